Background: an optimization exercise with open tools, aiming at small area, a short achievable clock period and few clock cycles. Do not read the settings as production practice.
RTL that was checked went through simulation tests only; none was proved equivalent to the original.
Order is by start time. A run may have started before the one above it ended, and the first run may already hold edits.
Some runs may be left out. An edit can pass the tests and still lose a function that they never use.
For runs 1 to 5, 9, 10, 12 and 13, only the layout was checked, not whether the RTL still works.
Power is estimated from default activity; no workload was simulated.

==> run.sh <==
#!/bin/bash
# synth_recipe.tcl (not shown) runs the flow's synth.tcl, then flattens the netlist and writes it again
# the make line also repeats each setting of config.mk as NAME=value (left out here)
make -C /OpenROAD-flow-scripts/flow DESIGN_CONFIG=/design/flow/config.mk WORK_HOME=/design/flow/orfs CLKGATE_MAP_FILE= SYNTH_SCRIPT=/design/flow/synth_recipe.tcl finish
==> config.mk <==
export PLATFORM = sky130hd
export DESIGN_NAME = alu_unit
export DESIGN_NICKNAME = alu_unit
export VERILOG_FILES = /design/flow/design.v
export SDC_FILE = /design/flow/constraint.sdc
export NUM_CORES = 4
export LEC_CHECK = 0
export CAP_MARGIN = 20
export CORE_MARGIN = 2
export CORE_UTILIZATION = 40
export PLACE_DENSITY = 0.6
export SLEW_MARGIN = 20
==> constraint.sdc <==
create_clock -name core_clock -period 64.0 [get_ports {clk}]
set_input_delay 12.8000 -clock core_clock [delete_from_list [all_inputs] [get_ports {clk}]]
set_output_delay 12.8000 -clock core_clock [all_outputs]
set_load 0.01 [all_outputs]
==> design.v <==
module ALU (
    input  wire [ 4:0] ALUOp,
    input  wire [31:0] A,
    input  wire [31:0] B,
    output wire [31:0] Result,
    output wire        ALUExp
);
  wire        is_sub = (ALUOp == 5'b00001) | (ALUOp == 5'b00010) | (ALUOp == 5'b00011);
  wire [31:0] adder_b = is_sub ? ~B : B;
  wire [31:0] adder_res;
  wire        adder_cout;
  assign {adder_cout, adder_res} = A + adder_b + is_sub;
  wire ovf = (A[31] ~^ adder_b[31]) & (A[31] ^ adder_res[31]);
  wire slt = (A[31] & ~B[31]) | ((A[31] ~^ B[31]) & adder_res[31]);
  wire sltu = ~adder_cout;
  wire [31:0] sll_res = A << B[4:0];
  wire [63:0] sr64 = {{32{(ALUOp == 5'b01010) & A[31]}}, A} >> B[4:0];
  reg [31:0] r;
  always @(*) begin
    case (ALUOp)
      5'b00000, 5'b00001: r = adder_res;
      5'b00010:  r = {31'b0, slt};
      5'b00011: r = {31'b0, sltu};
      5'b00100:  r = A & B;
      5'b00101:  r = ~(A | B);
      5'b00110:   r = A | B;
      5'b00111:  r = A ^ B;
      5'b01000:  r = sll_res;
      5'b01001, 5'b01010: r = sr64[31:0];
      5'b01011:  r = B;
      5'b01100: r = A & ~B;
      5'b01101:  r = A | ~B;
      default:   r = 32'b0;
    endcase
  end
  assign Result = r;
  assign ALUExp = ((ALUOp == 5'b00000) | (ALUOp == 5'b00001)) & ovf;
endmodule
module alu_unit (
    input  wire        clk,
    input  wire        rst,
    input  wire        in_valid,
    output wire        in_ready,
    input  wire [ 4:0] in_op,
    input  wire [31:0] in_a,
    input  wire [31:0] in_b,
    output reg         out_valid,
    output reg  [31:0] out_result,
    output reg         out_exc
);
  reg        busy;
  reg        v1;
  reg [ 4:0] op1;
  reg [31:0] a1;
  reg [31:0] b1;
  reg [ 1:0] ph;   
  assign in_ready = ~busy;
  wire acc = in_valid & ~busy;
  wire in_long = (in_op == 5'b01110) | (in_op == 5'b01111);
  wire is_mul = (op1 == 5'b01110);
  wire is_div = (op1 == 5'b01111);
  wire [31:0] alu_res;
  wire        alu_exc;
  ALU u_alu (
      .ALUOp (op1),
      .A     (a1),
      .B     (b1),
      .Result(alu_res),
      .ALUExp(alu_exc)
  );
  wire        first = (ph == 2'd0);
  wire [31:0] mul_acc = (first ? 32'b0 : out_result)
                      + (b1[0] ? a1 : 32'b0)
                      + (b1[1] ? {a1[30:0], 1'b0} : 32'b0)
                      + (b1[2] ? {a1[29:0], 2'b0} : 32'b0)
                      + (b1[3] ? {a1[28:0], 3'b0} : 32'b0);
  wire        mul_last = (b1[31:4] == 28'b0);
  wire        mul_next_last = (b1[31:8] == 24'b0);
  function [5:0] bitlen;
    input [31:0] x;
    integer i;
    begin
      bitlen = 6'd0;
      for (i = 0; i < 32; i = i + 1) if (x[i]) bitlen = i + 1;
    end
  endfunction
  wire [5:0] la = bitlen(a1);
  wire [5:0] lb = bitlen(b1);
  wire        b_zero = (lb == 6'd0);
  wire        div_triv = b_zero | (la < lb);   
  wire [4:0]  d = la[4:0] - lb[4:0];           
  wire [31:0] a_sr = a1 >> d;
  wire [31:0] a_sl = a1 << (5'd0 - d);
  wire [ 4:0] cnt_init = d;
  wire [32:0] r_in = (ph == 2'd1) ? {1'b0, out_result} : {out_result, a1[31]};
  wire [32:0] r_sub = r_in - {1'b0, b1};
  wire        q = ~r_sub[32];
  wire [31:0] r_new = q ? r_sub[31:0] : r_in[31:0];
  reg  [ 4:0] cnt;
  always @(posedge clk) begin
    if (rst) begin
      busy      <= 1'b0;
      v1        <= 1'b0;
      out_valid <= 1'b0;
      ph        <= 2'd0;
    end else begin
      out_valid <= 1'b0;
      if (v1 && is_mul) begin
        out_result <= mul_acc;
        a1 <= {a1[27:0], 4'b0};
        b1 <= {4'b0, b1[31:4]};
        ph <= 2'd2;
        if (mul_last) begin
          out_valid <= 1'b1;
          out_exc   <= 1'b0;
          v1        <= 1'b0;
          busy      <= 1'b0;
          ph        <= 2'd0;
        end else if (mul_next_last) begin
          busy <= 1'b0;
        end
      end else if (v1 && is_div) begin
        if (ph == 2'd0) begin
          if (div_triv) begin
            out_result <= 32'b0;
            out_exc    <= b_zero;
            out_valid  <= 1'b1;
            v1         <= 1'b0;
            busy       <= 1'b0;
          end else begin
            out_result <= a_sr;
            ph         <= 2'd1;
            if (d == 5'd0) busy <= 1'b0;
          end
        end else if (ph == 2'd1) begin
          out_result <= r_new;
          a1         <= (d == 5'd0) ? {31'b0, q} : (a_sl | {31'b0, q});
          cnt        <= cnt_init;
          ph         <= 2'd2;
          if (d == 5'd0) begin
            out_result <= {31'b0, q};
            out_exc    <= 1'b0;
            out_valid  <= 1'b1;
            v1         <= 1'b0;
            ph         <= 2'd0;
          end else if (d == 5'd1) begin
            busy <= 1'b0;
          end
        end else begin
          out_result <= r_new;
          a1         <= {a1[30:0], q};
          cnt        <= cnt - 5'd1;
          if (cnt == 5'd1) begin
            out_result <= {a1[30:0], q};
            out_exc    <= 1'b0;
            out_valid  <= 1'b1;
            v1         <= 1'b0;
            ph         <= 2'd0;
          end else if (cnt == 5'd2) begin
            busy <= 1'b0;
          end
        end
      end else if (v1) begin
        out_result <= alu_res;
        out_exc    <= alu_exc;
        out_valid  <= 1'b1;
        v1         <= 1'b0;
      end
      if (acc) begin
        v1   <= 1'b1;
        op1  <= in_op;
        a1   <= in_a;
        b1   <= in_b;
        busy <= in_long;
        ph   <= 2'd0;
      end
    end
  end
endmodule
==> run_results.csv, run 1 <==
group,metric,value,unit
cts,post_cts_buffers,0,
detailed_routing,drt_iter0_markers,3812,
synthesis,ys_ff_latch,112,
worst_setup_path,r2r-end,"a1[29]",
grt,use_met1,50.31,%
timing,fin_crit,14.93,ns
grt,grt_pass1_wl,175400,µm
worst_setup_path,cp-start-kind,"primary input",
finish,multi_input_area,19730,µm²
timing,tns,0,ns
min_path,hold_depth,2,
power,combPwrFrac,67.6,%
cts,clkTransAtPathRegs,0.09,ns
timing,fin_skew,0.02553,ns
power,p_int,229.7,µW
worst_setup_path,reg2reg_setup_slack,55.84,ns
power,clkPwrFrac,13.0,%
power,p_sw_share,50.63,%
timing,grt_setup_unrepaired,"no",
detailed_routing,ant_nets,0,
cts,cts_made_buffers,9,
worst_setup_path,crit_type,"primary input to flop",
timing,setup_violations,0,
cts,cts_max_level,3,
detailed_routing,drt-vias-per-instance,6.926,
job,drv_cap,0,
timing,hold_ws,0.5616,ns
floorplanning,dieHeight,251.7,µm
timing,slew_headroom,23.36,%
synthesis,synthArstFlopShare,0,%
grt,grt_pass1_vias,24910,
grt,grt_max_degree,101,
cts,cts_buffer_depth,2,
placed_design,gp_congestion,1.044,
placed_design,io_buffers,106,
placed_design,place_ws,47.72,ns
finish,ff_latch_area,3313,µm²
power,pwr-share-seq,19.4,%
power,p_leak,10.85,nW
floorplanning,io_pins,107,
cts,root_buffer,"clkbuf_16",
power,netSwitchingPower,235.6,µW
placed_design,hpwl,88810,µm
synthesis,synth_cells,3082,
cts,hold_buffers,0,
finish,fillers,6055,
cts,clock-sinks,112,
grt,use_met3,9.037,%
worst_setup_path,arrival,15.07,ns
synthesis,yosysTopAreaCellShare,13.10,%
min_path,whs_endpoint,"busy",
synthesis,ys_warn_count,2,
status,status,"no timing/DRC/antenna violations",
synthesis,syn-cell-area,24530,µm²
detailed_routing,drt-pass1-iter-count,6,
power,ir_drop,0.01529,mV
detailed_routing,drc,0,
synthesis,avgSynthCellArea,7.960,µm²
timing,worst_slack,49.07,ns
synthesis,ys_top_cells_by_area,"edfxtp_1 13%, mux4_2 9.5%, ha_1 8.9%",
detailed_routing,wire_per_inst,31.82,µm
synthesis,synth_seq_area_share,13.50,%
finish,area_delta_synth_final,8.767,%
synthesis,synthFlopType,"edfxtp_1",
timing,drv_slew,0,
timing,finalCritPeriodShare,23.33,%
power,power.total,465.2,µW
grt,antenna_found_initial,8,
timing,tightest_slew,1.139,ns
power,p_per_area,17.43,nW/µm²
cts,cts_tree,"yes",
timing,max_clock_freq,66.97,MHz
synthesis,yosys.area.top_type,"edfxtp_1",
detailed_routing,via_count,26480,
finish,nets,3372,
min_path,hold_start,"busy",
floorplanning,die_x,251.7,µm
grt,grtUsageTotal,37.83,%
floorplanning,num_rows,90,
grt,overflow,0,
cts,cts_resized,0,
floorplanning,fp.dieArea,63330,µm²
floorplanning,start_util,40.57,%
floorplanning,design.core.area,60470,µm²
worst_setup_path,crit_fanout,17,
worst_setup_path,ff2ff_path_depth,16,
detailed_routing,wl,121700,µm
synthesis,yosysUniqueCellTypes,92,
cts,clk_latency,0.43,ns
worst_setup_path,crit_path_end_kind,"flop",
worst_setup_path,r2r-start,"b1[2]",
finish,layout-drive-gt1-share,9.082,%
grt,grt_busiest_layer,"met2",
grt,use_met2,56.42,%
timing,hold_viol,0,
synthesis,syn_nets,3420,
min_path,hold_path_class,"flop to flop",
worst_setup_path,crit_required,64.14,ns
synthesis,synth_edf_count,107,
-- final cells by class --
cell class | count | share of cell area, %
clock buffer | 9 | 0.8440
tap | 782 | 3.667
multi-input combinational | 2551 | 73.93
antenna | 2 | 0.01876
timing repair buffer | 193 | 6.593
clock inverter | 7 | 0.1735
inverter | 167 | 2.354
sequential | 112 | 12.42
-- worst max-delay path by stage --
stage,start,end,cells after the start
6_report,in_valid,a1[31],6
5_1_grt,in_valid,a1[30],6
4_1_cts,in_valid,a1[30],5
3_5_place_dp,in_valid,a1[30],5
3_3_place_gp,in_valid,a1[30],5
2_1_floorplan,in_valid,a1[30],5
-- registers in the layout (all words and copies together) (netlist names) --
register and cells:
out_exc 1, cnt 5, ph 2, v1 1
op1 5, busy 1, out_valid 1, out_result 32
b1 32, a1 32
-- metal layers --
metal  wire length (µm)  up-vias
li1                   -    11250
met1              48460    13110
met2              51780     1727
met3              13740      379
met4               7620        8
met5                 53        -
-- cells by family (layout without fill, tap and decap cells) --
family	Yosys count	after routing	share of synthesized area [%]
buf+inv	419	376	6.701
xor+xnor	136	136	5.003
compound gates	864	864	24.00
flops	112	112	13.50
fa+ha+maj	266	266	16.35
mux	267	267	16.26
other cells	0	2	0
simple gates	1018	1018	18.18
-- Yosys cell counts, types with 54 or more instances --
library cell and instances:
a21oi_1 172, clkbuf_1 180, edfxtp_1 107, fa_1 91, ha_1 175, inv_1 162
mux2i_1 144, mux4_2 103, nand2_1 442, nand3_1 54, nor2_1 297, o211ai_1 56
o21ai_0 206, xnor2_1 95
-- layout by cell type, fill, tap and decap left out, types with 46 or more instances in the layout --
| master | count |
|---|---|
| mux4_2 | 103 |
| xnor2_1 | 92 |
| nor2_1 | 293 |
| ha_1 | 173 |
| a21oi_1 | 170 |
| nand3_1 | 53 |
| edfxtp_1 | 107 |
| a211oi_1 | 52 |
| mux2i_1 | 144 |
| fa_1 | 90 |
| clkdlybuf4s50_1 | 106 |
| inv_1 | 161 |
| nor3_1 | 46 |
| o21ai_0 | 206 |
| o211ai_1 | 56 |
| buf_4 | 84 |
| nand2_1 | 442 |
-- power by group through the flow --
stage / clock network, mW / registers (mW) / logic (mW)
5_1_grt: 0.0642 / 0.0905 / 0.333
6_report: 0.0607 / 0.0902 / 0.314
4_1_cts: 0.0618 / 0.0900 / 0.304
2_1_floorplan: 0 / 0.0898 / 0.210
3_3_place_gp: 0 / 0.0915 / 0.299
3_5_place_dp: 0 / 0.0917 / 0.302
-- critical path, cell delays in order --
cell	delay, ns
clkdlybuf4s50_1	0.49
nor2b_4	0.42
nor2_1	0.31
a21oi_4	0.63
buf_16	0.24
o21a_1	0.17
-- per-stage QoR --
stage | cells | utilization [%] | instance area, µm²
2_1_floorplan | 3082 | - | 24530
3_3_place_gp | 3803 | 43.59 | 26360
3_5_place_dp | 3803 | 43.59 | 26360
4_1_cts | 3819 | 44.04 | 26630
5_1_grt | 3821 | 44.12 | 26680
6_report | 3823 | 44.13 | 26680
==> run 2, diff against run 1 <==
==> design.v (replaced) <==
module ALU_add #(
    parameter W = 32,
    parameter L = 24
) (
    input  wire [W-1:0] x,
    input  wire [W-1:0] y,
    input  wire         ci,
    output wire [W-1:0] s,
    output wire         co
);
  wire [L:0] cl;
  wire [W:L] c0, c1;
  wire [W-1:L] s0, s1;
  assign cl[0] = ci;
  genvar i;
  generate
    for (i = 0; i < L; i = i + 1) begin : g_lo
      assign s[i] = x[i] ^ y[i] ^ cl[i];
      assign cl[i+1] = (x[i] & y[i]) | (x[i] & cl[i]) | (y[i] & cl[i]);
    end
    assign c0[L] = 1'b0;
    assign c1[L] = 1'b1;
    for (i = L; i < W; i = i + 1) begin : g_hi
      assign s0[i] = x[i] ^ y[i] ^ c0[i];
      assign c0[i+1] = (x[i] & y[i]) | (x[i] & c0[i]) | (y[i] & c0[i]);
      assign s1[i] = x[i] ^ y[i] ^ c1[i];
      assign c1[i+1] = (x[i] & y[i]) | (x[i] & c1[i]) | (y[i] & c1[i]);
    end
  endgenerate
  assign s[W-1:L] = cl[L] ? s1 : s0;
  assign co = cl[L] ? c1[W] : c0[W];
endmodule
module ALU_bitlen (
    input  wire [31:0] x,
    output reg  [ 5:0] n
);
  integer i;
  always @(*) begin
    n = 6'd0;
    for (i = 0; i < 32; i = i + 1) if (x[i]) n = i + 1;
  end
endmodule
module alu_unit (
    input  wire        clk,
    input  wire        rst,
    input  wire        in_valid,
    output wire        in_ready,
    input  wire [ 4:0] in_op,
    input  wire [31:0] in_a,
    input  wire [31:0] in_b,
    output reg         out_valid,
    output reg  [31:0] out_result,
    output reg         out_exc
);
  reg        rdy;
  reg        v1;
  reg [ 4:0] op1;
  reg [31:0] a1;
  reg [31:0] b1;
  reg        first;  
  reg [ 4:0] cnt;    
  reg        bprev;  
  assign in_ready = rdy;
  wire acc     = in_valid & rdy;
  wire in_long = (in_op[4:1] == 4'b0111);   
  wire o_add  = (op1 == 5'b00000);
  wire o_sub  = (op1 == 5'b00001);
  wire o_slt  = (op1 == 5'b00010);
  wire o_sltu = (op1 == 5'b00011);
  wire o_sll  = (op1 == 5'b01000);
  wire o_srl  = (op1 == 5'b01001);
  wire o_sra  = (op1 == 5'b01010);
  wire o_mul  = (op1 == 5'b01110);
  wire o_div  = (op1 == 5'b01111);
  wire o_sh   = o_sll | o_srl | o_sra;
  wire [5:0] la, lb;
  ALU_bitlen u_la (.x(a1), .n(la));
  ALU_bitlen u_lb (.x(b1), .n(lb));
  wire       b_zero   = (lb == 6'd0);
  wire       div_triv = b_zero | (la < lb);   
  wire [4:0] d        = la[4:0] - lb[4:0];    
  wire        sh_left = ~(o_srl | o_sra);
  wire [31:0] sh_in = o_div ? b1 : a1;
  wire [31:0] sh_hi = sh_left ? {1'b0, sh_in[31:1]} : {32{o_sra & a1[31]}};
  wire [31:0] sh_lo = sh_left ? {sh_in[0], 31'b0} : sh_in;
  wire [ 4:0] sh_amt = o_div ? ~d : (o_sll ? ~b1[4:0] : b1[4:0]);
  wire [62:0] f0 = {sh_hi[30:0], sh_lo};
  wire [46:0] f1 = sh_amt[4] ? f0[62:16] : f0[46:0];
  wire [38:0] f2 = sh_amt[3] ? f1[46:8] : f1[38:0];
  wire [34:0] f3 = sh_amt[2] ? f2[38:4] : f2[34:0];
  wire [32:0] f4 = sh_amt[1] ? f3[34:2] : f3[32:0];
  wire [31:0] sh_res = sh_amt[0] ? f4[32:1] : f4[31:0];
  reg [3:0] lt;
  always @(*) begin
    case (op1)
      5'b00100:  lt = 4'b1000;
      5'b00101:  lt = 4'b0001;
      5'b00110:   lt = 4'b1110;
      5'b00111:  lt = 4'b0110;
      5'b01011:  lt = 4'b1010;
      5'b01100: lt = 4'b0100;
      5'b01101:  lt = 4'b1101;
      default:   lt = 4'b0000;
    endcase
  end
  wire [31:0] lg_res;
  genvar gi;
  generate
    for (gi = 0; gi < 32; gi = gi + 1) begin : g_lg
      assign lg_res[gi] = a1[gi] ? (b1[gi] ? lt[3] : lt[2]) : (b1[gi] ? lt[1] : lt[0]);
    end
  endgenerate
  function [32:0] booth_row;   
    input [31:0] a;
    input [2:0] bits;
    reg one, two, neg;
    begin
      one = bits[1] ^ bits[0];
      two = (bits == 3'b100) | (bits == 3'b011);
      neg = bits[2] & ~(bits[1] & bits[0]);
      booth_row = {neg, ({32{one}} & a | {32{two}} & {a[30:0], 1'b0}) ^ {32{neg}}};
    end
  endfunction
  wire [32:0] r0 = booth_row(a1, {b1[1:0], bprev & ~first});
  wire [32:0] r1 = booth_row(a1, b1[3:1]);
  wire        n0 = r0[32];
  wire        n1 = r1[32];
  wire [31:0] m_acc = first ? 32'b0 : out_result;
  wire [31:0] m_p = r0[31:0];
  wire [31:0] m_q = {r1[29:0], n1, n1};   
  wire [31:0] csa_s = m_acc ^ m_p ^ m_q;
  wire [31:0] csa_c = (m_acc & m_p) | (m_acc & m_q) | (m_p & m_q);
  wire        mul_last = ((b1[31:4] == 28'b0) & ~b1[3]) | (cnt == 5'd7);
  wire        mul_next_last = ((b1[31:8] == 24'b0) & ~b1[7]) | (cnt == 5'd6);
  wire [31:0] ax = o_mul ? csa_s : a1;
  wire [31:0] ay = o_mul ? {csa_c[30:0], n1} : (o_add ? b1 : ~b1);
  wire        aci = o_mul ? n0 : ~o_add;
  wire [31:0] sum;
  wire        cout;
  ALU_add #(.W(32), .L(24)) u_add (.x(ax), .y(ay), .ci(aci), .s(sum), .co(cout));
  wire ovf  = (a1[31] ~^ ay[31]) & (a1[31] ^ sum[31]);
  wire slt  = (a1[31] & ~b1[31]) | ((a1[31] ~^ b1[31]) & sum[31]);
  wire sltu = ~cout;
  wire q    = cout;   
  wire [31:0] quo = {out_result[30:0], q};
  wire sel_sum = o_add | o_sub | o_mul;
  wire sel_b0  = o_slt | o_sltu;
  wire [31:0] res_ops = ({32{sel_sum}} & sum) | ({32{o_sh}} & sh_res) | lg_res
                      | {31'b0, sel_b0 & (o_slt ? slt : sltu)};
  wire exc_ops = (o_add | o_sub) & ovf;
  wire mul_go = v1 & o_mul;
  wire div_go = v1 & o_div;
  always @(posedge clk) begin
    out_result <= res_ops;
    out_exc    <= exc_ops;
    if (rst) begin
      rdy       <= 1'b1;
      v1        <= 1'b0;
      out_valid <= 1'b0;
    end else begin
      out_valid <= v1 & ~o_mul & ~o_div;
      if (v1) v1 <= 1'b0;
      if (mul_go) begin
        a1    <= {a1[27:0], 4'b0};
        b1    <= {4'b0, b1[31:4]};
        bprev <= b1[3];
        cnt   <= cnt + 5'd1;
        first <= 1'b0;
        if (mul_last) begin
          out_valid <= 1'b1;
          rdy       <= 1'b1;
        end else begin
          v1 <= 1'b1;
          if (mul_next_last) rdy <= 1'b1;
        end
      end
      if (div_go) begin
        first <= 1'b0;
        if (first) begin
          out_result <= 32'b0;
          out_exc    <= b_zero;
          b1         <= sh_res;
          cnt        <= d;
          if (div_triv) begin
            out_valid <= 1'b1;
            rdy       <= 1'b1;
          end else begin
            v1 <= 1'b1;
            if (d == 5'd0) rdy <= 1'b1;
          end
        end else begin
          out_result <= quo;
          out_exc    <= 1'b0;
          if (q) a1 <= sum;
          b1  <= {1'b0, b1[31:1]};
          cnt <= cnt - 5'd1;
          if (cnt == 5'd0) begin
            out_valid <= 1'b1;
          end else begin
            v1 <= 1'b1;
            if (cnt == 5'd1) rdy <= 1'b1;
          end
        end
      end
      if (rdy) begin
        op1   <= in_op;
        a1    <= in_a;
        b1    <= in_b;
        first <= 1'b1;
        cnt   <= 5'd0;
      end
      if (acc) begin
        v1  <= 1'b1;
        rdy <= ~in_long;
      end
    end
  end
endmodule
==> run_results.csv, run 2 <==
group,metric,value,unit
status,status,"no timing/DRC/antenna violations",
cts,clkTransAtPathRegs,0.10,ns
synthesis,ys_ff_latch,112,
finish,final_cells,2539,
floorplanning,io_pins,107,
grt,use_met2,55.09,%
finish,multi_input_area,11640,µm²
synthesis,yosysUniqueCellTypes,94,
synthesis,synth.most_common_cell,"nand2_1",
timing,slew_headroom,32.20,%
worst_setup_path,r2r-start,"op1[1]",
worst_setup_path,crit_path_end_kind,"flop",
cts,cts_resized,0,
floorplanning,fp.dieArea,40560,µm²
finish,layout-drive-gt1-share,8.659,%
finish,nets,2168,
synthesis,ys_top_cells_by_area,"edfxtp_1 15%, fa_1 7.2%, a21oi_1 7.1%",
grt,grt_busiest_layer,"met2",
cts,root_buffer,"clkbuf_16",
cts,cts_max_level,3,
grt,grt_pass1_vias,16520,
power,power.total,310.7,µW
cts,cts_made_buffers,9,
grt,antenna_found_initial,0,
floorplanning,num_rows,72,
detailed_routing,drc,0,
placed_design,dpl.cell_count,2523,
timing,grt_setup_unrepaired,"no",
placed_design,placed_area,16890,µm²
worst_setup_path,r2r-end,"a1[29]",
timing,tightest_slew,1.015,ns
power,p_leak,6.297,nW
synthesis,ys_warn_count,2,
synthesis,synthFlopType,"edfxtp_1",
worst_setup_path,ff2ff_path_depth,36,
cts,clock-sinks,112,
min_path,hold_path_class,"flop to flop",
worst_setup_path,arrival,16.87,ns
worst_setup_path,crit_fanout,49,
detailed_routing,wire_per_inst,29.94,µm
grt,grt_pass1_wl,111600,µm
grt,grt_max_degree,142,
detailed_routing,via_count,17260,
finish,reg_top3,"a1 (32), b1 (32), out_result (32)",
cts,clk_latency,0.40,ns
placed_design,hpwl,55160,µm
finish,fillers,3990,
grt,use_met3,8.358,%
floorplanning,dieHeight,201.4,µm
synthesis,synth_edf_count,76,
synthesis,yosysTopAreaCellShare,14.64,%
worst_setup_path,crit_required,64.15,ns
floorplanning,die_x,201.4,µm
cts,cts_tree,"yes",
min_path,whs_endpoint,"out_result[16]",
detailed_routing,drt-pass1-iter-count,6,
timing,fin_skew,0.01696,ns
finish,ff_latch_area,3007,µm²
placed_design,io_buffers,106,
job,drv_cap,0,
power,p_per_area,18.03,nW/µm²
placed_design,gp_congestion,1.032,
synthesis,syn-cell-area,15580,µm²
grt,use_met1,48.69,%
worst_setup_path,cp-start-kind,"flop",
worst_setup_path,crit_path_frequent_cell,"fa_1",
finish,diodes,0,
synthesis,avgSynthCellArea,7.507,µm²
synthesis,synth_cells,2076,
cts,cts_buffer_depth,2,
grt,overflow,0,
timing,hold_ws,0.6511,ns
synthesis,syn_nets,2228,
timing,finalCritPeriodShare,26.13,%
cts,post_cts_buffers,0,
timing,setup_violations,0,
power,ir_drop,0.01176,mV
floorplanning,design.core.area,38560,µm²
detailed_routing,drt_iter0_markers,2130,
synthesis,synthArstFlopShare,0,%
finish,area_delta_synth_final,10.61,%
min_path,hold_depth,3,
finish,final_area,17240,µm²
worst_setup_path,crit_path_max_incr_delay,0.81,ns
timing,tns,0,ns
worst_setup_path,reg2reg_setup_slack,47.28,ns
detailed_routing,wl,76020,µm
timing,max_clock_freq,59.80,MHz
min_path,hold_start,"out_result[15]",
detailed_routing,drt-vias-per-instance,6.798,
floorplanning,start_util,40.42,%
timing,hold_viol,0,
synthesis,synth_seq_area_share,19.27,%
detailed_routing,ant_nets,0,
timing,fin_crit,16.72,ns
grt,grtUsageTotal,36.81,%
finish,layout_commonest_cell,"nand2_1",
synthesis,synthTopCellsByCount,"256 x nand2_1, 222 x a21oi_1, 170 x clkbuf_1",
synthesis,yosys.area.top_type,"edfxtp_1",
worst_setup_path,critPathSlowestCell,"edfxtp_1",
cts,hold_buffers,0,
finish,final_cell_mix,"254 x nand2_1, 220 x a21oi_1, 151 x nor2_1",
timing,drv_slew,0,
worst_setup_path,crit_type,"flop to flop",
==> run 2: cell count changes after synthesis, sizes merged, moves of 57 or more <==
cell   change
nor2     -139
ha       -151
inv      -125
mux4      -80
nand2    -184
mux2i    -106
a22oi     +57
==> run 2: cells by family after synthesis <==
family,count (synthesis),share of synthesized area (%)
AND/OR/NAND/NOR,702,20.96
multiplexers,94,8.173
buffers and inverters,267,6.944
XOR/XNOR,109,6.214
AO/OA/AOI/OAI,712,29.32
flip-flops,112,19.27
adder cells (fa/ha/maj),80,9.120
==> run 2: metal layers <==
metal,wire length [µm],part of all wire (%)
met4,4697,6.2
met5,0,0
met3,8139,11
met2,32930,43
met1,30260,40
==> run 2: critical path: cells and delay by family (launching register included) <==
kind	cells	cell delay, ns
muxes	2	0.41
DFF	1	0.81
AOI/OAI and AO/OA	6	1.54
and+or+nand+nor	3	1.89
adders and majority gates	24	11.22
buffers and inverters	1	0.55
==> run 2: area by class of cell <==
cell class | count | area share [%]
clock buffer | 9 | 1.307
clock inverter | 7 | 0.6533
inverter | 38 | 0.8275
multi-input combinational | 1697 | 67.52
sequential | 112 | 17.44
tap | 518 | 3.760
timing repair buffer | 158 | 8.492
==> run 2: stage by stage <==
stage / utilization [%] / worst slack, ns
final: 44.71 / 47.28
after global routing: 44.71 / 46.45
after CTS: 44.69 / 47.28
after detailed placement: 43.81 / 47.29
after global placement: 43.79 / 47.51
after floorplan: - / 48.28
==> run 2: worst max path at each step <==
stage                     startpoint     end  slack [ns]
final                         op1[1]  a1[29]       47.28
after global routing          op1[1]  a1[26]       46.45
after CTS                      first  a1[29]       47.28
after detailed placement       first  a1[29]       47.29
after global placement         first  a1[29]       47.51
after floorplan                first  a1[28]       48.28
==> run 2: where the power goes <==
part | total, mW | internal [mW] | switching [mW]
combinational | 0.144 | 0.0559 | 0.0879
sequential | 0.0968 | 0.0838 | 0.0130
clock | 0.0700 | 0.0355 | 0.0345
==> run 3, diff against run 2 <==
--- a/design.v
+++ b/design.v
@@ -77,8 +77,9 @@
   ALU_bitlen u_la (.x(a1), .n(la));
   ALU_bitlen u_lb (.x(b1), .n(lb));
   wire       b_zero   = (lb == 6'd0);
-  wire       div_triv = b_zero | (la < lb);   
-  wire [4:0] d        = la[4:0] - lb[4:0];    
+  wire [6:0] ldiff    = {1'b0, la} - {1'b0, lb};
+  wire       div_triv = b_zero | ldiff[6];   
+  wire [4:0] d        = ldiff[4:0];          
   wire        sh_left = ~(o_srl | o_sra);
   wire [31:0] sh_in = o_div ? b1 : a1;
   wire [31:0] sh_hi = sh_left ? {1'b0, sh_in[31:1]} : {32{o_sra & a1[31]}};
@@ -130,8 +131,8 @@
   wire [31:0] m_q = {r1[29:0], n1, n1};   
   wire [31:0] csa_s = m_acc ^ m_p ^ m_q;
   wire [31:0] csa_c = (m_acc & m_p) | (m_acc & m_q) | (m_p & m_q);
-  wire        mul_last = ((b1[31:4] == 28'b0) & ~b1[3]) | (cnt == 5'd7);
-  wire        mul_next_last = ((b1[31:8] == 24'b0) & ~b1[7]) | (cnt == 5'd6);
+  wire        mul_last = ((b1[31:4] == 28'b0) & ~b1[3]) | (a1[27:0] == 28'b0);
+  wire        mul_next_last = ((b1[31:8] == 24'b0) & ~b1[7]) | (a1[23:0] == 24'b0);
   wire [31:0] ax = o_mul ? csa_s : a1;
   wire [31:0] ay = o_mul ? {csa_c[30:0], n1} : (o_add ? b1 : ~b1);
   wire        aci = o_mul ? n0 : ~o_add;
@@ -151,21 +152,35 @@
   wire mul_go = v1 & o_mul;
   wire div_go = v1 & o_div;
   always @(posedge clk) begin
-    out_result <= res_ops;
-    out_exc    <= exc_ops;
+    if (rdy) begin
+      op1 <= in_op;
+      a1  <= in_a;
+      b1  <= in_b;
+    end else if (o_mul) begin
+      a1 <= {a1[27:0], 4'b0};
+      b1 <= {4'b0, b1[31:4]};
+    end else begin   
+      if (~first & q) a1 <= sum;
+      b1 <= first ? sh_res : {1'b0, b1[31:1]};
+    end
+    first <= rdy;
+    bprev <= b1[3];
+    cnt   <= first ? d : cnt - 5'd1;
+    if (div_go)
+      out_result <= first ? 32'b0 : quo;
+    else
+      out_result <= res_ops;
+    out_exc <= div_go ? first & b_zero : exc_ops;
+  end
+  always @(posedge clk) begin
     if (rst) begin
       rdy       <= 1'b1;
       v1        <= 1'b0;
       out_valid <= 1'b0;
     end else begin
-      out_valid <= v1 & ~o_mul & ~o_div;
-      if (v1) v1 <= 1'b0;
+      out_valid <= 1'b0;
+      v1        <= 1'b0;
       if (mul_go) begin
-        a1    <= {a1[27:0], 4'b0};
-        b1    <= {4'b0, b1[31:4]};
-        bprev <= b1[3];
-        cnt   <= cnt + 5'd1;
-        first <= 1'b0;
         if (mul_last) begin
           out_valid <= 1'b1;
           rdy       <= 1'b1;
@@ -173,41 +188,16 @@
           v1 <= 1'b1;
           if (mul_next_last) rdy <= 1'b1;
         end
-      end
-      if (div_go) begin
-        first <= 1'b0;
-        if (first) begin
-          out_result <= 32'b0;
-          out_exc    <= b_zero;
-          b1         <= sh_res;
-          cnt        <= d;
-          if (div_triv) begin
-            out_valid <= 1'b1;
-            rdy       <= 1'b1;
-          end else begin
-            v1 <= 1'b1;
-            if (d == 5'd0) rdy <= 1'b1;
-          end
+      end else if (div_go) begin
+        if (first ? div_triv : cnt == 5'd0) begin
+          out_valid <= 1'b1;
+          rdy       <= 1'b1;
         end else begin
-          out_result <= quo;
-          out_exc    <= 1'b0;
-          if (q) a1 <= sum;
-          b1  <= {1'b0, b1[31:1]};
-          cnt <= cnt - 5'd1;
-          if (cnt == 5'd0) begin
-            out_valid <= 1'b1;
-          end else begin
-            v1 <= 1'b1;
-            if (cnt == 5'd1) rdy <= 1'b1;
-          end
+          v1 <= 1'b1;
+          if (first ? d == 5'd0 : cnt == 5'd1) rdy <= 1'b1;
         end
-      end
-      if (rdy) begin
-        op1   <= in_op;
-        a1    <= in_a;
-        b1    <= in_b;
-        first <= 1'b1;
-        cnt   <= 5'd0;
+      end else begin
+        out_valid <= v1;
       end
       if (acc) begin
         v1  <= 1'b1;
--- a/config.mk
+++ b/config.mk
@@ -5,6 +5,7 @@
 export SDC_FILE = /design/flow/constraint.sdc
 export NUM_CORES = 4
 export LEC_CHECK = 0
+export ABC_AREA = 1
 export CAP_MARGIN = 20
 export CORE_MARGIN = 2
 export CORE_UTILIZATION = 40
==> run_results.csv, run 3 <==
group,metric,value,unit
cts,hold_buffers,0,
worst_setup_path,cp.depth,54,
detailed_routing,wire_per_inst,22.58,µm
synthesis,synthFlopType,"dfxtp_1",
cts,cts_max_level,3,
cts,post_cts_buffers,0,
cts,clk_latency,0.40,ns
detailed_routing,drt-pass1-iter-count,6,
finish,fillers,3542,
detailed_routing,drt-vias-per-instance,6.026,
synthesis,yosys.area.top_type,"nand2_1",
finish,fin_util,45.08,%
finish,final_cell_mix,"491 x nand2_1, 256 x o21ai_0, 174 x a21oi_1",
synthesis,syn-cell-area,13670,µm²
grt,grt_max_degree,89,
finish,ff_latch_area,2618,µm²
timing,tns,0,ns
synthesis,ys_top_cells_by_area,"nand2_1 13%, dfxtp_1 11%, o21ai_0 9.4%",
finish,diodes,0,
floorplanning,design.core.area,33620,µm²
timing,grt_setup_unrepaired,"no",
timing,setup_violations,0,
synthesis,synthTopCellsByCount,"491 x nand2_1, 257 x o21ai_0, 174 x a21oi_1",
finish,reg_top3,"a1 (32), b1 (32), out_result (32)",
timing,fin_crit,15.68,ns
cts,cts_made_buffers,9,
worst_setup_path,critPathSlowestCell,"inv_2",
timing,finalCritPeriodShare,24.50,%
detailed_routing,drc,0,
status,status,"no timing/DRC/antenna violations",
cts,cts_resized,0,
synthesis,synth_edf_count,37,
synthesis,ys_warn_count,2,
grt,grt_pass1_vias,14830,
floorplanning,die_x,188.9,µm
timing,fin_skew,0.01408,ns
floorplanning,num_rows,67,
synthesis,ys_ff_latch,112,
synthesis,yosysUniqueCellTypes,60,
detailed_routing,via_count,15490,
floorplanning,fp.dieArea,35680,µm²
finish,layout-drive-gt1-share,5.323,%
worst_setup_path,ff2ff_path_depth,54,
synthesis,syn_nets,2280,
worst_setup_path,crit_required,64.05,ns
placed_design,gp_congestion,0.9722,
timing,slew_headroom,29.71,%
synthesis,synth_seq_area_share,19.11,%
finish,multi_input_area,9604,µm²
timing,hold_viol,0,
worst_setup_path,crit_fanout,46,
worst_setup_path,arrival,15.73,ns
synthesis,synth.most_common_cell,"nand2_1",
detailed_routing,ant_nets,0,
timing,max_clock_freq,63.77,MHz
synthesis,avgSynthCellArea,6.420,µm²
floorplanning,io_pins,107,
grt,overflow,0,
synthesis,yosysTopAreaCellShare,13.48,%
finish,area_delta_synth_final,10.82,%
cts,cts_tree,"yes",
worst_setup_path,crit_type,"flop to flop",
worst_setup_path,crit_path_frequent_cell,"fa_1",
grt,antenna_found_initial,1,
floorplanning,dieHeight,188.9,µm
floorplanning,start_util,40.68,%
min_path,hold_path_class,"flop to flop",
worst_setup_path,cp-start-kind,"flop",
job,drv_cap,0,
cts,root_buffer,"clkbuf_16",
placed_design,io_buffers,106,
placed_design,hpwl,42600,µm
worst_setup_path,worst_path_dominant_cell_family,"adder cells",
grt,grt_pass1_wl,88280,µm
cts,cts_buffer_depth,2,
finish,layout_commonest_cell,"nand2_1",
cts,clkTransAtPathRegs,0.09,ns
worst_setup_path,cp_num_buf_inv,9,
worst_setup_path,crit_path_max_incr_delay,0.50,ns
synthesis,synthArstFlopShare,0,%
synthesis,synth_cells,2130,
finish,nets,2268,
timing,drv_slew,0,
cts,clock-sinks,112,
worst_setup_path,crit_path_end_kind,"flop",
detailed_routing,drt_iter0_markers,1835,
grt,grtUsageTotal,32.46,%
detailed_routing,wl,58040,µm
timing,tightest_slew,1.053,ns
min_path,hold_depth,2,
-- run 3: worst register-to-register path: cells and delay by family, from the launching register on --
family	cells	cell delay, ns
AOI/OAI and AO/OA	9	0.97
buffers and inverters	9	1.49
and+or+nand+nor	12	1.75
DFF	1	0.46
adders and majority gates	24	10.61
-- run 3: metal layers --
metal / share of wire [%] / vias up / track usage, %
li1: - / 7184 / -
met1: 41 / 7310 / 42.40
met2: 44 / 838 / 49.99
met3: 11 / 162 / 9.138
met4: 4.2 / 0 / 14.30
met5: 0 / - / 0
-- run 3: kinds of logic (layout without fill, tap and decap cells) --
kind of cell / Yosys count / after routing / synth area share, %
buf+inv: 357 / 350 / 10.84
fa+ha+maj: 78 / 78 / 10.21
compound gates: 726 / 726 / 30.45
xor+xnor: 82 / 82 / 5.307
simple gates: 753 / 753 / 22.47
mux: 22 / 22 / 1.610
flops: 112 / 112 / 19.11
-- run 3: final timing paths --
check,startpoint,endpoint,slack (ns)
setup / recovery,op1[4],a1[7],48.32
hold reg to reg,v1,out_valid,0.47
hold / removal,v1,out_valid,0.47
setup reg to reg,op1[4],a1[7],48.32
-- run 3: cell type report --
type / count / share of cell area, %
Inverter: 202 / 5.053
Clock inverter: 7 / 0.8256
Timing Repair Buffer: 132 / 8.289
Multi-Input combinational cell: 1661 / 63.38
Sequential cell: 112 / 17.27
Tap cell: 448 / 3.699
Clock buffer: 9 / 1.486
-- run 3: metrics by stage --
stage               setup slack (ns)  hold slack (ns)  area [µm²]  instances
floorplan                      48.54           0.3258       13670       2130
global placement               48.43           0.4634       14800       2555
detailed placement             48.37           0.4593       14800       2555
CTS                            48.32           0.4704       15150       2571
global route                   47.62           0.4993       15150       2571
finish                         48.32           0.4740       15150       2571
Power of run 3 is not shown: the default activity estimate is doubtful for this run.
==> run 4, diff against run 3 <==
--- a/design.v
+++ b/design.v
@@ -138,7 +138,7 @@
   wire        aci = o_mul ? n0 : ~o_add;
   wire [31:0] sum;
   wire        cout;
-  ALU_add #(.W(32), .L(24)) u_add (.x(ax), .y(ay), .ci(aci), .s(sum), .co(cout));
+  ALU_add #(.W(32), .L(16)) u_add (.x(ax), .y(ay), .ci(aci), .s(sum), .co(cout));
   wire ovf  = (a1[31] ~^ ay[31]) & (a1[31] ^ sum[31]);
   wire slt  = (a1[31] & ~b1[31]) | ((a1[31] ~^ b1[31]) & sum[31]);
   wire sltu = ~cout;
--- a/config.mk
+++ b/config.mk
@@ -5,7 +5,6 @@
 export SDC_FILE = /design/flow/constraint.sdc
 export NUM_CORES = 4
 export LEC_CHECK = 0
-export ABC_AREA = 1
 export CAP_MARGIN = 20
 export CORE_MARGIN = 2
 export CORE_UTILIZATION = 40
==> run_results.csv, run 4 <==
group,metric,value,unit
finish,layout_commonest_cell,"nand2_1",
worst_setup_path,ff2ff_path_depth,31,
finish,diodes,0,
floorplanning,design.core.area,36700,µm²
synthesis,yosys.area.top_type,"dfxtp_1",
worst_setup_path,crit_path_max_incr_delay,0.76,ns
worst_setup_path,crit_type,"flop to output port",
synthesis,yosysUniqueCellTypes,85,
worst_setup_path,r2r-start,"op1[1]",
worst_setup_path,crit_path_end_kind,"output port",
timing,fin_crit,14.62,ns
worst_setup_path,arrival,1.82,ns
worst_setup_path,worst_path_dominant_cell_family,"flip-flops",
timing,tns,0,ns
timing,tightest_slew,1.209,ns
finish,layout-drive-gt1-share,8.373,%
synthesis,avgSynthCellArea,7.625,µm²
grt,antenna_found_initial,0,
detailed_routing,ant_nets,0,
worst_setup_path,crit_fanout,64,
detailed_routing,via_count,15930,
synthesis,ys_top_cells_by_area,"dfxtp_1 10%, edfxtp_1 7.4%, mux2i_1 7.3%",
worst_setup_path,path_cells,"clkdlybuf4s50_1",
floorplanning,num_rows,70,
status,status,"no timing/DRC/antenna violations",
timing,hold_viol,0,
cts,clock-sinks,112,
synthesis,synth.most_common_cell,"nand2_1",
detailed_routing,drt_iter0_markers,1960,
cts,cts_max_level,3,
detailed_routing,drt-pass1-iter-count,8,
grt,grt_max_degree,77,
floorplanning,start_util,40.75,%
worst_setup_path,reg2reg_setup_slack,50.94,ns
finish,final_cell_mix,"266 x nand2_1, 139 x o21ai_0, 124 x nor2_1",
min_path,whs_endpoint,"cnt[0]",
cts,cts_made_buffers,9,
floorplanning,dieHeight,197.3,µm
cts,cts_tree,"yes",
worst_setup_path,cp_num_buf_inv,1,
synthesis,synth_cells,1961,
worst_setup_path,critPathLaunch,"rdy",
cts,root_buffer,"clkbuf_16",
timing,hold_ws,0.5152,ns
synthesis,synthFlopType,"dfxtp_1",
synthesis,syn_nets,2111,
timing,finalCritPeriodShare,22.85,%
finish,nets,2056,
grt,grt_pass1_wl,97080,µm
timing,setup_violations,0,
timing,grt_setup_unrepaired,"no",
synthesis,synth_edf_count,37,
detailed_routing,drt-vias-per-instance,6.696,
detailed_routing,drc,0,
timing,max_clock_freq,68.39,MHz
placed_design,gp_congestion,0.9703,
detailed_routing,wire_per_inst,27.41,µm
grt,overflow,0,
cts,hold_buffers,0,
timing,slew_headroom,19.39,%
synthesis,syn-cell-area,14950,µm²
cts,clk_latency,0.39,ns
synthesis,synthArstFlopShare,0,%
worst_setup_path,critPathSlowestCell,"dfxtp_4",
min_path,hold_start,"cnt[0]",
cts,post_cts_buffers,0,
floorplanning,fp.dieArea,38950,µm²
floorplanning,io_pins,107,
synthesis,ys_warn_count,2,
detailed_routing,wl,65220,µm
worst_setup_path,r2r-end,"a1[8]",
min_path,hold_depth,1,
min_path,hold_path_class,"flop to flop",
cts,clkTransAtPathRegs,0.09,ns
worst_setup_path,cp-start-kind,"flop",
placed_design,hpwl,46580,µm
cts,cts_resized,0,
finish,area_delta_synth_final,9.773,%
placed_design,io_buffers,106,
synthesis,synth_seq_area_share,17.47,%
finish,reg_top3,"a1 (32), b1 (32), out_result (32)",
synthesis,ys_ff_latch,112,
synthesis,yosysTopAreaCellShare,10.04,%
synthesis,synthTopCellsByCount,"268 x nand2_1, 156 x clkbuf_1, 141 x o21ai_0",
floorplanning,die_x,197.3,µm
cts,cts_buffer_depth,2,
grt,grtUsageTotal,33.19,%
job,drv_cap,0,
timing,drv_slew,0,
grt,grt_pass1_vias,15140,
worst_setup_path,crit_required,51.20,ns
timing,fin_skew,0.01539,ns
run 4: changes by cell type after synthesis, moves of 28 or more:
cell      before  now
nand2_1      491  268
a221oi_1       1   29
xor2_1        76   46
a21oi_1      174  120
mux2i_1       22  109
o22ai_1       64   17
o21ai_0      257  141
clkbuf_1     101  156
xnor2_1        5   69
inv_1        173   34
nor2b_1        0   37
o21ai_1       97    2
a22oi_1        1   69
run 4: cells by family after synthesis:
family                     synth area share (%)
and+or+nand+nor                           19.62
AOI/OAI and AO/OA                         27.55
buffers and inverters                     6.660
muxes                                     13.02
xor gates and xnor gates                  6.736
DFF                                       17.47
adders and majority gates                 8.936
run 4: how the worst max path moves through the flow:
| stage | to | slack [ns] | cells past startpoint |
|---|---|---|---|
| 5_1_grt | in_ready | 49.30 | 1 |
| 3_3_place_gp | in_ready | 49.79 | 1 |
| 2_1_floorplan | a1[0] | 50.23 | 37 |
| 3_5_place_dp | in_ready | 49.79 | 1 |
| 4_1_cts | in_ready | 49.37 | 1 |
| 6_report | in_ready | 49.38 | 1 |
run 4: final cells by class:
type	count	area, µm²
Clock inverter	6	52.55
Tap cell	468	585.6
Timing Repair Buffer	149	1384
Inverter	35	131.4
Fill cell	3691	20280
Multi-Input combinational cell	1599	11410
Clock buffer	10	229.0
Sequential cell	112	2618
run 4: routing by layer:
metal	track usage (%)	share of wire [%]	vias to the layer above
li1	-	-	7053
met1	45.43	41	7692
met2	49.96	43	987
met3	6.727	11	197
met4	15.76	4.9	0
met5	0	0	-
run 4: stage by stage:
stage / cells / instance area, µm² / util (%) / worst slack [ns]
after CTS: 2379 / 16410 / 44.71 / 49.37
after global placement: 2363 / 16120 / 43.94 / 49.79
final: 2379 / 16410 / 44.73 / 49.38
after detailed placement: 2363 / 16120 / 43.94 / 49.79
after global routing: 2379 / 16410 / 44.73 / 49.30
after floorplan: 1961 / 14950 / - / 50.23
Power of run 4 is not shown: the default activity estimate is doubtful for this run.
==> run 5, diff against run 4 <==
--- a/config.mk
+++ b/config.mk
@@ -5,6 +5,7 @@
 export SDC_FILE = /design/flow/constraint.sdc
 export NUM_CORES = 4
 export LEC_CHECK = 0
+export ABC_AREA = 1
 export CAP_MARGIN = 20
 export CORE_MARGIN = 2
 export CORE_UTILIZATION = 40
==> run_results.csv, run 5 <==
group,metric,value,unit
cts,hold_buffers,0,
timing,fin_crit,14.40,ns
synthesis,synth_seq_area_share,18.72,%
detailed_routing,wl,62230,µm
synthesis,synthMuxAreaShare,0.2869,%
cts,cts_resized,0,
synthesis,yosysUniqueCellTypes,48,
timing,drv_slew,0,
synthesis,synth_fa_ha_area_share,9.574,%
synthesis,ys_top_cells_by_area,"nand2_1 16%, o21ai_0 14%, dfxtp_1 11%",
synthesis,synth_edf_count,37,
finish,final_cell_mix,"580 x nand2_1, 379 x o21ai_0, 205 x inv_1",
detailed_routing,drc,0,
cts,cts_made_buffers,9,
timing,worst_slack,49.60,ns
floorplanning,fp.dieArea,36400,µm²
detailed_routing,ant_nets,0,
finish,diodes,0,
detailed_routing,via_count,16670,
worst_setup_path,crit_path_max_incr_delay,0.61,ns
finish,area_delta_synth_final,11.39,%
worst_setup_path,arrival,1.60,ns
synthesis,ys_warn_count,2,
timing,fin_skew,0.01916,ns
cts,cts_buffer_depth,2,
min_path,hold_path_class,"flop to flop",
synthesis,ys_ff_latch,112,
synthesis,yosys.area_share.xor_xnor,5.585,%
worst_setup_path,cp_num_buf_inv,1,
synthesis,synth_top_family_by_area,"compound AO/OA/AOI/OAI gates",
finish,layout-drive-gt1-share,4.456,%
synthesis,synth.most_common_cell,"nand2_1",
finish,reg_top3,"a1 (32), b1 (32), out_result (32)",
timing,setup_violations,0,
cts,cts_max_level,3,
grt,grt_max_degree,78,
timing,max_clock_freq,69.45,MHz
placed_design,place_ws,50.00,ns
timing,hold_viol,0,
floorplanning,dieHeight,190.8,µm
worst_setup_path,worst_path_dominant_cell_family,"buffers and inverters",
synthesis,syn_nets,2435,
synthesis,synthArstFlopShare,0,%
finish,nets,2434,
synthesis,synthSimpleGateAreaFrac,26.08,%
finish,layout_commonest_cell,"nand2_1",
finish,fin_util,45.12,%
grt,grt_pass1_wl,94080,µm
synthesis,yosysTopAreaCellShare,15.60,%
floorplanning,die_x,190.8,µm
synthesis,synth_compound_area_share,29.10,%
worst_setup_path,path_cells,"clkdlybuf4s50_1",
cts,root_buffer,"clkbuf_16",
placed_design,gp_congestion,1.033,
timing,grt_setup_unrepaired,"no",
timing,slew_headroom,26.24,%
detailed_routing,drt_iter0_markers,2395,
worst_setup_path,critPathSlowestCell,"clkdlybuf4s50_1",
synthesis,yosys.area.top_type,"nand2_1",
worst_setup_path,crit_path_end_kind,"output port",
worst_setup_path,crit_required,51.20,ns
timing,finalCritPeriodShare,22.50,%
cts,cts_tree,"yes",
status,status,"no timing/DRC/antenna violations",
cts,post_cts_buffers,0,
synthesis,avgSynthCellArea,6.108,µm²
timing,tightest_slew,1.095,ns
floorplanning,io_pins,107,
job,drv_cap,0,
placed_design,io_buffers,106,
worst_setup_path,crit_fanout,31,
floorplanning,design.core.area,34460,µm²
floorplanning,num_rows,68,
cts,clkTransAtPathRegs,0.08,ns
detailed_routing,drt-pass1-iter-count,7,
placed_design,hpwl,44900,µm
cts,clk_latency,0.40,ns
synthesis,synthTopCellsByCount,"580 x nand2_1, 381 x o21ai_0, 205 x inv_1",
grt,antenna_found_initial,0,
synthesis,syn-cell-area,13960,µm²
synthesis,synthFlopType,"dfxtp_1",
worst_setup_path,crit_type,"flop to output port",
grt,grt_pass1_vias,15270,
synthesis,synth_cells,2285,
worst_setup_path,cp-start-kind,"flop",
timing,tns,0,ns
finish,fillers,3789,
floorplanning,start_util,40.50,%
cts,clock-sinks,112,
grt,overflow,0,
detailed_routing,wire_per_inst,22.68,µm
grt,grtUsageTotal,34.13,%
detailed_routing,drt-vias-per-instance,6.074,
run 5: metal layers:
layer	track usage, %	vias to the layer above	share of wire [%]
li1	-	7693	-
met1	48.60	7766	43
met2	50.93	1061	42
met3	6.680	146	12
met4	12.10	0	3.5
met5	0	-	0
run 5: kinds of logic after synthesis:
family | Yosys count
and+or+nand+nor | 879
xor gates and xnor gates | 89
AOI/OAI and AO/OA | 738
DFF | 112
buffers and inverters | 385
muxes | 4
adders and majority gates | 78
run 5: layout make-up:
class | instances | area (µm²) | share of cell area, %
multi-input combinational | 1788 | 9893 | 63.63
tap | 455 | 569.3 | 3.662
clock inverter | 6 | 45.04 | 0.2897
timing repair buffer | 138 | 1309 | 8.418
clock buffer | 10 | 229.0 | 1.473
inverter | 235 | 884.6 | 5.690
sequential | 112 | 2618 | 16.84
run 5: worst paths after layout:
kind | start | end | slack (ns) | depth (start not counted)
worst max-delay path | rdy | in_ready | 49.60 | 1
worst min-delay path | v1 | out_valid | 0.48 | 2
worst max register to register | op1[0] | a1[29] | 51.64 | 35
worst min register to register | v1 | out_valid | 0.48 | 2
run 5: metrics by stage:
stage                     hold slack [ns]  area (µm²)  std cells
after CTS                          0.4833       15530       2743
final                              0.4812       15550       2744
after global routing               0.5275       15550       2744
after detailed placement           0.4692       15260       2727
after floorplan                    0.3290       13960       2285
after global placement             0.4687       15260       2727
Power of run 5 is not shown: default switching activity piles up to over one toggle a cycle in this logic, so the estimate is an artifact.
==> run 6, diff against run 5 <==
--- a/design.v
+++ b/design.v
@@ -52,7 +52,8 @@
     output reg  [31:0] out_result,
     output reg         out_exc
 );
-  reg        rdy;
+  reg        rdy;    
+  reg        busy;   
   reg        v1;
   reg [ 4:0] op1;
   reg [31:0] a1;
@@ -61,7 +62,7 @@
   reg [ 4:0] cnt;    
   reg        bprev;  
   assign in_ready = rdy;
-  wire acc     = in_valid & rdy;
+  wire acc     = in_valid & ~busy;
   wire in_long = (in_op[4:1] == 4'b0111);   
   wire o_add  = (op1 == 5'b00000);
   wire o_sub  = (op1 == 5'b00001);
@@ -91,26 +92,20 @@
   wire [34:0] f3 = sh_amt[2] ? f2[38:4] : f2[34:0];
   wire [32:0] f4 = sh_amt[1] ? f3[34:2] : f3[32:0];
   wire [31:0] sh_res = sh_amt[0] ? f4[32:1] : f4[31:0];
-  reg [3:0] lt;
-  always @(*) begin
-    case (op1)
-      5'b00100:  lt = 4'b1000;
-      5'b00101:  lt = 4'b0001;
-      5'b00110:   lt = 4'b1110;
-      5'b00111:  lt = 4'b0110;
-      5'b01011:  lt = 4'b1010;
-      5'b01100: lt = 4'b0100;
-      5'b01101:  lt = 4'b1101;
-      default:   lt = 4'b0000;
-    endcase
-  end
-  wire [31:0] lg_res;
-  genvar gi;
-  generate
-    for (gi = 0; gi < 32; gi = gi + 1) begin : g_lg
-      assign lg_res[gi] = a1[gi] ? (b1[gi] ? lt[3] : lt[2]) : (b1[gi] ? lt[1] : lt[0]);
-    end
-  endgenerate
+  wire o_and  = (op1 == 5'b00100);
+  wire o_nor  = (op1 == 5'b00101);
+  wire o_or   = (op1 == 5'b00110);
+  wire o_xor  = (op1 == 5'b00111);
+  wire o_lui  = (op1 == 5'b01011);
+  wire o_andn = (op1 == 5'b01100);
+  wire o_orn  = (op1 == 5'b01101);
+  wire arith_sub = o_sub | o_slt | o_sltu | o_div;
+  wire inv_b  = arith_sub | o_nor | o_andn | o_or;   
+  wire neg_a  = o_nor | o_or | o_orn;                 
+  wire zero_a = o_lui;                                
+  wire sel_c  = o_and | o_nor | o_andn | o_or | o_orn;
+  wire inv_c  = o_or | o_orn;
+  wire sel_s  = o_xor | o_lui;
   function [32:0] booth_row;   
     input [31:0] a;
     input [2:0] bits;
@@ -122,37 +117,40 @@
       booth_row = {neg, ({32{one}} & a | {32{two}} & {a[30:0], 1'b0}) ^ {32{neg}}};
     end
   endfunction
-  wire [32:0] r0 = booth_row(a1, {b1[1:0], bprev & ~first});
-  wire [32:0] r1 = booth_row(a1, b1[3:1]);
+  wire [ 2:0] r0b = o_mul ? {b1[1:0], bprev & ~first}
+                          : (zero_a ? 3'b000 : (neg_a ? 3'b101 : 3'b010));
+  wire [ 2:0] r1b = o_mul ? b1[3:1] : 3'b000;
+  wire [32:0] r0 = booth_row(a1, r0b);
+  wire [32:0] r1 = booth_row(a1, r1b);
   wire        n0 = r0[32];
   wire        n1 = r1[32];
-  wire [31:0] m_acc = first ? 32'b0 : out_result;
+  wire [31:0] m_acc = o_mul ? (first ? 32'b0 : out_result) : (b1 ^ {32{inv_b}});
   wire [31:0] m_p = r0[31:0];
   wire [31:0] m_q = {r1[29:0], n1, n1};   
   wire [31:0] csa_s = m_acc ^ m_p ^ m_q;
   wire [31:0] csa_c = (m_acc & m_p) | (m_acc & m_q) | (m_p & m_q);
   wire        mul_last = ((b1[31:4] == 28'b0) & ~b1[3]) | (a1[27:0] == 28'b0);
   wire        mul_next_last = ((b1[31:8] == 24'b0) & ~b1[7]) | (a1[23:0] == 24'b0);
-  wire [31:0] ax = o_mul ? csa_s : a1;
-  wire [31:0] ay = o_mul ? {csa_c[30:0], n1} : (o_add ? b1 : ~b1);
-  wire        aci = o_mul ? n0 : ~o_add;
   wire [31:0] sum;
-  wire        cout;
-  ALU_add #(.W(32), .L(16)) u_add (.x(ax), .y(ay), .ci(aci), .s(sum), .co(cout));
-  wire ovf  = (a1[31] ~^ ay[31]) & (a1[31] ^ sum[31]);
+  wire        acout;
+  ALU_add #(.W(32), .L(16)) u_add (.x(csa_s), .y({csa_c[30:0], n1}), .ci(o_mul ? n0 : arith_sub),
+                                   .s(sum), .co(acout));
+  wire        cout = acout | csa_c[31];   
+  wire ovf  = (a1[31] ~^ m_acc[31]) & (a1[31] ^ sum[31]);
   wire slt  = (a1[31] & ~b1[31]) | ((a1[31] ~^ b1[31]) & sum[31]);
   wire sltu = ~cout;
   wire q    = cout;   
   wire [31:0] quo = {out_result[30:0], q};
   wire sel_sum = o_add | o_sub | o_mul;
   wire sel_b0  = o_slt | o_sltu;
+  wire [31:0] lg_res = ({32{sel_c}} & (csa_c ^ {32{inv_c}})) | ({32{sel_s}} & csa_s);
   wire [31:0] res_ops = ({32{sel_sum}} & sum) | ({32{o_sh}} & sh_res) | lg_res
                       | {31'b0, sel_b0 & (o_slt ? slt : sltu)};
   wire exc_ops = (o_add | o_sub) & ovf;
   wire mul_go = v1 & o_mul;
   wire div_go = v1 & o_div;
   always @(posedge clk) begin
-    if (rdy) begin
+    if (~busy) begin
       op1 <= in_op;
       a1  <= in_a;
       b1  <= in_b;
@@ -163,7 +161,7 @@
       if (~first & q) a1 <= sum;
       b1 <= first ? sh_res : {1'b0, b1[31:1]};
     end
-    first <= rdy;
+    first <= ~busy;
     bprev <= b1[3];
     cnt   <= first ? d : cnt - 5'd1;
     if (div_go)
@@ -175,6 +173,7 @@
   always @(posedge clk) begin
     if (rst) begin
       rdy       <= 1'b1;
+      busy      <= 1'b0;
       v1        <= 1'b0;
       out_valid <= 1'b0;
     end else begin
@@ -184,24 +183,33 @@
         if (mul_last) begin
           out_valid <= 1'b1;
           rdy       <= 1'b1;
+      busy      <= 1'b0;
         end else begin
           v1 <= 1'b1;
-          if (mul_next_last) rdy <= 1'b1;
+          if (mul_next_last) begin
+            rdy  <= 1'b1;
+            busy <= 1'b0;
+          end
         end
       end else if (div_go) begin
         if (first ? div_triv : cnt == 5'd0) begin
           out_valid <= 1'b1;
           rdy       <= 1'b1;
+      busy      <= 1'b0;
         end else begin
           v1 <= 1'b1;
-          if (first ? d == 5'd0 : cnt == 5'd1) rdy <= 1'b1;
+          if (first ? d == 5'd0 : cnt == 5'd1) begin
+            rdy  <= 1'b1;
+            busy <= 1'b0;
+          end
         end
       end else begin
         out_valid <= v1;
       end
       if (acc) begin
         v1  <= 1'b1;
-        rdy <= ~in_long;
+        rdy  <= ~in_long;
+        busy <= in_long;
       end
     end
   end
==> run_results.csv, run 6 <==
group,metric,value,unit
status,status,"no timing/DRC/antenna violations",
floorplanning,num_rows,66,
grt,grtUsageTotal,32.94,%
power,ir_drop,0.02069,mV
min_path,whs_endpoint,"bprev",
cts,hold_buffers,0,
worst_setup_path,crit_type,"flop to output port",
synthesis,yosysTopAreaCellShare,11.53,%
cts,post_cts_buffers,0,
detailed_routing,drt-vias-per-instance,6.131,
timing,drv_slew,0,
synthesis,avgSynthCellArea,6.628,µm²
timing,tightest_slew,1.121,ns
cts,clk_latency,0.46,ns
detailed_routing,drc,0,
synthesis,synthArstFlopShare,0,%
min_path,hold_start,"b1[3]",
timing,fin_crit,14.31,ns
cts,cts_max_level,4,
worst_setup_path,r2r-start,"op1[2]",
synthesis,ys_warn_count,2,
synthesis,syn_nets,2141,
worst_setup_path,ff2ff_path_depth,65,
synthesis,ys_top_cells_by_area,"dfxtp_1 12%, nand2_1 11%, o21ai_0 9.4%",
finish,area_delta_synth_final,14.14,%
floorplanning,io_pins,107,
timing,max_clock_freq,69.88,MHz
finish,fin_util,46.27,%
worst_setup_path,arrival,1.51,ns
power,p_int,213.7,µW
cts,cts_buffer_depth,2,
floorplanning,design.core.area,32540,µm²
timing,fin_skew,0.01389,ns
worst_setup_path,cp.depth,1,
worst_setup_path,crit_path_end_kind,"output port",
worst_setup_path,reg2reg_setup_slack,50.30,ns
timing,finalCritPeriodShare,22.36,%
floorplanning,start_util,40.54,%
placed_design,io_buffers,106,
timing,slew_headroom,25.29,%
synthesis,synth_cells,1990,
timing,setup_violations,0,
worst_setup_path,r2r-end,"a1[7]",
grt,overflow,0,
detailed_routing,met3_length,5612,µm
synthesis,syn-cell-area,13190,µm²
synthesis,ys_ff_latch,113,
synthesis,synthTopCellsByCount,"401 x nand2_1, 248 x o21ai_0, 169 x inv_1",
power,p_leak,6.410,nW
finish,reg_top3,"a1 (32), b1 (32), out_result (32)",
grt,antenna_found_initial,0,
job,drv_cap,0,
power,p_per_area,25.96,nW/µm²
detailed_routing,wl,56390,µm
detailed_routing,drt_iter0_markers,2111,
detailed_routing,route.top_layer_used,"met4",
cts,root_buffer,"clkbuf_16",
detailed_routing,dr_wl_met2,24770,µm
detailed_routing,drt-pass1-iter-count,6,
synthesis,synth.most_common_cell,"nand2_1",
power,combPwrFrac,50.5,%
cts,cts_made_buffers,17,
placed_design,gp_congestion,0.9630,
synthesis,synthFlopType,"dfxtp_1",
timing,tns,0,ns
detailed_routing,via_count,15080,
placed_design,hpwl,41960,µm
cts,cts_tree,"yes",
worst_setup_path,crit_required,51.20,ns
detailed_routing,wl_met1,23070,µm
power,clkPwrFrac,25.6,%
finish,diodes,0,
cts,clkTransAtPathRegs,0.06,ns
min_path,hold_depth,0,
timing,grt_setup_unrepaired,"no",
detailed_routing,wire_per_inst,22.92,µm
synthesis,yosys.area.top_type,"dfxtp_1",
cts,clock-sinks,113,
cts,cts_resized,0,
finish,nets,2156,
worst_setup_path,worst_path_dominant_cell_family,"buffers and inverters",
grt,grt_pass1_wl,84570,µm
synthesis,synth_seq_area_share,19.96,%
power,netSwitchingPower,177.2,µW
grt,grt_pass1_vias,14040,
power,p_sw_share,45.32,%
floorplanning,die_x,185.6,µm
finish,layout-drive-gt1-share,8.077,%
timing,hold_viol,0,
power,pwr-share-seq,23.9,%
worst_setup_path,cp_num_buf_inv,1,
detailed_routing,ant_nets,0,
floorplanning,fp.dieArea,34440,µm²
min_path,hold_path_class,"flop to flop",
worst_setup_path,crit_path_max_incr_delay,0.60,ns
worst_setup_path,critPathSlowestCell,"clkdlybuf4s50_1",
worst_setup_path,cp-start-kind,"flop",
worst_setup_path,crit_fanout,3,
synthesis,synth_edf_count,37,
finish,final_cell_mix,"400 x nand2_1, 247 x o21ai_0, 167 x inv_1",
floorplanning,dieHeight,185.6,µm
finish,layout_commonest_cell,"nand2_1",
worst_setup_path,path_cells,"clkdlybuf4s50_1",
synthesis,yosysUniqueCellTypes,61,
grt,grt_max_degree,77,
run 6: how the worst max path moves through the flow:
stage / to / slack, ns / startpoint
5_1_grt: a1[7] / 49.63 / op1[1]
3_5_place_dp: busy / 49.71 / in_valid
4_1_cts: out_result[30] / 49.72 / out_result[30]
2_1_floorplan: busy / 50.27 / in_valid
6_report: out_result[30] / 49.69 / out_result[30]
3_3_place_gp: busy / 49.74 / in_valid
run 6: cells by family (layout without fill, tap and decap cells):
| logic type | after synthesis | count (layout) | share of synthesized area [%] |
|---|---|---|---|
| flip-flops | 113 | 113 | 19.96 |
| multiplexers | 17 | 17 | 1.290 |
| AND/OR/NAND/NOR | 702 | 702 | 23.00 |
| AO/OA/AOI/OAI | 638 | 638 | 28.18 |
| XOR/XNOR | 114 | 114 | 7.570 |
| buffers and inverters | 327 | 355 | 9.770 |
| adder cells (fa/ha/maj) | 79 | 79 | 10.23 |
run 6: layout make-up:
cell class	instances	area [µm²]
Fill cell	3483	17480
Clock inverter	15	157.7
Sequential cell	113	2634
Timing Repair Buffer	134	1271
Inverter	189	713.2
Clock buffer	17	425.4
Multi-Input combinational cell	1550	9301
Tap cell	442	553.0
run 6: stage by stage:
| step | worst slack (ns) | instance area, µm² | hold WS (ns) | total power, mW | cells |
|---|---|---|---|---|---|
| after floorplan | 50.27 | 13190 | 0.3961 | 0.2196 | 1990 |
| after global routing | 49.63 | 15060 | 0.4867 | 0.4121 | 2460 |
| after detailed placement | 49.71 | 14470 | 0.4528 | 0.2872 | 2428 |
| after global placement | 49.74 | 14470 | 0.4582 | 0.2858 | 2428 |
| final | 49.69 | 15060 | 0.4732 | 0.3909 | 2460 |
| after CTS | 49.72 | 15060 | 0.4735 | 0.3869 | 2460 |
run 6: power by group through the flow:
stage / logic (mW) / clock network (mW) / registers [mW]
global route: 0.216 / 0.102 / 0.0944
floorplan: 0.126 / 0 / 0.0931
global placement: 0.192 / 0 / 0.0941
CTS: 0.194 / 0.0994 / 0.0930
finish: 0.197 / 0.100 / 0.0933
detailed placement: 0.193 / 0 / 0.0943
run 6: metal layers:
metal,global-route usage (%),vias up
met3,5.107,156
met1,44.51,7146
met2,50.96,920
li1,-,6860
met4,16.66,0
met5,0,-
Testbench counts for the RTL of run 6, summed over its fixed seeds: cycles 39,421.
==> run 7, diff against run 6 <==
==> flow/run.sh (new file) <==
#!/bin/bash
set -e
export BUFFER_PORTS_ARGS="-buffer_cell sky130_fd_sc_hd__buf_1"
cp standard.sh standard.sh.copy.txt
bash standard.sh > standard.log 2>&1
==> standard.sh (new file) <==
#!/bin/bash
# synth_recipe.tcl (not shown) runs the flow's synth.tcl, then flattens the netlist and writes it again
# the make line also repeats each setting of config.mk as NAME=value (left out here)
make -C /OpenROAD-flow-scripts/flow DESIGN_CONFIG=/design/flow/config.mk WORK_HOME=/design/flow/orfs CLKGATE_MAP_FILE= SYNTH_SCRIPT=/design/flow/synth_recipe.tcl "${@:-finish}"
removed: run.sh
==> run_results.csv, run 7 <==
group,metric,value,unit
worst_setup_path,crit_path_max_incr_delay,0.46,ns
synthesis,syn-cell-area,13190,µm²
timing,grt_setup_unrepaired,"no",
placed_design,dpl.cell_count,2429,
worst_setup_path,crit_required,51.20,ns
synthesis,synth_edf_count,37,
cts,root_buffer,"clkbuf_16",
detailed_routing,drt-pass1-iter-count,6,
worst_setup_path,critPathSlowestCell,"dfxtp_1",
min_path,hold_start,"b1[3]",
synthesis,ys_ff_latch,113,
floorplanning,die_x,185.6,µm
grt,grt_pass1_vias,13950,
cts,post_cts_buffers,0,
power,p_leak,6.123,nW
power,p_per_area,26.08,nW/µm²
synthesis,avgSynthCellArea,6.628,µm²
placed_design,place_ws,50.09,ns
finish,final_cells,2461,
cts,clock-sinks,113,
synthesis,synthFlopType,"dfxtp_1",
cts,clkTransAtPathRegs,0.06,ns
timing,max_clock_freq,71.91,MHz
finish,layout-drive-gt1-share,7.875,%
placed_design,hpwl,41500,µm
synthesis,synthTopCellsByCount,"401 x nand2_1, 248 x o21ai_0, 169 x inv_1",
detailed_routing,wire_per_inst,22.64,µm
synthesis,yosysTopAreaCellShare,11.53,%
timing,fin_crit,13.91,ns
synthesis,synthArstFlopShare,0,%
grt,overflow,0,
worst_setup_path,cp-start-kind,"flop",
detailed_routing,drt-vias-per-instance,6.051,
synthesis,syn_nets,2141,
cts,cts_tree,"yes",
power,ir_drop,0.02133,mV
finish,diodes,0,
synthesis,synth_seq_area_share,19.96,%
floorplanning,num_rows,66,
cts,cts_resized,0,
timing,hold_viol,0,
synthesis,ys_top_cells_by_area,"dfxtp_1 12%, nand2_1 11%, o21ai_0 9.4%",
synthesis,synth.most_common_cell,"nand2_1",
finish,multi_input_area,9306,µm²
timing,worst_slack,50.09,ns
placed_design,io_buffers,106,
grt,grt_max_degree,76,
grt,antenna_found_initial,1,
finish,fin_util,44.15,%
finish,final_cell_mix,"399 x nand2_1, 247 x o21ai_0, 167 x inv_1",
detailed_routing,wl,55720,µm
finish,ff_latch_area,2634,µm²
cts,cts_made_buffers,17,
worst_setup_path,critPathLaunch,"out_result[4]",
detailed_routing,drc,0,
worst_setup_path,crit_fanout,3,
finish,area_delta_synth_final,8.917,%
detailed_routing,drt_iter0_markers,1973,
worst_setup_path,crit_path_end_kind,"output port",
cts,cts_buffer_depth,2,
floorplanning,io_pins,107,
floorplanning,dieHeight,185.6,µm
worst_setup_path,path_cells,"buf_1",
worst_setup_path,crit_type,"flop to output port",
finish,layout_commonest_cell,"nand2_1",
timing,tns,0,ns
status,status,"no timing/DRC/antenna violations",
cts,cts_max_level,4,
timing,setup_violations,0,
floorplanning,design.core.area,32540,µm²
finish,nets,2157,
grt,grt_pass1_wl,84200,µm
timing,slew_headroom,26.15,%
worst_setup_path,r2r-start,"op1[2]",
timing,drv_slew,0,
placed_design,gp_congestion,0.9709,
detailed_routing,via_count,14890,
timing,tightest_slew,1.092,ns
worst_setup_path,arrival,1.11,ns
timing,fin_skew,0.01436,ns
job,drv_cap,0,
finish,reg_top3,"a1 (32), b1 (32), out_result (32)",
power,power.total,374.6,µW
floorplanning,start_util,40.54,%
floorplanning,fp.dieArea,34440,µm²
cts,clk_latency,0.45,ns
synthesis,yosys.area.top_type,"dfxtp_1",
detailed_routing,ant_nets,0,
synthesis,yosysUniqueCellTypes,61,
grt,grtUsageTotal,32.71,%
timing,finalCritPeriodShare,21.73,%
synthesis,synth_cells,1990,
min_path,hold_path_class,"flop to flop",
worst_setup_path,cp_num_buf_inv,1,
cts,hold_buffers,0,
finish,fillers,3482,
worst_setup_path,worst_path_dominant_cell_family,"flip-flops",
synthesis,ys_warn_count,2,
==> run 7: path summary, 6_finish.rpt <==
check | to | slack [ns] | cells after the start
max | out_result[4] | 50.09 | 1
min | bprev | 0.46 | 0
max reg2reg | a1[9] | 50.31 | 64
min reg2reg | bprev | 0.46 | 0
==> run 7: logic make-up after synthesis <==
kind of cell               Yosys count  share of synthesized area [%]
and+or+nand+nor                    702                          23.00
AOI/OAI and AO/OA                  638                          28.18
buffers and inverters              327                          9.770
xor gates and xnor gates           114                          7.570
DFF                                113                          19.96
adders and majority gates           79                          10.23
muxes                               17                          1.290
==> run 7: metrics by stage <==
stage          instance area (µm²)  hold WS [ns]
3_3_place_gp                 13820        0.4407
6_report                     14370        0.4644
3_5_place_dp                 13820        0.4419
4_1_cts                      14370        0.4500
5_1_grt                      14370        0.4805
2_1_floorplan                13190        0.3961
==> run 7: final cells by class <==
class                      instances  area share, %
clock buffer                      24          3.353
clock inverter                     8         0.4355
inverter                         189          4.964
multi-input combinational       1550          64.78
sequential                       113          18.33
tap                              442          3.849
timing repair buffer             135          4.285
==> run 7: layer usage <==
| metal | vias to the layer above | GRT usage (%) | wire (µm) |
|---|---|---|---|
| met5 | - | 0 | 11 |
| met4 | 2 | 13.39 | 2359 |
| met3 | 139 | 6.691 | 5767 |
| met2 | 795 | 51.45 | 24870 |
| met1 | 7081 | 43.73 | 22710 |
| li1 | 6875 | - | - |
==> run 7: where the power goes <==
part	switching, mW	internal (mW)	total [mW]	leakage, nW
Combinational	0.124	0.0642	0.188	4.83
Clock	0.0369	0.0557	0.0926	0.264
Sequential	0.0102	0.0835	0.0936	1.03
Total	0.171	0.203	0.375	6.12
==> run 8, diff against run 7 <==
--- a/config.mk
+++ b/config.mk
@@ -8,6 +8,6 @@
 export ABC_AREA = 1
 export CAP_MARGIN = 20
 export CORE_MARGIN = 2
-export CORE_UTILIZATION = 40
-export PLACE_DENSITY = 0.6
+export CORE_UTILIZATION = 65
+export PLACE_DENSITY = 0.75
 export SLEW_MARGIN = 20
==> run_results.csv, run 8 <==
group,metric,value,unit
worst_setup_path,crit_path_max_incr_delay,0.66,ns
grt,grt_pass1_vias,14470,
worst_setup_path,critPathLaunch,"op1[0]",
placed_design,hpwl,38550,µm
synthesis,syn-cell-area,13190,µm²
power,ir_drop,0.02246,mV
cts,clkTransAtPathRegs,0.06,ns
floorplanning,io_pins,107,
floorplanning,dieHeight,146.5,µm
timing,hold_viol,0,
timing,tns,0,ns
cts,post_cts_buffers,0,
timing,slew_headroom,29.24,%
detailed_routing,ant_nets,0,
synthesis,ys_ff_latch,113,
finish,nets,2156,
cts,clock-sinks,113,
finish,fin_util,70.55,%
grt,grt_max_degree,76,
timing,grt_setup_unrepaired,"no",
synthesis,ys_top_cells_by_area,"dfxtp_1 12%, nand2_1 11%, o21ai_0 9.4%",
synthesis,synth.most_common_cell,"nand2_1",
grt,antenna_found_initial,0,
worst_setup_path,crit_type,"flop to flop",
cts,root_buffer,"clkbuf_16",
detailed_routing,wl,53360,µm
timing,drv_slew,0,
worst_setup_path,crit_fanout,46,
synthesis,synth_cells,1990,
worst_setup_path,critPathSlowestCell,"clkinv_2",
worst_setup_path,arrival,14.21,ns
timing,max_clock_freq,70.70,MHz
grt,use_met2,73.14,%
finish,area_delta_synth_final,7.532,%
finish,reg_top3,"a1 (32), b1 (32), out_result (32)",
finish,final_cell_mix,"400 x nand2_1, 247 x o21ai_0, 167 x inv_1",
cts,cts_made_buffers,17,
cts,cts_max_level,4,
detailed_routing,drt-vias-per-instance,6.796,
timing,setup_violations,0,
synthesis,synthArstFlopShare,0,%
worst_setup_path,ff2ff_path_depth,65,
worst_setup_path,crit_path_end_kind,"flop",
grt,grt_busiest_layer,"met2",
power,p_per_area,26.96,nW/µm²
synthesis,synthFlopType,"dfxtp_1",
finish,final_cells,2290,
synthesis,synth_edf_count,37,
finish,layout_commonest_cell,"nand2_1",
synthesis,yosysUniqueCellTypes,61,
floorplanning,start_util,65.61,%
cts,cts_resized,0,
detailed_routing,via_count,15560,
cts,clk_latency,0.44,ns
grt,grtUsageTotal,49.22,%
worst_setup_path,r2r-end,"a1[0]",
worst_setup_path,cp-start-kind,"flop",
grt,use_met1,61.95,%
worst_setup_path,crit_path_frequent_cell,"nand2_2",
min_path,hold_path_class,"flop to flop",
synthesis,avgSynthCellArea,6.628,µm²
timing,tightest_slew,1.047,ns
floorplanning,fp.dieArea,21450,µm²
power,p_leak,6.132,nW
grt,overflow,0,
status,status,"no timing/DRC/antenna violations",
job,drv_cap,0,
placed_design,dpl.cell_count,2256,
floorplanning,design.core.area,20100,µm²
floorplanning,num_rows,52,
cts,cts_tree,"yes",
worst_setup_path,reg2reg_setup_slack,49.86,ns
cts,hold_buffers,0,
worst_setup_path,crit_required,64.07,ns
synthesis,yosysTopAreaCellShare,11.53,%
timing,fin_skew,0.01365,ns
finish,layout-drive-gt1-share,8.077,%
cts,cts_buffer_depth,2,
detailed_routing,drt-pass1-iter-count,12,
worst_setup_path,endpoint,"a1[0]",
detailed_routing,wire_per_inst,23.30,µm
synthesis,synth_seq_area_share,19.96,%
synthesis,ys_warn_count,2,
detailed_routing,drt_iter0_markers,2280,
timing,finalCritPeriodShare,22.10,%
grt,use_met3,16.59,%
placed_design,io_buffers,106,
floorplanning,die_x,146.5,µm
placed_design,gp_congestion,1.024,
synthesis,yosys.area.top_type,"dfxtp_1",
synthesis,synthTopCellsByCount,"401 x nand2_1, 248 x o21ai_0, 169 x inv_1",
timing,fin_crit,14.14,ns
grt,grt_pass1_wl,81350,µm
worst_setup_path,r2r-start,"op1[0]",
detailed_routing,drc,0,
synthesis,syn_nets,2141,
[run 8: changes by cell type in the layout (fill, tap and decap cells not counted), moves of 2 or more]
cell        previous run  this run
diode_2                0         2
inv_6                  0         4
clkbuf_8               3         0
clkbuf_1               4         1
clkinvlp_4             1         3
clkinv_4               0         3
clkinv_1               7         3
[run 8: worst min path at each step]
stage          startpoint     to  slack, ns  depth (start not counted)
6_report            b1[3]  bprev       0.47                          0
5_1_grt             b1[3]  bprev       0.47                          0
4_1_cts             b1[3]  bprev       0.45                          0
3_5_place_dp        b1[3]  bprev       0.44                          0
3_3_place_gp        b1[3]  bprev       0.44                          0
2_1_floorplan       b1[3]  bprev       0.40                          0
[run 8: worst max-delay path, delay by kind of cell, from the launching register on]
family / cells / cell delay, ns
fa+ha+maj: 17 / 7.16
buf+inv: 9 / 2.36
simple gates: 30 / 2.23
compound gates: 7 / 1.09
flops: 1 / 0.52
xor+xnor: 1 / 0.18
mux: 1 / 0.16
[run 8: kinds of logic after synthesis]
family | share of synthesized area, %
xor gates and xnor gates | 7.570
muxes | 1.290
buffers and inverters | 9.770
adders and majority gates | 10.23
and+or+nand+nor | 23.00
AOI/OAI and AO/OA | 28.18
DFF | 19.96
[run 8: metal layers]
layer / wire length [µm] / part of all wire [%] / up-vias
met5: 0 / 0 / -
met3: 8299 / 16 / 318
met1: 18860 / 35 / 7023
met4: 3759 / 7.0 / 0
li1: - / - / 6862
met2: 22440 / 42 / 1359
[run 8: layout make-up]
cell class,count,area [µm²]
Multi-Input combinational cell,1550,9301
Fill cell,1785,5921
Sequential cell,113,2634
Inverter,189,713.2
Timing Repair Buffer,134,608.1
Clock buffer,18,429.2
Tap cell,270,337.8
Clock inverter,14,155.1
Antenna cell,2,5.005
[run 8: metrics by stage]
| step | total power [mW] | cell area (µm²) | hold slack [ns] | setup WS [ns] |
|---|---|---|---|---|
| floorplan | 0.2196 | 13190 | 0.3961 | 50.27 |
| global placement | 0.2726 | 13590 | 0.4377 | 50.12 |
| detailed placement | 0.2750 | 13590 | 0.4399 | 50.11 |
| CTS | 0.3729 | 14180 | 0.4469 | 50.11 |
| global route | 0.3990 | 14180 | 0.4741 | 49.23 |
| finish | 0.3823 | 14180 | 0.4722 | 49.86 |
[run 8: power by group]
part / internal [mW] / switching, mW / total [mW]
clock network: 0.0579 / 0.0408 / 0.0986
logic: 0.0644 / 0.126 / 0.190
registers: 0.0834 / 0.00999 / 0.0934
==> run 9, diff against run 8 <==
--- a/design.v
+++ b/design.v
@@ -81,11 +81,12 @@
   wire [6:0] ldiff    = {1'b0, la} - {1'b0, lb};
   wire       div_triv = b_zero | ldiff[6];   
   wire [4:0] d        = ldiff[4:0];          
-  wire        sh_left = ~(o_srl | o_sra);
-  wire [31:0] sh_in = o_div ? b1 : a1;
+  wire        sh_b    = o_div | o_mul;   
+  wire        sh_left = o_sll | (o_div & first);
+  wire [31:0] sh_in = sh_b ? b1 : a1;
   wire [31:0] sh_hi = sh_left ? {1'b0, sh_in[31:1]} : {32{o_sra & a1[31]}};
   wire [31:0] sh_lo = sh_left ? {sh_in[0], 31'b0} : sh_in;
-  wire [ 4:0] sh_amt = o_div ? ~d : (o_sll ? ~b1[4:0] : b1[4:0]);
+  wire [ 4:0] sh_amt = o_mul ? 5'd4 : o_div ? (first ? ~d : 5'd1) : (o_sll ? ~b1[4:0] : b1[4:0]);
   wire [62:0] f0 = {sh_hi[30:0], sh_lo};
   wire [46:0] f1 = sh_amt[4] ? f0[62:16] : f0[46:0];
   wire [38:0] f2 = sh_amt[3] ? f1[46:8] : f1[38:0];
@@ -100,28 +101,28 @@
   wire o_andn = (op1 == 5'b01100);
   wire o_orn  = (op1 == 5'b01101);
   wire arith_sub = o_sub | o_slt | o_sltu | o_div;
-  wire inv_b  = arith_sub | o_nor | o_andn | o_or;   
-  wire neg_a  = o_nor | o_or | o_orn;                 
-  wire zero_a = o_lui;                                
+  wire inv_b  = arith_sub | o_nor | o_andn | o_orn;   
+  wire neg_a  = o_nor;                                 
+  wire zero_a = o_lui;                                 
+  wire ones_q = o_or | o_orn;                          
   wire sel_c  = o_and | o_nor | o_andn | o_or | o_orn;
-  wire inv_c  = o_or | o_orn;
-  wire sel_s  = o_xor | o_lui;
   function [32:0] booth_row;   
     input [31:0] a;
     input [2:0] bits;
+    input ones;   
     reg one, two, neg;
     begin
       one = bits[1] ^ bits[0];
       two = (bits == 3'b100) | (bits == 3'b011);
-      neg = bits[2] & ~(bits[1] & bits[0]);
+      neg = bits[2] & ~(bits[1] & bits[0]) | (bits == 3'b000) & ones;
       booth_row = {neg, ({32{one}} & a | {32{two}} & {a[30:0], 1'b0}) ^ {32{neg}}};
     end
   endfunction
   wire [ 2:0] r0b = o_mul ? {b1[1:0], bprev & ~first}
                           : (zero_a ? 3'b000 : (neg_a ? 3'b101 : 3'b010));
   wire [ 2:0] r1b = o_mul ? b1[3:1] : 3'b000;
-  wire [32:0] r0 = booth_row(a1, r0b);
-  wire [32:0] r1 = booth_row(a1, r1b);
+  wire [32:0] r0 = booth_row(a1, r0b, 1'b0);
+  wire [32:0] r1 = booth_row(a1, r1b, ones_q);
   wire        n0 = r0[32];
   wire        n1 = r1[32];
   wire [31:0] m_acc = o_mul ? (first ? 32'b0 : out_result) : (b1 ^ {32{inv_b}});
@@ -141,9 +142,9 @@
   wire sltu = ~cout;
   wire q    = cout;   
   wire [31:0] quo = {out_result[30:0], q};
-  wire sel_sum = o_add | o_sub | o_mul;
+  wire sel_sum = o_add | o_sub | o_mul | o_lui;
   wire sel_b0  = o_slt | o_sltu;
-  wire [31:0] lg_res = ({32{sel_c}} & (csa_c ^ {32{inv_c}})) | ({32{sel_s}} & csa_s);
+  wire [31:0] lg_res = ({32{sel_c}} & csa_c) | ({32{o_xor}} & csa_s);
   wire [31:0] res_ops = ({32{sel_sum}} & sum) | ({32{o_sh}} & sh_res) | lg_res
                       | {31'b0, sel_b0 & (o_slt ? slt : sltu)};
   wire exc_ops = (o_add | o_sub) & ovf;
@@ -154,12 +155,10 @@
       op1 <= in_op;
       a1  <= in_a;
       b1  <= in_b;
-    end else if (o_mul) begin
-      a1 <= {a1[27:0], 4'b0};
-      b1 <= {4'b0, b1[31:4]};
-    end else begin   
-      if (~first & q) a1 <= sum;
-      b1 <= first ? sh_res : {1'b0, b1[31:1]};
+    end else begin
+      if (o_mul) a1 <= {a1[27:0], 4'b0};
+      else if (~first & q) a1 <= sum;   
+      b1 <= sh_res;   
     end
     first <= ~busy;
     bprev <= b1[3];
--- a/config.mk
+++ b/config.mk
@@ -8,6 +8,6 @@
 export ABC_AREA = 1
 export CAP_MARGIN = 20
 export CORE_MARGIN = 2
-export CORE_UTILIZATION = 65
-export PLACE_DENSITY = 0.75
+export CORE_UTILIZATION = 40
+export PLACE_DENSITY = 0.6
 export SLEW_MARGIN = 20
==> run_results.csv, run 9 <==
group,metric,value,unit
status,status,"no timing/DRC/antenna violations",
power,p_sw_share,44.83,%
power,netSwitchingPower,161.6,µW
synthesis,synthTopCellsByCount,"489 x nand2_1, 217 x o21ai_0, 205 x inv_1",
synthesis,yosysUniqueCellTypes,58,
placed_design,io_buffers,106,
floorplanning,num_rows,64,
worst_setup_path,crit_fanout,65,
detailed_routing,dr_wl_met2,22390,µm
floorplanning,dieHeight,180.3,µm
synthesis,ys_top_cells_by_area,"nand2_1 15%, dfxtp_1 12%, edfxtp_1 8.9%",
timing,grt_setup_unrepaired,"no",
synthesis,synth.most_common_cell,"nand2_1",
detailed_routing,route.top_layer_used,"met4",
detailed_routing,drc,0,
synthesis,synthArstFlopShare,0,%
synthesis,ys_warn_count,2,
floorplanning,start_util,40.65,%
floorplanning,fp.dieArea,32510,µm²
detailed_routing,via_count,13260,
timing,fin_skew,0.01472,ns
power,combPwrFrac,46.4,%
power,p_per_area,26.36,nW/µm²
finish,final_area,13670,µm²
worst_setup_path,crit_required,64.13,ns
detailed_routing,wire_per_inst,21.80,µm
worst_setup_path,crit_type,"flop to flop",
cts,clock-sinks,113,
finish,nets,2066,
synthesis,yosysTopAreaCellShare,14.76,%
finish,layout-drive-gt1-share,5.806,%
worst_setup_path,reg2reg_setup_slack,49.37,ns
timing,setup_violations,0,
synthesis,yosys.area.top_type,"nand2_1",
min_path,hold_path_class,"flop to flop",
worst_setup_path,cp-start-kind,"flop",
timing,slew_headroom,27.09,%
cts,hold_buffers,0,
power,pwr-share-seq,25.9,%
timing,max_clock_freq,68.37,MHz
synthesis,synth_fa_ha_area_share,10.75,%
synthesis,syn_nets,2030,
grt,grt_pass1_wl,75980,µm
placed_design,placed_area,13080,µm²
cts,root_buffer,"clkbuf_16",
worst_setup_path,crit_path_max_incr_delay,0.61,ns
grt,grt_pass1_vias,12460,
finish,fillers,3312,
floorplanning,design.core.area,30590,µm²
cts,clk_latency,0.45,ns
timing,finalCritPeriodShare,22.85,%
synthesis,ys_ff_latch,113,
job,drv_cap,0,
detailed_routing,wl_met1,21640,µm
grt,antenna_found_initial,0,
synthesis,synth_compound_area_share,23.84,%
timing,drv_slew,0,
synthesis,synthFlopType,"dfxtp_1",
synthesis,synth_seq_area_share,21.17,%
synthesis,synthMuxAreaShare,2.254,%
grt,overflow,0,
placed_design,hpwl,38940,µm
floorplanning,io_pins,107,
worst_setup_path,crit_path_end_kind,"flop",
synthesis,syn-cell-area,12430,µm²
finish,ff_latch_area,2633,µm²
grt,grt_max_degree,86,
synthesis,synth_cells,1880,
detailed_routing,met3_length,4051,µm
finish,reg_top3,"a1 (32), b1 (32), out_result (32)",
power,p_leak,6.068,nW
timing,hold_viol,0,
worst_setup_path,arrival,14.76,ns
synthesis,synth_edf_count,37,
worst_setup_path,crit_path_frequent_cell,"fa_1",
detailed_routing,drt_iter0_markers,1308,
timing,tightest_slew,1.085,ns
cts,cts_made_buffers,17,
finish,layout_commonest_cell,"nand2_1",
cts,post_cts_buffers,0,
finish,multi_input_area,8561,µm²
worst_setup_path,cp_num_buf_inv,12,
detailed_routing,drt-pass1-iter-count,5,
synthesis,yosys.area_share.xor_xnor,8.312,%
synthesis,synth_top_family_by_area,"compound AO/OA/AOI/OAI gates",
finish,final_cell_mix,"488 x nand2_1, 217 x o21ai_0, 204 x inv_1",
worst_setup_path,worst_path_dominant_cell_family,"adder cells",
timing,fin_crit,14.63,ns
cts,cts_resized,0,
cts,clkTransAtPathRegs,0.06,ns
timing,tns,0,ns
grt,grtUsageTotal,30.76,%
cts,cts_tree,"yes",
finish,area_delta_synth_final,9.962,%
power,p_int,198.8,µW
worst_setup_path,critPathSlowestCell,"fa_1",
detailed_routing,ant_nets,0,
placed_design,gp_congestion,0.9869,
power,clkPwrFrac,27.7,%
synthesis,avgSynthCellArea,6.614,µm²
power,ir_drop,0.02061,mV
cts,cts_buffer_depth,2,
floorplanning,die_x,180.3,µm
synthesis,synthSimpleGateAreaFrac,23.22,%
detailed_routing,drt-vias-per-instance,5.704,
finish,diodes,0,
detailed_routing,wl,50690,µm
cts,cts_max_level,4,
-- run 9: cell types whose count changed after synthesis, sizes merged, moves of 26 or more --
cell / delta
nand2: +73
a21oi: -81
nand3: -28
xor2: +36
xnor2: -32
o21ai: -26
inv: +30
-- run 9: cell families (layout without fill, tap and decap cells) --
logic type / Yosys count / count (layout)
simple gates: 706 / 706
buf+inv: 329 / 378
mux: 28 / 28
fa+ha+maj: 78 / 78
flops: 113 / 113
xor+xnor: 118 / 118
compound gates: 508 / 508
-- run 9: final cells by class --
cell class | instances | share of cell area [%]
inverter | 216 | 5.939
sequential | 113 | 19.25
multi-input combinational | 1438 | 62.61
tap | 396 | 3.624
timing repair buffer | 130 | 4.228
clock buffer | 17 | 3.111
clock inverter | 15 | 1.235
-- run 9: final timing paths --
check / cells after the start / endpoint / start
max reg2reg: 69 / a1[14] / op1[1]
max: 69 / a1[14] / op1[1]
min reg2reg: 0 / bprev / b1[3]
min: 0 / bprev / b1[3]
-- run 9: metal layers --
metal  vias to the layer above  global-route usage, %
li1                       6341                      -
met1                      6204                  40.85
met2                       610                  47.34
met3                       107                  6.508
met4                         0                  15.19
met5                         -                      0
-- run 9: power groups by stage --
stage	sequential, mW	combinational [mW]	clock, mW
global placement	0.0944	0.164	0
CTS	0.0930	0.165	0.101
global route	0.0942	0.186	0.104
detailed placement	0.0944	0.164	0
floorplan	0.0931	0.114	0
finish	0.0933	0.167	0.100
-- run 9: stage by stage --
| step | instances | total power [mW] | utilization, % | hold WS, ns | worst slack, ns |
|---|---|---|---|---|---|
| 2_1_floorplan | 1880 | 0.2071 | - | 0.3761 | 50.28 |
| 3_3_place_gp | 2293 | 0.2580 | 42.76 | 0.4253 | 49.63 |
| 3_5_place_dp | 2293 | 0.2583 | 42.76 | 0.4372 | 49.36 |
| 4_1_cts | 2325 | 0.3590 | 44.70 | 0.4489 | 49.38 |
| 5_1_grt | 2325 | 0.3841 | 44.70 | 0.4687 | 48.46 |
| 6_report | 2325 | 0.3605 | 44.70 | 0.4604 | 49.37 |
==> run 10, diff against run 9 <==
--- a/config.mk
+++ b/config.mk
@@ -9,5 +9,8 @@
 export CAP_MARGIN = 20
 export CORE_MARGIN = 2
 export CORE_UTILIZATION = 40
+export CTS_BUF_LIST = sky130_fd_sc_hd__clkbuf_8
+export CTS_CLUSTER_DIAMETER = 100
+export CTS_CLUSTER_SIZE = 40
 export PLACE_DENSITY = 0.6
 export SLEW_MARGIN = 20
==> run_results.csv, run 10 <==
group,metric,value,unit
min_path,hold_path_class,"flop to flop",
detailed_routing,drt_iter0_markers,1280,
timing,finalCritPeriodShare,22.86,%
finish,layout_commonest_cell,"nand2_1",
power,combPwrFrac,49.9,%
detailed_routing,ant_nets,0,
floorplanning,start_util,40.65,%
timing,setup_violations,0,
synthesis,ys_ff_latch,113,
synthesis,synthArstFlopShare,0,%
detailed_routing,wire_per_inst,21.78,µm
synthesis,synth_top_family_by_area,"compound AO/OA/AOI/OAI gates",
worst_setup_path,crit_path_max_incr_delay,0.61,ns
finish,fillers,3348,
synthesis,synthSimpleGateAreaFrac,23.22,%
timing,tns,0,ns
worst_setup_path,crit_path_frequent_cell,"fa_1",
floorplanning,num_rows,64,
timing,fin_skew,0.02097,ns
synthesis,yosysUniqueCellTypes,58,
synthesis,ys_warn_count,2,
worst_setup_path,arrival,14.82,ns
synthesis,yosys.area_share.xor_xnor,8.312,%
power,netSwitchingPower,159.0,µW
power,p_sw_share,47.46,%
timing,max_clock_freq,68.36,MHz
synthesis,synthMuxAreaShare,2.254,%
cts,cts_made_buffers,17,
finish,area_delta_synth_final,8.422,%
cts,hold_buffers,0,
grt,overflow,0,
finish,nets,2066,
finish,final_cell_mix,"488 x nand2_1, 217 x o21ai_0, 204 x inv_1",
cts,cts_max_level,4,
finish,reg_top3,"a1 (32), b1 (32), out_result (32)",
detailed_routing,via_count,13320,
grt,grtUsageTotal,30.70,%
power,pwr-share-seq,27.8,%
grt,grt_pass1_vias,12440,
timing,tightest_slew,1.172,ns
placed_design,hpwl,38940,µm
cts,cts_buffer_depth,2,
floorplanning,design.core.area,30590,µm²
placed_design,gp_congestion,0.9869,
power,clkPwrFrac,22.2,%
timing,grt_setup_unrepaired,"no",
status,status,"no timing/DRC/antenna violations",
timing,fin_crit,14.63,ns
worst_setup_path,crit_required,64.19,ns
detailed_routing,drt-vias-per-instance,5.727,
detailed_routing,wl,50640,µm
synthesis,synth_seq_area_share,21.17,%
synthesis,synth_edf_count,37,
grt,grt_max_degree,86,
floorplanning,die_x,180.3,µm
synthesis,synth.most_common_cell,"nand2_1",
synthesis,ys_top_cells_by_area,"nand2_1 15%, dfxtp_1 12%, edfxtp_1 8.9%",
finish,layout-drive-gt1-share,5.806,%
placed_design,io_buffers,106,
cts,cts_tree,"yes",
timing,hold_ws,0.4617,ns
floorplanning,fp.dieArea,32510,µm²
synthesis,synthTopCellsByCount,"489 x nand2_1, 217 x o21ai_0, 205 x inv_1",
power,p_int,176.0,µW
cts,clock-sinks,113,
cts,clkTransAtPathRegs,0.08,ns
synthesis,syn_nets,2030,
floorplanning,io_pins,107,
cts,cts_resized,0,
power,p_leak,5.981,nW
worst_setup_path,crit_type,"flop to flop",
timing,slew_headroom,21.23,%
synthesis,synth_compound_area_share,23.84,%
floorplanning,dieHeight,180.3,µm
synthesis,synthFlopType,"dfxtp_1",
job,drv_cap,0,
grt,antenna_found_initial,1,
synthesis,synth_cells,1880,
timing,hold_viol,0,
power,p_per_area,24.85,nW/µm²
finish,ff_latch_area,2633,µm²
grt,grt_pass1_wl,76180,µm
cts,clk_latency,0.51,ns
worst_setup_path,critPathSlowestCell,"fa_1",
synthesis,avgSynthCellArea,6.614,µm²
worst_setup_path,crit_fanout,65,
synthesis,synth_fa_ha_area_share,10.75,%
detailed_routing,drc,0,
synthesis,syn-cell-area,12430,µm²
finish,multi_input_area,8561,µm²
detailed_routing,drt-pass1-iter-count,6,
power,ir_drop,0.01383,mV
cts,root_buffer,"clkbuf_8",
finish,diodes,0,
cts,post_cts_buffers,0,
timing,drv_slew,0,
worst_setup_path,cp-start-kind,"flop",
worst_setup_path,crit_path_end_kind,"flop",
synthesis,yosys.area.top_type,"nand2_1",
synthesis,yosysTopAreaCellShare,14.76,%
## run 10: final timing paths
check             slack [ns]  cells past startpoint    from     end
hold / removal          0.46                      0   b1[3]   bprev
setup / recovery       49.37                     69  op1[1]  a1[14]
hold reg to reg         0.46                      0   b1[3]   bprev
setup reg to reg       49.37                     69  op1[1]  a1[14]
## run 10: routing by layer
metal / wire (µm) / vias up / share of wire, % / GRT usage (%)
li1: - / 6334 / - / -
met1: 22020 / 6306 / 43 / 41.30
met2: 22970 / 581 / 45 / 49.16
met3: 3654 / 92 / 7.2 / 5.437
met4: 1974 / 2 / 3.9 / 11.45
met5: 17 / - / 0.034 / 0
## run 10: worst max-delay path: cells and delay by family, from the launching register on
kind	cells	cell delay, ns
simple gates	31	3.12
xor+xnor	1	0.30
fa+ha+maj	17	7.18
buf+inv	12	2.51
compound gates	8	0.82
flops	1	0.39
## run 10: layout make-up
cell class              instances  area share, %
multi-input cells            1438          63.50
flip-flops and latches        113          19.53
inverters                     216          6.023
repair buffers                130          4.288
well taps                     396          3.675
clock buffers                  17          1.735
clock inverters                15          1.253
## run 10: cells by family after synthesis
| family | after synthesis |
|---|---|
| and+or+nand+nor | 706 |
| xor gates and xnor gates | 118 |
| AOI/OAI and AO/OA | 508 |
| DFF | 113 |
| muxes | 28 |
| adders and majority gates | 78 |
| buffers and inverters | 329 |
## run 10: per-stage QoR
| step | power, mW | area, µm² | instances | utilization, % | setup WS [ns] |
|---|---|---|---|---|---|
| 2_1_floorplan | 0.2071 | 12430 | 1880 | - | 50.28 |
| 3_3_place_gp | 0.2580 | 13080 | 2293 | 42.76 | 49.63 |
| 3_5_place_dp | 0.2583 | 13080 | 2293 | 42.76 | 49.36 |
| 4_1_cts | 0.3330 | 13480 | 2325 | 44.07 | 49.38 |
| 5_1_grt | 0.3572 | 13480 | 2325 | 44.07 | 48.47 |
| 6_report | 0.3350 | 13480 | 2325 | 44.07 | 49.37 |
## run 10: power by group through the flow
stage	Sequential, mW	Clock, mW	Combinational [mW]
floorplan	0.0931	0	0.114
global placement	0.0944	0	0.164
detailed placement	0.0944	0	0.164
CTS	0.0929	0.0747	0.165
global route	0.0942	0.0774	0.186
finish	0.0932	0.0745	0.167
==> run 11, diff against run 10 <==
--- a/design.v
+++ b/design.v
@@ -71,8 +71,9 @@
   wire o_sll  = (op1 == 5'b01000);
   wire o_srl  = (op1 == 5'b01001);
   wire o_sra  = (op1 == 5'b01010);
-  wire o_mul  = (op1 == 5'b01110);
-  wire o_div  = (op1 == 5'b01111);
+  reg  c_mul, c_div, c_sub, c_invb, c_nega, c_zeroa, c_ones;
+  wire o_mul  = c_mul;
+  wire o_div  = c_div;
   wire o_sh   = o_sll | o_srl | o_sra;
   wire [5:0] la, lb;
   ALU_bitlen u_la (.x(a1), .n(la));
@@ -100,11 +101,11 @@
   wire o_lui  = (op1 == 5'b01011);
   wire o_andn = (op1 == 5'b01100);
   wire o_orn  = (op1 == 5'b01101);
-  wire arith_sub = o_sub | o_slt | o_sltu | o_div;
-  wire inv_b  = arith_sub | o_nor | o_andn | o_orn;   
-  wire neg_a  = o_nor;                                 
-  wire zero_a = o_lui;                                 
-  wire ones_q = o_or | o_orn;                          
+  wire arith_sub = c_sub;     
+  wire inv_b  = c_invb;       
+  wire neg_a  = c_nega;       
+  wire zero_a = c_zeroa;      
+  wire ones_q = c_ones;       
   wire sel_c  = o_and | o_nor | o_andn | o_or | o_orn;
   function [32:0] booth_row;   
     input [31:0] a;
@@ -152,7 +153,15 @@
   wire div_go = v1 & o_div;
   always @(posedge clk) begin
     if (~busy) begin
-      op1 <= in_op;
+      op1     <= in_op;
+      c_mul   <= (in_op == 5'b01110);
+      c_div   <= (in_op == 5'b01111);
+      c_sub   <= (in_op == 5'b00001) | (in_op == 5'b00010) | (in_op == 5'b00011) | (in_op == 5'b01111);
+      c_invb  <= (in_op == 5'b00001) | (in_op == 5'b00010) | (in_op == 5'b00011) | (in_op == 5'b01111)
+               | (in_op == 5'b00101) | (in_op == 5'b01100) | (in_op == 5'b01101);
+      c_nega  <= (in_op == 5'b00101);
+      c_zeroa <= (in_op == 5'b01011);
+      c_ones  <= (in_op == 5'b00110) | (in_op == 5'b01101);
       a1  <= in_a;
       b1  <= in_b;
     end else begin
==> run_results.csv, run 11 <==
group,metric,value,unit
status,status,"no timing/DRC/antenna violations",
timing,setup_violations,0,
floorplanning,dieHeight,182.0,µm
floorplanning,die_x,182.0,µm
grt,grt_pass1_wl,77200,µm
timing,hold_viol,0,
min_path,hold_start,"cnt[0]",
synthesis,ys_ff_latch,120,
cts,clk_latency,0.49,ns
finish,layout-drive-gt1-share,5.755,%
grt,overflow,0,
placed_design,io_buffers,106,
floorplanning,design.core.area,31390,µm²
detailed_routing,drt_iter0_markers,1750,
cts,hold_buffers,0,
cts,cts_max_level,4,
worst_setup_path,critPathSlowestCell,"dfxtp_1",
cts,root_buffer,"clkbuf_8",
finish,diodes,0,
power,power.total,385.7,µW
timing,tns,0,ns
synthesis,ys_top_cells_by_area,"nand2_1 14%, dfxtp_1 12%, edfxtp_1 10%",
synthesis,synthArstFlopShare,0,%
finish,area_delta_synth_final,9.006,%
synthesis,synthFlopType,"dfxtp_1",
timing,fin_crit,13.92,ns
worst_setup_path,path_cells,"buf_1",
synthesis,syn-cell-area,12670,µm²
worst_setup_path,cp_num_buf_inv,1,
cts,cts_made_buffers,17,
finish,fillers,3424,
worst_setup_path,reg2reg_setup_slack,50.81,ns
detailed_routing,via_count,14040,
synthesis,yosysTopAreaCellShare,13.98,%
worst_setup_path,arrival,1.12,ns
synthesis,ys_warn_count,2,
detailed_routing,drc,0,
grt,grt_pass1_vias,13200,
synthesis,avgSynthCellArea,6.544,µm²
floorplanning,fp.dieArea,33110,µm²
worst_setup_path,worst_path_dominant_cell_family,"flip-flops",
finish,nets,2115,
worst_setup_path,crit_path_max_incr_delay,0.44,ns
timing,slew_headroom,26.24,%
worst_setup_path,r2r-end,"a1[9]",
detailed_routing,wl,50860,µm
cts,clkTransAtPathRegs,0.09,ns
finish,reg_top3,"a1 (32), b1 (32), out_result (32)",
cts,cts_buffer_depth,2,
worst_setup_path,cp-start-kind,"flop",
grt,grtUsageTotal,30.43,%
finish,layout_commonest_cell,"nand2_1",
synthesis,synth_cells,1936,
cts,cts_tree,"yes",
placed_design,gp_congestion,0.9733,
detailed_routing,ant_nets,0,
min_path,hold_depth,1,
timing,fin_skew,0.01840,ns
synthesis,synthTopCellsByCount,"472 x nand2_1, 260 x o21ai_0, 235 x inv_1",
placed_design,hpwl,38290,µm
floorplanning,num_rows,65,
timing,max_clock_freq,71.85,MHz
worst_setup_path,ff2ff_path_depth,66,
timing,grt_setup_unrepaired,"no",
cts,post_cts_buffers,0,
synthesis,syn_nets,2083,
worst_setup_path,crit_fanout,3,
finish,final_cell_mix,"471 x nand2_1, 259 x o21ai_0, 234 x inv_1",
job,drv_cap,0,
synthesis,synth_seq_area_share,22.44,%
grt,antenna_found_initial,0,
synthesis,yosys.area.top_type,"nand2_1",
detailed_routing,wire_per_inst,21.34,µm
power,p_leak,6.297,nW
worst_setup_path,r2r-start,"c_mul",
detailed_routing,drt-vias-per-instance,5.890,
min_path,hold_path_class,"flop to flop",
synthesis,synth.most_common_cell,"nand2_1",
finish,fin_util,43.99,%
cts,cts_resized,0,
power,p_per_area,27.93,nW/µm²
worst_setup_path,crit_type,"flop to output port",
power,ir_drop,0.01498,mV
min_path,whs_endpoint,"cnt[0]",
synthesis,synth_edf_count,44,
timing,tightest_slew,1.098,ns
floorplanning,io_pins,107,
timing,finalCritPeriodShare,21.75,%
synthesis,yosysUniqueCellTypes,48,
grt,grt_max_degree,80,
worst_setup_path,crit_required,51.20,ns
detailed_routing,drt-pass1-iter-count,6,
cts,clock-sinks,120,
timing,drv_slew,0,
worst_setup_path,crit_path_end_kind,"output port",
floorplanning,start_util,40.36,%
## run 11: stage by stage
| step | hold slack (ns) | cells | area (µm²) | setup WS, ns |
|---|---|---|---|---|
| floorplan | 0.3757 | 1936 | 12670 | 50.44 |
| global placement | 0.4677 | 2351 | 13320 | 50.08 |
| detailed placement | 0.4648 | 2351 | 13320 | 50.09 |
| CTS | 0.4742 | 2383 | 13810 | 50.06 |
| global route | 0.4757 | 2383 | 13810 | 50.05 |
| finish | 0.4804 | 2383 | 13810 | 50.08 |
## run 11: logic make-up (layout without fill, tap and decap cells)
family / count (synthesis) / count (layout) / share of synthesized area [%]
simple gates: 685 / 685 / 22.16
compound gates: 580 / 580 / 26.05
buf+inv: 364 / 409 / 11.19
flops: 120 / 120 / 22.44
xor+xnor: 95 / 95 / 6.567
fa+ha+maj: 75 / 75 / 10.25
mux: 17 / 17 / 1.343
## run 11: cell type report
class                      instances  area [µm²]  area share (%)
multi-input combinational       1452        8453           61.21
sequential                       120        2843           20.58
inverter                         244       918.4           6.650
timing repair buffer             133       600.6           4.349
tap                              402       503.0           3.642
clock buffer                      18       247.7           1.794
clock inverter                    14       245.2           1.776
## run 11: per-layer routing
metal | vias up | track usage, % | share of wire (%)
met1 | 6607 | 43.36 | 44
li1 | 6554 | - | -
met5 | - | 0 | 0
met4 | 0 | 11.16 | 3.2
met3 | 106 | 5.054 | 9.8
met2 | 769 | 46.25 | 43
## run 11: power by group
| group | internal [mW] | switching, mW |
|---|---|---|
| Clock | 0.0516 | 0.0377 |
| Sequential | 0.0899 | 0.0137 |
| Combinational | 0.0670 | 0.126 |
## run 11: worst max-delay path by stage
stage | startpoint | to | slack, ns | cells past startpoint
5_1_grt | out_result[20] | out_result[20] | 50.05 | 1
3_3_place_gp | in_op[3] | c_invb | 50.08 | 8
3_5_place_dp | in_op[3] | c_invb | 50.09 | 8
2_1_floorplan | in_op[3] | c_invb | 50.44 | 7
4_1_cts | out_result[0] | out_result[0] | 50.06 | 1
6_report | out_result[0] | out_result[0] | 50.08 | 1
Testbench counts for the RTL of run 11, summed over its fixed seeds: cycles 39,421.
==> run 12, diff against run 11 <==
--- a/design.v
+++ b/design.v
@@ -82,12 +82,13 @@
   wire [6:0] ldiff    = {1'b0, la} - {1'b0, lb};
   wire       div_triv = b_zero | ldiff[6];   
   wire [4:0] d        = ldiff[4:0];          
-  wire        sh_b    = o_div | o_mul;   
+  wire        mul_swap = v1 & o_mul & first & ldiff[6] & (ldiff[5:2] != 4'b1111);
+  wire        sh_b    = o_div | (o_mul & ~mul_swap);   
   wire        sh_left = o_sll | (o_div & first);
   wire [31:0] sh_in = sh_b ? b1 : a1;
   wire [31:0] sh_hi = sh_left ? {1'b0, sh_in[31:1]} : {32{o_sra & a1[31]}};
   wire [31:0] sh_lo = sh_left ? {sh_in[0], 31'b0} : sh_in;
-  wire [ 4:0] sh_amt = o_mul ? 5'd4 : o_div ? (first ? ~d : 5'd1) : (o_sll ? ~b1[4:0] : b1[4:0]);
+  wire [ 4:0] sh_amt = o_mul ? (mul_swap ? 5'd0 : 5'd4) : o_div ? (first ? ~d : 5'd1) : (o_sll ? ~b1[4:0] : b1[4:0]);
   wire [62:0] f0 = {sh_hi[30:0], sh_lo};
   wire [46:0] f1 = sh_amt[4] ? f0[62:16] : f0[46:0];
   wire [38:0] f2 = sh_amt[3] ? f1[46:8] : f1[38:0];
@@ -165,11 +166,11 @@
       a1  <= in_a;
       b1  <= in_b;
     end else begin
-      if (o_mul) a1 <= {a1[27:0], 4'b0};
+      if (o_mul) a1 <= mul_swap ? b1 : {a1[27:0], 4'b0};
       else if (~first & q) a1 <= sum;   
       b1 <= sh_res;   
     end
-    first <= ~busy;
+    first <= ~busy | mul_swap;
     bprev <= b1[3];
     cnt   <= first ? d : cnt - 5'd1;
     if (div_go)
@@ -187,7 +188,9 @@
     end else begin
       out_valid <= 1'b0;
       v1        <= 1'b0;
-      if (mul_go) begin
+      if (mul_swap) begin
+        v1 <= 1'b1;
+      end else if (mul_go) begin
         if (mul_last) begin
           out_valid <= 1'b1;
           rdy       <= 1'b1;
==> run_results.csv, run 12 <==
group,metric,value,unit
timing,drv_slew,0,
worst_setup_path,r2r-end,"a1[2]",
synthesis,synthFlopType,"dfxtp_1",
worst_setup_path,crit_required,64.12,ns
worst_setup_path,crit_path_frequent_cell,"nand2_1",
worst_setup_path,crit_type,"flop to flop",
power,pwr-share-seq,27.8,%
worst_setup_path,critPathLaunch,"c_mul",
grt,grtUsageTotal,32.12,%
finish,final_cell_mix,"561 x nand2_1, 187 x inv_1, 123 x o21ai_0",
synthesis,syn_nets,2091,
synthesis,ys_warn_count,2,
finish,area_delta_synth_final,8.033,%
placed_design,placed_area,13430,µm²
finish,ff_latch_area,2843,µm²
synthesis,synth.most_common_cell,"nand2_1",
floorplanning,io_pins,107,
finish,fillers,3369,
placed_design,dpl.cell_count,2360,
synthesis,synth_cells,1944,
floorplanning,dieHeight,182.8,µm
grt,overflow,0,
worst_setup_path,crit_path_end_kind,"flop",
floorplanning,design.core.area,31560,µm²
detailed_routing,drc,0,
synthesis,syn-cell-area,12790,µm²
placed_design,gp_congestion,0.9820,
synthesis,yosysTopAreaCellShare,16.50,%
detailed_routing,wire_per_inst,22.37,µm
worst_setup_path,arrival,14.20,ns
cts,root_buffer,"clkbuf_8",
detailed_routing,via_count,14240,
finish,layout-drive-gt1-share,5.678,%
worst_setup_path,crit_fanout,33,
grt,grt_pass1_vias,13470,
cts,clock-sinks,120,
synthesis,ys_top_cells_by_area,"nand2_1 16%, dfxtp_1 12%, edfxtp_1 10%",
worst_setup_path,reg2reg_setup_slack,49.92,ns
synthesis,ys_ff_latch,120,
finish,reg_top3,"a1 (32), b1 (32), out_result (32)",
grt,grt_max_degree,64,
cts,post_cts_buffers,0,
cts,cts_tree,"yes",
finish,fin_util,43.78,%
power,p_sw_share,47.17,%
detailed_routing,wl,53500,µm
timing,finalCritPeriodShare,22.00,%
timing,fin_skew,0.02529,ns
worst_setup_path,worst_path_dominant_cell_family,"adder cells",
synthesis,yosys.area.top_type,"nand2_1",
cts,cts_made_buffers,17,
worst_setup_path,ff2ff_path_depth,55,
floorplanning,start_util,40.53,%
cts,clk_latency,0.50,ns
power,p_int,195.5,µW
floorplanning,num_rows,65,
placed_design,hpwl,39570,µm
worst_setup_path,r2r-start,"c_mul",
power,netSwitchingPower,174.5,µW
power,clkPwrFrac,19.8,%
job,drv_cap,0,
cts,hold_buffers,0,
cts,cts_max_level,4,
synthesis,avgSynthCellArea,6.578,µm²
worst_setup_path,cp_num_buf_inv,7,
timing,tns,0,ns
timing,grt_setup_unrepaired,"no",
worst_setup_path,cp.depth,55,
floorplanning,die_x,182.8,µm
finish,layout_commonest_cell,"nand2_1",
finish,nets,2124,
timing,max_clock_freq,71.03,MHz
power,p_per_area,26.79,nW/µm²
placed_design,io_buffers,106,
detailed_routing,drt-vias-per-instance,5.952,
cts,cts_resized,0,
timing,fin_crit,14.08,ns
finish,final_area,13820,µm²
power,ir_drop,0.01763,mV
status,status,"no timing/DRC/antenna violations",
finish,final_cells,2392,
grt,grt_pass1_wl,81050,µm
worst_setup_path,crit_path_max_incr_delay,0.81,ns
min_path,hold_path_class,"flop to flop",
timing,tightest_slew,1.111,ns
placed_design,place_ws,50.06,ns
timing,setup_violations,0,
timing,hold_viol,0,
synthesis,synth_seq_area_share,22.23,%
cts,cts_buffer_depth,2,
synthesis,synth_edf_count,44,
worst_setup_path,cp-start-kind,"flop",
grt,antenna_found_initial,0,
min_path,hold_start,"rdy",
power,p_leak,6.010,nW
power,combPwrFrac,52.4,%
min_path,hold_depth,2,
min_path,whs_endpoint,"rdy",
timing,worst_slack,49.92,ns
finish,diodes,0,
detailed_routing,drt-pass1-iter-count,6,
synthesis,synthTopCellsByCount,"562 x nand2_1, 184 x inv_1, 124 x o21ai_0",
finish,multi_input_area,8726,µm²
cts,clkTransAtPathRegs,0.08,ns
floorplanning,fp.dieArea,33420,µm²
detailed_routing,drt_iter0_markers,1640,
synthesis,yosysUniqueCellTypes,57,
synthesis,synthArstFlopShare,0,%
worst_setup_path,critPathSlowestCell,"inv_1",
timing,slew_headroom,25.84,%
detailed_routing,ant_nets,0,
==> run 12: cell type report <==
class	count	area share, %
tap	402	3.641
timing repair buffer	135	4.456
clock buffer	20	1.992
inverter	197	5.370
sequential	120	20.58
clock inverter	12	0.8060
multi-input combinational	1506	63.16
==> run 12: worst max-delay path by stage <==
stage,end
final,a1[2]
after CTS,out_result[15]
after detailed placement,c_invb
after global routing,a1[2]
after floorplan,c_invb
after global placement,c_invb
==> run 12: cells by family after synthesis <==
group | count (synthesis) | share of synthesized area [%]
adder cells (fa/ha/maj) | 75 | 10.16
multiplexers | 12 | 0.9393
AND/OR/NAND/NOR | 790 | 25.17
buffers and inverters | 318 | 9.784
XOR/XNOR | 91 | 6.232
AO/OA/AOI/OAI | 538 | 25.49
flip-flops | 120 | 22.23
==> run 12: stage by stage <==
stage | hold WS [ns] | total power [mW]
finish | 0.4794 | 0.3701
global route | 0.5154 | 0.3954
CTS | 0.4817 | 0.3664
detailed placement | 0.4638 | 0.2932
global placement | 0.4594 | 0.2914
floorplan | 0.4100 | 0.2386
==> run 12: power groups by stage <==
stage / clock network, mW / logic [mW] / registers (mW)
3_3_place_gp: 0 / 0.187 / 0.104
5_1_grt: 0.0767 / 0.215 / 0.104
4_1_cts: 0.0735 / 0.191 / 0.102
3_5_place_dp: 0 / 0.189 / 0.104
6_report: 0.0734 / 0.194 / 0.103
2_1_floorplan: 0 / 0.137 / 0.101
==> run 12: worst register-to-register path, delay by kind of cell, from the launching register on <==
| kind | cells | cell delay (ns) |
|---|---|---|
| buffers and inverters | 7 | 2.20 |
| and+or+nand+nor | 20 | 1.61 |
| AOI/OAI and AO/OA | 10 | 1.50 |
| DFF | 1 | 0.33 |
| xor gates and xnor gates | 1 | 0.21 |
| adders and majority gates | 17 | 7.84 |
==> run 12: layer usage <==
layer	global-route usage, %	vias up	wire length, µm
li1	-	6670	-
met1	42.63	6609	22500
met2	48.96	818	22740
met3	6.632	140	5053
met4	17.66	0	3208
met5	0	-	0
==> run 13, diff against run 12 <==
--- a/design.v
+++ b/design.v
@@ -120,7 +120,7 @@
       booth_row = {neg, ({32{one}} & a | {32{two}} & {a[30:0], 1'b0}) ^ {32{neg}}};
     end
   endfunction
-  wire [ 2:0] r0b = o_mul ? {b1[1:0], bprev & ~first}
+  wire [ 2:0] r0b = o_mul ? {b1[1:0], bprev}
                           : (zero_a ? 3'b000 : (neg_a ? 3'b101 : 3'b010));
   wire [ 2:0] r1b = o_mul ? b1[3:1] : 3'b000;
   wire [32:0] r0 = booth_row(a1, r0b, 1'b0);
@@ -171,7 +171,7 @@
       b1 <= sh_res;   
     end
     first <= ~busy | mul_swap;
-    bprev <= b1[3];
+    bprev <= ~busy | mul_swap ? 1'b0 : b1[3];   
     cnt   <= first ? d : cnt - 5'd1;
     if (div_go)
       out_result <= first ? 32'b0 : quo;
==> run_results.csv, run 13 <==
group,metric,value,unit
detailed_routing,drc,0,
timing,hold_viol,0,
cts,cts_tree,"yes",
cts,cts_resized,0,
timing,setup_violations,0,
floorplanning,num_rows,65,
placed_design,gp_congestion,0.9937,
worst_setup_path,cp-start-kind,"flop",
grt,overflow,0,
synthesis,ys_top_cells_by_area,"nand2_1 16%, dfxtp_1 12%, edfxtp_1 10%",
timing,tns,0,ns
min_path,hold_start,"cnt[0]",
timing,grt_setup_unrepaired,"no",
synthesis,synthTopCellsByCount,"556 x nand2_1, 185 x inv_1, 148 x o21ai_0",
synthesis,ys_warn_count,2,
finish,layout-drive-gt1-share,5.250,%
finish,layout_commonest_cell,"nand2_1",
cts,cts_made_buffers,17,
synthesis,synth_seq_area_share,22.03,%
worst_setup_path,critPathSlowestCell,"or2_2",
worst_setup_path,crit_required,64.17,ns
grt,grt_pass1_vias,13180,
status,status,"no timing/DRC/antenna violations",
cts,clkTransAtPathRegs,0.09,ns
cts,clock-sinks,120,
timing,fin_skew,0.01698,ns
min_path,hold_path_class,"flop to flop",
detailed_routing,via_count,14230,
floorplanning,start_util,40.79,%
cts,cts_buffer_depth,2,
worst_setup_path,crit_type,"flop to flop",
finish,final_area,13920,µm²
synthesis,synth_cells,1958,
floorplanning,dieHeight,183.6,µm
grt,grtUsageTotal,32.28,%
synthesis,syn_nets,2105,
timing,hold_ws,0.4829,ns
detailed_routing,wire_per_inst,22.67,µm
finish,final_cell_mix,"556 x nand2_1, 182 x inv_1, 147 x o21ai_0",
worst_setup_path,crit_path_max_incr_delay,0.79,ns
timing,drv_slew,0,
detailed_routing,wl,54450,µm
placed_design,io_buffers,106,
synthesis,synthFlopType,"dfxtp_1",
worst_setup_path,crit_fanout,32,
cts,post_cts_buffers,0,
synthesis,yosysTopAreaCellShare,16.17,%
worst_setup_path,r2r-start,"c_mul",
grt,grt_max_degree,74,
floorplanning,fp.dieArea,33710,µm²
finish,diodes,0,
finish,nets,2134,
worst_setup_path,critPathLaunch,"c_mul",
timing,finalCritPeriodShare,22.51,%
synthesis,syn-cell-area,12900,µm²
detailed_routing,drt-pass1-iter-count,8,
cts,root_buffer,"clkbuf_8",
cts,hold_buffers,0,
job,drv_cap,0,
synthesis,ys_ff_latch,120,
worst_setup_path,crit_path_frequent_cell,"nand2_1",
detailed_routing,ant_nets,0,
finish,reg_top3,"a1 (32), b1 (32), out_result (32)",
power,p_per_area,28.30,nW/µm²
grt,grt_pass1_wl,81620,µm
synthesis,yosys.area.top_type,"nand2_1",
synthesis,synthArstFlopShare,0,%
placed_design,hpwl,41570,µm
timing,fin_crit,14.41,ns
power,ir_drop,0.01511,mV
detailed_routing,drt-vias-per-instance,5.925,
synthesis,synth.most_common_cell,"nand2_1",
cts,clk_latency,0.50,ns
detailed_routing,drt_iter0_markers,1625,
placed_design,placed_area,13490,µm²
power,p_leak,6.059,nW
synthesis,synth_edf_count,44,
cts,cts_max_level,4,
floorplanning,design.core.area,31640,µm²
floorplanning,die_x,183.6,µm
synthesis,yosysUniqueCellTypes,57,
worst_setup_path,arrival,14.58,ns
timing,slew_headroom,29.80,%
timing,tightest_slew,1.046,ns
floorplanning,io_pins,107,
grt,antenna_found_initial,0,
finish,area_delta_synth_final,7.844,%
synthesis,avgSynthCellArea,6.590,µm²
timing,max_clock_freq,69.41,MHz
worst_setup_path,crit_path_end_kind,"flop",
==> run 13: layout make-up <==
class,count,area [µm²]
clock buffer,17,234.0
clock inverter,15,188.9
fill,3376,17720
inverter,197,740.7
multi-input combinational,1520,8821
sequential,120,2843
tap,402,503.0
timing repair buffer,131,585.6
==> run 13: logic make-up (layout without fill, tap and decap cells) <==
family	count (synthesis)	after routing	synth area share [%]
adder cells (fa/ha/maj)	75	75	10.06
AO/OA/AOI/OAI	527	527	24.23
multiplexers	12	12	0.9309
XOR/XNOR	116	116	7.874
flip-flops	120	120	22.03
buffers and inverters	318	360	9.813
AND/OR/NAND/NOR	790	790	25.06
==> run 13: worst paths after layout <==
check / to / slack [ns] / depth (start not counted)
worst min-delay path: cnt[0] / 0.48 / 1
worst min register to register: cnt[0] / 0.48 / 1
worst max register to register: a1[8] / 49.59 / 54
worst max-delay path: a1[8] / 49.59 / 54
==> run 13: routing by layer <==
layer  GRT usage, %  vias to the layer above  share of wire [%]  wire length [µm]
met5              0                        -                  0                 0
met4          16.54                        0                5.5              2982
met2          49.24                      763                 43             23470
met1          44.38                     6679                 43             23360
li1               -                     6650                  -                 -
met3          4.635                      141                8.5              4641
==> run 13: critical path, delay by kind of cell, from the launching register on <==
family | cells | cell delay (ns)
AOI/OAI and AO/OA | 8 | 1.23
xor gates and xnor gates | 1 | 0.26
adders and majority gates | 17 | 7.74
buffers and inverters | 2 | 0.49
DFF | 1 | 0.72
and+or+nand+nor | 26 | 3.60
==> run 13: through the flow <==
stage          power, mW  util [%]  setup WS (ns)  instances
2_1_floorplan     0.2502         -          50.51       1958
3_3_place_gp      0.3078     42.65          49.66       2370
3_5_place_dp      0.3112     42.65          49.63       2370
4_1_cts           0.3904     43.99          49.72       2402
5_1_grt           0.4220     43.99          48.84       2402
6_report          0.3939     43.99          49.59       2402
==> run 13: power by group <==
| group | internal [mW] | switching, mW |
|---|---|---|
| registers | 0.0906 | 0.0111 |
| logic | 0.0754 | 0.138 |
| clock network | 0.0395 | 0.0390 |
| total | 0.206 | 0.188 |
==> run 14, diff against run 13 <==
--- a/design.v
+++ b/design.v
@@ -60,7 +60,6 @@
   reg [31:0] b1;
   reg        first;  
   reg [ 4:0] cnt;    
-  reg        bprev;  
   assign in_ready = rdy;
   wire acc     = in_valid & ~busy;
   wire in_long = (in_op[4:1] == 4'b0111);   
@@ -71,7 +70,7 @@
   wire o_sll  = (op1 == 5'b01000);
   wire o_srl  = (op1 == 5'b01001);
   wire o_sra  = (op1 == 5'b01010);
-  reg  c_mul, c_div, c_sub, c_invb, c_nega, c_zeroa, c_ones;
+  reg  c_mul, c_div, c_sub, c_invb, c_ones;
   wire o_mul  = c_mul;
   wire o_div  = c_div;
   wire o_sh   = o_sll | o_srl | o_sra;
@@ -104,8 +103,6 @@
   wire o_orn  = (op1 == 5'b01101);
   wire arith_sub = c_sub;     
   wire inv_b  = c_invb;       
-  wire neg_a  = c_nega;       
-  wire zero_a = c_zeroa;      
   wire ones_q = c_ones;       
   wire sel_c  = o_and | o_nor | o_andn | o_or | o_orn;
   function [32:0] booth_row;   
@@ -120,9 +117,7 @@
       booth_row = {neg, ({32{one}} & a | {32{two}} & {a[30:0], 1'b0}) ^ {32{neg}}};
     end
   endfunction
-  wire [ 2:0] r0b = o_mul ? {b1[1:0], bprev}
-                          : (zero_a ? 3'b000 : (neg_a ? 3'b101 : 3'b010));
-  wire [ 2:0] r1b = o_mul ? b1[3:1] : 3'b000;
+  reg  [ 2:0] r0b, r1b;
   wire [32:0] r0 = booth_row(a1, r0b, 1'b0);
   wire [32:0] r1 = booth_row(a1, r1b, ones_q);
   wire        n0 = r0[32];
@@ -160,18 +155,29 @@
       c_sub   <= (in_op == 5'b00001) | (in_op == 5'b00010) | (in_op == 5'b00011) | (in_op == 5'b01111);
       c_invb  <= (in_op == 5'b00001) | (in_op == 5'b00010) | (in_op == 5'b00011) | (in_op == 5'b01111)
                | (in_op == 5'b00101) | (in_op == 5'b01100) | (in_op == 5'b01101);
-      c_nega  <= (in_op == 5'b00101);
-      c_zeroa <= (in_op == 5'b01011);
       c_ones  <= (in_op == 5'b00110) | (in_op == 5'b01101);
       a1  <= in_a;
       b1  <= in_b;
+      if (in_op == 5'b01110) begin
+        r0b <= {in_b[1:0], 1'b0};
+        r1b <= in_b[3:1];
+      end else begin
+        r0b <= (in_op == 5'b01011) ? 3'b000 : (in_op == 5'b00101) ? 3'b101 : 3'b010;
+        r1b <= 3'b000;
+      end
     end else begin
+      if (mul_swap) begin
+        r0b <= {a1[1:0], 1'b0};
+        r1b <= a1[3:1];
+      end else if (o_mul) begin
+        r0b <= b1[5:3];
+        r1b <= b1[7:5];
+      end
       if (o_mul) a1 <= mul_swap ? b1 : {a1[27:0], 4'b0};
       else if (~first & q) a1 <= sum;   
       b1 <= sh_res;   
     end
     first <= ~busy | mul_swap;
-    bprev <= ~busy | mul_swap ? 1'b0 : b1[3];   
     cnt   <= first ? d : cnt - 5'd1;
     if (div_go)
       out_result <= first ? 32'b0 : quo;
==> run_results.csv, run 14 <==
group,metric,value,unit
status,status,"no timing/DRC/antenna violations",
timing,fin_crit,13.98,ns
floorplanning,num_rows,66,
cts,clkTransAtPathRegs,0.08,ns
cts,root_buffer,"clkbuf_8",
finish,final_cell_mix,"558 x nand2_1, 200 x inv_1, 133 x o21ai_1",
grt,grt_max_degree,65,
detailed_routing,wl,56380,µm
floorplanning,start_util,40.39,%
worst_setup_path,worst_path_dominant_cell_family,"flip-flops",
worst_setup_path,crit_path_end_kind,"output port",
grt,antenna_found_initial,0,
finish,nets,2160,
min_path,hold_path_class,"flop to flop",
timing,slew_headroom,30.92,%
worst_setup_path,arrival,1.18,ns
synthesis,syn-cell-area,13080,µm²
worst_setup_path,critPathLaunch,"out_result[16]",
synthesis,synth_cells,1977,
power,p_leak,6.164,nW
cts,cts_buffer_depth,2,
worst_setup_path,crit_required,51.20,ns
finish,layout-drive-gt1-share,6.080,%
synthesis,synthArstFlopShare,0,%
timing,hold_viol,0,
floorplanning,io_pins,107,
worst_setup_path,crit_fanout,2,
worst_setup_path,crit_path_max_incr_delay,0.46,ns
detailed_routing,wire_per_inst,22.87,µm
worst_setup_path,path_cells,"buf_1",
timing,setup_violations,0,
worst_setup_path,critPathSlowestCell,"dfxtp_1",
cts,cts_tree,"yes",
cts,cts_max_level,4,
detailed_routing,ant_nets,0,
finish,final_cells,2465,
timing,finalCritPeriodShare,21.84,%
synthesis,synthTopCellsByCount,"560 x nand2_1, 195 x inv_1, 133 x o21ai_1",
timing,fin_skew,0.02255,ns
synthesis,synth_seq_area_share,22.51,%
detailed_routing,drt-vias-per-instance,5.992,
job,drv_cap,0,
synthesis,synth.most_common_cell,"nand2_1",
placed_design,hpwl,40970,µm
power,ir_drop,0.01779,mV
finish,layout_commonest_cell,"nand2_1",
finish,reg_top3,"a1 (32), b1 (32), out_result (32)",
synthesis,ys_top_cells_by_area,"nand2_1 16%, dfxtp_1 11%, edfxtp_1 11%",
finish,diodes,0,
placed_design,dpl.cell_count,2433,
power,p_per_area,27.03,nW/µm²
cts,post_cts_buffers,0,
worst_setup_path,r2r-start,"r0b[0]",
synthesis,avgSynthCellArea,6.614,µm²
detailed_routing,drt_iter0_markers,1747,
worst_setup_path,crit_type,"flop to output port",
worst_setup_path,cp-start-kind,"flop",
power,power.total,382.9,µW
synthesis,ys_warn_count,2,
floorplanning,die_x,184.8,µm
min_path,hold_start,"out_result[30]",
placed_design,gp_congestion,1.005,
cts,hold_buffers,0,
detailed_routing,drc,0,
timing,grt_setup_unrepaired,"no",
synthesis,yosysUniqueCellTypes,54,
floorplanning,fp.dieArea,34150,µm²
cts,clk_latency,0.51,ns
timing,drv_slew,0,
cts,cts_resized,0,
timing,max_clock_freq,71.55,MHz
synthesis,yosys.area.top_type,"nand2_1",
synthesis,ys_ff_latch,123,
grt,overflow,0,
placed_design,io_buffers,106,
floorplanning,dieHeight,184.8,µm
detailed_routing,drt-pass1-iter-count,8,
synthesis,syn_nets,2127,
cts,cts_made_buffers,17,
grt,grt_pass1_wl,84600,µm
worst_setup_path,cp_num_buf_inv,1,
grt,grt_pass1_vias,13940,
synthesis,yosysTopAreaCellShare,16.08,%
grt,grtUsageTotal,33.10,%
cts,clock-sinks,123,
detailed_routing,via_count,14770,
synthesis,synth_edf_count,48,
timing,tns,0,ns
timing,tightest_slew,1.035,ns
floorplanning,design.core.area,32370,µm²
finish,area_delta_synth_final,8.335,%
synthesis,synthFlopType,"dfxtp_1",
## run 14: changes by cell type after synthesis, moves of 10 or more
cell      delta
o22ai_1     +27
xor2_1      -15
o21ai_0     -58
o21ai_2     +19
xnor2_1     -11
inv_1       +10
o21ai_1     +30
a32oi_1     +24
o221ai_1    -13
## run 14: per-layer routing
metal  track usage, %  routed length [µm]  vias to the layer above
met1            43.66               23400                     6956
met4            16.79                3087                        0
met3            6.056                5009                      194
met5                0                   0                        -
met2            51.84               24880                      845
li1                 -                   -                     6775
## run 14: power breakdown
part | internal (mW) | leakage [nW] | switching [mW]
sequential | 0.0925 | 1.15 | 0.0136
combinational | 0.0715 | 4.80 | 0.131
clock | 0.0383 | 0.216 | 0.0363
## run 14: path summary, 6_finish.rpt
kind                     to  slack (ns)  cells after the start
min          out_result[31]        0.48                      2
max          out_result[16]       50.02                      1
min reg2reg  out_result[31]        0.48                      2
max reg2reg          a1[25]       50.60                     52
## run 14: area by class of cell
type                            instances  area, µm²
Fill cell                            3544      18210
Multi-Input combinational cell       1522       8876
Sequential cell                       123       2943
Inverter                              212      797.0
Timing Repair Buffer                  134      608.1
Tap cell                              442      553.0
Clock buffer                           18      247.7
Clock inverter                         14      140.1
## run 14: cells by family (layout without fill, tap and decap cells)
group / after synthesis / in the layout / share of synthesized area (%)
AO/OA/AOI/OAI: 540 / 540 / 25.38
adder cells (fa/ha/maj): 78 / 78 / 10.22
multiplexers: 14 / 14 / 1.072
AND/OR/NAND/NOR: 800 / 800 / 24.85
buffers and inverters: 332 / 378 / 9.943
flip-flops: 123 / 123 / 22.51
XOR/XNOR: 90 / 90 / 6.029
## run 14: per-stage QoR
step,instance area (µm²),hold WS [ns],utilization (%),worst slack [ns]
5_1_grt,14160,0.5082,43.76,49.93
3_3_place_gp,13780,0.4524,42.56,50.09
6_report,14160,0.4763,43.76,50.02
2_1_floorplan,13080,0.4401,-,50.35
4_1_cts,14160,0.4781,43.76,50.05
3_5_place_dp,13780,0.4622,42.56,50.02
Testbench counts for the RTL of run 14, summed over its fixed seeds: cycles 37,641.
==> run 15, diff against run 14 <==
--- a/config.mk
+++ b/config.mk
@@ -12,5 +12,5 @@
 export CTS_BUF_LIST = sky130_fd_sc_hd__clkbuf_8
 export CTS_CLUSTER_DIAMETER = 100
 export CTS_CLUSTER_SIZE = 40
-export PLACE_DENSITY = 0.6
+export PLACE_DENSITY = 0.72
 export SLEW_MARGIN = 20
==> run_results.csv, run 15 <==
group,metric,value,unit
status,status,"no timing/DRC/antenna violations",
cts,cts_buffer_depth,2,
job,drv_cap,0,
synthesis,synthSimpleGateAreaFrac,24.85,%
worst_setup_path,crit_path_end_kind,"output port",
cts,post_cts_buffers,0,
synthesis,avgSynthCellArea,6.614,µm²
synthesis,yosys.area.top_type,"nand2_1",
power,p_sw_share,47.49,%
synthesis,syn_nets,2127,
synthesis,synth_compound_area_share,25.38,%
detailed_routing,drt_iter0_markers,2023,
worst_setup_path,crit_fanout,3,
floorplanning,io_pins,107,
cts,clkTransAtPathRegs,0.10,ns
synthesis,ys_ff_latch,123,
floorplanning,num_rows,66,
timing,hold_viol,0,
worst_setup_path,critPathSlowestCell,"dfxtp_1",
timing,fin_skew,0.01688,ns
synthesis,yosysTopAreaCellShare,16.08,%
placed_design,gp_congestion,1.001,
cts,cts_tree,"yes",
power,p_int,203.5,µW
worst_setup_path,crit_path_max_incr_delay,0.47,ns
timing,fin_crit,13.96,ns
worst_setup_path,crit_type,"flop to output port",
grt,antenna_found_initial,0,
power,clkPwrFrac,20.5,%
synthesis,synthArstFlopShare,0,%
grt,grt_pass1_vias,13870,
timing,grt_setup_unrepaired,"no",
power,pwr-share-seq,27.3,%
finish,layout_commonest_cell,"nand2_1",
synthesis,ys_top_cells_by_area,"nand2_1 16%, dfxtp_1 11%, edfxtp_1 11%",
finish,final_cells,2466,
worst_setup_path,path_cells,"buf_1",
cts,cts_resized,0,
finish,nets,2161,
synthesis,synthTopCellsByCount,"560 x nand2_1, 195 x inv_1, 133 x o21ai_1",
worst_setup_path,cp_num_buf_inv,1,
worst_setup_path,arrival,1.16,ns
min_path,hold_depth,2,
worst_setup_path,cp.depth,1,
worst_setup_path,cp-start-kind,"flop",
detailed_routing,via_count,14930,
detailed_routing,drt-pass1-iter-count,6,
cts,root_buffer,"clkbuf_8",
cts,clock-sinks,123,
power,ir_drop,0.01581,mV
grt,grtUsageTotal,31.53,%
power,netSwitchingPower,184.0,µW
floorplanning,die_x,184.8,µm
min_path,hold_path_class,"flop to flop",
floorplanning,fp.dieArea,34150,µm²
cts,clk_latency,0.50,ns
synthesis,synthFlopType,"dfxtp_1",
placed_design,io_buffers,106,
floorplanning,start_util,40.39,%
synthesis,synth_fa_ha_area_share,10.22,%
timing,max_clock_freq,71.64,MHz
synthesis,synth_seq_area_share,22.51,%
power,combPwrFrac,52.2,%
finish,final_cell_mix,"559 x nand2_1, 195 x inv_1, 133 x o21ai_1",
worst_setup_path,reg2reg_setup_slack,50.46,ns
cts,hold_buffers,0,
detailed_routing,drc,0,
placed_design,dpl.cell_count,2433,
detailed_routing,wl,53900,µm
grt,grt_pass1_wl,80890,µm
detailed_routing,drt-vias-per-instance,6.053,
finish,area_delta_synth_final,8.680,%
finish,reg_top3,"a1 (32), b1 (32), out_result (32)",
synthesis,yosys.area_share.xor_xnor,6.029,%
worst_setup_path,worst_path_dominant_cell_family,"flip-flops",
synthesis,ys_warn_count,2,
timing,tightest_slew,0.9686,ns
synthesis,synth_top_family_by_area,"compound AO/OA/AOI/OAI gates",
detailed_routing,wire_per_inst,21.86,µm
timing,setup_violations,0,
synthesis,synth_cells,1977,
finish,diodes,0,
floorplanning,dieHeight,184.8,µm
synthesis,yosysUniqueCellTypes,54,
power,power.total,387.5,µW
detailed_routing,ant_nets,0,
cts,cts_max_level,4,
grt,grt_max_degree,59,
synthesis,synthMuxAreaShare,1.072,%
timing,slew_headroom,35.36,%
synthesis,synth.most_common_cell,"nand2_1",
synthesis,syn-cell-area,13080,µm²
worst_setup_path,ff2ff_path_depth,54,
floorplanning,design.core.area,32370,µm²
worst_setup_path,crit_required,51.20,ns
timing,tns,0,ns
cts,cts_made_buffers,17,
finish,layout-drive-gt1-share,6.324,%
grt,overflow,0,
placed_design,hpwl,39610,µm
power,p_leak,6.162,nW
timing,drv_slew,0,
synthesis,synth_edf_count,48,
timing,finalCritPeriodShare,21.81,%
power,p_per_area,27.27,nW/µm²
==> run 15: per-layer routing <==
metal / up-vias / part of all wire (%) / GRT usage (%)
li1: 6769 / - / -
met1: 6955 / 39 / 40.69
met2: 1032 / 44 / 49.38
met3: 170 / 11 / 5.997
met4: 0 / 6.1 / 17.97
met5: - / 0 / 0
==> run 15: path summary, 6_finish.rpt <==
| check | endpoint | startpoint |
|---|---|---|
| worst max-delay path | out_result[12] | out_result[12] |
| worst min-delay path | out_result[21] | out_result[20] |
| worst max register to register | a1[22] | c_mul |
| worst min register to register | out_result[21] | out_result[20] |
==> run 15: power groups by stage <==
stage / logic (mW) / registers, mW / clock network (mW)
detailed placement: 0.196 / 0.107 / 0
floorplan: 0.143 / 0.104 / 0
global placement: 0.192 / 0.107 / 0
global route: 0.224 / 0.106 / 0.0820
CTS: 0.198 / 0.105 / 0.0795
finish: 0.202 / 0.106 / 0.0794
==> run 15: final cells by class <==
| cell class | instances | area, µm² |
|---|---|---|
| clock buffer | 17 | 234.0 |
| clock inverter | 15 | 188.9 |
| fill | 3487 | 18160 |
| inverter | 212 | 797.0 |
| multi-input combinational | 1522 | 8871 |
| sequential | 123 | 2943 |
| tap | 442 | 553.0 |
| timing repair buffer | 135 | 623.1 |
==> run 15: metrics by stage <==
stage | cell area, µm² | hold slack [ns] | worst slack [ns] | utilization (%)
after floorplan | 13080 | 0.4401 | 50.35 | -
after global placement | 13770 | 0.4567 | 50.11 | 42.54
after detailed placement | 13770 | 0.4723 | 50.10 | 42.54
after CTS | 14190 | 0.4849 | 50.05 | 43.85
after global routing | 14210 | 0.5026 | 49.83 | 43.90
final | 14210 | 0.4858 | 50.04 | 43.90
==> run 15: logic make-up (layout without fill, tap and decap cells) <==
kind of cell / count (synthesis) / after routing
compound gates: 540 / 540
flops: 123 / 123
simple gates: 800 / 800
buf+inv: 332 / 379
mux: 14 / 14
xor+xnor: 90 / 90
fa+ha+maj: 78 / 78
==> run 16, diff against run 15 <==
--- a/config.mk
+++ b/config.mk
@@ -12,5 +12,5 @@
 export CTS_BUF_LIST = sky130_fd_sc_hd__clkbuf_8
 export CTS_CLUSTER_DIAMETER = 100
 export CTS_CLUSTER_SIZE = 40
-export PLACE_DENSITY = 0.72
+export PLACE_DENSITY = 0.5
 export SLEW_MARGIN = 20
==> run_results.csv, run 16 <==
group,metric,value,unit
detailed_routing,drc,0,
min_path,hold_start,"cnt[0]",
synthesis,ys_warn_count,2,
synthesis,yosysTopAreaCellShare,16.08,%
worst_setup_path,critPathSlowestCell,"dfxtp_1",
worst_setup_path,worst_path_dominant_cell_family,"flip-flops",
cts,clk_latency,0.52,ns
placed_design,gp_congestion,0.9520,
worst_setup_path,cp-start-kind,"flop",
finish,diodes,0,
finish,area_delta_synth_final,8.527,%
cts,hold_buffers,0,
worst_setup_path,crit_required,51.20,ns
synthesis,ys_ff_latch,123,
timing,slew_headroom,27.79,%
synthesis,synth.most_common_cell,"nand2_1",
timing,grt_setup_unrepaired,"no",
detailed_routing,drt_iter0_markers,1444,
worst_setup_path,cp_num_buf_inv,1,
floorplanning,start_util,40.39,%
grt,grt_max_degree,61,
cts,cts_tree,"yes",
synthesis,synthFlopType,"dfxtp_1",
floorplanning,die_x,184.8,µm
worst_setup_path,cp.depth,1,
synthesis,syn_nets,2127,
worst_setup_path,crit_path_end_kind,"output port",
timing,hold_viol,0,
grt,overflow,0,
synthesis,synthArstFlopShare,0,%
timing,max_clock_freq,71.45,MHz
cts,post_cts_buffers,0,
worst_setup_path,crit_path_max_incr_delay,0.49,ns
cts,cts_made_buffers,17,
floorplanning,design.core.area,32370,µm²
min_path,hold_path_class,"flop to flop",
worst_setup_path,critPathLaunch,"out_result[11]",
timing,fin_skew,0.02687,ns
timing,tightest_slew,1.082,ns
power,p_int,195.6,µW
worst_setup_path,path_cells,"buf_1",
detailed_routing,drt-vias-per-instance,5.880,
power,combPwrFrac,53.5,%
finish,final_cells,2469,
cts,root_buffer,"clkbuf_8",
detailed_routing,wire_per_inst,24.71,µm
timing,finalCritPeriodShare,21.87,%
status,status,"no timing/DRC/antenna violations",
placed_design,hpwl,45210,µm
floorplanning,num_rows,66,
worst_setup_path,crit_type,"flop to output port",
synthesis,ys_top_cells_by_area,"nand2_1 16%, dfxtp_1 11%, edfxtp_1 11%",
timing,setup_violations,0,
finish,layout_commonest_cell,"nand2_1",
power,netSwitchingPower,187.2,µW
synthesis,synth_edf_count,48,
synthesis,syn-cell-area,13080,µm²
synthesis,yosys.area.top_type,"nand2_1",
detailed_routing,via_count,14520,
detailed_routing,drt-pass1-iter-count,6,
synthesis,yosysUniqueCellTypes,54,
finish,fillers,3635,
worst_setup_path,r2r-start,"r0b[0]",
timing,drv_slew,0,
worst_setup_path,ff2ff_path_depth,52,
finish,layout-drive-gt1-share,6.463,%
power,ir_drop,0.01504,mV
placed_design,io_buffers,106,
placed_design,dpl.cell_count,2436,
finish,final_cell_mix,"558 x nand2_1, 196 x inv_1, 133 x o21ai_1",
job,drv_cap,0,
floorplanning,fp.dieArea,34150,µm²
power,pwr-share-seq,27.7,%
floorplanning,io_pins,107,
cts,clkTransAtPathRegs,0.08,ns
worst_setup_path,arrival,1.20,ns
power,p_per_area,26.98,nW/µm²
cts,cts_resized,0,
timing,hold_ws,0.4821,ns
floorplanning,dieHeight,184.8,µm
timing,fin_crit,14.00,ns
power,p_leak,6.162,nW
power,clkPwrFrac,18.8,%
detailed_routing,wl,61000,µm
synthesis,synth_seq_area_share,22.51,%
synthesis,synthTopCellsByCount,"560 x nand2_1, 195 x inv_1, 133 x o21ai_1",
synthesis,avgSynthCellArea,6.614,µm²
grt,grtUsageTotal,36.17,%
synthesis,synth_cells,1977,
cts,cts_buffer_depth,2,
cts,cts_max_level,4,
grt,grt_pass1_wl,89650,µm
grt,grt_pass1_vias,13780,
power,p_sw_share,48.90,%
grt,antenna_found_initial,0,
timing,tns,0,ns
cts,clock-sinks,123,
min_path,hold_depth,1,
detailed_routing,ant_nets,0,
worst_setup_path,crit_fanout,3,
finish,reg_top3,"a1 (32), b1 (32), out_result (32)",
finish,nets,2164,
[run 16: layer usage]
layer	track usage [%]	part of all wire, %	up-vias
met3	6.665	8.0	147
li1	-	-	6779
met2	56.75	45	683
met4	20.38	5.9	0
met1	46.81	41	6908
met5	0	0	-
[run 16: worst paths after layout]
| kind | endpoint | slack, ns |
|---|---|---|
| max | out_result[11] | 50.00 |
| max reg2reg | a1[28] | 50.64 |
| min reg2reg | cnt[0] | 0.48 |
| min | cnt[0] | 0.48 |
[run 16: cells by family after synthesis]
| kind of cell | synth area share (%) |
|---|---|
| AND/OR/NAND/NOR | 24.85 |
| AO/OA/AOI/OAI | 25.38 |
| buffers and inverters | 9.943 |
| flip-flops | 22.51 |
| XOR/XNOR | 6.029 |
| adder cells (fa/ha/maj) | 10.22 |
| multiplexers | 1.072 |
[run 16: area by class of cell]
type / count / area (µm²) / area share (%)
tap: 442 / 553.0 / 3.897
multi-input combinational: 1522 / 8876 / 62.55
inverter: 212 / 798.3 / 5.626
sequential: 123 / 2943 / 20.74
timing repair buffer: 138 / 645.6 / 4.550
clock buffer: 17 / 234.0 / 1.649
clock inverter: 15 / 140.1 / 0.9876
[run 16: power by group through the flow]
stage	Sequential (mW)	Combinational, mW	Clock (mW)
6_report	0.106	0.205	0.0718
5_1_grt	0.107	0.229	0.0757
4_1_cts	0.106	0.202	0.0724
3_5_place_dp	0.108	0.201	0
3_3_place_gp	0.108	0.199	0
2_1_floorplan	0.104	0.143	0
[run 16: metrics by stage]
stage | total power [mW] | worst slack, ns | instance area [µm²] | utilization (%)
2_1_floorplan | 0.2468 | 50.35 | 13080 | -
3_3_place_gp | 0.3071 | 50.08 | 13800 | 42.63
3_5_place_dp | 0.3086 | 50.00 | 13800 | 42.63
4_1_cts | 0.3806 | 50.03 | 14170 | 43.79
5_1_grt | 0.4118 | 50.01 | 14190 | 43.84
6_report | 0.3828 | 50.00 | 14190 | 43.84

==> what the ideal ports hide <==
How much do the figures lean on ideal ports? The routed layouts below were timed once more, with nothing changed but the port constraints. Step 1 (the two cells are an assumption about what drives the block):
set clk [get_ports {clk}]
set_driving_cell -lib_cell sky130_fd_sc_hd__clkbuf_16 $clk
set_driving_cell -lib_cell sky130_fd_sc_hd__buf_2 [delete_from_list [all_inputs] $clk]
Step 2 moves the port delays by t, midway between the first and last clock arrival at a register: inputs arrive t later, outputs are due t later. That takes back most of the time a late clock gives input paths. Three values: no drivers, after step 1, after step 2; two values: the first two.
run | t (ns) | slack for setup (ns) | hold WS [ns] | worst slew at a driven data input, ns | pins driven straight from the clock port
run 1 | 0.477 | 49.068 / 49.105 / 48.628 | 0.562 / 0.562 / 0.562 | 0.07 | 1
run 2 | 0.443 | 47.278 / 47.278 / 47.278 | 0.651 / 0.651 / 0.651 | 0.07 | 1
run 3 | 0.440 | 48.318 / 48.318 / 48.318 | 0.474 / 0.474 / 0.474 | 0.07 | 1
run 4 | 0.435 | 49.378 / 49.323 / 49.758 | 0.515 / 0.515 / 0.515 | 0.05 | 1
run 5 | 0.447 | 49.600 / 49.545 / 49.992 | 0.481 / 0.481 / 0.481 | 0.05 | 1
run 6 | 0.497 | 49.690 / 49.641 / 49.691 | 0.473 / 0.473 / 0.473 | 0.05 | 1
run 7 | 0.493 | 50.094 / 50.043 / 50.058 | 0.464 / 0.464 / 0.464 | 0.05 | 1
run 8 | 0.481 | 49.856 / 49.856 / 49.856 | 0.472 / 0.472 / 0.472 | 0.05 | 1
run 9 | 0.499 | 49.374 / 49.374 / 49.374 | 0.460 / 0.460 / 0.460 | 0.06 | 1
run 10 | 0.548 | 49.372 / 49.372 / 49.372 | 0.462 / 0.462 / 0.462 | 0.06 | 1
run 11 | 0.530 | 50.082 / 50.035 / 50.059 | 0.480 / 0.480 / 0.480 | 0.07 | 1
run 12 | 0.538 | 49.922 / 49.922 / 49.922 | 0.479 / 0.479 / 0.479 | 0.04 | 1
run 13 | 0.532 | 49.593 / 49.593 / 49.477 | 0.483 / 0.483 / 0.483 | 0.05 | 1
run 14 | 0.544 | 50.023 / 49.979 / 50.020 | 0.476 / 0.476 / 0.476 | 0.04 | 1
run 15 | 0.530 | 50.041 / 50.000 / 50.080 | 0.486 / 0.486 / 0.486 | 0.04 | 1
run 16 | 0.551 | 50.004 / 49.958 / 50.013 | 0.482 / 0.482 / 0.482 | 0.04 | 1
After both steps every run listed still meets setup and hold. The setup slack of run 1, which loses most, moves by +0.037 ns with the drivers and by -0.440 ns with both steps.
